Source: an optimization exercise on an open RTL-to-GDS flow (aim: small area, a short achievable clock period and few clock cycles). Production flows keep margins and buffers that such runs may drop. Where RTL was checked, it was by simulation tests only, not by an equivalence proof against the original. Runs are listed by start time; runs that overlapped did not see each other's results, and the first one shown may already differ from the original design. The series may have gaps, and a smaller design here may also do less where the tests do not look. No functional check of the RTL was part of runs 2 to 5, 13 to 15, 20 to 22, 24, 25, 30 and 32 to 34. The flow treats the clock pin as an ideal source, which a real chip does not have. Power figures rest on the tool's default switching activity, not on a simulated workload.

==> flow/design.v <==
module LZ77_Encoder(clk,reset,chardata,valid,encode,finish,offset,match_len,char_nxt);
input 				clk;
input 				reset;
input 		[7:0] 	chardata;
output  	reg  valid;
output  			encode;
output  	reg	finish;
output  	reg [4:0] 	offset;
output  	reg [4:0] 	match_len;
output  		[7:0] 	char_nxt;
reg		[4*31-1:0]	hist;
reg		[29:0]		alive;
reg		[4:0]		j;
reg		[9:0]		cnt;	 
assign	encode = 1'b1;
assign	char_nxt = {2'b00, finish, 1'b0, hist[7:4]};
wire		run = ~cnt[9];
wire		eob = cnt[9] & ~|cnt[8:0];
wire		fresh = ~|j;
wire		full = j[4] & j[3];
reg		[29:0]		hv;
reg		[29:0]		m;
integer i;
always @(*)
begin
	for (i = 0; i < 30; i = i + 1)
	begin
		hv[i] = run & ((|cnt[8:5]) | (cnt[4:0] > i));
		m[i] = (hist[4*(i+1) +: 4] == hist[3:0]);
	end
end
wire	[29:0]	a = (fresh ? hv : alive) & m;
wire			emit = full | ~|a;
reg		[4:0]	best;
always @(*)
begin
	best = 5'd0;
	for (i = 0; i < 30; i = i + 1)
		if (alive[i]) best = i;
end
always @(posedge clk or posedge reset)
begin
	if (reset)
	begin
		cnt <= 10'h3ff;
		j <= 5'd0;
		valid <= 1'b0;
		finish <= 1'b0;
	end
	else
	begin
		cnt <= cnt + 10'd1;
		j <= emit ? 5'd0 : j + 5'd1;
		valid <= ~finish & (eob | (run & emit));
		finish <= finish | eob;
	end
end
always @(posedge clk)
begin
	hist <= {hist[4*30-1:0], (cnt == 10'd511) ? 4'h4 : chardata[3:0]};
	alive <= a;
	offset <= fresh ? 5'd0 : best;
	match_len <= j;
end
endmodule
==> flow/run.sh <==
#!/bin/bash
# synth_recipe.tcl (not shown) runs the flow's synth.tcl, then flattens the netlist and writes it again
# the make line also repeats each setting of config.mk as NAME=value (left out here)
make -C /OpenROAD-flow-scripts/flow DESIGN_CONFIG=/design/flow/config.mk WORK_HOME=/design/flow/orfs CLKGATE_MAP_FILE= SYNTH_SCRIPT=/design/flow/synth_recipe.tcl finish
==> flow/config.mk <==
export PLATFORM = sky130hd
export DESIGN_NAME = LZ77_Encoder
export DESIGN_NICKNAME = LZ77_Encoder
export VERILOG_FILES = /design/flow/design.v
export SDC_FILE = /design/flow/constraint.sdc
export NUM_CORES = 4
export LEC_CHECK = 0
export CAP_MARGIN = 20
export CORE_MARGIN = 2
export CORE_UTILIZATION = 30
export SLEW_MARGIN = 20
==> flow/constraint.sdc <==
create_clock -name core_clock -period 10.0 [get_ports {clk}]
set_input_delay 2.0000 -clock core_clock [delete_from_list [all_inputs] [get_ports {clk}]]
set_output_delay 2.0000 -clock core_clock [all_outputs]
set_load 0.01 [all_outputs]
==> summary.txt, run 1 <==
Async SR Flop Fraction 9.39%; Final Max Tran Viols 0; Filler cells 2221; Rel. slew slack between 30% and 40%; Seq/Total Area, Yosys ~56%; sw frac 29.1%; CTS HTree Levels 4; synthesized instance count 619; Final Hold Vio Count 0; non-filler cells, final 924; power share of the combinational group 19.0%; LEAKAGE 2.85 nW; Final Skew 10.3 ps; gr usage total roughly an eighth; Seq pwr share 43.8%; CTS sink count approximately 180; setup bufs post-CTS 0; final-report setup violation count 0; Power per Cell Area 245 nW/um^2; FMAX 0.294 GHz; multi-input combinational cell area 2710 um^2; grt ovf 0; Final Cell Area a little under 8000 um^2; Post-synth EDFFs 0; Hold Buf Count CTS 0; status timing/DRC/antenna clean; Rows 54; setup TNS 0 ps; post-synth top area share 49.1%; Yosys warnings 1; Die Footprint 23500 um^2; Buf/Inv on CP 1; Avg WL per Cell between 10 and 15 um; Hold Startpoint hist[102]; Setup crit start finish; CP Max Fanout 4; total CTS buffers 17; CORE AREA about 22000 um^2; internal power about 1.3 mW; RSZ-0062 raised after global routing no; Clk pin slew, worst setup/hold paths 70 ps; nets 648; clk root buf clkbuf_16; slowest stage delay, CP 560 ps; initial antenna violation count 1; Yosys cell types 62; Starting Density 30.6%; crit start category flip-flop; Worst Hold Class flip-flop to flip-flop; final setup margin 6600 ps; Net Sw Power 0.549 mW; n_diodes 0; ANT nets after route 0; area added between synthesis and finish 15.2%; via count 4285; Setup CP Type flip-flop to output port; clk buf depth 2; Pre-antenna DRT Iters 5; vias in the first global route 4100; total power roughly 1.9 mW; Yosys top cell by area dfxtp_1; Ports 31; Max rail drop VDD 0.129 mV; Crit path max-delay family buffers and inverters; clock network power share between 30 and 40%; slowest stage cell, crit path clkdlybuf4s50_1; GPL Wtd Cong 0.887; PortBufs 22; period utilization 34.0%; pre-CTS setup slack 6820 ps; max_cap viols 0; dpl hpwl 9460 um; Final Hold Slack roughly 360 ps; Yosys reg bits 181; Synth Flop Type dfxtp_1; Synth Cell Area 6690 um^2; worst-margin pin slew 981 ps; Setup crit end kind output port; Die H roughly 150 um; Worst-Skew Late Latency 420 ps; top post-synthesis cells by area dfxtp_1, xnor2_1, dfstp_2, dfrtp_1, nand4_1; post_cts resized 0; worst reg2reg startpoint j[0]; # DRC 0; Crit path arrival time 1400 ps; Starting DRT DRC Count between 300 and 400; Syn Area/Cell ~11 um^2; sequential cell area 3730 um^2; CTS tree yes; DP Area 7080 um^2; CP required ~8000 ps; largest net degree at the start of global routing 36; vias per cell about 4.6; total routed wirelength 13500 um; min cycle time layout about 3400 ps; Die X 153 um; CP Cell Sequence clkdlybuf4s50_1; final design utilization 35.2%; layout cell share with drive strength beyond 1 under 10%; Post-Place Cells 892; first-pass GRT wire length 22000 um
kinds of logic after synthesis:
family | count (synthesis) | share of synthesized area [%]
and+or+nand+nor | 156 | 12.5
DFF | 181 | 55.6
xor gates and xnor gates | 129 | 16.9
AOI/OAI and AO/OA | 93 | 9.27
adders and majority gates | 7 | 1.31
other | 2 | 0.112
buffers and inverters | 49 | 3.98
muxes | 2 | 0.299
registers in the layout, summed over array words and instances, names as in the netlist:
name,count
cnt,10
hist,124
valid,1
finish,1
match_len,5
j,5
offset,5
alive,30
power by group through the flow:
stage,Combinational [mW],Sequential (mW),Clock (mW)
6_report,0.358,0.825,0.702
3_5_place_dp,0.356,0.842,0
3_3_place_gp,0.354,0.840,0
2_1_floorplan,0.270,0.828,0
5_1_grt,0.394,0.834,0.747
4_1_cts,0.359,0.827,0.717
synthesized netlist by cell type (7+ instances only):
| master | instances |
|---|---|
| nand2_1 | 37 |
| xor2_1 | 14 |
| dfstp_2 | 10 |
| o21ai_0 | 17 |
| a21oi_1 | 29 |
| nor4_1 | 8 |
| ha_1 | 7 |
| dfrtp_1 | 7 |
| buf_2 | 15 |
| dfxtp_1 | 164 |
| buf_4 | 9 |
| xnor2_1 | 115 |
| nor3_1 | 8 |
| inv_1 | 16 |
| nor2_1 | 38 |
| o31ai_1 | 7 |
| nand4_1 | 28 |
cell type report:
cell class / count / share of cell area [%]
Timing Repair Buffer: 24 / 3.05
Clock buffer: 18 / 5.70
Multi-Input combinational cell: 391 / 35.2
Inverter: 16 / 0.779
Clock inverter: 14 / 2.40
Sequential cell: 181 / 48.3
Tap cell: 280 / 4.55
layer usage:
metal | part of all wire [%] | vias to the layer above | track usage, % | wire length (um)
met5 | 0 | - | 0 | 0
met4 | 1.1 | 0 | 3.80 | 143
met3 | 4.8 | 13 | 3.01 | 647
met2 | 46 | 102 | 18.7 | 6220
met1 | 48 | 2036 | 16.1 | 6460
li1 | - | 2134 | - | -
final timing paths:
kind	to	slack, ps	depth (start not counted)
min in group asynchronous	finish	1980	2
worst max-delay path	finish	6600	1
worst max register to register	valid	6820	11
worst min register to register	hist[106]	360	0
worst min-delay path	hist[106]	360	0
max in group asynchronous	j[3]	7590	2
cells in the final DEF (no fill, tap or decap), types with 8 or more instances in the layout:
cell type / netlist / final
o21ai_0: 17 / 17
a21oi_1: 29 / 29
clkdlybuf4s50_1: 0 / 22
nor4_1: 8 / 8
nand4_1: 28 / 28
nor2_1: 38 / 38
nand2_1: 37 / 37
dfstp_2: 10 / 10
dfxtp_1: 164 / 160
clkbuf_16: 0 / 17
nor3_1: 8 / 8
xnor2_1: 115 / 115
xor2_1: 14 / 14
inv_1: 16 / 16
Testbench counts, summed over its fixed seeds: cycles 16,448.
==> run 2, diff against run 1 <==
--- a/flow/design.v
+++ b/flow/design.v
@@ -14,2 +14,4 @@
 reg		[9:0]		cnt;	 
+reg					fresh;	 
+reg					full;	 
 assign	encode = 1'b1;
@@ -18,4 +20,2 @@
 wire		eob = cnt[9] & ~|cnt[8:0];
-wire		fresh = ~|j;
-wire		full = j[4] & j[3];
 reg		[29:0]		hv;
@@ -46,2 +46,4 @@
 		j <= 5'd0;
+		fresh <= 1'b1;
+		full <= 1'b0;
 		valid <= 1'b0;
@@ -53,2 +55,4 @@
 		j <= emit ? 5'd0 : j + 5'd1;
+		fresh <= emit;
+		full <= ~emit & (j == 5'd23);
 		valid <= ~finish & (eob | (run & emit));
==> flow/flow/run.sh (new file) <==
#!/bin/bash
# Standard ORFS layout, with port buffers of a real drive strength.
set -euo pipefail
export BUFFER_PORTS_ARGS="-buffer_cell sky130_fd_sc_hd__buf_4"
bash standard.sh finish > orfs_make.log 2>&1
==> flow/standard.sh (new file) <==
#!/bin/bash
# synth_recipe.tcl (not shown) runs the flow's synth.tcl, then flattens the netlist and writes it again
# the make line also repeats each setting of config.mk as NAME=value (left out here)
make -C /OpenROAD-flow-scripts/flow DESIGN_CONFIG=/design/flow/config.mk WORK_HOME=/design/flow/orfs CLKGATE_MAP_FILE= SYNTH_SCRIPT=/design/flow/synth_recipe.tcl "${@:-finish}"
removed: flow/run.sh
==> run 2 against run 1 <==
Effect of this change:
- synthesized cell count fell by 0.32%
- largest cell class unchanged
- critical path type is now flip-flop to flip-flop
- global-route usage is 0.087 points lower
- wire length is 0.34% lower
- sequential share of layout area rose by 0.71 points
- clock skew is 5.3 ps higher
- worst hold slack improved by 1.0 ps
- combinational power shrank 31%
- setup slack improved by 110 ps
- cell count down 0.65%
- via count shrank 0.84%
==> summary.txt, run 2 <==
initial antenna violation count 0; Yosys reg bits 183; GR Layer Usage met2 17.8%; met1 Use GR between 10% and 20%; final-report setup violation count 0; Top reg by flops hist; post_cts resized 0; Setup CP Type flip-flop to flip-flop; final setup margin about 6700 ps; clk root buf clkbuf_16; Yosys top cell by area dfxtp_1; GPL Wtd Cong 0.879; Avg WL per Cell 14.6 um; post-synth top area share 48.9%; PortBufs 22; Ports 31; Pre-antenna DRT Iters 4; Final Skew between 15 and 20 ps; Power per Cell Area 236 nW/um^2; Final Max Tran Viols 0; pre-CTS setup slack 6750 ps; grt ovf 0; first-pass GRT wire length roughly 22000 um; synth cell count leaders dfxtp_1, xnor2_1, nor2_1; FMAX 0.304 GHz; Starting DRT DRC Count ~220; Post-synth EDFFs 0; Async SR Flop Fraction between 10% and 20%; synthesized instance count ~600; dpl hpwl approximately 9300 um; vias per cell 4.63; RSZ-0062 raised after global routing no; status timing/DRC/antenna clean; period utilization 32.9%; nets around 640; Seq/Total Area, Yosys 56.2%; setup bufs post-CTS 0; vias in the first global route 4115; largest net degree at the start of global routing 32; CORE AREA around 22000 um^2; Yosys cell types 61; met3 usage 3.49%; Filler cells around 2200; Die H 154 um; CP Max Fanout 26; commonest non-fill, non-tap cells in the layout dfxtp_1, xnor2_1, nor2_1; Synth Flop Type dfxtp_1; # DRC 0; max reg flops 124; max_cap viols 0; Worst-Skew Late Latency 430 ps; Die Footprint 23600 um^2; global route hottest layer met2; Worst Hold Class flip-flop to flip-flop; Hold Buf Count CTS 0; CP required 10300 ps; Clk pin slew, worst setup/hold paths 70 ps; top-count cell post-synth dfxtp_1; CTS tree yes; final design utilization about a third; Crit path arrival time 3590 ps; Max rail drop VDD 0.115 mV; crit start category flip-flop; worst-margin pin slew roughly 1000 ps; Rel. slew slack 33.5%; layout cell share with drive strength beyond 1 approximately 12%; clk buf depth 2; slowest stage delay, CP about 880 ps; via count ~4200; Setup crit end kind flip-flop; Synth Cell Area 6720 um^2; CTS sink count 183; top post-synthesis cells by area dfxtp_1, xnor2_1, dfstp_2, dfrtp_1, nand4_1; commonest non-fill, non-tap cell in the layout dfxtp_1; total routed wirelength 13400 um; Yosys warnings 1; Rows 54; area added between synthesis and finish 14.6%; Syn Area/Cell 10.9 um^2; n_diodes 0; total CTS buffers 17; Starting Density about 30%; slowest stage cell, crit path dfstp_2; Final Hold Vio Count 0; CTS HTree Levels 4; Largest regs hist: 124 flops, alive: 30 flops, cnt: 10 flops; setup TNS 0 ps; ANT nets after route 0; min cycle time layout 3290 ps; LEAKAGE 2.88 nW; CP Cell Sequence inv_1 > a211oi_1 > nor3_1 > nor4_1 > o2111ai_1 > o31ai_4 > nor2_1; gr usage total 11.8%; Die X 154 um
==> run 2: cell count changes after synthesis, sizes merged, moves of 7 or more <==
cell	previous run	this run
nand2b	0	7
clkbuf	6	13
a31oi	1	13
a21oi	29	19
nand2	37	25
o211ai	0	9
==> run 2: kinds of logic (layout without fill, tap and decap cells) <==
| family | after synthesis | in the layout | synth area share, % |
|---|---|---|---|
| flip-flops | 183 | 183 | 56.2 |
| AO/OA/AOI/OAI | 93 | 93 | 9.96 |
| adder cells (fa/ha/maj) | 6 | 6 | 1.12 |
| AND/OR/NAND/NOR | 148 | 148 | 11.8 |
| other | 2 | 4 | 0.112 |
| XOR/XNOR | 130 | 130 | 16.9 |
| buffers and inverters | 55 | 74 | 3.91 |
==> run 2: path summary, 6_finish.rpt <==
path                           from        to  slack (ps)  cells past startpoint
min in group asynchronous     reset    finish        1690                      2
setup / recovery              fresh      j[3]        6710                      7
max in group asynchronous     reset      full        7850                      2
hold reg to reg            hist[47]  hist[51]         360                      0
hold / removal             hist[47]  hist[51]         360                      0
setup reg to reg              fresh      j[3]        6710                      7
==> run 2: where the power goes <==
group	leakage (nW)	internal [mW]	switching (mW)	total [mW]
Sequential	1.59	0.792	0.0632	0.855
Clock	0.308	0.426	0.288	0.714
Combinational	0.978	0.114	0.134	0.248
==> run 2: metrics by stage <==
| stage | std cells | hold slack (ps) | area (um^2) | total power, mW |
|---|---|---|---|---|
| 2_1_floorplan | 619 | 349 | 6730 | 1.03 |
| 3_5_place_dp | 886 | 354 | 7060 | 1.12 |
| 3_3_place_gp | 886 | 351 | 7060 | 1.11 |
| 5_1_grt | 918 | 365 | 7700 | 1.90 |
| 6_report | 918 | 358 | 7700 | 1.82 |
| 4_1_cts | 918 | 358 | 7700 | 1.83 |
==> run 2: routing by layer <==
metal  part of all wire [%]  wire, um  up-vias
li1                       -         -     2131
met1                     49      6550     2007
met2                     45      6000      100
met3                    5.5       735       11
met4                    1.1       147        0
met5                      0         0        -
==> run 2: critical path, delay by kind of cell, from the launching register on <==
family	cells	cell delay (ps)
AO/OA/AOI/OAI	3	1230
AND/OR/NAND/NOR	3	530
buffers and inverters	1	520
flip-flops	1	880
==> run 2: area by class of cell <==
cell class	instances	area, um^2	area share [%]
clock buffers	21	482	6.26
clock inverters	11	156	2.03
inverters	19	71.3	0.926
multi-input cells	381	2690	34.9
flip-flops and latches	183	3780	49.1
well taps	280	350	4.55
repair buffers	23	173	2.24
==> run 3, diff against run 2 <==
--- a/flow/flow/run.sh
+++ b/flow/flow/run.sh
@@ -4,2 +4,3 @@
 export BUFFER_PORTS_ARGS="-buffer_cell sky130_fd_sc_hd__buf_4"
+export SETUP_SLACK_MARGIN=7.0
 bash standard.sh finish > orfs_make.log 2>&1
==> run 3 against run 2 <==
Effect of this change:
- critical path depth fell by 6
- sequential power grew 0.6%
- cell count rose by 0.65%
- largest power group unchanged
- largest cell class unchanged
- setup slack improved by 310 ps
- die area unchanged
- global-route usage increased by 0.10 points
- highest routed layer unchanged
- synthesized cell count did not move
- maximum frequency is 11% higher
- critical path type is now flip-flop to output port
- via count is 1.2% higher
- design area increased by 1.1%
- wire length is 1.2% higher
- register-to-register slack better by 430 ps
- still clean on timing, DRC and antenna
==> summary.txt, run 3 <==
Top reg by flops hist; Final Skew 15.1 ps; slowest stage delay, CP slightly below 400 ps; Yosys reg bits ~180; first-pass GRT wire length 22100 um; Clk pin slew, worst setup/hold paths 70 ps; GPL Wtd Cong ~0.88; Final Cell Area roughly 8000 um^2; total routed wirelength between 10000 and 15000 um; status timing/DRC/antenna clean; worst reg2reg startpoint cnt[6]; RSZ-0062 raised after global routing yes; n_diodes 0; Synth Flop Type dfxtp_1; final-report setup violation count 0; hold path cells 0; Die Footprint 23600 um^2; total power 1.84 mW; Starting DRT DRC Count approximately 180; slowest stage cell, crit path dfrtp_1; Crit path max-delay family flip-flops; internal reg-to-reg setup slack slightly above 7000 ps; non-filler cells, final 924; Buf/Inv on CP 1; Filler cells 2187; Max rail drop VDD 0.121 mV; ANT nets after route 0; final setup margin between 7000 and 8000 ps; Crit path arrival time 970 ps; top post-synthesis cells by area dfxtp_1, xnor2_1, dfstp_2, dfrtp_1, nand4_1; max_cap viols 0; grt ovf 0; Yosys warnings 1; synthesized instance count 617; Ports 31; vias in the first global route between 4000 and 5000; CP Max Fanout 3; Die H 154 um; commonest non-fill, non-tap cell in the layout dfxtp_1; CP required 8000 ps; Avg WL per Cell 14.7 um; worst-margin pin slew 996 ps; dpl hpwl 9300 um; layout cell share with drive strength beyond 1 14.0%; area added between synthesis and finish 15.8%; LEAKAGE between 2 and 3 nW; Crit Reg-Reg Endpoint j[3]; vias per cell 4.65; Power per Cell Area 237 nW/um^2; Worst-Skew Late Latency 430 ps; Yosys cell types 61; Yosys top cell by area dfxtp_1; Rows 54; WHS Endpoint hist[51]; Final Max Tran Viols 0; Seq/Total Area, Yosys 56.2%; FMAX 0.336 GHz; min cycle time layout 2970 ps; Setup crit start finish; max reg flops 124; Post-synth EDFFs 0; total CTS buffers 17; Crit. path cell count 1; sequential cell area 3790 um^2; Syn Area/Cell 10.9 um^2; pre-CTS setup slack 6750 ps; clk root buf clkbuf_16; post-synth top area share 48.9%; CTS sink count around 180; R2R depth 7; setup TNS 0 ps; via count 4300; CTS tree yes; gr usage total 11.9%; CTS HTree Levels 4; Starting Density 30.7%; largest net degree at the start of global routing 32; Setup crit end kind output port; # DRC 0; Final Hold Vio Count 0; CP Cell Sequence buf_4; period utilization a little under 30%; Rel. slew slack 33.6%; Setup CP Type flip-flop to output port; commonest non-fill, non-tap cells in the layout dfxtp_1, xnor2_1, nor2_1; Die X 154 um; Async SR Flop Fraction about a tenth; Post-Place Cells 886; initial antenna violation count 0; multi-input combinational cell area 2700 um^2; clk buf depth 2; PortBufs 22; crit start category flip-flop; Largest regs hist: 124 flops, alive: 30 flops, cnt: 10 flops; Pre-antenna DRT Iters 6; CORE AREA 21900 um^2; DP Area 7060 um^2; Synth Cell Area 6720 um^2; Worst Hold Class flip-flop to flip-flop; Hold Startpoint hist[47]; synth cell count leaders dfxtp_1, xnor2_1, nor2_1; top-count cell post-synth dfxtp_1; nets 647
==> run 3: cell counts after synthesis <==
Identical to the previous run, type by type.
==> run 3: area by class of cell <==
class	instances	share of cell area [%]
clock buffer	21	6.19
timing repair inverter	1	0.0965
inverter	19	0.965
clock inverter	11	2.01
tap	280	4.50
timing repair buffer	28	2.86
sequential	183	48.7
multi-input combinational	381	34.7
==> run 3: cells by family after synthesis <==
kind of cell | after synthesis | share of synthesized area (%)
adder cells (fa/ha/maj) | 6 | 1.12
XOR/XNOR | 130 | 16.9
other | 2 | 0.112
AO/OA/AOI/OAI | 93 | 9.96
buffers and inverters | 55 | 3.91
flip-flops | 183 | 56.2
AND/OR/NAND/NOR | 148 | 11.8
==> run 3: stage by stage <==
step | util [%] | hold WS (ps)
CTS | 35.3 | 358
global route | 35.5 | 365
floorplan | - | 349
finish | 35.5 | 358
global placement | 32.3 | 351
detailed placement | 32.3 | 354
==> run 3: routing by layer <==
metal	part of all wire [%]	GRT usage [%]	wire length, um
met1	48	16.6	6560
met2	45	17.9	6090
met3	5.8	3.64	790
met4	1.1	3.28	144
met5	0	0	0
==> run 3: repair_timing <==
action	CTS	global route
gates cloned	1	0
pin swaps	0	0
endpoints found under the setup margin	11	13
gates resized for setup	3	6
setup buffers	1	4
hold buffers	0	0
==> run 3: worst max path at each step <==
stage / endpoint / slack (ps)
2_1_floorplan: char_nxt[5] / 7440
3_3_place_gp: full / 6780
3_5_place_dp: j[3] / 6750
4_1_cts: finish / 7000
5_1_grt: char_nxt[5] / 6980
6_report: finish / 7030
==> run 3: report_power, final <==
part / switching [mW] / total [mW] / internal (mW)
Combinational: 0.141 / 0.271 / 0.130
Clock: 0.286 / 0.712 / 0.426
Sequential: 0.0660 / 0.860 / 0.794
==> run 4, diff against run 3 <==
--- a/flow/design.v
+++ b/flow/design.v
@@ -8,3 +8,3 @@
 output  	reg [4:0] 	offset;
-output  	reg [4:0] 	match_len;
+output  		[4:0] 	match_len;
 output  		[7:0] 	char_nxt;
@@ -12,7 +12,8 @@
 reg		[29:0]		alive;
-reg		[4:0]		j;
-reg		[9:0]		cnt;	 
+reg		[4:0]		len;
 reg					fresh;	 
 reg					full;	 
+reg		[9:0]		cnt;	 
 assign	encode = 1'b1;
+assign	match_len = len;
 assign	char_nxt = {2'b00, finish, 1'b0, hist[7:4]};
@@ -32,3 +33,4 @@
 wire	[29:0]	a = (fresh ? hv : alive) & m;
-wire			emit = full | ~|a;
+wire			emit = full | cnt[9] | ~|a;
+wire	[4:0]	cur = fresh ? 5'd0 : len;
 reg		[4:0]	best;
@@ -45,5 +47,2 @@
 		cnt <= 10'h3ff;
-		j <= 5'd0;
-		fresh <= 1'b1;
-		full <= 1'b0;
 		valid <= 1'b0;
@@ -54,5 +53,2 @@
 		cnt <= cnt + 10'd1;
-		j <= emit ? 5'd0 : j + 5'd1;
-		fresh <= emit;
-		full <= ~emit & (j == 5'd23);
 		valid <= ~finish & (eob | (run & emit));
@@ -65,4 +61,6 @@
 	alive <= a;
+	len <= emit ? cur : cur + 5'd1;
+	fresh <= emit;
+	full <= ~emit & (cur == 5'd23);
 	offset <= fresh ? 5'd0 : best;
-	match_len <= j;
 end
==> flow/flow/run.sh (replaced) <==
#!/bin/bash
# Standard ORFS layout, with buf_4 port buffers and repair_timing aiming at
# a setup slack of 7.2 ns (the design's natural period is far below the 10 ns clock).
set -euo pipefail
export BUFFER_PORTS_ARGS="-buffer_cell sky130_fd_sc_hd__buf_4"
export SETUP_SLACK_MARGIN=7.2
bash standard.sh finish > orfs_make.log 2>&1
==> run 4 against run 3 <==
Effect of this change:
- still clean on timing, DRC and antenna
- worst hold slack worse by 0.76 ps
- combinational power increased by about 30%
- die area fell by 0.98%
- maximum frequency down 6.5%
- global-route usage grew 0.63 points
- largest power group unchanged
- highest routed layer unchanged
==> summary.txt, run 4 <==
status timing/DRC/antenna clean; Rel. slew slack 63.1%; Compound-Gate Fraction of Synth Area roughly a tenth; FMAX 0.314 GHz; Yosys warnings 1; PortBufs 22; final setup margin slightly below 7000 ps; RSZ-0062 raised after global routing yes; power share of the combinational group 19.2%; Die Footprint 23400 um^2; Die H 153 um; min cycle time layout about 3200 ps; Ports 31; gr usage total 12.5%; dpl hpwl 10000 um; Crit Reg-Reg Endpoint len[1]; Clk pin slew, worst setup/hold paths ~70 ps; CORE AREA 21800 um^2; area added between synthesis and finish 20.8%; period utilization about a third; Setup crit start cnt[0]; Starting Density 30.5%; top post-synthesis cells by area dfxtp_1, xnor2_1, xor2_1, dfstp_2, nand4_1; layout cell share with drive strength beyond 1 about a fifth; critical path capture point len[1]; largest net degree at the start of global routing 33; internal reg-to-reg setup slack 6820 ps; vias per cell 4.70; Setup CP Type flip-flop to flip-flop; n_diodes 0; LEAKAGE about 3.0 nW; commonest non-fill, non-tap cell in the layout dfxtp_1; post-synth top area share 50.0%; Crit path arrival time 3500 ps; GPL Wtd Cong 0.867; clock network power share 37.2%; Final Skew 6.13 ps; clk root buf clkbuf_16; via count 4462; Async SR Flop Fraction under 10%; Yosys reg bits ~180; xor-xnor portion of the synthesized cell area 17.0%; Syn Area/Cell between 10 and 15 um^2; pre-CTS setup slack roughly 6200 ps; sequential cell area 3660 um^2; Rows 54; worst-margin pin slew 548 ps; Power per Cell Area between 200 and 250 nW/um^2; Yosys top cell by area dfxtp_1; total CTS buffers 17; commonest non-fill, non-tap cells in the layout dfxtp_1, xnor2_1, xor2_1; non-filler cells, final 950; Net Sw Power ~0.51 mW; Synth Cell Area 6650 um^2; multi-input combinational cell area 2920 um^2; mux cell area share after synthesis 0.320%; ANT nets after route 0; setup TNS 0 ps; Synth Area in Adders 1.13%; # DRC 0; Die X around 150 um; top-count cell post-synth dfxtp_1; Pre-antenna DRT Iters 4; vias in the first global route 4423; nets 674; clk buf depth 2; Final Max Tran Viols 0; Seq/Total Area, Yosys between 50 and 60%; max reg flops 124; Filler cells 2135; Max rail drop VDD 0.111 mV; Worst Hold Class flip-flop to flip-flop; synth cell count leaders dfxtp_1, xnor2_1, xor2_1; CP Max Fanout 2; Top reg by flops hist; initial antenna violation count 0; worst reg2reg startpoint cnt[0]; Hold Buf Count CTS 0; synthesized instance count 626; sw frac between 20 and 30%; grt ovf 0; Final Cell Area roughly 8000 um^2; R2R depth 9; Post-Place Cells 901; final-report setup violation count 0; first-pass GRT wire length around 23000 um; Post-synth EDFFs 0; DP Area about 7000 um^2; CTS sink count approximately 180; Synth Flop Type dfxtp_1; CP required 10310 ps; max_cap viols 0; Avg WL per Cell ~15 um; internal power 1.33 mW; total routed wirelength 14300 um; crit start category flip-flop; Setup crit end kind flip-flop; Synth Area in Simple Gates 13.5%; Seq pwr share a little over two fifths; CTS tree yes; main combinational cell family by area after synthesis XOR/XNOR gates; CTS HTree Levels 4; Final Hold Vio Count 0; Worst-Skew Late Latency 420 ps; Yosys cell types 60; Starting DRT DRC Count 298; Largest regs hist: 124 flops, alive: 30 flops, cnt: 10 flops
[run 4: changes by cell type after synthesis, sizes merged, moves of 4 or more]
cell    before  now
a211oi       2    6
a21oi       19   26
a31oi       13    6
dfrtp        8    2
nand2b       7   11
nor2        39   25
nor2b        3   11
nor3         9    4
nor4        12   17
o211ai       9    4
o21ai       12   18
xnor2      113   88
xor2        17   41
[run 4: repair_timing]
action	4_1_cts	5_1_grt
pin swaps	10	6
gates resized for setup	41	25
setup endpoints to repair	25	25
buffers inserted	18	0
[run 4: cell families after synthesis]
| family | after synthesis |
|---|---|
| flops | 178 |
| simple gates | 158 |
| fa+ha+maj | 6 |
| xor+xnor | 129 |
| compound gates | 94 |
| mux | 2 |
| buf+inv | 57 |
| other cells | 2 |
[run 4: how the worst min path moves through the flow]
stage / from / end / depth (start not counted)
floorplan: hist[112] / hist[116] / 0
global placement: hist[86] / hist[90] / 0
detailed placement: hist[86] / hist[90] / 0
CTS: hist[95] / hist[99] / 0
global route: hist[114] / hist[118] / 0
finish: hist[95] / hist[99] / 0
[run 4: routing by layer]
| layer | vias up | GRT usage [%] | wire length [um] |
|---|---|---|---|
| met3 | 16 | 3.94 | 1050 |
| met4 | 0 | 3.79 | 190 |
| met1 | 2097 | 16.9 | 6640 |
| met2 | 151 | 19.3 | 6440 |
| li1 | 2198 | - | - |
| met5 | - | 0 | 0 |
[run 4: final cells by class]
| class | instances | share of cell area, % |
|---|---|---|
| well taps | 280 | 4.36 |
| flip-flops and latches | 178 | 45.5 |
| clock buffers | 18 | 5.34 |
| inverters | 21 | 1.01 |
| clock inverters | 13 | 2.18 |
| multi-input cells | 393 | 36.4 |
| repair buffers | 47 | 5.19 |
[run 4: power groups by stage]
stage | Sequential [mW] | Clock (mW) | Combinational [mW]
finish | 0.802 | 0.683 | 0.352
global route | 0.808 | 0.727 | 0.384
CTS | 0.801 | 0.697 | 0.334
detailed placement | 0.813 | 0 | 0.295
global placement | 0.812 | 0 | 0.296
floorplan | 0.817 | 0 | 0.197
[run 4: critical path, stage by stage, from the launching register on]
cell and delay [ps]:
dfstp_2 560, ha_4 140, and3b_2 220, or4_4 510
o211a_4 160, nor4_4 190, or4b_4 530, nor4_4 270
or2b_4 200, mux2_4 290
[run 4: metrics by stage]
step	util, %	total power [mW]	hold WS (ps)
3_5_place_dp	32.3	1.11	353
4_1_cts	36.3	1.83	359
2_1_floorplan	-	1.01	349
6_report	36.8	1.84	358
3_3_place_gp	32.3	1.11	350
5_1_grt	36.8	1.92	364
==> run 5, diff against run 4 <==
--- a/flow/config.mk
+++ b/flow/config.mk
@@ -9,3 +9,5 @@
 export CORE_MARGIN = 2
-export CORE_UTILIZATION = 30
+export CORE_UTILIZATION = 55
+export CTS_BUF_LIST = sky130_fd_sc_hd__clkbuf_8
+export CTS_CLUSTER_SIZE = 30
 export SLEW_MARGIN = 20
==> run 5 against run 4 <==
Effect of this change:
- sequential share of layout area grew 1.8 points
- maximum frequency fell by 2.2%
- clock power shrank 22%
- via count increased by 1.6%
- critical path depth did not move
- non-clock buffer count rose by 5
- first-iteration DRC count grew 4.0%
- global-route usage increased by 12 points
- highest routed layer unchanged
==> summary.txt, run 5 <==
Async SR Flop Fraction 6.74%; synthesized instance count 626; max reg flops 124; Top reg by flops hist; min cycle time layout around 3300 ps; Worst-Skew Late Latency 460 ps; synth cell count leaders dfxtp_1, xnor2_1, xor2_1; Synth Cell Area 6650 um^2; Pre-antenna DRT Iters 5; Final Skew 13.0 ps; DP Area between 6000 and 7000 um^2; PortBufs 22; Rows 40; CTS sink count 178; total routed wirelength 14800 um; CP required 10350 ps; CORE AREA about 12000 um^2; gr usage total 24.6%; dpl hpwl 10400 um; Rel. slew slack 61.8%; top post-synthesis cells by area dfxtp_1, xnor2_1, xor2_1, dfstp_2, nand4_1; Syn Area/Cell 10.6 um^2; Filler cells 966; Starting DRT DRC Count just over 300; Synth Flop Type dfxtp_1; CTS HTree Levels 4; ANT nets after route 0; Yosys cell types 60; top-count cell post-synth dfxtp_1; Setup crit end kind flip-flop; Power per Cell Area 217 nW/um^2; commonest non-fill, non-tap cell in the layout dfxtp_1; GPL Wtd Cong 0.957; first-pass GRT wire length around 24000 um; RSZ-0062 raised after global routing yes; Setup CP Type flip-flop to flip-flop; Post-synth EDFFs 0; post-synth top area share 50.0%; final setup margin 6740 ps; Clk pin slew, worst setup/hold paths 90 ps; total CTS buffers 17; layout cell share with drive strength beyond 1 19.9%; Yosys reg bits approximately 180; Ports 31; Max rail drop VDD 0.147 mV; Starting Density 55.8%; via count roughly 4500; Final Cell Area 7740 um^2; Largest regs hist: 124 flops, alive: 30 flops, cnt: 10 flops; crit start category flip-flop; status timing/DRC/antenna clean; nets 679; # DRC 0; largest net degree at the start of global routing 33; Die H 114 um; Seq/Total Area, Yosys 54.7%; Die Footprint 13000 um^2; Die X 114 um; vias in the first global route approximately 4600; n_diodes 0; final-report setup violation count 0; max_cap viols 0; clk root buf clkbuf_8; worst-margin pin slew 568 ps; Final Hold Vio Count 0; Avg WL per Cell 18.0 um; Final Max Tran Viols 0; Hold Buf Count CTS 0; vias per cell 5.52; Worst Hold Class flip-flop to flip-flop; FMAX a little over 0.3 GHz; Yosys warnings 1; CP Max Fanout 5; Crit path arrival time 3600 ps; initial antenna violation count 0; CTS tree yes; grt ovf 0; clk buf depth 2; Yosys top cell by area dfxtp_1; LEAKAGE 2.97 nW; setup TNS 0 ps; pre-CTS setup slack 6080 ps; area added between synthesis and finish 16.4%; period utilization 32.6%; commonest non-fill, non-tap cells in the layout dfxtp_1, xnor2_1, xor2_1
## run 5: metal layers
layer  share of wire (%)  vias up  track usage, %
met5                   0        -               0
li1                    -     2211               -
met4                 2.8        0            9.92
met3                 5.2       29            6.70
met1                  46     2158            33.0
met2                  46      137            37.9
## run 5: layout make-up
| cell class | count | area [um^2] | area share (%) |
|---|---|---|---|
| Timing Repair Buffer | 52 | 467 | 6.03 |
| Multi-Input combinational cell | 393 | 2900 | 37.4 |
| Clock inverter | 12 | 181 | 2.34 |
| Inverter | 21 | 83.8 | 1.08 |
| Tap cell | 147 | 184 | 2.38 |
| Sequential cell | 178 | 3670 | 47.4 |
| Clock buffer | 19 | 262 | 3.38 |
## run 5: through the flow
step	hold slack [ps]	total power [mW]	utilization [%]	instances
2_1_floorplan	349	1.01	-	628
4_1_cts	362	1.69	64.8	820
3_5_place_dp	353	1.11	57.7	766
5_1_grt	369	1.76	65.0	822
6_report	359	1.68	65.0	822
3_3_place_gp	352	1.11	57.7	766
## run 5: worst max-delay path, stage by stage, from the launching register on
cell and delay, ps:
dfstp_2 400, or4_4 550, buf_4 180, nor4_4 240, nor2b_1 230, o211ai_1 110
or4b_4 540, nor4_4 410, or2b_4 200, mux2_4 290
## run 5: final timing paths
kind / start / to / slack [ps] / cells past startpoint
hold reg to reg: hist[19] / hist[23] / 360 / 0
setup / recovery: cnt[5] / len[1] / 6740 / 9
setup reg to reg: cnt[5] / len[1] / 6740 / 9
hold / removal: hist[19] / hist[23] / 360 / 0
max in group asynchronous: reset / cnt[8] / 8090 / 2
min in group asynchronous: reset / valid / 1560 / 2
## run 5: cells by family (layout without fill, tap and decap cells)
kind of cell / after synthesis / after routing / synth area share, %
DFF: 178 / 178 / 54.7
and+or+nand+nor: 158 / 158 / 13.5
xor gates and xnor gates: 129 / 129 / 17.0
AOI/OAI and AO/OA: 94 / 94 / 9.33
buffers and inverters: 57 / 104 / 3.89
adders and majority gates: 6 / 6 / 1.13
other: 2 / 4 / 0.113
muxes: 2 / 2 / 0.320
## run 5: timing repair
action / CTS / global route
buffers inserted: 23 / 2
gates resized for setup: 59 / 4
gates cloned: 0 / 0
setup endpoints to repair: 25 / 25
pin swaps: 13 / 2
## run 5: power by group
group / switching (mW) / internal, mW
Combinational: 0.184 / 0.157
Clock: 0.247 / 0.286
Sequential: 0.0383 / 0.767
==> run 6, diff against run 5 <==
--- a/flow/design.v
+++ b/flow/design.v
@@ -11,3 +11,3 @@
 reg		[4*31-1:0]	hist;
-reg		[29:0]		alive;
+reg		[29:0]		base;
 reg		[4:0]		len;
@@ -21,2 +21,3 @@
 wire		eob = cnt[9] & ~|cnt[8:0];
+wire	[9:0]	cnt_nxt = cnt + 10'd1;
 reg		[29:0]		hv;
@@ -28,3 +29,3 @@
 	begin
-		hv[i] = run & ((|cnt[8:5]) | (cnt[4:0] > i));
+		hv[i] = ~cnt_nxt[9] & ((|cnt_nxt[8:5]) | (cnt_nxt[4:0] > i));
 		m[i] = (hist[4*(i+1) +: 4] == hist[3:0]);
@@ -32,3 +33,3 @@
 end
-wire	[29:0]	a = (fresh ? hv : alive) & m;
+wire	[29:0]	a = base & m;
 wire			emit = full | cnt[9] | ~|a;
@@ -40,3 +41,3 @@
 	for (i = 0; i < 30; i = i + 1)
-		if (alive[i]) best = i;
+		if (base[i]) best = i;
 end
@@ -52,3 +53,3 @@
 	begin
-		cnt <= cnt + 10'd1;
+		cnt <= cnt_nxt;
 		valid <= ~finish & (eob | (run & emit));
@@ -60,3 +61,3 @@
 	hist <= {hist[4*30-1:0], (cnt == 10'd511) ? 4'h4 : chardata[3:0]};
-	alive <= a;
+	base <= emit ? hv : a;
 	len <= emit ? cur : cur + 5'd1;
==> flow/flow/run.sh (replaced) <==
#!/bin/bash
# Standard ORFS layout, with buf_4 port buffers and repair_timing aiming at
# a setup slack of 7.0 ns (the design's natural period is far below the 10 ns clock).
set -euo pipefail
export BUFFER_PORTS_ARGS="-buffer_cell sky130_fd_sc_hd__buf_4"
export SETUP_SLACK_MARGIN=7.0
bash standard.sh finish > orfs_make.log 2>&1
--- a/flow/config.mk
+++ b/flow/config.mk
@@ -7,7 +7,6 @@
 export LEC_CHECK = 0
+export ABC_CLOCK_PERIOD_IN_PS = 2500
 export CAP_MARGIN = 20
 export CORE_MARGIN = 2
-export CORE_UTILIZATION = 55
-export CTS_BUF_LIST = sky130_fd_sc_hd__clkbuf_8
-export CTS_CLUSTER_SIZE = 30
+export CORE_UTILIZATION = 50
 export SLEW_MARGIN = 20
==> run 6 against run 5 <==
Effect of this change:
- count of clock-buffer cells in the layout rose by 2
- power rose by 20%
- maximum frequency is 9.7% higher
- core utilization shrank 8.5 points
- clock power up 18%
- design area is 0.57% higher
- worst hold slack worse by 0.77 ps
- combinational power up about 30%
- area after synthesis increased by 5.2%
- die area rose by 15%
- still clean
- via count is 4.7% lower
==> summary.txt, run 6 <==
Largest regs hist: 124 flops, base: 30 flops, cnt: 10 flops; gr usage total 19.5%; clk buf depth 2; Hold Startpoint hist[36]; Final Cell Area 7780 um^2; Filler cells 1192; synthesized instance count 624; period utilization 29.7%; # DRC 0; Final Hold Slack 358 ps; Async SR Flop Fraction 6.74%; internal reg-to-reg setup slack 7070 ps; worst-margin pin slew ~830 ps; vias in the first global route 4356; pre-CTS setup slack ~6500 ps; final setup margin 7030 ps; total CTS buffers 17; Die Footprint 15000 um^2; LEAKAGE 3.08 nW; Setup CP Type flip-flop to output port; Seq/Total Area, Yosys 51.9%; CTS HTree Levels 4; top post-synthesis cells by area dfxtp_1, xor2_1, xnor2_1, mux2_4, dfstp_2; clk root buf clkbuf_16; CORE AREA 13800 um^2; Ports 31; CP Max Fanout 3; grt ovf 0; synth cell count leaders dfxtp_1, xor2_1, xnor2_1; RSZ-0062 raised after global routing yes; Yosys warnings 1; Syn Area/Cell ~11 um^2; slowest stage cell, crit path dfrtp_1; Yosys cell types 45; commonest non-fill, non-tap cells in the layout dfxtp_1, xor2_1, xnor2_1; Synth Cell Area 7000 um^2; Final Hold Vio Count 0; min cycle time layout about 3000 ps; Max rail drop VDD 0.140 mV; Die H 122 um; n_diodes 0; GPL Wtd Cong 0.874; Hold Buf Count CTS 0; top-count cell post-synth dfxtp_1; Post-synth EDFFs 0; WHS Endpoint hist[40]; Clk pin slew, worst setup/hold paths 60 ps; Crit path arrival time 970 ps; CP Cell Sequence buf_4; Final Max Tran Viols 0; commonest non-fill, non-tap cell in the layout dfxtp_1; vias per cell roughly 5.2; slowest stage delay, CP 390 ps; ANT nets after route 0; Final Skew 14.2 ps; Crit Reg-Reg Endpoint base[0]; CP required 8000 ps; layout cell share with drive strength beyond 1 20.9%; hold path cells 0; largest net degree at the start of global routing 36; Setup crit end kind output port; Yosys top cell by area dfxtp_1; Buf/Inv on CP 1; via count 4320; max reg flops 124; Yosys reg bits 178; CTS tree yes; DP Area 7080 um^2; FMAX 0.337 GHz; Rel. slew slack 44.4%; worst reg2reg startpoint hist[0]; CTS sink count between 150 and 200; crit start category flip-flop; Die X 122 um; first-pass GRT wire length around 22000 um; initial antenna violation count 0; Starting DRT DRC Count 285; Synth Flop Type dfxtp_1; Pre-antenna DRT Iters 5; post-synth top area share 47.5%; PortBufs 22; area added between synthesis and finish 11.2%; nets 653; Rows 43; Worst Hold Class flip-flop to flip-flop; dpl hpwl 9470 um; Power per Cell Area between 200 and 300 nW/um^2; final-report setup violation count 0; Starting Density 50.8%; total routed wirelength 14500 um; Avg WL per Cell 17.5 um; Crit path max-delay family flip-flops; Worst-Skew Late Latency 430 ps; R2R depth 6; setup TNS 0 ps; status timing/DRC/antenna clean; max_cap viols 0; Top reg by flops hist
-- run 6: what timing repair did --
action	CTS	global route
hold endpoints to repair	0	0
resized for setup	7	6
setup endpoints to repair	37	32
setup buffers	1	3
-- run 6: cell type report --
| type | count | area (um^2) | area share (%) |
|---|---|---|---|
| timing repair buffer | 27 | 248 | 3.18 |
| clock inverter | 11 | 105 | 1.35 |
| multi-input combinational | 402 | 3050 | 39.2 |
| tap | 180 | 225 | 2.89 |
| sequential | 178 | 3650 | 46.9 |
| inverter | 11 | 41.3 | 0.530 |
| clock buffer | 21 | 460 | 5.92 |
-- run 6: how the worst max path moves through the flow --
stage               startpoint           end  cells after the start
floorplan               finish   char_nxt[5]                      1
global placement       hist[3]      base[24]                      7
detailed placement     hist[3]      base[12]                      6
CTS                     len[2]  match_len[2]                      1
global route           hist[0]       base[0]                      6
finish                  finish   char_nxt[5]                      1
-- run 6: routing by layer --
metal | wire, um | vias to the layer above | GRT usage [%] | part of all wire, %
met5 | 0 | - | 0 | 0
met4 | 334 | 0 | 8.98 | 2.3
met3 | 580 | 22 | 4.41 | 4.0
met2 | 6900 | 88 | 31.5 | 48
met1 | 6680 | 2091 | 24.9 | 46
li1 | - | 2119 | - | -
-- run 6: kinds of logic after synthesis --
group,synth area share (%)
buf+inv,5.29
fa+ha+maj,1.07
flops,51.9
mux,6.70
other cells,0.107
xor+xnor,16.3
simple gates,12.8
compound gates,5.79
-- run 6: metrics by stage --
stage          power (mW)  utilization (%)  instances
2_1_floorplan        1.31                -        626
3_3_place_gp         1.38             51.4        794
3_5_place_dp         1.39             51.4        794
4_1_cts              2.01             55.8        827
5_1_grt              2.10             56.5        830
6_report             2.01             56.5        830
-- run 6: report_power, final --
| part | total (mW) | switching (mW) | leakage [nW] | internal, mW |
|---|---|---|---|---|
| sequential | 0.931 | 0.107 | 1.53 | 0.824 |
| clock | 0.630 | 0.274 | 0.254 | 0.356 |
| combinational | 0.445 | 0.189 | 1.30 | 0.256 |
Testbench counts for the RTL of run 6, summed over its fixed seeds: cycles 16,448.
==> run 7, diff against run 6 <==
--- a/flow/config.mk
+++ b/flow/config.mk
@@ -7,3 +7,2 @@
 export LEC_CHECK = 0
-export ABC_CLOCK_PERIOD_IN_PS = 2500
 export CAP_MARGIN = 20
@@ -11,2 +10,3 @@
 export CORE_UTILIZATION = 50
+export CTS_BUF_LIST = sky130_fd_sc_hd__clkbuf_8
 export SLEW_MARGIN = 20
==> run 7 against run 6 <==
Effect of this change:
- first-iteration DRC count rose by 8.8%
- sequential power hardly changed
- combinational power about the same
- global-route usage decreased by 0.15 points
- via count down 0.74%
- cell count is 0.24% higher
- design area shrank 2.1%
- die area unchanged
- power is 8.5% lower
- largest power group unchanged
==> summary.txt, run 7 <==
FMAX 0.334 GHz; synthesized instance count 624; Setup crit end kind output port; top-count cell post-synth dfxtp_1; # DRC 0; layout cell share with drive strength beyond 1 21.9%; max_cap viols 0; vias per cell about 5; synth cell count leaders dfxtp_1, xor2_1, xnor2_1; Seq/Total Area, Yosys 51.9%; clock network power share around a quarter; Crit Reg-Reg Endpoint base[0]; Yosys warnings 1; Buf/Inv on CP 1; Yosys top cell by area dfxtp_1; setup TNS 0 ps; internal power 1.29 mW; largest net degree at the start of global routing 36; internal reg-to-reg setup slack 7140 ps; Die Footprint 15000 um^2; Async SR Flop Fraction 6.74%; Starting Density between 50% and 60%; Crit path arrival time 1000 ps; Yosys reg bits 178; Final Max Tran Viols 0; CORE AREA around 14000 um^2; total routed wirelength 14500 um; Worst-Skew Late Latency 460 ps; Post-synth EDFFs 0; status timing/DRC/antenna clean; non-filler cells, final 832; post-synth top area share around 47%; Starting DRT DRC Count slightly above 300; nets 655; Power per Cell Area approximately 240 nW/um^2; Final Skew 11.9 ps; DP Area 7080 um^2; Die X approximately 120 um; Hold Buf Count CTS 0; Top reg by flops hist; final setup margin 7000 ps; first-pass GRT wire length 21800 um; Syn Area/Cell ~11 um^2; CTS tree yes; Net Sw Power ~0.55 mW; slowest stage cell, crit path dfrtp_1; Final Hold Vio Count 0; gr usage total 19.4%; LEAKAGE 3.02 nW; sequential cell area between 3000 and 4000 um^2; commonest non-fill, non-tap cell in the layout dfxtp_1; CP Max Fanout 3; total CTS buffers 17; CTS HTree Levels 4; Ports 31; Largest regs hist: 124 flops, base: 30 flops, cnt: 10 flops; commonest non-fill, non-tap cells in the layout dfxtp_1, xor2_1, xnor2_1; vias in the first global route 4341; CTS sink count ~180; Crit. path cell count 1; Die H 122 um; Synth Flop Type dfxtp_1; Seq pwr share 50.6%; Post-Place Cells 794; clk root buf clkbuf_8; top post-synthesis cells by area dfxtp_1, xor2_1, xnor2_1, mux2_4, dfstp_2; min cycle time layout 3000 ps; grt ovf 0; Avg WL per Cell ~17 um; CP Cell Sequence buf_4; R2R depth 6; Final Hold Slack 352 ps; Final Cell Area 7620 um^2; final-report setup violation count 0; Rel. slew slack 43.7%; area added between synthesis and finish 8.92%; initial antenna violation count 0; Rows 43; Max rail drop VDD 0.115 mV; dpl hpwl 9470 um; GPL Wtd Cong about 0.9; Worst Hold Class flip-flop to flip-flop; period utilization 30.0%; RSZ-0062 raised after global routing yes; n_diodes 0; clk buf depth 2; multi-input combinational cell area 3050 um^2; CP required 8000 ps; Pre-antenna DRT Iters 4; WHS Endpoint hist[76]; Clk pin slew, worst setup/hold paths 90 ps; PortBufs 22; Crit path max-delay family flip-flops; slowest stage delay, CP 400 ps; max reg flops 124; worst-margin pin slew ~840 ps; sw frac between 20% and 30%; power share of the combinational group between 20% and 30%; hold path cells 0; crit start category flip-flop; Yosys cell types 45; ANT nets after route 0; Setup CP Type flip-flop to output port; via count 4288; Hold Startpoint hist[72]; worst reg2reg startpoint hist[2]; Filler cells 1219; Synth Cell Area 7000 um^2; pre-CTS setup slack 6520 ps
==> run 7: kinds of logic (layout without fill, tap and decap cells) <==
logic type / Yosys count / count (layout) / synth area share (%)
other cells: 2 / 4 / 0.107
buf+inv: 46 / 72 / 5.29
compound gates: 71 / 71 / 5.79
xor+xnor: 130 / 130 / 16.3
flops: 178 / 178 / 51.9
mux: 33 / 33 / 6.70
simple gates: 158 / 158 / 12.8
fa+ha+maj: 6 / 6 / 1.07
==> run 7: repair_timing <==
action | in CTS | in global routing
endpoints found under the setup margin | 40 | 38
gates resized for setup | 10 | 8
setup buffers | 1 | 5
==> run 7: routing by layer <==
metal,wire length (um),GRT usage (%)
met1,6510,25.0
met2,7060,31.0
met3,605,4.41
met4,287,8.55
met5,0,0
==> run 7: area by class of cell <==
class	instances	share of cell area, %
flip-flops and latches	178	48.0
multi-input cells	402	40.0
repair buffers	29	3.61
clock buffers	19	3.43
well taps	180	2.95
clock inverters	13	1.48
inverters	11	0.542
==> run 7: power groups by stage <==
stage	clock network, mW	logic (mW)	registers (mW)
floorplan	0	0.404	0.907
global placement	0	0.431	0.947
detailed placement	0	0.436	0.949
CTS	0.472	0.438	0.933
global route	0.502	0.488	0.945
finish	0.461	0.447	0.929
==> run 7: through the flow <==
step | total power, mW | util (%)
3_3_place_gp | 1.38 | 51.4
5_1_grt | 1.94 | 55.4
2_1_floorplan | 1.31 | -
3_5_place_dp | 1.39 | 51.4
4_1_cts | 1.84 | 54.4
6_report | 1.84 | 55.4
==> run 7: worst max-delay path by stage <==
stage                     slack, ps     from          end
after global routing           6960   finish       finish
after floorplan                7430   finish  char_nxt[5]
final                          7000   finish       finish
after CTS                      6970   finish  char_nxt[5]
after global placement         6550  hist[3]     base[24]
after detailed placement       6520  hist[3]     base[12]
==> run 8, diff against run 7 <==
--- a/flow/flow/run.sh
+++ b/flow/flow/run.sh
@@ -6,2 +6,3 @@
 export SETUP_SLACK_MARGIN=7.0
+export CTS_ARGS="-sink_clustering_enable -repair_clock_nets -dont_use_dummy_load -buf_list sky130_fd_sc_hd__clkbuf_8 -sink_clustering_size 30"
 bash standard.sh finish > orfs_make.log 2>&1
--- a/flow/config.mk
+++ b/flow/config.mk
@@ -10,3 +10,2 @@
 export CORE_UTILIZATION = 50
-export CTS_BUF_LIST = sky130_fd_sc_hd__clkbuf_8
 export SLEW_MARGIN = 20
==> run 8 against run 7 <==
Effect of this change:
- still clean
- combinational power is essentially flat
- global-route usage shrank 0.085 points
- synthesized cell count is the same
- wire length shrank 0.71%
- first-iteration DRC count grew 5.2%
- worst hold slack lost 13 ps
- maximum frequency grew 0.72%
- count of clock-buffer cells in the layout shrank 2
- sequential cell count is the same
- critical path depth is the same
- setup slack gained 22 ps
==> summary.txt, run 8 <==
commonest non-fill, non-tap cell in the layout dfxtp_1; grt ovf 0; FMAX 0.336 GHz; slowest stage delay, CP 390 ps; pre-CTS setup slack 6520 ps; Max rail drop VDD 0.102 mV; Power per Cell Area 233 nW/um^2; Die H 122 um; status timing/DRC/antenna clean; final-report setup violation count 0; Synth Area in Simple Gates 12.8%; crit start category flip-flop; vias per cell 5.22; power share of the combinational group 25.7%; via count 4263; Avg WL per Cell ~18 um; n_diodes 0; CP Max Fanout 3; slowest stage cell, crit path dfrtp_1; worst-margin pin slew 834 ps; Final Max Tran Viols 0; final setup margin 7020 ps; min cycle time layout roughly 3000 ps; Clk pin slew, worst setup/hold paths around 90 ps; top post-synthesis cells by area dfxtp_1, xor2_1, xnor2_1, mux2_4, dfstp_2; GPL Wtd Cong 0.874; CP required about 8000 ps; Synth Cell Area 7000 um^2; Largest regs hist: 124 flops, base: 30 flops, cnt: 10 flops; xor-xnor portion of the synthesized cell area 16.3%; met1 Use GR 24.8%; Final Hold Vio Count 0; Compound-Gate Fraction of Synth Area slightly below 6%; Final Hold Slack 338 ps; PortBufs 22; initial antenna violation count 0; max reg flops 124; Ports 31; final design utilization around 54%; Die Footprint 15000 um^2; Crit path arrival time ~980 ps; Setup CP Type flip-flop to output port; Top reg by flops hist; vias in the first global route 4307; period utilization 29.8%; total routed wirelength 14400 um; Seq pwr share 53.4%; global route hottest layer met2; clock network power share 20.8%; setup TNS 0 ps; largest net degree at the start of global routing 36; Yosys warnings 1; Rows 43; Worst-Skew Late Latency 450 ps; Setup crit end kind output port; first-pass GRT wire length 21700 um; Pre-antenna DRT Iters 4; Hold Buf Count CTS 0; post-synth top area share 47.5%; GR Layer Usage met2 30.9%; main combinational cell family by area after synthesis XOR/XNOR gates; # DRC 0; max_cap viols 0; Net Sw Power 0.508 mW; nets 655; Yosys reg bits 178; Yosys cell types 45; CORE AREA 13800 um^2; clk buf depth 2; Synth Flop Type dfxtp_1; sw frac ~29%; commonest non-fill, non-tap cells in the layout dfxtp_1, xor2_1, xnor2_1; mux cell area share after synthesis under 10%; total CTS buffers 17; CTS tree yes; CTS sink count 178; met3 usage 4.60%; Crit path max-delay family flip-flops; LEAKAGE 2.96 nW; Buf/Inv on CP 1; Starting DRT DRC Count 326; Final Skew 26.9 ps; ANT nets after route 0; Worst Hold Class flip-flop to flip-flop; Synth Area in Adders 1.07%; dpl hpwl 9470 um; area added between synthesis and finish 6.78%; Die X 122 um; synth cell count leaders dfxtp_1, xor2_1, xnor2_1; RSZ-0062 raised after global routing yes; Post-synth EDFFs 0; clk root buf clkbuf_8; internal power 1.23 mW; layout cell share with drive strength beyond 1 19.9%; Seq/Total Area, Yosys 51.9%; gr usage total 19.3%; Async SR Flop Fraction 6.74%; Rel. slew slack approximately 44%; top-count cell post-synth dfxtp_1; Yosys top cell by area dfxtp_1; CTS HTree Levels 4; Syn Area/Cell 11.2 um^2; synthesized instance count between 600 and 700; Starting Density between 50% and 60%; CP Cell Sequence buf_4
[run 8: metrics by stage]
step                      power [mW]  cell area, um^2  std cells
after floorplan                 1.31             7010        626
after global placement          1.38             7080        794
after detailed placement        1.39             7080        794
after CTS                       1.74             7360        812
after global routing            1.84             7470        817
final                           1.74             7470        817
[run 8: path summary, 6_finish.rpt]
check,startpoint,endpoint,slack [ps],cells past startpoint
max,finish,finish,7020,1
min in group asynchronous,reset,valid,1570,2
max reg2reg,hist[2],base[0],7170,6
min reg2reg,hist[41],hist[45],340,0
min,hist[41],hist[45],340,0
max in group asynchronous,reset,cnt[2],8080,2
[run 8: final cells by class]
cell class	instances	area [um^2]
multi-input cells	402	3040
flip-flops and latches	178	3660
clock buffers	17	234
inverters	11	41.3
well taps	180	225
repair buffers	29	275
fillers	1227	6300
[run 8: what timing repair did]
item                                    CTS  global route
endpoints found under the setup margin   39            36
endpoints found under the hold margin     0             0
pin swaps                                 0             0
buffers inserted                          1             5
gates resized for setup                   9             6
[run 8: routing by layer]
layer | part of all wire (%) | up-vias
met5 | 0 | -
met4 | 2.0 | 0
met3 | 3.8 | 21
met2 | 48 | 78
met1 | 46 | 2059
li1 | - | 2105
[run 8: cells by family (layout without fill, tap and decap cells)]
group | Yosys count | count (layout)
compound gates | 71 | 71
fa+ha+maj | 6 | 6
other cells | 2 | 4
buf+inv | 46 | 57
mux | 33 | 33
flops | 178 | 178
simple gates | 158 | 158
xor+xnor | 130 | 130
[run 8: power by group through the flow]
stage / combinational [mW] / clock (mW) / sequential (mW)
CTS: 0.438 / 0.374 / 0.933
detailed placement: 0.436 / 0 / 0.949
global route: 0.488 / 0.403 / 0.945
global placement: 0.431 / 0 / 0.947
finish: 0.448 / 0.362 / 0.929
floorplan: 0.404 / 0 / 0.907
==> run 9, diff against run 8 <==
--- a/flow/config.mk
+++ b/flow/config.mk
@@ -7,2 +7,3 @@
 export LEC_CHECK = 0
+export ABC_AREA = 1
 export CAP_MARGIN = 20
==> run 9 against run 8 <==
Effect of this change:
- global-route usage increased by 3.2 points
- first-iteration DRC count increased by 22%
- area after synthesis decreased by 2.8%
- maximum frequency decreased by 0.15%
- die area decreased by 2.7%
- critical path depth unchanged
- non-clock buffer count increased by 8
- clock skew decreased by 4.9 ps
- clock power about the same
- register-to-register slack got worse by 80 ps
- largest cell class unchanged
- highest routed layer unchanged
==> summary.txt, run 9 <==
DP Area 6960 um^2; setup TNS 0 ps; worst reg2reg startpoint hist[1]; commonest non-fill, non-tap cell in the layout dfxtp_1; largest net degree at the start of global routing 60; Setup CP Type flip-flop to output port; Crit path max-delay family flip-flops; area added between synthesis and finish 10.4%; grt ovf 0; slowest stage delay, CP 390 ps; top-count cell post-synth dfxtp_1; total CTS buffers 17; CP required 8000 ps; Syn Area/Cell 8.89 um^2; Buf/Inv on CP 1; CP Cell Sequence buf_4; min cycle time layout approximately 3000 ps; nets 798; Setup crit end kind output port; WHS Endpoint hist[89]; CTS HTree Levels 4; RSZ-0062 raised after global routing yes; Post-synth EDFFs 0; crit start category flip-flop; clk buf depth 2; max_cap viols 0; n_diodes 0; initial antenna violation count 0; synth cell count leaders dfxtp_1, nand2_1, inv_1; Yosys cell types 47; CTS tree yes; Rows between 40 and 50; Largest regs hist: 124 flops, base: 30 flops, cnt: 10 flops; Crit Reg-Reg Endpoint base[29]; dpl hpwl between 10000 and 15000 um; Starting DRT DRC Count 399; CP Max Fanout 3; clk root buf clkbuf_8; Hold Buf Count CTS 0; Yosys top cell by area dfxtp_1; Max rail drop VDD ~0.11 mV; Worst-Skew Late Latency between 400 and 500 ps; ANT nets after route 0; GPL Wtd Cong between 0.8 and 0.9; Final Cell Area 7510 um^2; Die X 121 um; Rel. slew slack about 45%; via count 5263; Synth Flop Type dfxtp_1; CTS sink count 178; Final Max Tran Viols 0; Seq/Total Area, Yosys roughly 53%; post-synth top area share 48.9%; R2R depth 13; Die H 121 um; total routed wirelength 15500 um; Hold Startpoint hist[85]; period utilization 29.8%; layout cell share with drive strength beyond 1 between 15 and 20%; top post-synthesis cells by area dfxtp_1, nand2_1, dfstp_2, inv_1, nand3_1; LEAKAGE 3.10 nW; final-report setup violation count 0; synthesized instance count roughly 770; Avg WL per Cell 16.3 um; Pre-antenna DRT Iters 5; hold path cells 0; Async SR Flop Fraction 6.74%; Yosys warnings 1; internal reg-to-reg setup slack slightly above 7000 ps; Die Footprint roughly 15000 um^2; Clk pin slew, worst setup/hold paths 80 ps; Yosys reg bits 178; Power per Cell Area 231 nW/um^2; FMAX 0.336 GHz; PortBufs 22; worst-margin pin slew 824 ps; GR Layer Usage met2 38.0%; Top reg by flops hist; Crit path arrival time 980 ps; CORE AREA 13200 um^2; Starting Density 51.4%; met1 Use GR 27.9%; global route hottest layer met2; Synth Cell Area 6800 um^2; # DRC 0; gr usage total 22.5%; vias in the first global route 5174; slowest stage cell, crit path dfrtp_1; Ports 31; Worst Hold Class flip-flop to flip-flop; max reg flops 124; met3 usage 4.91%; Final Skew 21.9 ps; first-pass GRT wire length roughly 26000 um; status timing/DRC/antenna clean; vias per cell between 5 and 6; commonest non-fill, non-tap cells in the layout dfxtp_1, nand2_1, inv_1; Final Hold Vio Count 0
==> run 9: cell type report <==
cell class                 instances  area [um^2]
fill                            1213         5730
sequential                       178         3640
multi-input combinational        477         2820
timing repair buffer              37          300
inverter                          71          288
clock buffer                      17          234
tap                              176          220
==> run 9: cells by family (layout without fill, tap and decap cells) <==
kind of cell | count (synthesis) | count (layout) | share of synthesized area [%]
AND/OR/NAND/NOR | 300 | 301 | 20.1
flip-flops | 178 | 178 | 53.4
AO/OA/AOI/OAI | 126 | 126 | 12.1
buffers and inverters | 113 | 125 | 7.93
XOR/XNOR | 38 | 38 | 4.89
adder cells (fa/ha/maj) | 6 | 6 | 1.10
other | 2 | 4 | 0.110
multiplexers | 2 | 2 | 0.331
==> run 9: worst max-delay path by stage <==
stage | from | slack, ps | cells after the start | endpoint
after global placement | hist[2] | 5570 | 11 | base[27]
after CTS | hist[1] | 6980 | 16 | base[27]
after floorplan | finish | 7450 | 1 | char_nxt[5]
after detailed placement | hist[2] | 5470 | 11 | base[27]
final | finish | 7020 | 1 | finish
after global routing | finish | 6980 | 1 | finish
==> run 9: routing by layer <==
metal  vias up  share of wire (%)
li1       2616                  -
met5         -                  0
met3        30                3.5
met2       104                 48
met4         0                2.4
met1      2513                 46
==> run 9: per-stage QoR <==
| step | setup slack, ps | total power [mW] | hold WS [ps] | instances | util [%] |
|---|---|---|---|---|---|
| CTS | 6980 | 1.73 | 347 | 952 | 55.5 |
| floorplan | 7450 | 1.20 | 332 | 767 | - |
| global route | 6980 | 1.85 | 350 | 956 | 56.7 |
| finish | 7020 | 1.73 | 349 | 956 | 56.7 |
| detailed placement | 5470 | 1.32 | 352 | 928 | 52.6 |
| global placement | 5570 | 1.31 | 350 | 928 | 52.6 |
==> run 9: power breakdown <==
| group | leakage, nW | total, mW | internal, mW | switching [mW] |
|---|---|---|---|---|
| clock | 0.122 | 0.360 | 0.150 | 0.210 |
| sequential | 1.53 | 0.897 | 0.823 | 0.0732 |
| combinational | 1.45 | 0.478 | 0.188 | 0.290 |
| total | 3.10 | 1.73 | 1.16 | 0.573 |
==> run 9: what timing repair did <==
| action | 4_1_cts | 5_1_grt |
|---|---|---|
| endpoints found under the setup margin | 40 | 35 |
| endpoints found under the hold margin | 0 | 0 |
| setup buffers | 6 | 4 |
| gates resized for setup | 25 | 35 |
| gates cloned | 1 | 0 |
| pin swaps | 2 | 1 |
==> run 10, diff against run 9 <==
==> flow/flow/run.sh (replaced) <==
#!/bin/bash
# Standard ORFS layout, with buf_4 port buffers and repair_timing aiming at
# a setup slack of 7.15 ns (the design's natural period is far below the 10 ns clock).
set -euo pipefail
export BUFFER_PORTS_ARGS="-buffer_cell sky130_fd_sc_hd__buf_4"
export SETUP_SLACK_MARGIN=7.15
export CTS_ARGS="-sink_clustering_enable -repair_clock_nets -dont_use_dummy_load -buf_list sky130_fd_sc_hd__clkbuf_16 -sink_clustering_size 50 -sink_clustering_max_diameter 100"
bash standard.sh finish > orfs_make.log 2>&1
--- a/flow/config.mk
+++ b/flow/config.mk
@@ -7,3 +7,2 @@
 export LEC_CHECK = 0
-export ABC_AREA = 1
 export CAP_MARGIN = 20
==> run 10 against run 9 <==
Effect of this change:
- wire length is 2.1% lower
- register-to-register slack better by 160 ps
- critical path type unchanged
- maximum frequency is 0.92% higher
- highest routed layer unchanged
- power is 15% higher
- combinational power is 11% higher
- largest power group unchanged
- cell count is 12% lower
==> summary.txt, run 10 <==
status timing/DRC/antenna clean; CP required 8000 ps; Hold Buf Count CTS 0; Pre-antenna DRT Iters 5; commonest non-fill, non-tap cell in the layout dfxtp_1; via count 4430; worst-margin pin slew 826 ps; Ports 31; Yosys warnings 1; Top reg by flops hist; FMAX 0.339 GHz; Final Hold Vio Count 0; dpl hpwl about 9500 um; Final Max Tran Viols 0; worst reg2reg startpoint hist[0]; final-report setup violation count 0; Seq/Total Area, Yosys between 50% and 60%; grt ovf 0; Post-synth EDFFs 0; Synth Cell Area 7000 um^2; Yosys reg bits 178; Buf/Inv on CP 1; largest net degree at the start of global routing 36; Final Hold Slack 349 ps; vias in the first global route 4449; Die Footprint 15000 um^2; Final Skew 14.9 ps; synthesized instance count 624; initial antenna violation count 0; GPL Wtd Cong a little under 0.9; total CTS buffers 17; internal reg-to-reg setup slack 7250 ps; Worst-Skew Late Latency between 400 and 500 ps; period utilization 29.5%; first-pass GRT wire length 23700 um; Rel. slew slack 44.7%; LEAKAGE roughly 3.2 nW; Crit path max-delay family flip-flops; top-count cell post-synth dfxtp_1; top post-synthesis cells by area dfxtp_1, xor2_1, xnor2_1, mux2_4, dfstp_2; Setup crit end kind output port; WHS Endpoint hist[76]; CP Cell Sequence buf_4; min cycle time layout 2950 ps; CORE AREA 13800 um^2; Avg WL per Cell 18.1 um; clk root buf clkbuf_16; non-filler cells, final 842; slowest stage delay, CP 390 ps; R2R depth 8; total routed wirelength 15200 um; Post-Place Cells just under 800; CP Max Fanout 3; # DRC 0; max_cap viols 0; Die H between 100 and 150 um; gr usage total 21.7%; post-synth top area share 47.5%; Power per Cell Area 248 nW/um^2; vias per cell ~5.3; n_diodes 0; DP Area ~7000 um^2; Yosys cell types 45; synth cell count leaders dfxtp_1, xor2_1, xnor2_1; hold path cells 0; Rows 43; layout cell share with drive strength beyond 1 24.5%; area added between synthesis and finish 14.8%; total power 1.99 mW; Crit path arrival time 950 ps; PortBufs 22; Crit Reg-Reg Endpoint base[0]; clk buf depth 2; max reg flops 124; RSZ-0062 raised after global routing yes; nets 680; crit start category flip-flop; Final Cell Area 8030 um^2; Max rail drop VDD 0.140 mV; Synth Flop Type dfxtp_1; Setup CP Type flip-flop to output port; commonest non-fill, non-tap cells in the layout dfxtp_1, xor2_1, xnor2_1; ANT nets after route 0; Worst Hold Class flip-flop to flip-flop; Starting DRT DRC Count 301; CTS sink count between 150 and 200; setup TNS 0 ps; Largest regs hist: 124 flops, base: 30 flops, cnt: 10 flops; CTS HTree Levels 4; Async SR Flop Fraction 6.74%; slowest stage cell, crit path dfrtp_1; Yosys top cell by area dfxtp_1; Clk pin slew, worst setup/hold paths 60 ps; Hold Startpoint hist[72]; CTS tree yes; Starting Density between 50% and 60%; Setup crit start finish; Syn Area/Cell 11.2 um^2; Die X about 120 um
run 10: cell types whose count changed after synthesis, moves of 16 or more:
cell / change
nand3_1: -32
nand2_1: -86
o22ai_1: -18
mux2_4: +26
inv_1: -56
xnor2_1: +35
xor2_1: +57
a21oi_1: +20
nor2_1: -20
nor4_2: +16
o21ai_0: -18
run 10: area by class of cell:
cell class / count / area [um^2]
Fill cell: 1176 / 5740
Sequential cell: 178 / 3670
Multi-Input combinational cell: 403 / 3060
Timing Repair Buffer: 53 / 612
Clock buffer: 17 / 425
Tap cell: 180 / 225
Inverter: 11 / 41.3
run 10: worst max path at each step:
stage,endpoint,slack (ps),cells past startpoint
final,finish,7050,1
after global placement,base[24],6550,7
after global routing,finish,7020,1
after detailed placement,base[12],6520,6
after CTS,char_nxt[5],7030,1
after floorplan,char_nxt[5],7430,1
run 10: repair_timing:
action / 4_1_cts / 5_1_grt
endpoints found under the setup margin: 54 / 51
cloned: 0 / 1
gates resized for setup: 37 / 4
pin swaps: 0 / 1
buffers inserted: 16 / 14
hold endpoints to repair: 0 / 0
run 10: where the power goes:
group | internal, mW | switching (mW) | total, mW
combinational | 0.315 | 0.217 | 0.532
clock | 0.295 | 0.236 | 0.531
sequential | 0.828 | 0.103 | 0.931
run 10: metal layers:
metal,part of all wire (%),GRT usage (%)
met2,47,34.2
met4,2.3,9.27
met1,46,28.5
met3,4.4,5.11
met5,0,0
run 10: cell families after synthesis:
| family | after synthesis | share of synthesized area (%) |
|---|---|---|
| DFF | 178 | 51.9 |
| and+or+nand+nor | 158 | 12.8 |
| xor gates and xnor gates | 130 | 16.3 |
| AOI/OAI and AO/OA | 71 | 5.79 |
| buffers and inverters | 46 | 5.29 |
| muxes | 33 | 6.70 |
| adders and majority gates | 6 | 1.07 |
| other | 2 | 0.107 |
run 10: stage by stage:
step,worst slack (ps),util [%]
floorplan,7430,-
global placement,6550,51.4
detailed placement,6520,51.4
CTS,7030,57.0
global route,7020,58.3
finish,7050,58.3
==> run 11, diff against run 10 <==
==> flow/flow/run.sh (replaced) <==
#!/bin/bash
# Standard ORFS layout, with buf_4 port buffers and repair_timing aiming at
# a setup slack of 7.0 ns (the design's natural period is far below the 10 ns clock).
set -euo pipefail
export BUFFER_PORTS_ARGS="-buffer_cell sky130_fd_sc_hd__buf_4"
export SETUP_SLACK_MARGIN=7.0
export CTS_ARGS="-sink_clustering_enable -repair_clock_nets -dont_use_dummy_load -buf_list sky130_fd_sc_hd__clkbuf_8 -sink_clustering_size 30"
export POST_FLOORPLAN_TCL=$PWD/flow/downsize.tcl
bash standard.sh finish > orfs_make.log 2>&1
==> flow/flow/downsize.tcl (new file) <==
# Size every combinational cell down to the smallest drive strength the
# platform allows; the flow's later repair steps size up what timing needs.
set db [ord::get_db]
set dont_use $::env(DONT_USE_CELLS)
set n 0
foreach inst [[ord::get_db_block] getInsts] {
  set m [[$inst getMaster] getName]
  if { ![regexp {^(sky130_fd_sc_hd__[a-z0-9]+)_(\d+)$} $m -> base drive] } { continue }
  if { [regexp {__(df|ed|sd|dl|tap|conb|fill|decap|clk)} $m] } { continue }
  foreach s {0 1 2 4} {
    set cand ${base}_$s
    if { $cand eq $m } { break }
    if { [lsearch -exact $dont_use $cand] >= 0 } { continue }
    set nm [$db findMaster $cand]
    if { $nm eq "NULL" } { continue }
    if { [$inst swapMaster $nm] } { incr n; break }
  }
}
puts "downsize: resized $n instances"
--- a/flow/config.mk
+++ b/flow/config.mk
@@ -7,2 +7,3 @@
 export LEC_CHECK = 0
+export ABC_AREA = 1
 export CAP_MARGIN = 20
==> run 11 against run 10 <==
Effect of this change:
- still clean
- register-to-register slack lost 150 ps
- power fell by 15%
- first-iteration DRC count increased by 65%
==> summary.txt, run 11 <==
Yosys warnings 1; vias per cell roughly 5.5; Die H between 100 and 150 um; dpl hpwl 10400 um; hold path cells 0; synth cell count leaders dfxtp_1, nand2_1, inv_1; Buf/Inv on CP 1; Ports 31; Yosys top cell by area dfxtp_1; clk root buf clkbuf_8; total CTS buffers 17; commonest non-fill, non-tap cells in the layout dfxtp_1, nand2_1, inv_1; n_diodes 0; max_cap viols 0; CP required ~8000 ps; CP Cell Sequence buf_6; Rel. slew slack between 40 and 50%; # DRC 0; LEAKAGE a little over 3 nW; CORE AREA 13200 um^2; Setup CP Type flip-flop to output port; commonest non-fill, non-tap cell in the layout dfxtp_1; Crit Reg-Reg Endpoint len[4]; Async SR Flop Fraction 6.74%; slowest stage delay, CP 410 ps; status timing/DRC/antenna clean; Setup crit end kind output port; min cycle time layout 3000 ps; Synth Cell Area 6800 um^2; GPL Wtd Cong between 0.9 and 1; Syn Area/Cell ~9 um^2; FMAX 0.333 GHz; synthesized instance count 765; Top reg by flops hist; slowest stage cell, crit path dfrtp_1; Post-Place Cells 930; grt ovf 0; Final Hold Slack 350 ps; Die Footprint between 10000 and 15000 um^2; total power 1.69 mW; Final Skew 27.4 ps; Rows 42; Pre-antenna DRT Iters 5; Largest regs hist: 124 flops, base: 30 flops, cnt: 10 flops; Final Cell Area approximately 7400 um^2; Yosys reg bits 178; CTS HTree Levels 4; Avg WL per Cell 16.0 um; Clk pin slew, worst setup/hold paths roughly 90 ps; WHS Endpoint hist[101]; via count 5206; nets 797; worst-margin pin slew 813 ps; Final Hold Vio Count 0; Synth Flop Type dfxtp_1; ANT nets after route 0; CTS tree yes; gr usage total 22.1%; period utilization 30.0%; CP Max Fanout 3; non-filler cells, final 955; Crit path arrival time 1000 ps; first-pass GRT wire length between 20000 and 25000 um; Seq/Total Area, Yosys a little over half; setup TNS 0 ps; Power per Cell Area 229 nW/um^2; area added between synthesis and finish 8.68%; multi-input combinational cell area 2700 um^2; Max rail drop VDD between 0.1 and 0.15 mV; R2R depth 12; Die X around 120 um; largest net degree at the start of global routing 60; PortBufs 22; post-synth top area share 48.9%; Yosys cell types 47; Worst Hold Class flip-flop to flip-flop; max reg flops 124; CTS sink count 178; layout cell share with drive strength beyond 1 11.0%; RSZ-0062 raised after global routing yes; top post-synthesis cells by area dfxtp_1, nand2_1, dfstp_2, inv_1, nand3_1; top-count cell post-synth dfxtp_1; Starting Density roughly half; total routed wirelength approximately 15000 um; Starting DRT DRC Count 497; Filler cells 1208; Final Max Tran Viols 0; Worst-Skew Late Latency between 400 and 500 ps; crit start category flip-flop; DP Area 6960 um^2; final-report setup violation count 0; vias in the first global route between 5000 and 6000; clk buf depth 2; Post-synth EDFFs 0; sequential cell area 3650 um^2; initial antenna violation count 0; Crit path max-delay family flip-flops; internal reg-to-reg setup slack between 7000 and 8000 ps; worst reg2reg startpoint hist[1]; Hold Startpoint hist[97]
==> run 11: repair_timing <==
item / 4_1_cts / 5_1_grt
buffers inserted: 4 / 4
gates cloned: 0 / 0
gates resized for setup: 20 / 26
pin swaps: 1 / 1
hold buffers: 0 / 0
setup endpoints to repair: 42 / 40
==> run 11: metrics by stage <==
| step | setup WS [ps] | utilization (%) |
|---|---|---|
| 3_3_place_gp | 5780 | 52.5 |
| 5_1_grt | 6920 | 55.8 |
| 4_1_cts | 6960 | 54.9 |
| 6_report | 7000 | 55.8 |
| 3_5_place_dp | 5740 | 52.5 |
| 2_1_floorplan | 7450 | - |
==> run 11: cells by family after synthesis <==
logic type / after synthesis / share of synthesized area [%]
buf+inv: 113 / 7.93
other cells: 2 / 0.110
compound gates: 126 / 12.1
fa+ha+maj: 6 / 1.10
flops: 178 / 53.4
mux: 2 / 0.331
simple gates: 300 / 20.1
xor+xnor: 38 / 4.89
==> run 11: cell type report <==
cell class / count / area share, %
clock buffer: 17 / 3.16
multi-input combinational: 476 / 36.5
inverter: 71 / 3.76
sequential: 178 / 49.3
tap: 176 / 2.98
timing repair buffer: 37 / 4.26
==> run 11: layer usage <==
layer	global-route usage (%)	up-vias	routed length [um]	share of wire, %
met2	35.8	119	7430	49
met3	5.57	22	645	4.2
met1	28.3	2466	6880	45
met5	0	-	0	0
li1	-	2599	-	-
met4	8.72	0	297	1.9
==> run 11: worst max path at each step <==
| stage | startpoint | endpoint | slack, ps | cells after the start |
|---|---|---|---|---|
| floorplan | finish | char_nxt[5] | 7450 | 1 |
| global route | hist[1] | len[4] | 6920 | 12 |
| finish | finish | char_nxt[5] | 7000 | 1 |
| detailed placement | hist[1] | base[27] | 5740 | 15 |
| global placement | hist[1] | base[27] | 5780 | 15 |
| CTS | finish | char_nxt[5] | 6960 | 1 |
==> run 11: power breakdown <==
group	total (mW)	leakage (nW)	switching, mW	internal, mW
combinational	0.434	1.41	0.266	0.168
sequential	0.897	1.53	0.0728	0.824
clock	0.361	0.122	0.211	0.150
==> run 12, diff against run 11 <==
--- a/flow/config.mk
+++ b/flow/config.mk
@@ -7,3 +7,2 @@
 export LEC_CHECK = 0
-export ABC_AREA = 1
 export CAP_MARGIN = 20
==> run 12 against run 11 <==
Effect of this change:
- still clean on timing, DRC and antenna
- die area increased by 2.8%
- cell count decreased by 13%
- sequential share of layout area is 0.31 points lower
- sequential cell count unchanged
- critical endpoint unchanged
- largest cell class unchanged
- largest power group unchanged
==> summary.txt, run 12 <==
status timing/DRC/antenna clean; area added between synthesis and finish 6.78%; Ports 31; via count 4288; CP required 8000 ps; CTS sink count 178; CORE AREA 13800 um^2; vias per cell 5.17; slowest stage cell, crit path dfrtp_1; Crit path arrival time 1000 ps; Final Hold Vio Count 0; total routed wirelength between 10000 and 15000 um; max_cap viols 0; GPL Wtd Cong around 0.92; Post-synth EDFFs 0; Setup crit end kind output port; Worst Hold Class flip-flop to flip-flop; Max rail drop VDD around 0.15 mV; Clk pin slew, worst setup/hold paths 90 ps; Avg WL per Cell 17.2 um; Crit path max-delay family flip-flops; Yosys cell types 45; CTS HTree Levels 4; vias in the first global route 4293; commonest non-fill, non-tap cells in the layout dfxtp_1, xor2_1, xnor2_1; gr usage total 20.4%; Final Max Tran Viols 0; max reg flops 124; CP Max Fanout 3; top post-synthesis cells by area dfxtp_1, xor2_1, xnor2_1, mux2_4, dfstp_2; Rel. slew slack 44.0%; Yosys reg bits 178; final design utilization 54.3%; Async SR Flop Fraction between 6 and 7%; Starting Density 50.8%; clk root buf clkbuf_8; initial antenna violation count 0; setup TNS 0 ps; Buf/Inv on CP 1; worst-margin pin slew 838 ps; commonest non-fill, non-tap cell in the layout dfxtp_1; Final Cell Area 7470 um^2; Worst-Skew Late Latency 460 ps; period utilization 30.0%; CTS tree yes; layout cell share with drive strength beyond 1 between 10% and 20%; clk buf depth 2; min cycle time layout around 3000 ps; Final Skew between 20 and 25 ps; DP Area slightly below 7000 um^2; synth cell count leaders dfxtp_1, xor2_1, xnor2_1; Starting DRT DRC Count 267; nets 668; # DRC 0; largest net degree at the start of global routing 34; synthesized instance count 624; top-count cell post-synth dfxtp_1; Die H 122 um; worst reg2reg startpoint hist[3]; Seq/Total Area, Yosys 51.9%; grt ovf 0; final-report setup violation count 0; Pre-antenna DRT Iters 4; dpl hpwl 9500 um; Rows 43; Hold Startpoint hist[12]; Die X approximately 120 um; first-pass GRT wire length 22800 um; Yosys top cell by area dfxtp_1; FMAX 0.333 GHz; slowest stage delay, CP 400 ps; crit start category flip-flop; post-synth top area share a little under half; Setup CP Type flip-flop to output port; Synth Cell Area 7000 um^2; LEAKAGE 2.96 nW; Yosys warnings 1; n_diodes 0; ANT nets after route 0; Syn Area/Cell 11.2 um^2; total CTS buffers 17; CP Cell Sequence buf_4; Largest regs hist: 124 flops, base: 30 flops, cnt: 10 flops; RSZ-0062 raised after global routing yes; Die Footprint about 15000 um^2; PortBufs 22; Top reg by flops hist; Synth Flop Type dfxtp_1; Power per Cell Area approximately 220 nW/um^2; Setup crit start finish
## run 12: cell types whose count changed in the layout (fill, tap and decap cells not counted), sizes merged, moves of 21 or more
cell	change
mux2	+31
xnor2	+35
nand2	-88
nor2	-21
nand3	-32
inv	-59
xor2	+57
o21ai	-27
## run 12: cell type report
type | count | area [um^2]
well taps | 180 | 225
multi-input cells | 402 | 2890
flip-flops and latches | 178 | 3660
fillers | 1251 | 6300
inverters | 11 | 41.3
clock buffers | 17 | 234
repair buffers | 42 | 424
## run 12: path summary, 6_finish.rpt
check,endpoint,slack [ps],depth (start not counted)
max in group asynchronous,cnt[9],8100,2
min reg2reg,hist[16],340,0
max,char_nxt[5],7000,1
min,hist[16],340,0
min in group asynchronous,finish,1550,2
max reg2reg,base[1],7160,9
## run 12: cells by family after synthesis
logic type,count (synthesis),share of synthesized area (%)
buffers and inverters,46,5.29
AND/OR/NAND/NOR,158,12.8
XOR/XNOR,130,16.3
multiplexers,33,6.70
flip-flops,178,51.9
other,2,0.107
adder cells (fa/ha/maj),6,1.07
AO/OA/AOI/OAI,71,5.79
## run 12: per-stage QoR
| stage | cells | hold WS, ps | power (mW) | setup slack [ps] |
|---|---|---|---|---|
| after floorplan | 626 | 329 | 1.31 | 7430 |
| after global placement | 796 | 351 | 1.28 | 6600 |
| after detailed placement | 796 | 353 | 1.29 | 6560 |
| after CTS | 817 | 340 | 1.66 | 6970 |
| after global routing | 830 | 345 | 1.76 | 6940 |
| final | 830 | 341 | 1.66 | 7000 |
## run 12: power breakdown
group / switching (mW) / internal (mW)
clock: 0.211 / 0.150
combinational: 0.189 / 0.188
sequential: 0.0970 / 0.825
total: 0.497 / 1.16
## run 12: routing by layer
metal	share of wire [%]	track usage, %	wire (um)
met3	3.9	5.58	552
met4	1.0	5.60	143
met2	48	33.1	6850
met5	0	0	0
met1	47	26.9	6740
## run 12: repair_timing
| action | CTS | global route |
|---|---|---|
| hold endpoints to repair | 0 | 0 |
| buffers inserted | 4 | 13 |
| hold buffers | 0 | 0 |
| gates resized for setup | 14 | 17 |
| setup endpoints to repair | 42 | 40 |
| gates cloned | 0 | 0 |
==> run 13, diff against run 12 <==
--- a/flow/design.v
+++ b/flow/design.v
@@ -33,4 +33,5 @@
 end
-wire	[29:0]	a = base & m;
-wire			emit = full | cnt[9] | ~|a;
+wire			go = run & ~full;
+wire	[29:0]	a = base & m & {30{go}};
+wire			emit = ~|a;
 wire	[4:0]	cur = fresh ? 5'd0 : len;
@@ -61,3 +62,3 @@
 	hist <= {hist[4*30-1:0], (cnt == 10'd511) ? 4'h4 : chardata[3:0]};
-	base <= emit ? hv : a;
+	base <= a | (hv & {30{emit}});	 
 	len <= emit ? cur : cur + 5'd1;
--- a/flow/config.mk
+++ b/flow/config.mk
@@ -7,2 +7,3 @@
 export LEC_CHECK = 0
+export ABC_AREA = 1
 export CAP_MARGIN = 20
==> run 13 against run 12 <==
Effect of this change:
- non-clock buffer count is 20 higher
- clock skew is 1.5 ps higher
- still clean
- worst hold slack worse by 3.6 ps
- setup slack better by 7.0 ps
- critical endpoint unchanged
- core utilization grew 3.2 points
- count of clock-buffer cells in the layout unchanged
- area after synthesis fell by 2.8%
- synthesized cell count rose by 19%
==> summary.txt, run 13 <==
Yosys cell types 52; Async SR Flop Fraction 6.74%; Syn Area/Cell 9.13 um^2; Die X 121 um; nets 810; largest net degree at the start of global routing 35; FMAX 0.334 GHz; total CTS buffers 17; Post-synth EDFFs 0; setup TNS 0 ps; ANT nets after route 0; top-count cell post-synth dfxtp_1; Worst-Skew Late Latency 460 ps; Synth Flop Type dfxtp_1; final-report setup violation count 0; clk root buf clkbuf_8; Pre-antenna DRT Iters 5; layout cell share with drive strength beyond 1 roughly 14%; internal reg-to-reg setup slack 7130 ps; Starting DRT DRC Count 401; Ports 31; Yosys reg bits 178; commonest non-fill, non-tap cells in the layout dfxtp_1, nand2_1, inv_1; post-synth top area share 48.8%; Rel. slew slack 53.5%; LEAKAGE 3.38 nW; Final Hold Vio Count 0; status timing/DRC/antenna clean; Worst Hold Class flip-flop to flip-flop; GPL Wtd Cong approximately 0.94; Die H approximately 120 um; Starting Density between 50 and 60%; Setup crit end kind output port; initial antenna violation count 0; Synth Cell Area a little under 7000 um^2; CTS sink count 178; Buf/Inv on CP 1; grt ovf 0; RSZ-0062 raised after global routing yes; Top reg by flops hist; Crit Reg-Reg Endpoint base[5]; max_cap viols 0; non-filler cells, final 968; CTS HTree Levels 4; period utilization 30.0%; Power per Cell Area 221 nW/um^2; synthesized instance count 745; slowest stage delay, CP 390 ps; Die Footprint 14600 um^2; R2R depth 14; total routed wirelength 15900 um; CTS tree yes; Clk pin slew, worst setup/hold paths 90 ps; final design utilization 57.5%; Yosys top cell by area dfxtp_1; Rows between 40 and 50; Avg WL per Cell 16.4 um; Setup crit start finish; Final Max Tran Viols 0; Crit path arrival time 1000 ps; n_diodes 0; synth cell count leaders dfxtp_1, nand2_1, inv_1; CP Max Fanout 3; Max rail drop VDD 0.122 mV; # DRC 0; via count 5096; commonest non-fill, non-tap cell in the layout dfxtp_1; min cycle time layout between 2000 and 3000 ps; Crit path max-delay family flip-flops; dpl hpwl roughly 11000 um; area added between synthesis and finish 11.9%; CORE AREA 13200 um^2; vias per cell 5.26; worst reg2reg startpoint hist[0]; first-pass GRT wire length 24900 um; Final Skew 26.4 ps; PortBufs 22; clk buf depth 2; CP Cell Sequence buf_4; critical path capture point char_nxt[5]; pre-CTS setup slack 6250 ps; crit start category flip-flop; top post-synthesis cells by area dfxtp_1, nand2_1, inv_1, nor2_1, dfstp_2; CP required 8000 ps; vias in the first global route ~4900; slowest stage cell, crit path dfrtp_1; Post-Place Cells slightly above 900; Seq/Total Area, Yosys 53.4%; Filler cells roughly 1200; Crit. path cell count 1; max reg flops 124; gr usage total 22.3%; Setup CP Type flip-flop to output port; worst-margin pin slew 695 ps; total power 1.68 mW; Yosys warnings 1; final setup margin 7000 ps; Largest regs hist: 124 flops, base: 30 flops, cnt: 10 flops
-- run 13: cell types whose count changed after synthesis, sizes merged, moves of 26 or more --
cell   before  now
inv        11   94
nand2      41  100
xor2       81   26
nor2       29   82
mux2       33    0
a21oi      42   16
-- run 13: what timing repair did --
action / CTS / global route
endpoints found under the setup margin: 37 / 34
cloned: 0 / 2
hold endpoints to repair: 0 / 0
setup buffers: 6 / 24
gates resized for setup: 21 / 39
hold buffers: 0 / 0
pin swaps: 2 / 7
-- run 13: layout make-up --
class	instances	area, um^2	share of cell area, %
tap	176	220	2.89
inverter	94	360	4.73
timing repair inverter	1	7.51	0.0986
multi-input combinational	440	2570	33.8
clock buffer	17	234	3.07
timing repair buffer	62	572	7.51
sequential	178	3650	47.9
-- run 13: kinds of logic (layout without fill, tap and decap cells) --
kind of cell / count (synthesis) / in the layout / synth area share (%)
AO/OA/AOI/OAI: 113 / 113 / 11.3
flip-flops: 178 / 178 / 53.4
XOR/XNOR: 56 / 56 / 7.21
buffers and inverters: 129 / 174 / 9.12
AND/OR/NAND/NOR: 261 / 261 / 17.7
other: 2 / 4 / 0.110
adder cells (fa/ha/maj): 6 / 6 / 1.10
-- run 13: layer usage --
layer  up-vias  GRT usage [%]  wire, um
met5         -              0         0
met4         0           8.21       308
met3        26           6.42       814
met2       106           36.8      7690
met1      2426           27.7      7040
li1       2538              -         -
-- run 13: power breakdown --
group,total (mW),switching (mW),leakage (nW),internal [mW]
Clock,0.358,0.208,0.122,0.150
Combinational,0.429,0.256,1.73,0.173
Sequential,0.892,0.0678,1.53,0.824
Total,1.68,0.532,3.38,1.15
-- run 13: worst min-delay path by stage --
| stage | startpoint | endpoint | slack, ps | depth (start not counted) |
|---|---|---|---|---|
| finish | hist[48] | hist[52] | 340 | 0 |
| global route | hist[48] | hist[52] | 340 | 0 |
| CTS | hist[48] | hist[52] | 340 | 0 |
| detailed placement | hist[83] | hist[87] | 350 | 0 |
| global placement | hist[36] | hist[40] | 350 | 0 |
| floorplan | hist[36] | hist[40] | 330 | 0 |
-- run 13: metrics by stage --
step / hold slack, ps / instance area, um^2
4_1_cts: 338 / 7260
5_1_grt: 344 / 7610
2_1_floorplan: 331 / 6810
3_5_place_dp: 354 / 6910
6_report: 337 / 7610
3_3_place_gp: 349 / 6910
==> run 14, diff against run 13 <==
==> flow/flow/run.sh (replaced) <==
#!/bin/bash
# Standard ORFS layout, with buf_4 port buffers and repair_timing aiming at
# a setup slack of 7.25 ns (the design's natural period is far below the 10 ns clock).
set -euo pipefail
export BUFFER_PORTS_ARGS="-buffer_cell sky130_fd_sc_hd__buf_4"
export SETUP_SLACK_MARGIN=7.25
export CTS_ARGS="-sink_clustering_enable -repair_clock_nets -dont_use_dummy_load -buf_list sky130_fd_sc_hd__clkbuf_8 -sink_clustering_size 30"
export POST_FLOORPLAN_TCL=$PWD/flow/downsize.tcl
export POST_CTS_TCL=$PWD/flow/clkinv.tcl CLKINV_ROOT=sky130_fd_sc_hd__clkinv_16 CLKINV_LEAF=sky130_fd_sc_hd__clkinv_4
bash standard.sh finish > orfs_make.log 2>&1
==> flow/flow/clkinv.tcl (new file) <==
# Rebuild the two-level clock tree that CTS made (one root buffer feeding
# leaf buffers that feed the flip-flops) from inverters: root clkinv_16,
# leaves clkinv_4. Two inversions keep the clock's polarity, every flip-flop
# still sees the same two stages, and inverters have far less delay than
# clkbuf cells. Then re-run the standard timing repair and legalisation.
set db [ord::get_db]
set block [ord::get_db_block]
set clk_net [[$block findBTerm clk] getNet]
proc swap_to_inv { inst mname } {
  global db block
  set a [[$inst findITerm A] getNet]
  set x [[$inst findITerm X] getNet]
  set name [$inst getName]
  set loc [$inst getLocation]
  set orient [$inst getOrient]
  odb::dbInst_destroy $inst
  set new [odb::dbInst_create $block [$db findMaster $mname] $name]
  $new setOrient $orient
  $new setLocation [lindex $loc 0] [lindex $loc 1]
  $new setPlacementStatus PLACED
  [$new findITerm A] connect $a
  [$new findITerm Y] connect $x
  $new setSourceType TIMING
}
# root: the clkbuf driven by the clock port
set roots {}
foreach it [$clk_net getITerms] {
  if { [string match sky130_fd_sc_hd__clkbuf_* [[[$it getInst] getMaster] getName]] } { lappend roots [$it getInst] }
}
if { [llength $roots] != 1 } { error "clkinv: expected one root buffer, found [llength $roots]" }
set root [lindex $roots 0]
set root_out [[$root findITerm X] getNet]
set leaves {}
set bad 0
foreach it [$root_out getITerms] {
  if { [$it isOutputSignal] } { continue }
  set inst [$it getInst]
  if { ![string match sky130_fd_sc_hd__clkbuf_* [[$inst getMaster] getName]] } { incr bad; continue }
  # every load of a leaf must be a flip-flop clock pin
  foreach lt [[[$inst findITerm X] getNet] getITerms] {
    if { [$lt isOutputSignal] } { continue }
    if { ![regexp {__(df|ed|sd)} [[[$lt getInst] getMaster] getName]] } { incr bad }
  }
  lappend leaves $inst
}
if { $bad } { error "clkinv: clock tree is not root -> leaf buffers -> flip-flops ($bad)" }
puts "clkinv: root [$root getName], [llength $leaves] leaves"
swap_to_inv $root $::env(CLKINV_ROOT)
foreach l $leaves { swap_to_inv $l $::env(CLKINV_LEAF) }
estimate_parasitics -placement
report_clock_latency
repair_timing_helper
detailed_placement
check_placement -verbose
estimate_parasitics -placement
report_clock_latency
report_worst_slack -max
==> run 14 against run 13 <==
Effect of this change:
- the flow now stops in clock tree synthesis (4_1_cts)
- synthesized cell count unchanged
- area after synthesis is the same
==> summary.txt, run 14 <==
status stopped before the end; Failed at clock tree synthesis (4_1_cts); First Err Error: cts.tcl, 90 can't read "block": no such variable; top-count cell post-synth dfxtp_1; post-synth top area share 48.8%; Die X roughly 120 um; Yosys cell types 52; DP Area approximately 6900 um^2; Starting Density 51.4%; Seq/Total Area, Yosys 53.4%; Yosys top cell by area dfxtp_1; Die H 121 um; Async SR Flop Fraction under 10%; PortBufs 22; Yosys reg bits 178; Synth Area in Adders 1.10%; top post-synthesis cells by area dfxtp_1, nand2_1, inv_1, nor2_1, dfstp_2; Rows 42; CTS sink count 178; synth cell count leaders dfxtp_1, nand2_1, inv_1; Compound-Gate Fraction of Synth Area 11.3%; synthesized instance count about 750; Post-synth EDFFs 0; mux cell area share after synthesis 0%; Syn Area/Cell slightly above 9 um^2; xor-xnor portion of the synthesized cell area under 10%; Synth Flop Type dfxtp_1; Yosys warnings 1; Synth Cell Area approximately 7000 um^2; Synth Area in Simple Gates between 15 and 20%; main combinational cell family by area after synthesis simple AND/OR/NAND/NOR gates; Ports 31; GPL Wtd Cong roughly 0.94; dpl hpwl 10700 um
## run 14: cell counts after synthesis
Identical to the previous run, type by type.
## run 14: cell families after synthesis
group | after synthesis
flip-flops | 178
AND/OR/NAND/NOR | 261
XOR/XNOR | 56
adder cells (fa/ha/maj) | 6
AO/OA/AOI/OAI | 113
buffers and inverters | 129
other | 2
## run 14: power by group through the flow
| stage | Combinational, mW | Sequential, mW | Clock, mW |
|---|---|---|---|
| floorplan | 0.304 | 0.895 | 0 |
| global placement | 0.378 | 0.904 | 0 |
| detailed placement | 0.383 | 0.906 | 0 |
## run 14: worst min-delay path by stage
stage / to / startpoint / cells past startpoint / slack, ps
global placement: hist[40] / hist[36] / 0 / 350
detailed placement: hist[87] / hist[83] / 0 / 350
floorplan: hist[40] / hist[36] / 0 / 330
## run 14: stage by stage
step                instances  worst slack (ps)
floorplan                 747              7430
global placement          919              6270
detailed placement        919              6250
==> run 15, diff against run 14 <==
--- a/flow/flow/clkinv.tcl
+++ b/flow/flow/clkinv.tcl
@@ -9,3 +9,4 @@
 proc swap_to_inv { inst mname } {
-  global db block
+  set db [ord::get_db]
+  set block [ord::get_db_block]
   set a [[$inst findITerm A] getNet]
==> run 15 against run 14 <==
Effect of this change:
- the run now finishes clean
- area after synthesis stayed put
- synthesized cell count did not move
==> summary.txt, run 15 <==
status timing/DRC/antenna clean; CTS sink count between 150 and 200; Final Max Tran Viols 0; n_diodes 0; Final Skew 39.7 ps; synth cell count leaders dfxtp_1, nand2_1, inv_1; # DRC 0; Yosys top cell by area dfxtp_1; Starting Density 51.4%; PortBufs 22; Rows 42; Seq/Total Area, Yosys 53.4%; Async SR Flop Fraction 6.74%; Synth Cell Area about 7000 um^2; Yosys warnings 1; area added between synthesis and finish 20.0%; gr usage total 26.1%; Pre-antenna DRT Iters 5; top-count cell post-synth dfxtp_1; Die X between 100 and 150 um; Setup crit end kind flip-flop; CORE AREA 13200 um^2; Setup CP Type flip-flop to flip-flop; Seq pwr share about half; final-report setup violation count 0; Worst-Skew Late Latency 260 ps; RSZ-0062 raised after global routing yes; Net Sw Power 0.631 mW; FMAX 0.346 GHz; Power per Cell Area 217 nW/um^2; slowest stage cell, crit path dfxtp_2; Largest regs hist: 124 flops, base: 30 flops, cnt: 10 flops; Worst Hold Class flip-flop to flip-flop; commonest non-fill, non-tap cell in the layout dfxtp_1; Synth Flop Type dfxtp_1; Syn Area/Cell between 9 and 10 um^2; CP Cell Sequence buf_12 > clkinvlp_4 > clkbuf_16 > o221a_1 > nand4_1 > o41ai_2 > or2_1 > nor4_4 > nand2_2 > buf_6 > nor2_4 > buf_12 > clkinvlp_4 > a211o_1 > nand2_1; Top reg by flops hist; Yosys reg bits 178; Rel. slew slack 54.2%; ANT nets after route 0; Final Hold Slack 334 ps; internal power between 1 and 1.5 mW; worst-margin pin slew 685 ps; Starting DRT DRC Count between 400 and 500; grt ovf 0; dpl hpwl 10700 um; Die Footprint 14600 um^2; min cycle time layout between 2000 and 3000 ps; largest net degree at the start of global routing 35; total power 1.77 mW; via count 5354; Crit path arrival time slightly above 3000 ps; Max rail drop VDD between 0.15 and 0.2 mV; synthesized instance count between 700 and 800; first-pass GRT wire length 28500 um; clock network power share 16.4%; CP required ~10000 ps; GPL Wtd Cong 0.938; slowest stage delay, CP about 360 ps; max_cap viols 0; Post-synth EDFFs 0; initial antenna violation count 0; nets 837; power share of the combinational group 32.9%; Yosys cell types 52; commonest non-fill, non-tap cells in the layout dfxtp_1, nand2_1, inv_1; sw frac between 30% and 40%; LEAKAGE 3.58 nW; Clk pin slew, worst setup/hold paths about 100 ps; total routed wirelength ~18000 um; period utilization 28.9%; Avg WL per Cell 18.2 um; top post-synthesis cells by area dfxtp_1, nand2_1, inv_1, nor2_1, dfstp_2; Ports 31; CTS tree yes; vias in the first global route 5365; max reg flops 124; layout cell share with drive strength beyond 1 23.2%; Final Hold Vio Count 0; non-filler cells, final 995; crit start category flip-flop; post-synth top area share 48.8%; setup TNS 0 ps; CP Max Fanout 5; Post-Place Cells 919; Die H 121 um; vias per cell about 5.4
-- run 15: cell counts after synthesis --
Identical to the previous run, type by type.
-- run 15: cell type report --
class / instances / area, um^2
clock inverters: 17 / 170
fillers: 1158 / 5080
inverters: 94 / 375
multi-input cells: 440 / 2780
flip-flops and latches: 178 / 3660
well taps: 176 / 220
repair buffers: 89 / 957
repair inverters: 1 / 7.51
-- run 15: worst paths after layout --
kind | from | endpoint | slack, ps | depth (start not counted)
max | hist[1] | base[5] | 7110 | 15
min | hist[48] | hist[52] | 330 | 0
max reg2reg | hist[1] | base[5] | 7110 | 15
min reg2reg | hist[48] | hist[52] | 330 | 0
max in group asynchronous | reset | cnt[4] | 7890 | 2
min in group asynchronous | reset | finish | 1760 | 2
-- run 15: logic make-up after synthesis --
group                    after synthesis  synth area share (%)
other                                  2                 0.110
XOR/XNOR                              56                  7.21
adder cells (fa/ha/maj)                6                  1.10
AO/OA/AOI/OAI                        113                  11.3
buffers and inverters                129                  9.12
flip-flops                           178                  53.4
AND/OR/NAND/NOR                      261                  17.7
-- run 15: stage by stage --
| stage | worst slack (ps) | util [%] | cell area (um^2) |
|---|---|---|---|
| floorplan | 7430 | - | 6810 |
| global placement | 6270 | 52.2 | 6910 |
| detailed placement | 6250 | 52.2 | 6910 |
| global route | 6990 | 61.6 | 8160 |
| finish | 7110 | 61.6 | 8160 |
-- run 15: metal layers --
layer	wire length, um	track usage (%)
met5	0	0
met4	521	8.72
met3	926	6.13
met2	8880	44.8
met1	7750	32.1
-- run 15: critical path: cells and delay by family, from the launching register on --
family,cells,cell delay (ps)
flops,1,360
simple gates,6,940
buf+inv,6,900
compound gates,3,600
-- run 15: power groups by stage --
| stage | logic [mW] | registers [mW] | clock network (mW) |
|---|---|---|---|
| floorplan | 0.304 | 0.895 | 0 |
| global placement | 0.378 | 0.904 | 0 |
| detailed placement | 0.383 | 0.906 | 0 |
| global route | 0.638 | 0.911 | 0.326 |
| finish | 0.582 | 0.898 | 0.290 |
==> run 16, diff against run 15 <==
--- a/flow/design.v
+++ b/flow/design.v
@@ -11,3 +11,3 @@
 reg		[4*31-1:0]	hist;
-reg		[29:0]		base;
+reg		[29:0]		alive;
 reg		[4:0]		len;
@@ -21,3 +21,2 @@
 wire		eob = cnt[9] & ~|cnt[8:0];
-wire	[9:0]	cnt_nxt = cnt + 10'd1;
 reg		[29:0]		hv;
@@ -29,3 +28,3 @@
 	begin
-		hv[i] = ~cnt_nxt[9] & ((|cnt_nxt[8:5]) | (cnt_nxt[4:0] > i));
+		hv[i] = (|cnt[8:5]) | (cnt[4:0] > i);
 		m[i] = (hist[4*(i+1) +: 4] == hist[3:0]);
@@ -34,3 +33,3 @@
 wire			go = run & ~full;
-wire	[29:0]	a = base & m & {30{go}};
+wire	[29:0]	a = (fresh ? hv : alive) & m & {30{go}};
 wire			emit = ~|a;
@@ -42,3 +41,3 @@
 	for (i = 0; i < 30; i = i + 1)
-		if (base[i]) best = i;
+		if (alive[i]) best = i;
 end
@@ -54,3 +53,3 @@
 	begin
-		cnt <= cnt_nxt;
+		cnt <= cnt + 10'd1;
 		valid <= ~finish & (eob | (run & emit));
@@ -62,3 +61,3 @@
 	hist <= {hist[4*30-1:0], (cnt == 10'd511) ? 4'h4 : chardata[3:0]};
-	base <= a | (hv & {30{emit}});	 
+	alive <= a;
 	len <= emit ? cur : cur + 5'd1;
==> flow/flow/run.sh (replaced) <==
#!/bin/bash
# Standard ORFS layout, with buf_4 port buffers and repair_timing aiming at
# a setup slack of 6.9 ns (the design's natural period is far below the 10 ns clock).
set -euo pipefail
export BUFFER_PORTS_ARGS="-buffer_cell sky130_fd_sc_hd__buf_4"
export SETUP_SLACK_MARGIN=6.9
export CTS_ARGS="-sink_clustering_enable -repair_clock_nets -dont_use_dummy_load -buf_list sky130_fd_sc_hd__clkbuf_8 -sink_clustering_size 30"
export POST_FLOORPLAN_TCL=$PWD/flow/downsize.tcl
export POST_CTS_TCL=$PWD/flow/clkinv.tcl CLKINV_ROOT=sky130_fd_sc_hd__clkinv_16 CLKINV_LEAF=sky130_fd_sc_hd__clkinv_4 CLKINV_MARGIN=7.1
bash standard.sh finish > orfs_make.log 2>&1
--- a/flow/flow/clkinv.tcl
+++ b/flow/flow/clkinv.tcl
@@ -52,2 +52,3 @@
 report_clock_latency
+set ::env(SETUP_SLACK_MARGIN) $::env(CLKINV_MARGIN)
 repair_timing_helper
==> run 16 against run 15 <==
Effect of this change:
- critical path type is now flip-flop to output port
- maximum frequency up 1.9%
- die area down 1.3%
- power down 23%
- critical endpoint is now char_nxt[5]
- register-to-register slack better by 140 ps
- clock power about the same
==> summary.txt, run 16 <==
Syn Area/Cell roughly 9.4 um^2; largest net degree at the start of global routing 44; period utilization about 28%; sequential cell area between 3000 and 4000 um^2; Yosys top cell by area dfxtp_1; CTS tree yes; Setup CP Type flip-flop to output port; n_diodes 0; Power per Cell Area 194 nW/um^2; vias per cell 5.47; first-pass GRT wire length ~26000 um; layout cell share with drive strength beyond 1 between 10% and 20%; Ports 31; post-synth top area share 49.5%; Max rail drop VDD 0.121 mV; GR Layer Usage met2 a little under two fifths; FMAX 0.353 GHz; crit start category flip-flop; Top reg by flops hist; Final Hold Slack 335 ps; dpl hpwl ~11000 um; synth cell count leaders dfxtp_1, nand2_1, inv_1; Crit path arrival time between 800 and 900 ps; LEAKAGE a little under 3 nW; max reg flops about 120; Post-synth EDFFs 0; Final Cell Area 7060 um^2; via count roughly 5000; grt ovf 0; met1 Use GR 32.1%; Rows 42; Synth Cell Area 6710 um^2; Die H 120 um; Clk pin slew, worst setup/hold paths 100 ps; gr usage total 23.8%; met3 usage 5.70%; synthesized instance count 712; Final Max Tran Viols 0; slowest stage delay, CP 420 ps; DP Area a little under 7000 um^2; final-report setup violation count 0; RSZ-0062 raised after global routing no; Async SR Flop Fraction 6.74%; area added between synthesis and finish 5.16%; Seq/Total Area, Yosys 54.2%; CP Max Fanout 4; Avg WL per Cell between 15 and 20 um; multi-input combinational cell area 2480 um^2; final setup margin 7170 ps; commonest non-fill, non-tap cells in the layout dfxtp_1, nand2_1, inv_1; global route hottest layer met2; ANT nets after route 0; commonest non-fill, non-tap cell in the layout dfxtp_1; nets 745; total power 1.37 mW; slowest stage cell, crit path dfrtp_1; CORE AREA 13200 um^2; total routed wirelength 16000 um; Synth Flop Type dfxtp_1; Filler cells 1259; CP Cell Sequence buf_4; top-count cell post-synth dfxtp_1; # DRC 0; Worst-Skew Late Latency 260 ps; Worst Hold Class flip-flop to flip-flop; vias in the first global route 4869; Yosys cell types 59; setup TNS 0 ps; internal reg-to-reg setup slack 7250 ps; CTS sink count 178; pre-CTS setup slack 5700 ps; GPL Wtd Cong 0.937; Starting Density between 50% and 60%; Yosys reg bits 178; Buf/Inv on CP 1; Final Hold Vio Count 0; PortBufs 22; max_cap viols 0; Pre-antenna DRT Iters 5; Final Skew 28.8 ps; initial antenna violation count 0; Largest regs hist: 124 flops, alive: 30 flops, cnt: 10 flops; worst-margin pin slew 614 ps; Rel. slew slack 58.5%; Yosys warnings 1; Die X between 100 and 150 um; Setup crit end kind output port; top post-synthesis cells by area dfxtp_1, nand2_1, dfstp_2, xor2_1, inv_1; Crit path max-delay family flip-flops; CP required 8000 ps; Die Footprint 14400 um^2; min cycle time layout 2830 ps; Starting DRT DRC Count 430; status timing/DRC/antenna clean
## run 16: cell types whose count changed in the layout (fill, tap and decap cells not counted), moves of 20 or more
cell / change
nor2_1: -35
o21ai_0: +30
buf_6: -28
nand4_1: -26
inv_1: -20
## run 16: layout make-up
type | instances | area share (%)
sequential | 178 | 51.6
multi-input combinational | 426 | 35.1
inverter | 70 | 3.90
timing repair buffer | 34 | 3.67
tap | 176 | 3.12
clock inverter | 17 | 2.41
timing repair inverter | 2 | 0.177
## run 16: final timing paths
check                         start     endpoint  cells past startpoint
hold / removal             hist[39]     hist[43]                      0
setup reg to reg            hist[2]       len[2]                     12
setup / recovery             finish  char_nxt[5]                      1
min in group asynchronous     reset        valid                      2
hold reg to reg            hist[39]     hist[43]                      0
max in group asynchronous     reset       cnt[1]                      2
## run 16: power by group
part | internal [mW] | total (mW) | switching [mW]
sequential | 0.765 | 0.806 | 0.0405
combinational | 0.108 | 0.269 | 0.161
clock | 0.0414 | 0.292 | 0.251
## run 16: metrics by stage
stage,util (%),instances
after floorplan,-,714
after global placement,51.6,880
after detailed placement,51.6,880
after global routing,53.5,903
final,53.5,903
## run 16: logic make-up (layout without fill, tap and decap cells)
kind of cell             after synthesis  count (layout)  share of synthesized area [%]
adder cells (fa/ha/maj)                6               6                           1.12
flip-flops                           178             178                           54.2
buffers and inverters                110             123                           7.87
XOR/XNOR                              51              51                           6.65
other                                  2               4                          0.112
AND/OR/NAND/NOR                      219             219                           14.9
AO/OA/AOI/OAI                        146             146                           15.2
## run 16: layer usage
metal	wire (um)	part of all wire, %
met2	7480	47
met4	311	1.9
met1	7500	47
met5	0	0
met3	702	4.4
Testbench counts for the RTL of run 16, summed over its fixed seeds: cycles 16,448.
==> run 17, diff against run 16 <==
--- a/flow/flow/run.sh
+++ b/flow/flow/run.sh
@@ -8,3 +8,3 @@
 export POST_FLOORPLAN_TCL=$PWD/flow/downsize.tcl
-export POST_CTS_TCL=$PWD/flow/clkinv.tcl CLKINV_ROOT=sky130_fd_sc_hd__clkinv_16 CLKINV_LEAF=sky130_fd_sc_hd__clkinv_4 CLKINV_MARGIN=7.1
+export POST_CTS_TCL=$PWD/flow/clkinv.tcl CLKINV_ROOT=sky130_fd_sc_hd__clkinv_16 CLKINV_LEAF=sky130_fd_sc_hd__clkinv_4 CLKINV_MARGIN=7.2
 bash standard.sh finish > orfs_make.log 2>&1
==> run 17 against run 16 <==
Effect of this change:
- critical endpoint unchanged
- core utilization grew 0.12 points
- power is essentially flat
- global-route usage about the same
- maximum frequency increased by 0.92%
- highest routed layer unchanged
- sequential cell count did not move
- first-iteration DRC count grew 5.3%
==> summary.txt, run 17 <==
RSZ-0062 raised after global routing no; CP Cell Sequence buf_4; Yosys reg bits 178; max reg flops 124; Die Footprint around 14000 um^2; LEAKAGE 2.96 nW; post-synth top area share 49.5%; Final Skew 28.6 ps; max_cap viols 0; Pre-antenna DRT Iters 5; Post-synth EDFFs 0; Top reg by flops hist; slowest stage cell, crit path dfrtp_1; metal3 WL 901 um; ANT nets after route 0; dpl hpwl 10600 um; Worst Hold Class flip-flop to flip-flop; top post-synthesis cells by area dfxtp_1, nand2_1, dfstp_2, xor2_1, inv_1; Die H ~120 um; FMAX 0.356 GHz; total routed wirelength 16000 um; initial antenna violation count 0; pre-CTS setup slack ~5700 ps; Avg WL per Cell between 15 and 20 um; first-pass GRT wire length 25800 um; Rel. slew slack 58.5%; CP required roughly 8000 ps; area added between synthesis and finish 5.41%; setup TNS 0 ps; Async SR Flop Fraction ~6.7%; nets 746; largest net degree at the start of global routing 44; Buf/Inv on CP 1; commonest non-fill, non-tap cell in the layout dfxtp_1; Die X approximately 120 um; n_diodes 0; worst reg2reg startpoint cnt[9]; grt ovf 0; Hold Startpoint hist[39]; R2R depth 12; min cycle time layout 2810 ps; Power per Cell Area 193 nW/um^2; CORE AREA 13200 um^2; vias in the first global route 4875; top-count cell post-synth dfxtp_1; Syn Area/Cell 9.43 um^2; # DRC 0; period utilization between 20 and 30%; Max rail drop VDD 0.122 mV; Ports 31; PortBufs 22; Clk pin slew, worst setup/hold paths 100 ps; Crit Reg-Reg Endpoint len[0]; Final Hold Vio Count 0; GPL Wtd Cong about 0.94; WHS Endpoint hist[43]; CTS sink count 178; wl on met1 7360 um; CP Max Fanout 3; Worst-Skew Late Latency 260 ps; slowest stage delay, CP roughly 400 ps; synth cell count leaders dfxtp_1, nand2_1, inv_1; WL met2 around 7400 um; Largest regs hist: 124 flops, alive: 30 flops, cnt: 10 flops; Seq/Total Area, Yosys 54.2%; synthesized instance count 712; Synth Flop Type dfxtp_1; Setup crit end kind output port; layout cell share with drive strength beyond 1 a little over a tenth; Yosys top cell by area dfxtp_1; Synth Cell Area 6710 um^2; Starting Density between 50% and 60%; hold path cells 0; internal reg-to-reg setup slack 7230 ps; via count 4934; vias per cell 5.46; gr usage total 23.8%; worst-margin pin slew approximately 600 ps; Yosys cell types 59; CTS tree yes; Rows 42; status timing/DRC/antenna clean; final setup margin around 7200 ps; Yosys warnings 1; Final Max Tran Viols 0; Crit path max-delay family flip-flops; Starting DRT DRC Count 453; Setup CP Type flip-flop to output port; Crit path arrival time around 810 ps; Max Used Layer met4; final-report setup violation count 0; commonest non-fill, non-tap cells in the layout dfxtp_1, nand2_1, inv_1; crit start category flip-flop
## run 17: cell types whose count changed in the layout (fill, tap and decap cells not counted), sizes merged
cell | before | now
buf | 34 | 35
## run 17: routing by layer
layer  track usage (%)  up-vias
met5                 0        -
met4              8.46        0
met3              5.70       21
met2              37.5      122
met1              32.1     2356
li1                  -     2435
## run 17: per-stage QoR
| stage | std cells | power (mW) | cell area, um^2 | util [%] | hold slack (ps) |
|---|---|---|---|---|---|
| after floorplan | 714 | 1.00 | 6720 | - | 332 |
| after global routing | 904 | 1.45 | 7080 | 53.6 | 343 |
| final | 904 | 1.37 | 7080 | 53.6 | 335 |
| after detailed placement | 880 | 1.08 | 6800 | 51.6 | 354 |
| after global placement | 880 | 1.07 | 6800 | 51.6 | 350 |
## run 17: cells by family after synthesis
| group | after synthesis | synth area share [%] |
|---|---|---|
| simple gates | 219 | 14.9 |
| other cells | 2 | 0.112 |
| fa+ha+maj | 6 | 1.12 |
| compound gates | 146 | 15.2 |
| buf+inv | 110 | 7.87 |
| flops | 178 | 54.2 |
| xor+xnor | 51 | 6.65 |
## run 17: worst max-delay path by stage
stage / start / to / slack (ps) / cells after the start
floorplan: finish / char_nxt[5] / 7420 / 1
global placement: fresh / len[0] / 5830 / 12
detailed placement: fresh / len[0] / 5700 / 12
global route: cnt[9] / valid / 6920 / 12
finish: finish / char_nxt[5] / 7190 / 1
## run 17: cell type report
class | instances | area, um^2
Fill cell | 1260 | 6110
Sequential cell | 178 | 3640
Multi-Input combinational cell | 426 | 2490
Inverter | 70 | 275
Timing Repair Buffer | 35 | 267
Tap cell | 176 | 220
Clock inverter | 17 | 170
Timing Repair inverter | 2 | 12.5
## run 17: power breakdown
group / internal [mW] / switching, mW
sequential: 0.765 / 0.0405
clock: 0.0414 / 0.251
combinational: 0.108 / 0.162
==> run 18, diff against run 17 <==
--- a/flow/config.mk
+++ b/flow/config.mk
@@ -7,3 +7,2 @@
 export LEC_CHECK = 0
-export ABC_AREA = 1
 export CAP_MARGIN = 20
==> run 18 against run 17 <==
Effect of this change:
- critical endpoint is now len[4]
- wire length down 14%
- core utilization increased by 1.4 points
- power hardly changed
- combinational power is essentially flat
- clock skew decreased by 6.3 ps
- worst hold slack gained 10 ps
- register-to-register slack got worse by 350 ps
- maximum frequency shrank 10%
==> summary.txt, run 18 <==
Die Footprint 14200 um^2; Yosys top cell by area dfxtp_1; Power per Cell Area between 150 and 200 nW/um^2; status timing/DRC/antenna clean; sw frac a little under a third; Rel. slew slack between 30% and 40%; crit start category flip-flop; Max rail drop VDD roughly 0.11 mV; Filler cells 1196; Compound-Gate Fraction of Synth Area a little over a tenth; slowest stage cell, crit path or4_4; Die H 119 um; Synth Cell Area roughly 6600 um^2; via count 4256; dpl hpwl 9710 um; # DRC 0; commonest non-fill, non-tap cells in the layout dfxtp_1, xor2_1, xnor2_1; WHS Endpoint hist[51]; Synth Flop Type dfxtp_1; R2R depth 11; Seq pwr share between 50% and 60%; Synth Area in Simple Gates 11.0%; Synth Area in Adders 1.13%; power share of the combinational group 19.8%; Final Hold Vio Count 0; Crit path arrival time between 3000 and 4000 ps; Yosys cell types 64; Top reg by flops hist; internal power 0.936 mW; Setup crit end kind flip-flop; CP Max Fanout 5; Crit Reg-Reg Endpoint len[4]; hold path cells 0; main combinational cell family by area after synthesis XOR/XNOR gates; Net Sw Power between 0.4 and 0.5 mW; Setup CP Type flip-flop to flip-flop; commonest non-fill, non-tap cell in the layout dfxtp_1; Final Skew 22.3 ps; worst-margin pin slew 990 ps; Seq/Total Area, Yosys 54.9%; RSZ-0062 raised after global routing yes; max reg flops around 120; area added between synthesis and finish 8.69%; Async SR Flop Fraction 6.74%; first-pass GRT wire length 22400 um; multi-input combinational cell area about 2800 um^2; Pre-antenna DRT Iters 4; CORE AREA 13100 um^2; PortBufs 22; period utilization 31.2%; Worst-Skew Late Latency 250 ps; Starting Density 50.6%; vias per cell 5.31; n_diodes 0; Final Max Tran Viols 0; GPL Wtd Cong 0.892; max_cap viols 0; Starting DRT DRC Count between 300 and 400; Syn Area/Cell 11.0 um^2; Rows 42; total routed wirelength between 10000 and 15000 um; CTS tree yes; clock network power share 20.9%; Clk pin slew, worst setup/hold paths 80 ps; layout cell share with drive strength beyond 1 between 10% and 20%; post-synth top area share 50.2%; sequential cell area approximately 3700 um^2; CTS sink count 178; initial antenna violation count 1; Avg WL per Cell roughly 17 um; CP Cell Sequence or4_4 > buf_6 > nor2_4 > buf_12 > a211oi_2 > or4_4 > nor4_4 > nand4_1 > buf_6 > nand4_1 > mux2_4; FMAX 0.320 GHz; Worst Hold Class flip-flop to flip-flop; grt ovf 0; LEAKAGE 2.87 nW; top post-synthesis cells by area dfxtp_1, xor2_1, xnor2_1, dfstp_2, nor3_1; worst reg2reg startpoint cnt[7]; mux cell area share after synthesis 0.510%; Ports 31; vias in the first global route 4212; Largest regs hist: 124 flops, alive: 30 flops, cnt: 10 flops; min cycle time layout 3120 ps; nets 643; CP required 10130 ps; Yosys reg bits approximately 180; total power 1.37 mW; internal reg-to-reg setup slack ~7000 ps; xor-xnor portion of the synthesized cell area 17.1%; synthesized instance count 600; Yosys warnings 1; ANT nets after route 0; largest net degree at the start of global routing 44; Post-synth EDFFs 0; setup TNS 0 ps; final-report setup violation count 0; Die X 119 um; synth cell count leaders dfxtp_1, xor2_1, xnor2_1; top-count cell post-synth dfxtp_1; Hold Startpoint hist[47]; slowest stage delay, CP 580 ps; gr usage total 20.8%
[run 18: cell count changes after synthesis, moves of 16 or more]
cell     change
inv_1       -46
o22ai_1     -16
nand2_1    -101
xor2_1      +41
xnor2_1     +37
o21ai_0     -16
[run 18: how the worst max path moves through the flow]
stage	start	to	slack, ps	cells past startpoint
floorplan	cnt[8]	len[3]	6960	8
global placement	cnt[8]	len[4]	5780	8
detailed placement	cnt[8]	len[3]	5750	8
global route	cnt[7]	len[4]	6750	11
finish	cnt[7]	len[4]	6880	11
[run 18: cells by family after synthesis]
group                    count (synthesis)
flip-flops                             178
AND/OR/NAND/NOR                        130
XOR/XNOR                               129
AO/OA/AOI/OAI                           99
buffers and inverters                   53
adder cells (fa/ha/maj)                  6
multiplexers                             3
other                                    2
[run 18: per-layer routing]
| layer | GRT usage, % | wire, um |
|---|---|---|
| met1 | 28.2 | 6530 |
| met5 | 0 | 0 |
| met2 | 32.5 | 6420 |
| met4 | 6.03 | 144 |
| met3 | 5.51 | 632 |
[run 18: worst max-delay path, delay by kind of cell (launching register included)]
kind	cells	cell delay, ps
simple gates	6	1830
compound gates	1	70
flops	1	380
mux	1	300
buf+inv	3	430
[run 18: area by class of cell]
| class | instances | share of cell area [%] |
|---|---|---|
| sequential | 178 | 50.7 |
| multi-input combinational | 371 | 38.2 |
| timing repair buffer | 42 | 4.76 |
| tap | 176 | 3.06 |
| clock inverter | 17 | 2.36 |
| inverter | 17 | 0.886 |
[run 18: power groups by stage]
stage | combinational (mW) | clock [mW] | sequential (mW)
3_5_place_dp | 0.229 | 0 | 0.828
6_report | 0.270 | 0.286 | 0.811
2_1_floorplan | 0.174 | 0 | 0.817
3_3_place_gp | 0.227 | 0 | 0.825
5_1_grt | 0.299 | 0.330 | 0.819
[run 18: stage by stage]
stage          area, um^2  instances  utilization (%)  setup slack [ps]  hold slack [ps]
2_1_floorplan        6630        602                -              6960              349
3_3_place_gp         6770        768             51.7              5780              351
3_5_place_dp         6770        768             51.7              5750              354
5_1_grt              7200        801             55.0              6750              344
6_report             7200        801             55.0              6880              346
==> run 19, diff against run 18 <==
--- a/flow/flow/run.sh
+++ b/flow/flow/run.sh
@@ -8,3 +8,3 @@
 export POST_FLOORPLAN_TCL=$PWD/flow/downsize.tcl
-export POST_CTS_TCL=$PWD/flow/clkinv.tcl CLKINV_ROOT=sky130_fd_sc_hd__clkinv_16 CLKINV_LEAF=sky130_fd_sc_hd__clkinv_4 CLKINV_MARGIN=7.2
+export POST_CTS_TCL=$PWD/flow/clkinv.tcl CLKINV_ROOT=sky130_fd_sc_hd__clkinv_16 CLKINV_LEAF=sky130_fd_sc_hd__clkinv_8 CLKINV_MARGIN=7.2
 bash standard.sh finish > orfs_make.log 2>&1
--- a/flow/config.mk
+++ b/flow/config.mk
@@ -7,2 +7,3 @@
 export LEC_CHECK = 0
+export ABC_AREA = 1
 export CAP_MARGIN = 20
==> run 19 against run 18 <==
Effect of this change:
- core utilization hardly changed
- setup slack better by 250 ps
- via count is 17% higher
- maximum frequency is 8.7% higher
- critical path type is now flip-flop to output port
- critical endpoint is now char_nxt[5]
- largest cell class unchanged
==> summary.txt, run 19 <==
top-count cell post-synth dfxtp_1; total routed wirelength 16200 um; min cycle time layout 2870 ps; Yosys cell types 59; sw frac 35.0%; Die H 120 um; synthesized instance count 712; PortBufs 22; # DRC 0; hold path cells 0; Top reg by flops hist; Post-synth EDFFs 0; Rel. slew slack 58.4%; clock network power share 25.5%; Yosys reg bits 178; total power 1.45 mW; first-pass GRT wire length 26100 um; Crit path max-delay family flip-flops; Final Skew between 20 and 25 ps; FMAX about 0.35 GHz; Hold Startpoint hist[39]; Setup crit end kind output port; layout cell share with drive strength beyond 1 12.0%; Seq pwr share 55.5%; Power per Cell Area 200 nW/um^2; Starting Density 50.9%; pre-CTS setup slack 5700 ps; Setup CP Type flip-flop to output port; final-report setup violation count 0; via count roughly 5000; largest net degree at the start of global routing between 40 and 50; Async SR Flop Fraction under 10%; Syn Area/Cell 9.43 um^2; internal power 0.944 mW; n_diodes 0; ANT nets after route 0; Seq/Total Area, Yosys 54.2%; Setup crit start finish; worst-margin pin slew 615 ps; Yosys top cell by area dfxtp_1; Filler cells 1240; RSZ-0062 raised after global routing no; power share of the combinational group 18.9%; CORE AREA 13200 um^2; Ports 31; grt ovf 0; CTS tree yes; max reg flops 124; CP Cell Sequence buf_4; CTS sink count around 180; synth cell count leaders dfxtp_1, nand2_1, inv_1; CP required 8000 ps; Clk pin slew, worst setup/hold paths 90 ps; Buf/Inv on CP 1; Net Sw Power 0.509 mW; Rows between 40 and 50; LEAKAGE around 3.0 nW; Starting DRT DRC Count between 400 and 500; final design utilization 55.0%; slowest stage cell, crit path dfrtp_1; status timing/DRC/antenna clean; Largest regs hist: 124 flops, alive: 30 flops, cnt: 10 flops; Pre-antenna DRT Iters 5; initial antenna violation count 0; Synth Flop Type dfxtp_1; Die Footprint 14400 um^2; Max rail drop VDD 0.194 mV; commonest non-fill, non-tap cells in the layout dfxtp_1, nand2_1, inv_1; Final Max Tran Viols 0; slowest stage delay, CP roughly 400 ps; commonest non-fill, non-tap cell in the layout dfxtp_1; top post-synthesis cells by area dfxtp_1, nand2_1, dfstp_2, xor2_1, inv_1; Worst Hold Class flip-flop to flip-flop; R2R depth 14; Yosys warnings 1; GPL Wtd Cong 0.937; Final Hold Vio Count 0; vias per cell 5.50; worst reg2reg startpoint hist[3]; Synth Cell Area 6710 um^2; crit start category flip-flop; Crit. path cell count 1; gr usage total 24.2%; setup TNS 0 ps; max_cap viols 0; Worst-Skew Late Latency approximately 330 ps; period utilization 28.7%; area added between synthesis and finish 8.16%; Die X 120 um; post-synth top area share 49.5%; dpl hpwl about 11000 um; vias in the first global route between 4000 and 5000; Crit path arrival time around 870 ps; Final Hold Slack 346 ps; Avg WL per Cell 17.8 um; final setup margin 7130 ps; CP Max Fanout 3; nets between 700 and 800
## run 19: changes by cell type after synthesis, sizes merged, moves of 7 or more
| cell | delta |
|---|---|
| a211oi | +8 |
| a221oi | +15 |
| buf | +11 |
| clkbuf | -7 |
| inv | +52 |
| nand2 | +101 |
| nor2 | +14 |
| nor2b | -8 |
| nor3 | -12 |
| nor4 | +11 |
| o21ai | +21 |
| o22ai | +16 |
| xnor2 | -37 |
| xor2 | -41 |
## run 19: cell type report
class | instances | area (um^2) | area share [%]
clock inverter | 17 | 290 | 4.00
sequential | 178 | 3650 | 50.3
timing repair inverter | 2 | 12.5 | 0.172
tap | 176 | 220 | 3.03
inverter | 70 | 275 | 3.79
multi-input combinational | 426 | 2490 | 34.3
timing repair buffer | 39 | 319 | 4.39
## run 19: routing by layer
layer  up-vias  GRT usage [%]  wire length [um]
li1       2443              -                 -
met1      2396           32.4              7320
met2       122           38.0              7540
met3        32           5.09               890
met4         0           10.4               435
met5         -              0                 0
## run 19: path summary, 6_finish.rpt
| kind | endpoint | slack (ps) |
|---|---|---|
| worst min-delay path | hist[43] | 350 |
| worst max-delay path | char_nxt[5] | 7130 |
| worst min register to register | hist[43] | 350 |
| max in group asynchronous | cnt[6] | 7940 |
| min in group asynchronous | valid | 1680 |
| worst max register to register | len[2] | 7240 |
## run 19: power groups by stage
stage	sequential [mW]	clock (mW)	combinational [mW]
2_1_floorplan	0.811	0	0.192
3_3_place_gp	0.824	0	0.246
3_5_place_dp	0.826	0	0.250
5_1_grt	0.814	0.415	0.310
6_report	0.807	0.371	0.275
## run 19: cells by family (layout without fill, tap and decap cells)
logic type	count (synthesis)	after routing	synth area share, %
DFF	178	178	54.2
adders and majority gates	6	6	1.12
buffers and inverters	110	128	7.87
other	2	4	0.112
and+or+nand+nor	219	219	14.9
xor gates and xnor gates	51	51	6.65
AOI/OAI and AO/OA	146	146	15.2
## run 19: through the flow
step           instance area (um^2)  std cells
6_report                       7260        908
5_1_grt                        7260        908
3_5_place_dp                   6800        880
3_3_place_gp                   6800        880
2_1_floorplan                  6720        714
==> run 20, diff against run 19 <==
--- a/flow/design.v
+++ b/flow/design.v
@@ -11,2 +11,3 @@
 reg		[4*31-1:0]	hist;
+reg		[3:0]		xinv;	 
 reg		[29:0]		alive;
@@ -19,2 +20,3 @@
 assign	char_nxt = {2'b00, finish, 1'b0, hist[7:4]};
+wire	[3:0]	nxt = (cnt == 10'd511) ? 4'h4 : chardata[3:0];
 wire		run = ~cnt[9];
@@ -29,3 +31,3 @@
 		hv[i] = (|cnt[8:5]) | (cnt[4:0] > i);
-		m[i] = (hist[4*(i+1) +: 4] == hist[3:0]);
+		m[i] = (i < 15) ? (hist[4*(i+1) +: 4] == hist[3:0]) : (hist[4*(i+1) +: 4] == ~xinv);
 	end
@@ -33,3 +35,3 @@
 wire			go = run & ~full;
-wire	[29:0]	a = (fresh ? hv : alive) & m & {30{go}};
+wire	[29:0]	a = (alive | (hv & {30{fresh}})) & m & {30{go}};
 wire			emit = ~|a;
@@ -60,3 +62,4 @@
 begin
-	hist <= {hist[4*30-1:0], (cnt == 10'd511) ? 4'h4 : chardata[3:0]};
+	hist <= {hist[4*30-1:0], nxt};
+	xinv <= ~nxt;
 	alive <= a;
--- a/flow/flow/run.sh
+++ b/flow/flow/run.sh
@@ -8,3 +8,3 @@
 export POST_FLOORPLAN_TCL=$PWD/flow/downsize.tcl
-export POST_CTS_TCL=$PWD/flow/clkinv.tcl CLKINV_ROOT=sky130_fd_sc_hd__clkinv_16 CLKINV_LEAF=sky130_fd_sc_hd__clkinv_8 CLKINV_MARGIN=7.2
+export POST_CTS_TCL=$PWD/flow/clkinv.tcl CLKINV_ROOT=sky130_fd_sc_hd__clkinv_16 CLKINV_LEAF=sky130_fd_sc_hd__clkinv_4 CLKINV_MARGIN=7.2
 bash standard.sh finish > orfs_make.log 2>&1
==> run 20 against run 19 <==
Effect of this change:
- clock skew hardly changed
- design area is 0.48% higher
- area after synthesis is 3.6% higher
- highest routed layer unchanged
- global-route usage is 2.6 points lower
- critical endpoint is now len[4]
- largest power group unchanged
- still clean on timing, DRC and antenna
- worst hold slack worse by 3.1 ps
- setup slack better by 37 ps
==> summary.txt, run 20 <==
period utilization 28.4%; Rows 43; LEAKAGE around 3.2 nW; Worst Hold Class flip-flop to flip-flop; Crit path arrival time 2980 ps; Power per Cell Area just under 200 nW/um^2; R2R depth 17; CP required between 10000 and 15000 ps; first-pass GRT wire length 24600 um; Yosys cell types between 60 and 70; CP Max Fanout 8; # DRC 0; min cycle time layout about 2800 ps; initial antenna violation count 0; grt ovf 0; Yosys reg bits 182; Syn Area/Cell 9.00 um^2; RSZ-0062 raised after global routing no; vias per cell roughly 5.3; Final Hold Vio Count 0; Pre-antenna DRT Iters 5; Yosys top cell by area dfxtp_1; non-filler cells, final 968; Final Max Tran Viols 0; FMAX 0.352 GHz; Worst-Skew Late Latency 250 ps; Avg WL per Cell 15.0 um; synth cell count leaders dfxtp_1, nand2_1, inv_1; GR Layer Usage met2 33.7%; post-synth top area share 48.9%; gr usage total 21.6%; slowest stage delay, CP 400 ps; crit start category flip-flop; Final Skew 23.6 ps; Crit path max-delay family simple AND/OR/NAND/NOR gates; CTS sink count 182; pre-CTS setup slack 6620 ps; Yosys warnings 1; Ports 31; setup TNS 0 ps; Synth Flop Type dfxtp_1; Die H 122 um; Die X 122 um; largest net degree at the start of global routing 29; Max rail drop VDD about 0.13 mV; top post-synthesis cells by area dfxtp_1, nand2_1, inv_1, dfstp_2, xor2_1; area added between synthesis and finish 4.91%; total power 1.41 mW; synthesized instance count slightly below 800; ANT nets after route 0; commonest non-fill, non-tap cell in the layout dfxtp_1; CP Cell Sequence nor2_1 > nand3_4 > inv_2 > nor2_2 > inv_1 > nand2_1 > o31ai_1 > nand2_1 > nand2_1 > inv_1 > nor4_1 > nand2_1 > nor3_2 > nand2_2 > nand2_1 > nor3_2 > xor2_1; GPL Wtd Cong 0.871; Seq/Total Area, Yosys 53.4%; Rel. slew slack 33.5%; met1 Use GR 27.7%; layout cell share with drive strength beyond 1 9.90%; Post-synth EDFFs 0; Starting Density about half; met3 usage ~7.2%; Synth Cell Area between 6000 and 7000 um^2; Post-Place Cells 940; Buf/Inv on CP 3; commonest non-fill, non-tap cells in the layout dfxtp_1, nand2_1, inv_1; most frequent CP cell nand2_1; Crit. path cell count 17; Clk pin slew, worst setup/hold paths 90 ps; top-count cell post-synth dfxtp_1; Die Footprint 14900 um^2; final setup margin 7160 ps; final-report setup violation count 0; Setup CP Type flip-flop to flip-flop; n_diodes 0; vias in the first global route 4995; total routed wirelength 14600 um; global route hottest layer met2; CORE AREA between 10000 and 15000 um^2; Filler cells 1300; nets 806; status timing/DRC/antenna clean; CTS tree yes; max_cap viols 0; Largest regs hist: 124 flops, alive: 30 flops, cnt: 10 flops; Top reg by flops hist; Async SR Flop Fraction about 6.6%; hold path cells 0; via count 5083; worst-margin pin slew approximately 1000 ps; Final Hold Slack 343 ps; slowest stage cell, crit path dfstp_2; max reg flops 124; Setup crit end kind flip-flop; Starting DRT DRC Count 271; PortBufs 22; dpl hpwl 10500 um
run 20: cell types whose count changed after synthesis, sizes merged, moves of 5 or more:
| cell | change |
|---|---|
| inv | +27 |
| nand2 | +21 |
| nor2 | +14 |
| a221oi | -12 |
| nand4 | +12 |
| o2111ai | -12 |
| o21ai | -12 |
| a21oi | +9 |
| nand3 | +9 |
| o211ai | +7 |
| xor2 | -6 |
| or2 | +5 |
run 20: path summary, 6_finish.rpt:
path                          start  slack [ps]  endpoint
setup reg to reg             cnt[5]        7160    len[4]
hold / removal             hist[81]         340  hist[85]
hold reg to reg            hist[81]         340  hist[85]
min in group asynchronous     reset        1750    finish
setup / recovery             cnt[5]        7160    len[4]
max in group asynchronous     reset        7890    cnt[1]
run 20: cells by family after synthesis:
logic type	synth area share [%]
other cells	0.108
flops	53.4
fa+ha+maj	1.08
xor+xnor	5.29
buf+inv	8.74
compound gates	12.6
simple gates	18.8
run 20: metal layers:
| metal | routed length, um | vias to the layer above |
|---|---|---|
| li1 | - | 2570 |
| met3 | 917 | 29 |
| met5 | 0 | - |
| met4 | 351 | 0 |
| met2 | 6580 | 119 |
| met1 | 6720 | 2365 |
run 20: power by group:
group | internal [mW] | total [mW] | switching [mW]
clock | 0.0413 | 0.292 | 0.250
sequential | 0.782 | 0.831 | 0.0497
combinational | 0.114 | 0.284 | 0.170
run 20: stage by stage:
stage	area (um^2)	utilization (%)
5_1_grt	7300	53.2
2_1_floorplan	6960	-
6_report	7300	53.2
3_3_place_gp	6970	50.8
3_5_place_dp	6970	50.8
run 20: cell type report:
| type | count | area (um^2) | share of cell area [%] |
|---|---|---|---|
| inverter | 96 | 375 | 5.14 |
| timing repair buffer | 33 | 260 | 3.57 |
| timing repair inverter | 1 | 5.00 | 0.0686 |
| multi-input combinational | 459 | 2540 | 34.8 |
| clock inverter | 17 | 170 | 2.33 |
| tap | 180 | 225 | 3.09 |
| sequential | 182 | 3720 | 51.0 |
==> run 21, diff against run 20 <==
--- a/flow/design.v
+++ b/flow/design.v
@@ -11,3 +11,2 @@
 reg		[4*31-1:0]	hist;
-reg		[3:0]		xinv;	 
 reg		[29:0]		alive;
@@ -17,2 +16,3 @@
 reg		[9:0]		cnt;	 
+reg					late;	 
 assign	encode = 1'b1;
@@ -30,4 +30,4 @@
 	begin
-		hv[i] = (|cnt[8:5]) | (cnt[4:0] > i);
-		m[i] = (i < 15) ? (hist[4*(i+1) +: 4] == hist[3:0]) : (hist[4*(i+1) +: 4] == ~xinv);
+		hv[i] = late | (cnt[4:0] > i);
+		m[i] = (hist[4*(i+1) +: 4] == hist[3:0]);
 	end
@@ -50,2 +50,3 @@
 		cnt <= 10'h3ff;
+		late <= 1'b0;
 		valid <= 1'b0;
@@ -56,2 +57,3 @@
 		cnt <= cnt + 10'd1;
+		late <= run & (late | (&cnt[4:0]));
 		valid <= ~finish & (eob | (run & emit));
@@ -63,3 +65,2 @@
 	hist <= {hist[4*30-1:0], nxt};
-	xinv <= ~nxt;
 	alive <= a;
==> run 21 against run 20 <==
Effect of this change:
- still clean on timing, DRC and antenna
- synthesized cell count grew 3.1%
- clock skew grew 11 ps
- global-route usage is 2.5 points higher
- design area up 2.1%
- combinational power up 6%
- wire length increased by 14%
- sequential share of layout area is 1.7 points lower
- first-iteration DRC count up 14%
- die area increased by 0.24%
- register-to-register slack improved by 20 ps
- critical path depth down 4
- core utilization is 0.89 points higher
- largest cell class unchanged
==> summary.txt, run 21 <==
xor-xnor portion of the synthesized cell area under 10%; mux cell area share after synthesis 0%; top post-synthesis cells by area dfxtp_1, nand2_1, inv_1, dfstp_2, nor2_1; Async SR Flop Fraction 7.26%; nets 840; Synth Area in Simple Gates 21.7%; Power per Cell Area 189 nW/um^2; Yosys top cell by area dfxtp_1; setup TNS 0 ps; Synth Flop Type dfxtp_1; Clk pin slew, worst setup/hold paths 110 ps; Ports 31; period utilization 28.1%; vias per cell 5.34; CORE AREA 13800 um^2; Post-synth EDFFs 0; Largest regs hist: 124 flops, alive: 30 flops, cnt: 10 flops; worst-margin pin slew 608 ps; Max rail drop VDD 0.128 mV; dpl hpwl around 11000 um; CP Max Fanout 19; Setup crit end kind flip-flop; main combinational cell family by area after synthesis simple AND/OR/NAND/NOR gates; Synth Area in Adders 1.26%; area added between synthesis and finish 6.82%; status timing/DRC/antenna clean; Rows 43; Syn Area/Cell around 8.7 um^2; PortBufs 22; n_diodes 0; via count 5349; Die H 122 um; crit start category flip-flop; Compound-Gate Fraction of Synth Area 11.5%; Worst-Skew Late Latency ~260 ps; Yosys reg bits between 150 and 200; max reg flops 124; max_cap viols 0; LEAKAGE 3.25 nW; gr usage total 24.1%; GPL Wtd Cong 0.915; ANT nets after route 0; Final Hold Vio Count 0; Setup crit start fresh; Die Footprint 14900 um^2; Hold Startpoint hist[51]; largest net degree at the start of global routing 47; Crit path arrival time 2960 ps; Rel. slew slack 59.1%; commonest non-fill, non-tap cells in the layout dfxtp_1, nand2_1, inv_1; DP Area 7070 um^2; Synth Cell Area between 6000 and 7000 um^2; CP required 10150 ps; Top reg by flops hist; non-filler cells, final between 1000 and 1500; Final Skew 34.2 ps; Final Cell Area 7450 um^2; Setup CP Type flip-flop to flip-flop; layout cell share with drive strength beyond 1 11.0%; worst reg2reg startpoint fresh; synthesized instance count 797; total routed wirelength 16600 um; top-count cell post-synth dfxtp_1; CTS tree yes; CTS sink count 179; final setup margin 7190 ps; RSZ-0062 raised after global routing no; FMAX 0.356 GHz; Seq/Total Area, Yosys 52.5%; Avg WL per Cell about 17 um; final-report setup violation count 0; commonest non-fill, non-tap cell in the layout dfxtp_1; post-synth top area share 47.7%; pre-CTS setup slack 6400 ps; Worst Hold Class flip-flop to flip-flop; synth cell count leaders dfxtp_1, nand2_1, inv_1; # DRC 0; Final Max Tran Viols 0; first-pass GRT wire length ~27000 um; vias in the first global route 5352; grt ovf 0; Die X 122 um; Yosys warnings 1; min cycle time layout 2810 ps; Starting Density 50.6%; Yosys cell types 53; Pre-antenna DRT Iters 7; Post-Place Cells about 970; initial antenna violation count 0; Starting DRT DRC Count 309; internal reg-to-reg setup slack slightly above 7000 ps
run 21: layer usage:
layer	routed length, um	up-vias	share of wire [%]	track usage (%)
li1	-	2704	-	-
met1	7470	2518	45	29.6
met2	8300	105	50	41.8
met3	543	22	3.3	5.06
met4	338	0	2.0	8.69
met5	0	-	0	0
run 21: worst max-delay path: stages (launching register included):
cell and delay (ps):
dfxtp_4 510, clkinvlp_4 190, nor2_2 250, inv_1 190, nor2_1 230, nand2_1 160
o21ai_0 210, nor4b_2 240, nand3b_1 150, nor2_1 60, nand2_2 120, and3_1 200
nand2_1 70, xor2_1 140
run 21: final timing paths:
check | cells after the start | to
min | 0 | hist[55]
max | 13 | len[4]
min reg2reg | 0 | hist[55]
min in group asynchronous | 2 | valid
max reg2reg | 13 | len[4]
max in group asynchronous | 2 | cnt[6]
run 21: power breakdown:
part           switching [mW]  internal (mW)  leakage (nW)
registers              0.0446          0.769          1.53
clock network           0.251         0.0414        0.0773
logic                   0.182          0.118          1.64
run 21: logic make-up after synthesis:
| logic type | after synthesis |
|---|---|
| fa+ha+maj | 7 |
| xor+xnor | 33 |
| compound gates | 124 |
| flops | 179 |
| simple gates | 319 |
| buf+inv | 133 |
| other cells | 2 |
run 21: cell type report:
class                   count  area [um^2]
clock inverters            17          170
fillers                  1314         6330
inverters                  95          375
multi-input cells         487         2660
flip-flops and latches    179         3670
well taps                 180          225
repair buffers             42          334
repair inverters            1         7.51
run 21: per-stage QoR:
step                power (mW)  utilization [%]  hold slack [ps]
detailed placement        1.11             51.3              337
finish                    1.41             54.1              346
global placement          1.10             51.3              338
floorplan                 1.03                -              331
global route              1.49             54.1              350
==> run 22, diff against run 21 <==
--- a/flow/design.v
+++ b/flow/design.v
@@ -11,2 +11,3 @@
 reg		[4*31-1:0]	hist;
+reg		[3:0]		xinv;	 
 reg		[29:0]		alive;
@@ -31,3 +32,3 @@
 		hv[i] = late | (cnt[4:0] > i);
-		m[i] = (hist[4*(i+1) +: 4] == hist[3:0]);
+		m[i] = (i < 15) ? (hist[4*(i+1) +: 4] == hist[3:0]) : (hist[4*(i+1) +: 4] == ~xinv);
 	end
@@ -65,2 +66,3 @@
 	hist <= {hist[4*30-1:0], nxt};
+	xinv <= ~nxt;
 	alive <= a;
==> run 22 against run 21 <==
Effect of this change:
- still clean on timing, DRC and antenna
- design area is 2.7% lower
- power about the same
- sequential cell count is 4 higher
- wire length shrank 9.5%
- via count shrank 6.9%
- clock skew is 2.5 ps lower
- area after synthesis is 1.5% lower
- worst hold slack got worse by 5.2 ps
- sequential power grew 2.7%
- setup slack got worse by 77 ps
- sequential share of layout area rose by 2.6 points
- highest routed layer unchanged
==> summary.txt, run 22 <==
status timing/DRC/antenna clean; Top reg by flops hist; Final Hold Slack 341 ps; via count 4979; Yosys cell types just under 60; vias in the first global route 4880; Final Hold Vio Count 0; layout cell share with drive strength beyond 1 roughly 9.6%; initial antenna violation count 0; Synth Flop Type dfxtp_1; LEAKAGE 3.06 nW; crit start category flip-flop; Hold Startpoint hist[54]; grt ovf 0; CP required 10180 ps; PortBufs 22; Pre-antenna DRT Iters 4; hold path cells 0; main combinational cell family by area after synthesis simple AND/OR/NAND/NOR gates; RSZ-0062 raised after global routing no; CORE AREA approximately 13000 um^2; pre-CTS setup slack 6330 ps; Filler cells around 1300; Crit path arrival time 3070 ps; Worst Hold Class flip-flop to flip-flop; CTS tree yes; final setup margin roughly 7100 ps; setup TNS 0 ps; Ports 31; max reg flops 124; dpl hpwl about 11000 um; mux cell area share after synthesis 0%; Yosys warnings 1; synthesized instance count 758; gr usage total 22.0%; Syn Area/Cell 9.06 um^2; period utilization 28.9%; Yosys reg bits ~180; Final Max Tran Viols 0; Synth Cell Area a little under 7000 um^2; ANT nets after route 0; Seq/Total Area, Yosys 54.5%; # DRC 0; min cycle time layout 2890 ps; Starting DRT DRC Count 430; internal reg-to-reg setup slack about 7100 ps; total power 1.40 mW; R2R depth 12; Largest regs hist: 124 flops, alive: 30 flops, cnt: 10 flops; top-count cell post-synth dfxtp_1; top post-synthesis cells by area dfxtp_1, nand2_1, inv_1, dfstp_2, xnor2_1; Power per Cell Area just under 200 nW/um^2; post-synth top area share 49.6%; worst-margin pin slew 930 ps; Crit Reg-Reg Endpoint len[3]; Synth Area in Adders 1.28%; CP Max Fanout 26; commonest non-fill, non-tap cell in the layout dfxtp_1; Die X 121 um; Final Skew roughly 32 ps; vias per cell 5.28; Rows 42; Avg WL per Cell 16.0 um; Setup crit end kind flip-flop; n_diodes 0; synth cell count leaders dfxtp_1, nand2_1, inv_1; area added between synthesis and finish 5.52%; Compound-Gate Fraction of Synth Area between 10% and 20%; Synth Area in Simple Gates 16.4%; FMAX 0.346 GHz; GPL Wtd Cong 0.947; Async SR Flop Fraction 7.10%; max_cap viols 0; Die Footprint 14700 um^2; largest net degree at the start of global routing 29; CTS sink count 183; Clk pin slew, worst setup/hold paths 100 ps; total routed wirelength 15100 um; Worst-Skew Late Latency between 200 and 300 ps; Starting Density approximately half; worst reg2reg startpoint hist[0]; Post-synth EDFFs 0; Rel. slew slack 37.9%; final-report setup violation count 0; commonest non-fill, non-tap cells in the layout dfxtp_1, nand2_1, inv_1; WHS Endpoint hist[58]; xor-xnor portion of the synthesized cell area under 10%; Max rail drop VDD 0.115 mV; nets 786; Die H 121 um; first-pass GRT wire length 24600 um; Yosys top cell by area dfxtp_1; Setup CP Type flip-flop to flip-flop
[run 22: cell types whose count changed after synthesis, sizes merged, moves of 9 or more]
| cell | change |
|---|---|
| nand2 | -28 |
| xnor2 | +12 |
| o211ai | -11 |
| a211oi | +10 |
| a21oi | +9 |
| nor4 | -9 |
[run 22: power by group]
part | switching [mW] | total [mW] | internal (mW)
Clock | 0.252 | 0.293 | 0.0414
Sequential | 0.0505 | 0.836 | 0.786
Combinational | 0.166 | 0.275 | 0.109
Total | 0.468 | 1.40 | 0.936
[run 22: kinds of logic (layout without fill, tap and decap cells)]
kind of cell               count (synthesis)  count (layout)
and+or+nand+nor                          249             249
DFF                                      183             183
buffers and inverters                    126             133
xor gates and xnor gates                  46              46
AOI/OAI and AO/OA                        145             145
other                                      2               4
adders and majority gates                  7               7
[run 22: critical path, cell delays in order, from the launching register on]
cell and delay, ps:
dfxtp_1 530, inv_1 430, o22ai_1 300, a21oi_1 60
o2111ai_1 170, a21oi_1 110, nor4_2 380, nand2_1 120
nor3_1 180, nand3_2 100, buf_4 190, nand4_1 90
xor2_1 160
[run 22: layout make-up]
cell class,instances,area [um^2],area share (%)
Sequential cell,183,3760,51.9
Multi-Input combinational cell,451,2540,35.0
Inverter,88,338,4.66
Timing Repair Buffer,28,223,3.07
Tap cell,176,220,3.04
Clock inverter,17,170,2.35
[run 22: worst max-delay path by stage]
stage | from | to | slack (ps)
global route | hist[0] | len[3] | 6930
detailed placement | fresh | len[3] | 6330
floorplan | finish | char_nxt[5] | 7430
finish | hist[0] | len[3] | 7110
global placement | fresh | len[3] | 6410
[run 22: metrics by stage]
step | util (%) | cells | cell area (um^2)
3_3_place_gp | 52.1 | 922 | 6960
5_1_grt | 54.3 | 943 | 7250
3_5_place_dp | 52.1 | 922 | 6960
6_report | 54.3 | 943 | 7250
2_1_floorplan | - | 760 | 6870
[run 22: metal layers]
metal / wire [um] / track usage [%]
met1: 7510 / 31.0
met2: 6630 / 32.3
met3: 571 / 5.69
met4: 348 / 8.33
met5: 0 / 0
==> run 23, diff against run 22 <==
--- a/flow/design.v
+++ b/flow/design.v
@@ -11,3 +11,2 @@
 reg		[4*31-1:0]	hist;
-reg		[3:0]		xinv;	 
 reg		[29:0]		alive;
@@ -17,3 +16,2 @@
 reg		[9:0]		cnt;	 
-reg					late;	 
 assign	encode = 1'b1;
@@ -21,3 +19,2 @@
 assign	char_nxt = {2'b00, finish, 1'b0, hist[7:4]};
-wire	[3:0]	nxt = (cnt == 10'd511) ? 4'h4 : chardata[3:0];
 wire		run = ~cnt[9];
@@ -31,4 +28,4 @@
 	begin
-		hv[i] = late | (cnt[4:0] > i);
-		m[i] = (i < 15) ? (hist[4*(i+1) +: 4] == hist[3:0]) : (hist[4*(i+1) +: 4] == ~xinv);
+		hv[i] = (|cnt[8:5]) | (cnt[4:0] > i);
+		m[i] = (hist[4*(i+1) +: 4] == hist[3:0]);
 	end
@@ -36,3 +33,3 @@
 wire			go = run & ~full;
-wire	[29:0]	a = (alive | (hv & {30{fresh}})) & m & {30{go}};
+wire	[29:0]	a = (fresh ? hv : alive) & m & {30{go}};
 wire			emit = ~|a;
@@ -51,3 +48,2 @@
 		cnt <= 10'h3ff;
-		late <= 1'b0;
 		valid <= 1'b0;
@@ -58,3 +54,2 @@
 		cnt <= cnt + 10'd1;
-		late <= run & (late | (&cnt[4:0]));
 		valid <= ~finish & (eob | (run & emit));
@@ -65,4 +60,3 @@
 begin
-	hist <= {hist[4*30-1:0], nxt};
-	xinv <= ~nxt;
+	hist <= {hist[4*30-1:0], (cnt == 10'd511) ? 4'h4 : chardata[3:0]};
 	alive <= a;
--- a/flow/flow/run.sh
+++ b/flow/flow/run.sh
@@ -4,6 +4,6 @@
 set -euo pipefail
-export BUFFER_PORTS_ARGS="-buffer_cell sky130_fd_sc_hd__buf_4"
+export BUFFER_PORTS_ARGS="-buffer_cell sky130_fd_sc_hd__buf_2"
 export SETUP_SLACK_MARGIN=6.9
 export CTS_ARGS="-sink_clustering_enable -repair_clock_nets -dont_use_dummy_load -buf_list sky130_fd_sc_hd__clkbuf_8 -sink_clustering_size 30"
-export POST_FLOORPLAN_TCL=$PWD/flow/downsize.tcl
+export POST_FLOORPLAN_TCL=$PWD/flow/restructure.tcl RMP_LIB=$FLOW_HOME/platforms/sky130hd/lib/sky130_fd_sc_hd__tt_025C_1v80.lib
 export POST_CTS_TCL=$PWD/flow/clkinv.tcl CLKINV_ROOT=sky130_fd_sc_hd__clkinv_16 CLKINV_LEAF=sky130_fd_sc_hd__clkinv_4 CLKINV_MARGIN=7.2
==> flow/flow/restructure.tcl (new file) <==
# Re-map the synthesized combinational logic for area (registers untouched),
# then size every combinational cell down to the smallest drive strength; the
# flow's later repair steps size up what timing needs.
# restructure reads a liberty file and ignores set_dont_use, so hand it a copy
# of the platform's library without the don't-use cells.
set rmp_dir $::env(RESULTS_DIR)/rmp
file mkdir $rmp_dir
set f [open $::env(RMP_LIB) r]
set lib [read $f]
close $f
set starts [regexp -all -indices -inline {\n\s*cell\s*\(\s*"?([A-Za-z0-9_]+)"?\s*\)} $lib]
set out ""
set prev 0
set dropped 0
for {set k 0} {$k < [llength $starts]} {incr k 2} {
  set s [lindex [lindex $starts $k] 0]
  set name [string range $lib {*}[lindex $starts [expr {$k + 1}]]]
  if { $k + 2 < [llength $starts] } {
    set e [expr {[lindex [lindex $starts [expr {$k + 2}]] 0] - 1}]
  } else {
    set e [expr {[string last "\}" $lib] - 1}]
  }
  set drop 0
  foreach pat $::env(DONT_USE_CELLS) { if { [string match $pat $name] } { set drop 1 } }
  append out [string range $lib $prev [expr {$s - 1}]]
  if { !$drop } { append out [string range $lib $s $e] } else { incr dropped }
  set prev [expr {$e + 1}]
}
append out [string range $lib $prev end]
set f [open $rmp_dir/rmp.lib w]
puts -nonewline $f $out
close $f
puts "restructure: library without $dropped don't-use cells"
restructure -target area -liberty_file $rmp_dir/rmp.lib \
  -tielo_port sky130_fd_sc_hd__conb_1/LO -tiehi_port sky130_fd_sc_hd__conb_1/HI \
  -work_dir $rmp_dir -abc_logfile $rmp_dir/abc.log
report_design_area
foreach inst [[ord::get_db_block] getInsts] {
  set m [[$inst getMaster] getName]
  foreach pat $::env(DONT_USE_CELLS) { if { [string match $pat $m] } { error "restructure: don't-use cell $m" } }
}
source [file join [file dirname [info script]] downsize.tcl]
==> run 23 against run 22 <==
Effect of this change:
- clock power fell by 2%
- maximum frequency is 10% lower
- critical endpoint is now len[4]
- die area fell by 2.2%
- sequential power decreased by 3.6%
- cell count decreased by 13%
- wire length up 16%
- first-iteration DRC count rose by 18%
- clock skew about the same
- global-route usage up 1.3 points
- design area increased by 1.2%
- highest routed layer unchanged
- via count is 2.7% higher
- sequential cell count fell by 5
==> summary.txt, run 23 <==
Die H 120 um; most frequent CP cell nor2_4; Worst Hold Class flip-flop to flip-flop; Compound-Gate Fraction of Synth Area between 15 and 20%; Largest regs hist: 124 flops, alive: 30 flops, cnt: 10 flops; xor-xnor portion of the synthesized cell area 6.65%; Yosys top cell by area dfxtp_1; Synth Area in Simple Gates between 10 and 15%; largest net degree at the start of global routing 57; Starting Density 50.9%; layout cell share with drive strength beyond 1 25.5%; Synth Flop Type dfxtp_1; Final Max Tran Viols 0; Top reg by flops hist; CTS tree yes; slowest stage delay, CP 560 ps; commonest non-fill, non-tap cells in the layout dfxtp_1, o22ai_1, nor2_1; CP required 10150 ps; CORE AREA between 10000 and 15000 um^2; FMAX 0.311 GHz; Ports 31; min cycle time layout 3220 ps; Avg WL per Cell 21.2 um; synth cell count leaders dfxtp_1, nand2_1, inv_1; Die Footprint around 14000 um^2; main combinational cell family by area after synthesis compound AO/OA/AOI/OAI gates; Filler cells ~1100; grt ovf 0; Rel. slew slack approximately 61%; Pre-antenna DRT Iters 6; Async SR Flop Fraction 6.74%; Setup crit start cnt[5]; via count 5115; Yosys reg bits 178; Rows between 40 and 50; total routed wirelength 17500 um; setup TNS 0 ps; Power per Cell Area 192 nW/um^2; commonest non-fill, non-tap cell in the layout dfxtp_1; Setup crit end kind flip-flop; Worst-Skew Late Latency 250 ps; Final Skew 31.9 ps; period utilization 32.2%; LEAKAGE 2.70 nW; worst-margin pin slew about 590 ps; Crit path arrival time about 3400 ps; Clk pin slew, worst setup/hold paths 80 ps; GPL Wtd Cong 0.930; RSZ-0062 raised after global routing yes; n_diodes 0; gr usage total 23.2%; Starting DRT DRC Count 508; slowest stage cell, crit path or4_4; top-count cell post-synth dfxtp_1; dpl hpwl 10300 um; critical path capture point len[4]; top post-synthesis cells by area dfxtp_1, nand2_1, dfstp_2, xor2_1, inv_1; Final Hold Vio Count 0; Die X 120 um; nets 660; Post-synth EDFFs 0; Seq/Total Area, Yosys 54.2%; Max rail drop VDD about 0.15 mV; vias per cell 6.21; Yosys warnings 1; final-report setup violation count 0; internal reg-to-reg setup slack 6780 ps; max reg flops 124; max_cap viols 0; crit start category flip-flop; vias in the first global route 4710; # DRC 0; ANT nets after route 0; CTS sink count 178; initial antenna violation count 0; Synth Area in Adders under 10%; first-pass GRT wire length 25600 um; non-filler cells, final 824; synthesized instance count 712; worst reg2reg startpoint cnt[5]; Setup CP Type flip-flop to flip-flop; Synth Cell Area 6710 um^2; CP Max Fanout 6; Post-Place Cells 765; Syn Area/Cell 9.43 um^2; post-synth top area share 49.5%; PortBufs 22; CP Cell Sequence or4_4 > nor2_4 > clkinv_4 > nor2_4 > clkinv_4 > nor2_4 > buf_6 > nor4_2 > nor4_1 > nand4_1 > nor2_2 > or2_4 > or3_4 > nor2_4 > o31ai_2; Yosys cell types 59; status timing/DRC/antenna clean; R2R depth 15; Crit Reg-Reg Endpoint len[4]; area added between synthesis and finish 9.19%; mux cell area share after synthesis 0%
==> run 23: metrics by stage <==
step	hold WS [ps]	power, mW	setup WS (ps)	instance area, um^2	util [%]
after floorplan	332	1.00	7420	6720	-
after global placement	347	1.06	5360	6290	47.7
after detailed placement	354	1.07	5360	6290	47.7
after global routing	353	1.48	6630	7330	55.6
final	354	1.41	6780	7330	55.6
==> run 23: routing by layer <==
metal,vias to the layer above,track usage (%),part of all wire [%]
li1,2334,-,-
met1,2492,31.3,43
met2,240,35.6,47
met3,49,5.09,7.0
met4,0,10.9,2.9
met5,-,0,0
==> run 23: final cells by class <==
type	count	area [um^2]	area share (%)
clock inverter	17	170	2.32
inverter	43	219	2.99
multi-input combinational	340	2450	33.5
sequential	178	3650	49.8
tap	176	220	3.00
timing repair buffer	67	592	8.07
timing repair inverter	3	20.0	0.273
==> run 23: how the worst min path moves through the flow <==
stage	depth (start not counted)	to	startpoint	slack, ps
global placement	0	hist[55]	hist[51]	350
global route	0	hist[65]	hist[61]	350
finish	0	hist[65]	hist[61]	350
detailed placement	0	hist[55]	hist[51]	350
floorplan	0	hist[4]	hist[0]	330
==> run 23: where the power goes <==
part | internal (mW) | switching (mW) | total, mW
clock | 0.0413 | 0.247 | 0.288
combinational | 0.133 | 0.179 | 0.312
sequential | 0.766 | 0.0398 | 0.806
==> run 23: worst max-delay path: cells and delay by family, from the launching register on <==
| kind | cells | cell delay (ps) |
|---|---|---|
| AO/OA/AOI/OAI | 1 | 210 |
| flip-flops | 1 | 380 |
| AND/OR/NAND/NOR | 11 | 2240 |
| buffers and inverters | 3 | 320 |
==> run 23: cells by family (layout without fill, tap and decap cells) <==
kind of cell / after synthesis / count (layout)
simple gates: 219 / 130
flops: 178 / 178
compound gates: 146 / 200
buf+inv: 110 / 130
xor+xnor: 51 / 2
fa+ha+maj: 6 / 0
other cells: 2 / 8
Testbench counts for the RTL of run 23, summed over its fixed seeds: cycles 16,448.
==> run 24, diff against run 23 <==
--- a/flow/design.v
+++ b/flow/design.v
@@ -16,2 +16,3 @@
 reg		[9:0]		cnt;	 
+reg					late;	 
 assign	encode = 1'b1;
@@ -28,3 +29,3 @@
 	begin
-		hv[i] = (|cnt[8:5]) | (cnt[4:0] > i);
+		hv[i] = late | (cnt[4:0] > i);
 		m[i] = (hist[4*(i+1) +: 4] == hist[3:0]);
@@ -48,2 +49,3 @@
 		cnt <= 10'h3ff;
+		late <= 1'b0;
 		valid <= 1'b0;
@@ -54,2 +56,3 @@
 		cnt <= cnt + 10'd1;
+		late <= run & (late | (&cnt[4:0]));
 		valid <= ~finish & (eob | (run & emit));
@@ -65,3 +68,3 @@
 	full <= ~emit & (cur == 5'd23);
-	offset <= fresh ? 5'd0 : best;
+	offset <= best;	 
 end
--- a/flow/flow/run.sh
+++ b/flow/flow/run.sh
@@ -7,3 +7,3 @@
 export CTS_ARGS="-sink_clustering_enable -repair_clock_nets -dont_use_dummy_load -buf_list sky130_fd_sc_hd__clkbuf_8 -sink_clustering_size 30"
-export POST_FLOORPLAN_TCL=$PWD/flow/restructure.tcl RMP_LIB=$FLOW_HOME/platforms/sky130hd/lib/sky130_fd_sc_hd__tt_025C_1v80.lib
+export POST_FLOORPLAN_TCL=$PWD/flow/downsize.tcl
 export POST_CTS_TCL=$PWD/flow/clkinv.tcl CLKINV_ROOT=sky130_fd_sc_hd__clkinv_16 CLKINV_LEAF=sky130_fd_sc_hd__clkinv_4 CLKINV_MARGIN=7.2
removed: flow/flow/restructure.tcl
==> run 24 against run 23 <==
Effect of this change:
- core utilization is 0.67 points lower
- cell count increased by 14%
- sequential cell count grew 1
- register-to-register slack better by 360 ps
- combinational power fell by 9.9%
- synthesized cell count grew 1.3%
- worst hold slack got worse by 22 ps
- sequential power about the same
- critical path depth unchanged
- design area is 0.38% higher
- area after synthesis rose by 3.1%
- critical path type unchanged
- largest cell class unchanged
- highest routed layer unchanged
==> summary.txt, run 24 <==
status timing/DRC/antenna clean; Worst-Skew Late Latency 260 ps; period utilization 28.5%; total routed wirelength 17400 um; GPL Wtd Cong 0.928; CTS sink count roughly 180; ANT nets after route 0; gr usage total approximately a quarter; final-report setup violation count 0; Filler cells between 1000 and 1500; Post-synth EDFFs 0; synthesized instance count 721; RSZ-0062 raised after global routing no; grt ovf 0; Yosys top cell by area dfxtp_1; Yosys warnings 1; CP required between 10000 and 15000 ps; top post-synthesis cells by area dfxtp_1, nand2_1, xor2_1, dfstp_2, xnor2_1; CTS tree yes; Max rail drop VDD 0.161 mV; Worst Hold Class flip-flop to flip-flop; first-pass GRT wire length about 28000 um; max_cap viols 0; CP Cell Sequence ha_1 > inv_1 > nor2_2 > nor4_1 > nand2_1 > nor2_1 > or2_0 > nor3_1 > nand3_1 > nor2_1 > nand2_2 > nand2_1 > nor2_1 > nand2_1 > xor2_1; Final Skew 30.4 ps; via count 5213; layout cell share with drive strength beyond 1 15.2%; Pre-antenna DRT Iters 6; synth cell count leaders dfxtp_1, nand2_1, inv_1; n_diodes 0; Crit. path cell count 15; Crit path max-delay family simple AND/OR/NAND/NOR gates; Setup crit end kind flip-flop; Die Footprint 14800 um^2; FMAX 0.351 GHz; CORE AREA 13400 um^2; commonest non-fill, non-tap cells in the layout dfxtp_1, nand2_1, inv_1; Clk pin slew, worst setup/hold paths 100 ps; Starting DRT DRC Count 454; area added between synthesis and finish 6.35%; slowest stage delay, CP 630 ps; max reg flops 124; Rows between 40 and 50; total power 1.38 mW; crit start category flip-flop; Die H 122 um; Final Hold Slack 332 ps; Ports 31; commonest non-fill, non-tap cell in the layout dfxtp_1; Die X 122 um; top-count cell post-synth dfxtp_1; CP Max Fanout 8; non-filler cells, final 939; Buf/Inv on CP 1; Power per Cell Area 187 nW/um^2; Synth Cell Area 6920 um^2; vias per cell around 5.6; post-synth top area share ~48%; Yosys cell types 58; PortBufs 22; Post-Place Cells 891; Seq/Total Area, Yosys a little over half; Top reg by flops hist; slowest stage cell, crit path dfstp_2; # DRC 0; dpl hpwl 11600 um; Synth Flop Type dfxtp_1; Rel. slew slack 49.1%; vias in the first global route 5223; setup TNS 0 ps; LEAKAGE 3.06 nW; Largest regs hist: 124 flops, alive: 30 flops, cnt: 10 flops; Final Max Tran Viols 0; Setup CP Type flip-flop to flip-flop; min cycle time layout 2850 ps; Yosys reg bits 179; Final Hold Vio Count 0; Crit path arrival time around 3000 ps; Async SR Flop Fraction under 10%; Starting Density 51.6%; worst-margin pin slew 756 ps; Syn Area/Cell around 9.6 um^2; largest net degree at the start of global routing 26; Avg WL per Cell 18.6 um; R2R depth 15; nets 782; initial antenna violation count 0; hold path cells 0
## run 24: cell count changes after synthesis, moves of 5 or more
cell,previous run,this run
o21ai_0,36,17
inv_2,3,12
nor2_1,41,50
o221ai_1,1,9
a221oi_1,16,9
nor4_2,1,8
a211oi_1,12,6
nor3_2,1,7
xnor2_1,22,28
a21oi_1,20,25
nand4_1,3,8
o2111ai_1,15,10
## run 24: kinds of logic after synthesis
kind of cell	count (synthesis)	share of synthesized area, %
flip-flops	179	52.9
AND/OR/NAND/NOR	242	17.6
AO/OA/AOI/OAI	119	12.2
adder cells (fa/ha/maj)	7	1.27
buffers and inverters	110	7.83
other	2	0.109
XOR/XNOR	62	8.07
## run 24: layout make-up
type | instances | area, um^2 | area share (%)
multi-input combinational | 434 | 2590 | 35.3
timing repair buffer | 58 | 388 | 5.27
inverter | 73 | 304 | 4.13
clock inverter | 17 | 170 | 2.31
timing repair inverter | 2 | 10.0 | 0.136
sequential | 179 | 3670 | 49.9
tap | 176 | 220 | 2.99
## run 24: layer usage
| metal | global-route usage (%) | share of wire (%) | vias to the layer above |
|---|---|---|---|
| li1 | - | - | 2491 |
| met1 | 31.2 | 43 | 2522 |
| met2 | 43.1 | 49 | 169 |
| met3 | 5.20 | 5.2 | 31 |
| met4 | 10.3 | 2.7 | 0 |
| met5 | 0 | 0 | - |
## run 24: stage by stage
stage	utilization, %	setup slack [ps]	instance area [um^2]
after floorplan	-	7430	6930
after global placement	50.9	6280	6820
after detailed placement	50.9	6240	6820
after global routing	54.9	6910	7360
final	54.9	7150	7360
## run 24: final timing paths
check	startpoint	to	slack, ps
hold / removal	hist[38]	hist[42]	330
setup / recovery	cnt[0]	len[4]	7150
min in group asynchronous	reset	valid	1790
max in group asynchronous	reset	cnt[0]	7830
hold reg to reg	hist[38]	hist[42]	330
setup reg to reg	cnt[0]	len[4]	7150
## run 24: report_power, final
group	internal [mW]	total [mW]	switching, mW
logic	0.108	0.281	0.172
registers	0.770	0.807	0.0370
clock network	0.0413	0.288	0.247
==> run 25, diff against run 24 <==
--- a/flow/flow/run.sh
+++ b/flow/flow/run.sh
@@ -7,3 +7,3 @@
 export CTS_ARGS="-sink_clustering_enable -repair_clock_nets -dont_use_dummy_load -buf_list sky130_fd_sc_hd__clkbuf_8 -sink_clustering_size 30"
-export POST_FLOORPLAN_TCL=$PWD/flow/downsize.tcl
+export POST_FLOORPLAN_TCL=$PWD/flow/restructure.tcl RMP_LIB=$FLOW_HOME/platforms/sky130hd/lib/sky130_fd_sc_hd__tt_025C_1v80.lib
 export POST_CTS_TCL=$PWD/flow/clkinv.tcl CLKINV_ROOT=sky130_fd_sc_hd__clkinv_16 CLKINV_LEAF=sky130_fd_sc_hd__clkinv_4 CLKINV_MARGIN=7.2
==> flow/flow/restructure.tcl (new file) <==
# Re-map the synthesized combinational logic for area (registers untouched),
# then size every combinational cell down to the smallest drive strength; the
# flow's later repair steps size up what timing needs.
# restructure reads a liberty file and ignores set_dont_use, so hand it a copy
# of the platform's library without the don't-use cells.
set rmp_dir $::env(RESULTS_DIR)/rmp
file mkdir $rmp_dir
set f [open $::env(RMP_LIB) r]
set lib [read $f]
close $f
set starts [regexp -all -indices -inline {\n\s*cell\s*\(\s*"?([A-Za-z0-9_]+)"?\s*\)} $lib]
set out ""
set prev 0
set dropped 0
for {set k 0} {$k < [llength $starts]} {incr k 2} {
  set s [lindex [lindex $starts $k] 0]
  set name [string range $lib {*}[lindex $starts [expr {$k + 1}]]]
  if { $k + 2 < [llength $starts] } {
    set e [expr {[lindex [lindex $starts [expr {$k + 2}]] 0] - 1}]
  } else {
    set e [expr {[string last "\}" $lib] - 1}]
  }
  set drop 0
  foreach pat $::env(DONT_USE_CELLS) { if { [string match $pat $name] } { set drop 1 } }
  append out [string range $lib $prev [expr {$s - 1}]]
  if { !$drop } { append out [string range $lib $s $e] } else { incr dropped }
  set prev [expr {$e + 1}]
}
append out [string range $lib $prev end]
set f [open $rmp_dir/rmp.lib w]
puts -nonewline $f $out
close $f
puts "restructure: library without $dropped don't-use cells"
restructure -target area -liberty_file $rmp_dir/rmp.lib \
  -tielo_port sky130_fd_sc_hd__conb_1/LO -tiehi_port sky130_fd_sc_hd__conb_1/HI \
  -work_dir $rmp_dir -abc_logfile $rmp_dir/abc.log
report_design_area
foreach inst [[ord::get_db_block] getInsts] {
  set m [[$inst getMaster] getName]
  foreach pat $::env(DONT_USE_CELLS) { if { [string match $pat $m] } { error "restructure: don't-use cell $m" } }
}
source [file join [file dirname [info script]] downsize.tcl]
==> run 25 against run 24 <==
Effect of this change:
- first-iteration DRC count rose by 9.5%
- setup slack got worse by 120 ps
- critical path depth did not move
- power rose by 4.9%
- wire length fell by 0.20%
- via count fell by 2.0%
- critical endpoint is now len[3]
- synthesized cell count did not move
- largest power group unchanged
- cell count fell by 13%
==> summary.txt, run 25 <==
# DRC 0; Top reg by flops hist; Async SR Flop Fraction 7.26%; gr usage total 24.8%; dpl hpwl 10600 um; Worst Hold Class flip-flop to flip-flop; slowest stage cell, crit path dfxtp_4; Yosys warnings 1; CORE AREA 13400 um^2; crit start category flip-flop; final-report setup violation count 0; Setup crit end kind flip-flop; PortBufs 22; max reg flops between 100 and 150; commonest non-fill, non-tap cells in the layout dfxtp_1, nor2_1, o22ai_1; commonest non-fill, non-tap cell in the layout dfxtp_1; Buf/Inv on CP 4; layout cell share with drive strength beyond 1 26.0%; CP required approximately 10000 ps; Rows 42; synth cell count leaders dfxtp_1, nand2_1, inv_1; Final Max Tran Viols 0; pre-CTS setup slack 5060 ps; total routed wirelength around 17000 um; Avg WL per Cell 21.2 um; Worst-Skew Late Latency 250 ps; Ports 31; Yosys cell types 58; slowest stage delay, CP 370 ps; Final Hold Vio Count 0; period utilization between 20 and 30%; synthesized instance count 721; top-count cell post-synth dfxtp_1; CTS sink count 179; initial antenna violation count 1; top post-synthesis cells by area dfxtp_1, nand2_1, xor2_1, dfstp_2, xnor2_1; nets 655; grt ovf 0; setup TNS 0 ps; most frequent CP cell nor4_4; Yosys reg bits ~180; post-synth top area share 48.0%; Die Footprint 14800 um^2; Crit path arrival time 3110 ps; Synth Cell Area 6920 um^2; Largest regs hist: 124 flops, alive: 30 flops, cnt: 10 flops; Seq/Total Area, Yosys between 50% and 60%; vias in the first global route 5075; Die X between 100 and 150 um; vias per cell 6.23; largest net degree at the start of global routing 44; worst-margin pin slew 584 ps; ANT nets after route 0; Starting DRT DRC Count between 400 and 500; FMAX between 0.3 and 0.4 GHz; Pre-antenna DRT Iters 6; LEAKAGE 2.79 nW; GPL Wtd Cong 0.904; max_cap viols 0; CTS tree yes; CP Max Fanout 9; final setup margin 7030 ps; status timing/DRC/antenna clean; Post-synth EDFFs 0; RSZ-0062 raised after global routing no; Synth Flop Type dfxtp_1; Final Skew between 20 and 25 ps; Syn Area/Cell 9.59 um^2; Setup CP Type flip-flop to flip-flop; Rel. slew slack 60.5%; area added between synthesis and finish 7.85%; Die H 122 um; Crit path max-delay family simple AND/OR/NAND/NOR gates; min cycle time layout 2970 ps; first-pass GRT wire length 27500 um; Yosys top cell by area dfxtp_1; Starting Density 51.6%; CP Cell Sequence buf_12 > clkinv_8 > nor2_4 > nand3_4 > nor4_4 > nor4_2 > buf_4 > nor4_4 > nand3_2 > nor3_4 > clkinv_2 > nand4_1 > or2_1 > o21ai_1 > and2_1; Power per Cell Area 193 nW/um^2; Max rail drop VDD 0.162 mV; via count 5107; Clk pin slew, worst setup/hold paths 90 ps
## run 25: report_power, final
group          internal, mW  total (mW)  switching [mW]  leakage [nW]
Clock                0.0413       0.290           0.249        0.0773
Combinational         0.152       0.339           0.187          1.18
Sequential            0.773       0.815          0.0417          1.53
Total                 0.966        1.44           0.477          2.79
## run 25: path summary, 6_finish.rpt
kind                       slack (ps)  endpoint  cells past startpoint      from
setup / recovery                 7030    len[3]                     15     fresh
hold / removal                    360  hist[80]                      0  hist[76]
setup reg to reg                 7030    len[3]                     15     fresh
hold reg to reg                   360  hist[80]                      0  hist[76]
max in group asynchronous        7990    cnt[6]                      2     reset
min in group asynchronous        1700    finish                      2     reset
## run 25: logic make-up (layout without fill, tap and decap cells)
group                    Yosys count  after routing  share of synthesized area, %
XOR/XNOR                          62              2                          8.07
buffers and inverters            110            121                          7.83
AND/OR/NAND/NOR                  242            140                          17.6
flip-flops                       179            179                          52.9
AO/OA/AOI/OAI                    119            193                          12.2
other                              2              9                         0.109
adder cells (fa/ha/maj)            7              0                          1.27
## run 25: per-layer routing
layer  up-vias  part of all wire (%)  wire length (um)  track usage [%]
li1       2326                     -                 -                -
met1      2493                    42              7250             31.2
met2       239                    48              8280             39.8
met3        49                   7.8              1360             6.13
met4         0                   2.9               505             12.1
met5         -                     0                 0                0
## run 25: worst reg2reg max path: cells and delay by family, from the launching register on
| family | cells | cell delay (ps) |
|---|---|---|
| buf+inv | 4 | 440 |
| flops | 1 | 370 |
| simple gates | 10 | 1970 |
| compound gates | 1 | 80 |
## run 25: final cells by class
class / count / area [um^2]
Fill cell: 1151 / 5940
Sequential cell: 179 / 3680
Multi-Input combinational cell: 343 / 2530
Timing Repair Buffer: 68 / 618
Inverter: 36 / 239
Tap cell: 176 / 220
Clock inverter: 17 / 170
Antenna cell: 1 / 2.50
## run 25: metrics by stage
step / area (um^2) / hold WS (ps) / utilization [%] / power [mW] / std cells
global placement: 6330 / 355 / 47.2 / 1.07 / 763
finish: 7460 / 357 / 55.7 / 1.44 / 820
detailed placement: 6330 / 356 / 47.2 / 1.07 / 763
global route: 7460 / 363 / 55.7 / 1.51 / 819
floorplan: 6930 / 331 / - / 1.03 / 723
==> run 26, diff against run 25 <==
--- a/flow/design.v
+++ b/flow/design.v
@@ -8,3 +8,3 @@
 output  	reg [4:0] 	offset;
-output  		[4:0] 	match_len;
+output  	reg [4:0] 	match_len;
 output  		[7:0] 	char_nxt;
@@ -18,3 +18,2 @@
 assign	encode = 1'b1;
-assign	match_len = len;
 assign	char_nxt = {2'b00, finish, 1'b0, hist[7:4]};
@@ -33,3 +32,3 @@
 end
-wire			go = run & ~full;
+wire			go = run & (fresh | ~full);
 wire	[29:0]	a = (fresh ? hv : alive) & m & {30{go}};
@@ -65,5 +64,6 @@
 	alive <= a;
-	len <= emit ? cur : cur + 5'd1;
+	len <= cur + 5'd1;	 
+	match_len <= cur;
 	fresh <= emit;
-	full <= ~emit & (cur == 5'd23);
+	full <= (cur == 5'd23);
 	offset <= best;	 
--- a/flow/flow/run.sh
+++ b/flow/flow/run.sh
@@ -7,3 +7,3 @@
 export CTS_ARGS="-sink_clustering_enable -repair_clock_nets -dont_use_dummy_load -buf_list sky130_fd_sc_hd__clkbuf_8 -sink_clustering_size 30"
-export POST_FLOORPLAN_TCL=$PWD/flow/restructure.tcl RMP_LIB=$FLOW_HOME/platforms/sky130hd/lib/sky130_fd_sc_hd__tt_025C_1v80.lib
+export POST_FLOORPLAN_TCL=$PWD/flow/downsize.tcl
 export POST_CTS_TCL=$PWD/flow/clkinv.tcl CLKINV_ROOT=sky130_fd_sc_hd__clkinv_16 CLKINV_LEAF=sky130_fd_sc_hd__clkinv_4 CLKINV_MARGIN=7.2
removed: flow/flow/restructure.tcl
==> run 26 against run 25 <==
Effect of this change:
- clock skew fell by 3.9 ps
- clock power barely moved
- first-iteration DRC count fell by 24%
- global-route usage fell by 1.0 points
- maximum frequency rose by 5.8%
- die area rose by 0.12%
- sequential power rose by 2%
- largest cell class unchanged
- register-to-register slack improved by 170 ps
- sequential cell count rose by 5
- power fell by 3.9%
==> summary.txt, run 26 <==
FMAX 0.356 GHz; area added between synthesis and finish 5.29%; final design utilization 53.2%; period utilization 28.1%; vias per cell 5.38; ANT nets after route 0; first-pass GRT wire length 26000 um; crit start category flip-flop; RSZ-0062 raised after global routing no; Seq/Total Area, Yosys a little over half; commonest non-fill, non-tap cells in the layout dfxtp_1, nand2_1, inv_1; Avg WL per Cell 17.5 um; largest net degree at the start of global routing 39; layout cell share with drive strength beyond 1 10.1%; CP Cell Sequence buf_2; clock network power share between 20% and 30%; Crit path arrival time 810 ps; Max rail drop VDD 0.127 mV; GPL Wtd Cong 0.922; gr usage total a little under a quarter; Synth Flop Type dfxtp_1; Synth Area in Adders 1.26%; top post-synthesis cells by area dfxtp_1, xor2_1, nand2_1, dfstp_2, inv_1; CORE AREA 13700 um^2; power share of the combinational group roughly a fifth; via count 5021; CP required 8000 ps; LEAKAGE 3.14 nW; Yosys top cell by area dfxtp_1; vias in the first global route 4844; synthesized instance count 735; Final Skew 20.8 ps; slowest stage delay, CP 410 ps; max reg flops ~120; Yosys warnings 1; Buf/Inv on CP 1; top-count cell post-synth dfxtp_1; CTS tree yes; Yosys cell types 47; Seq pwr share 59.7%; PortBufs 22; total routed wirelength 16300 um; Power per Cell Area between 150 and 200 nW/um^2; Starting DRT DRC Count 380; # DRC 0; Async SR Flop Fraction under 10%; Final Hold Vio Count 0; Starting Density 50.5%; post-synth top area share 49.4%; status timing/DRC/antenna clean; Largest regs hist: 124 flops, alive: 30 flops, cnt: 10 flops; Die Footprint 14800 um^2; nets 772; Clk pin slew, worst setup/hold paths 90 ps; initial antenna violation count 0; Post-synth EDFFs 0; Synth Area in Simple Gates 16.6%; Setup crit end kind output port; internal power 0.940 mW; Rows 43; Die X 122 um; Compound-Gate Fraction of Synth Area 10.0%; Net Sw Power 0.447 mW; main combinational cell family by area after synthesis simple AND/OR/NAND/NOR gates; setup TNS 0 ps; min cycle time layout 2810 ps; CTS sink count 184; Rel. slew slack 48.4%; dpl hpwl 11200 um; Crit path max-delay family flip-flops; synth cell count leaders dfxtp_1, nand2_1, inv_1; max_cap viols 0; Syn Area/Cell roughly 9.4 um^2; Yosys reg bits 184; slowest stage cell, crit path dfrtp_1; Synth Cell Area 6930 um^2; Pre-antenna DRT Iters 6; worst-margin pin slew between 700 and 800 ps; final-report setup violation count 0; Worst-Skew Late Latency between 200 and 300 ps; Die H about 120 um; DP Area 6980 um^2; Top reg by flops hist; Filler cells around 1300; n_diodes 0; Final Cell Area ~7300 um^2; mux cell area share after synthesis 0%; grt ovf 0; Ports 31; xor-xnor portion of the synthesized cell area roughly a tenth; Final Max Tran Viols 0; commonest non-fill, non-tap cell in the layout dfxtp_1; sw frac 32.3%; Setup CP Type flip-flop to output port; CP Max Fanout 3; Worst Hold Class flip-flop to flip-flop
## run 26: power groups by stage
stage / clock (mW) / combinational, mW / sequential, mW
floorplan: 0 / 0.185 / 0.846
finish: 0.293 / 0.265 / 0.828
global placement: 0 / 0.251 / 0.843
detailed placement: 0 / 0.254 / 0.845
global route: 0.334 / 0.299 / 0.836
## run 26: cells by family (layout without fill, tap and decap cells)
family,Yosys count,count (layout)
XOR/XNOR,76,76
other,2,4
AO/OA/AOI/OAI,101,101
flip-flops,184,184
AND/OR/NAND/NOR,248,248
buffers and inverters,117,133
adder cells (fa/ha/maj),7,7
## run 26: cell type report
| type | count | area, um^2 | share of cell area (%) |
|---|---|---|---|
| Timing Repair inverter | 1 | 7.51 | 0.103 |
| Multi-Input combinational cell | 436 | 2560 | 35.2 |
| Inverter | 77 | 302 | 4.13 |
| Sequential cell | 184 | 3760 | 51.6 |
| Tap cell | 180 | 225 | 3.09 |
| Clock inverter | 17 | 170 | 2.33 |
| Timing Repair Buffer | 38 | 259 | 3.55 |
## run 26: metal layers
layer	global-route usage (%)	vias up	routed length, um
met5	0	-	0
met4	7.61	0	259
met3	4.78	23	864
met2	37.7	151	7430
met1	32.6	2393	7790
li1	-	2454	-
## run 26: through the flow
step	hold WS [ps]	total power, mW	instances	worst slack [ps]
finish	344	1.39	933	7190
global route	352	1.47	933	6950
detailed placement	336	1.10	906	6310
global placement	338	1.09	906	6280
floorplan	326	1.03	737	7430
## run 26: worst paths after layout
kind                                from           to  slack [ps]  cells past startpoint
max in group asynchronous          reset       cnt[3]        7900                      2
worst min-delay path            hist[95]     hist[99]         340                      0
worst max-delay path              finish  char_nxt[5]        7190                      1
worst min register to register  hist[95]     hist[99]         340                      0
worst max register to register     fresh        valid        7200                     14
min in group asynchronous          reset       finish        1740                      2
Testbench counts for the RTL of run 26, summed over its fixed seeds: cycles 16,448.
==> run 27, diff against run 26 <==
--- a/flow/flow/run.sh
+++ b/flow/flow/run.sh
@@ -7,3 +7,3 @@
 export CTS_ARGS="-sink_clustering_enable -repair_clock_nets -dont_use_dummy_load -buf_list sky130_fd_sc_hd__clkbuf_8 -sink_clustering_size 30"
-export POST_FLOORPLAN_TCL=$PWD/flow/downsize.tcl
+export POST_FLOORPLAN_TCL=$PWD/flow/restructure.tcl RMP_LIB=$FLOW_HOME/platforms/sky130hd/lib/sky130_fd_sc_hd__tt_025C_1v80.lib
 export POST_CTS_TCL=$PWD/flow/clkinv.tcl CLKINV_ROOT=sky130_fd_sc_hd__clkinv_16 CLKINV_LEAF=sky130_fd_sc_hd__clkinv_4 CLKINV_MARGIN=7.2
==> flow/flow/restructure.tcl (new file) <==
# Re-map the synthesized combinational logic for area (registers untouched),
# then size every combinational cell down to the smallest drive strength; the
# flow's later repair steps size up what timing needs.
# restructure reads a liberty file and ignores set_dont_use, so hand it a copy
# of the platform's library without the don't-use cells.
set rmp_dir $::env(RESULTS_DIR)/rmp
file mkdir $rmp_dir
set f [open $::env(RMP_LIB) r]
set lib [read $f]
close $f
set starts [regexp -all -indices -inline {\n\s*cell\s*\(\s*"?([A-Za-z0-9_]+)"?\s*\)} $lib]
set out ""
set prev 0
set dropped 0
for {set k 0} {$k < [llength $starts]} {incr k 2} {
  set s [lindex [lindex $starts $k] 0]
  set name [string range $lib {*}[lindex $starts [expr {$k + 1}]]]
  if { $k + 2 < [llength $starts] } {
    set e [expr {[lindex [lindex $starts [expr {$k + 2}]] 0] - 1}]
  } else {
    set e [expr {[string last "\}" $lib] - 1}]
  }
  set drop 0
  foreach pat $::env(DONT_USE_CELLS) { if { [string match $pat $name] } { set drop 1 } }
  append out [string range $lib $prev [expr {$s - 1}]]
  if { !$drop } { append out [string range $lib $s $e] } else { incr dropped }
  set prev [expr {$e + 1}]
}
append out [string range $lib $prev end]
set f [open $rmp_dir/rmp.lib w]
puts -nonewline $f $out
close $f
puts "restructure: library without $dropped don't-use cells"
restructure -target area -liberty_file $rmp_dir/rmp.lib \
  -tielo_port sky130_fd_sc_hd__conb_1/LO -tiehi_port sky130_fd_sc_hd__conb_1/HI \
  -work_dir $rmp_dir -abc_logfile $rmp_dir/abc.log
report_design_area
foreach inst [[ord::get_db_block] getInsts] {
  set m [[$inst getMaster] getName]
  foreach pat $::env(DONT_USE_CELLS) { if { [string match $pat $m] } { error "restructure: don't-use cell $m" } }
}
source [file join [file dirname [info script]] downsize.tcl]
==> run 27 against run 26 <==
Effect of this change:
- still clean on timing, DRC and antenna
- die area did not move
- design area fell by 8.4%
- area after synthesis did not move
- power fell by 0.13%
- wire length fell by 7.7%
- sequential cell count did not move
- maximum frequency fell by 1.1%
==> summary.txt, run 27 <==
Die X 122 um; max_cap viols 0; vias in the first global route 4566; Die Footprint approximately 15000 um^2; max reg flops 124; Max rail drop VDD approximately 0.12 mV; top-count cell post-synth dfxtp_1; Post-synth EDFFs 0; Pre-antenna DRT Iters 5; Final Hold Slack about 350 ps; # DRC 0; Top reg by flops hist; WHS Endpoint hist[88]; setup TNS 0 ps; area added between synthesis and finish -3.52%; internal power between 0.9 and 1 mW; Avg WL per Cell 18.7 um; min cycle time layout between 2000 and 3000 ps; hold path cells 0; Yosys cell types 47; Seq/Total Area, Yosys 54.3%; final-report setup violation count 0; nets 640; LEAKAGE ~2.5 nW; Syn Area/Cell 9.42 um^2; dpl hpwl 10100 um; synth cell count leaders dfxtp_1, nand2_1, inv_1; sw frac roughly a third; Rows 43; period utilization 28.4%; via count 4799; Setup crit end kind flip-flop; R2R depth 13; pre-CTS setup slack 5930 ps; worst reg2reg startpoint cnt[0]; Post-Place Cells 789; RSZ-0062 raised after global routing no; crit start category flip-flop; Crit path arrival time 2970 ps; Final Max Tran Viols 0; CTS tree yes; Yosys top cell by area dfxtp_1; ANT nets after route 0; total routed wirelength ~15000 um; PortBufs 22; initial antenna violation count 0; Starting DRT DRC Count 497; CP required 10130 ps; largest net degree at the start of global routing 59; Yosys reg bits 184; non-filler cells, final 808; Clk pin slew, worst setup/hold paths 90 ps; Rel. slew slack 50.7%; internal reg-to-reg setup slack about 7000 ps; Starting Density about half; Async SR Flop Fraction 7.07%; Final Hold Vio Count 0; commonest non-fill, non-tap cell in the layout dfxtp_1; power share of the combinational group 18.4%; Final Skew 31.3 ps; Setup CP Type flip-flop to flip-flop; synthesized instance count 735; CTS sink count 184; first-pass GRT wire length 24200 um; Crit Reg-Reg Endpoint valid; worst-margin pin slew 722 ps; Seq pwr share a little over 60%; Net Sw Power 0.443 mW; Worst Hold Class flip-flop to flip-flop; commonest non-fill, non-tap cells in the layout dfxtp_1, nor2_1, o22ai_1; total power 1.39 mW; layout cell share with drive strength beyond 1 11.1%; n_diodes 0; grt ovf 0; Hold Startpoint hist[84]; clock network power share 21.2%; final setup margin approximately 7200 ps; Ports 31; FMAX 0.353 GHz; top post-synthesis cells by area dfxtp_1, xor2_1, nand2_1, dfstp_2, inv_1; gr usage total around 21%; status timing/DRC/antenna clean; Die H 122 um; Power per Cell Area 207 nW/um^2; Worst-Skew Late Latency 260 ps; Yosys warnings 1; post-synth top area share 49.4%; CORE AREA around 14000 um^2; Synth Flop Type dfxtp_1; Largest regs hist: 124 flops, alive: 30 flops, cnt: 10 flops; vias per cell 5.94; CP Max Fanout 5; GPL Wtd Cong 0.896; Synth Cell Area between 6000 and 7000 um^2
-- run 27: cell counts after synthesis --
No cell type changed its count.
-- run 27: per-layer routing --
layer	GRT usage [%]	wire, um	up-vias
li1	-	-	2299
met1	28.9	6890	2258
met3	5.52	1020	31
met5	0	0	-
met2	33.0	6810	211
met4	8.55	374	0
-- run 27: worst max-delay path by stage --
stage               cells past startpoint  startpoint  slack (ps)           to
floorplan                               1      finish        7430  char_nxt[5]
global placement                       12       fresh        5930        valid
detailed placement                     12       fresh        5930        valid
global route                           13      cnt[0]        6940        valid
finish                                 13      cnt[0]        7160        valid
-- run 27: stage by stage --
stage	area (um^2)	utilization [%]
2_1_floorplan	6930	-
3_3_place_gp	6430	46.9
3_5_place_dp	6430	46.9
5_1_grt	6680	48.7
6_report	6680	48.7
-- run 27: logic make-up after synthesis --
group	after synthesis	share of synthesized area [%]
simple gates	248	16.6
flops	184	54.3
buf+inv	117	8.09
compound gates	101	10.0
xor+xnor	76	9.61
fa+ha+maj	7	1.26
other cells	2	0.108
-- run 27: area by class of cell --
type | instances | area, um^2
Fill cell | 1268 | 7040
Inverter | 40 | 163
Timing Repair Buffer | 31 | 190
Clock inverter | 17 | 170
Sequential cell | 184 | 3760
Multi-Input combinational cell | 356 | 2170
Tap cell | 180 | 225
-- run 27: power groups by stage --
stage	clock network, mW	logic (mW)	registers [mW]
after global routing	0.332	0.284	0.844
after detailed placement	0	0.241	0.851
after floorplan	0	0.185	0.846
final	0.294	0.255	0.837
after global placement	0	0.238	0.850
-- run 27: critical path: stages (launching register included) --
cell and delay (ps):
dfstp_2 550, clkinv_1 120, nor2_1 170, clkinv_1 180, nor2_1 220, clkinv_1 200
nor2_1 240, nor2_1 100, nor4_1 470, nor4_1 120, nand4_1 160, nor2_2 80
nand2_1 70, a21oi_1 60
==> run 28, diff against run 27 <==
==> flow/flow/run.sh (replaced) <==
#!/bin/bash
# Standard ORFS layout, with buf_4 port buffers and repair_timing aiming at
# a setup slack of 6.9 ns (the design's natural period is far below the 10 ns clock).
set -euo pipefail
export BUFFER_PORTS_ARGS="-buffer_cell sky130_fd_sc_hd__buf_2"
export SETUP_SLACK_MARGIN=6.9
export CTS_ARGS="-sink_clustering_enable -repair_clock_nets -dont_use_dummy_load -buf_list sky130_fd_sc_hd__clkbuf_8 -sink_clustering_size 30"
export POST_FLOORPLAN_TCL=$PWD/flow/downsize.tcl
export POST_CTS_TCL=$PWD/flow/clkinv.tcl CLKINV_ROOT=sky130_fd_sc_hd__clkinv_16 CLKINV_LEAF=sky130_fd_sc_hd__clkinv_4 CLKINV_MARGIN=7.15
bash standard.sh cts > orfs_make.log 2>&1
# after the clock tree is rebuilt, repair against the faster clock
export SETUP_SLACK_MARGIN=7.15
bash standard.sh finish > orfs_make2.log 2>&1
removed: flow/flow/restructure.tcl
==> run 28 against run 27 <==
Effect of this change:
- still clean on timing, DRC and antenna
- design area rose by 9.7%
- cell count is 16% higher
- synthesized cell count stayed put
- register-to-register slack better by 210 ps
- combinational power grew 7%
- sequential power down 1%
- worst hold slack got worse by 8.2 ps
- sequential share of layout area decreased by 5.0 points
- global-route usage is 1.9 points higher
- critical path type is now flip-flop to output port
- largest cell class unchanged
- largest power group unchanged
==> summary.txt, run 28 <==
status timing/DRC/antenna clean; metal3 WL 898 um; WHS Endpoint hist[99]; worst reg2reg startpoint fresh; Top reg by flops hist; CTS sink count 184; min cycle time layout 2810 ps; Crit Reg-Reg Endpoint valid; slowest stage delay, CP 410 ps; Die H 122 um; crit start category flip-flop; final-report setup violation count 0; Buf/Inv on CP 1; initial antenna violation count 0; Max rail drop VDD 0.128 mV; Yosys warnings 1; vias in the first global route between 4000 and 5000; synthesized instance count 735; R2R depth 14; gr usage total 23.3%; total routed wirelength 16200 um; max_cap viols 0; Seq pwr share 59.4%; Rel. slew slack between 50 and 60%; Setup CP Type flip-flop to output port; commonest non-fill, non-tap cell in the layout dfxtp_1; Crit path max-delay family flip-flops; Final Max Tran Viols 0; layout cell share with drive strength beyond 1 10.4%; Seq/Total Area, Yosys 54.3%; RSZ-0062 raised after global routing yes; multi-input combinational cell area about 2600 um^2; Pre-antenna DRT Iters 6; synth cell count leaders dfxtp_1, nand2_1, inv_1; Setup crit end kind output port; Yosys reg bits about 180; GPL Wtd Cong 0.922; Worst-Skew Late Latency 260 ps; Die Footprint roughly 15000 um^2; CTS tree yes; top post-synthesis cells by area dfxtp_1, xor2_1, nand2_1, dfstp_2, inv_1; Rows 43; Synth Flop Type dfxtp_1; clock network power share 21.1%; sw frac 32.3%; Net Sw Power around 0.45 mW; FMAX approximately 0.36 GHz; hold path cells 0; internal reg-to-reg setup slack 7370 ps; period utilization 28.1%; Final Hold Slack 343 ps; Die X 122 um; Async SR Flop Fraction 7.07%; Starting Density 50.5%; Starting DRT DRC Count 343; n_diodes 0; total power about 1.4 mW; Synth Cell Area approximately 6900 um^2; commonest non-fill, non-tap cells in the layout dfxtp_1, nand2_1, inv_1; via count just under 5000; Filler cells 1279; Avg WL per Cell 17.3 um; Ports 31; Max Used Layer met4; slowest stage cell, crit path dfrtp_1; power share of the combinational group 19.5%; CORE AREA between 10000 and 15000 um^2; CP Cell Sequence buf_2; Crit path arrival time 810 ps; wl on met1 between 7000 and 8000 um; largest net degree at the start of global routing 39; grt ovf 0; Post-synth EDFFs 0; max reg flops about 120; CP required 8000 ps; ANT nets after route 0; # DRC 0; PortBufs 22; dpl hpwl 11200 um; vias per cell 5.30; worst-margin pin slew 748 ps; Final Hold Vio Count 0; top-count cell post-synth dfxtp_1; post-synth top area share 49.4%; setup TNS 0 ps; sequential cell area 3760 um^2; Final Skew 21.3 ps; Largest regs hist: 124 flops, alive: 30 flops, cnt: 10 flops; Clk pin slew, worst setup/hold paths approximately 90 ps; Hold Startpoint hist[95]; LEAKAGE 3.15 nW; area added between synthesis and finish 5.87%; Syn Area/Cell roughly 9.4 um^2; Yosys top cell by area dfxtp_1; Power per Cell Area 190 nW/um^2; internal power 0.945 mW; WL met2 7370 um; Yosys cell types 47; first-pass GRT wire length 25500 um; CP Max Fanout 4; Worst Hold Class flip-flop to flip-flop; nets 775
run 28: changes by cell type in the layout (fill, tap and decap cells not counted), sizes merged, moves of 21 or more:
cell | before | now
nand2 | 13 | 105
xnor2 | 1 | 23
clkinv | 57 | 18
nand3 | 3 | 24
o22ai | 48 | 11
xor2 | 0 | 53
nor2 | 85 | 54
inv | 0 | 72
run 28: worst max-delay path by stage:
stage               slack [ps]           to    from  cells past startpoint
floorplan                 7430  char_nxt[5]  finish                      1
global placement          6280        valid   fresh                     15
detailed placement        6310        valid   fresh                     15
global route              7150  char_nxt[5]  finish                      1
finish                    7190  char_nxt[5]  finish                      1
run 28: power by group through the flow:
stage          Clock, mW  Combinational [mW]  Sequential (mW)
5_1_grt            0.334               0.306            0.837
3_5_place_dp           0               0.254            0.845
6_report           0.294               0.272            0.829
2_1_floorplan          0               0.185            0.846
3_3_place_gp           0               0.251            0.843
run 28: worst register-to-register path: cells and delay by family, from the launching register on:
kind	cells	cell delay (ps)
buffers and inverters	6	1000
AOI/OAI and AO/OA	3	490
DFF	1	360
and+or+nand+nor	5	670
run 28: cell families after synthesis:
group | synth area share [%]
AO/OA/AOI/OAI | 10.0
XOR/XNOR | 9.61
adder cells (fa/ha/maj) | 1.26
buffers and inverters | 8.09
flip-flops | 54.3
other | 0.108
AND/OR/NAND/NOR | 16.6
run 28: cell type report:
| type | count | area share (%) |
|---|---|---|
| Timing Repair inverter | 1 | 0.102 |
| Tap cell | 180 | 3.07 |
| Multi-Input combinational cell | 436 | 35.0 |
| Sequential cell | 184 | 51.3 |
| Inverter | 77 | 4.15 |
| Clock inverter | 17 | 2.32 |
| Timing Repair Buffer | 41 | 4.01 |
run 28: per-layer routing:
layer / vias to the layer above / track usage, %
met5: - / 0
met4: 0 / 7.47
met3: 16 / 4.45
met2: 135 / 37.0
met1: 2349 / 32.3
li1: 2464 / -
run 28: through the flow:
step / worst slack, ps / utilization [%] / area [um^2] / cells
global placement: 6280 / 50.9 / 6980 / 906
floorplan: 7430 / - / 6930 / 737
finish: 7190 / 53.5 / 7330 / 936
detailed placement: 6310 / 50.9 / 6980 / 906
global route: 7150 / 53.5 / 7330 / 936
==> run 29, diff against run 28 <==
--- a/flow/flow/run.sh
+++ b/flow/flow/run.sh
@@ -7,3 +7,3 @@
 export CTS_ARGS="-sink_clustering_enable -repair_clock_nets -dont_use_dummy_load -buf_list sky130_fd_sc_hd__clkbuf_8 -sink_clustering_size 30"
-export POST_FLOORPLAN_TCL=$PWD/flow/downsize.tcl
+export POST_FLOORPLAN_TCL=$PWD/flow/restructure.tcl RMP_LIB=$FLOW_HOME/platforms/sky130hd/lib/sky130_fd_sc_hd__tt_025C_1v80.lib
 export POST_CTS_TCL=$PWD/flow/clkinv.tcl CLKINV_ROOT=sky130_fd_sc_hd__clkinv_16 CLKINV_LEAF=sky130_fd_sc_hd__clkinv_4 CLKINV_MARGIN=7.15
==> flow/flow/restructure.tcl (new file) <==
# Re-map the synthesized combinational logic for area (registers untouched),
# then size every combinational cell down to the smallest drive strength; the
# flow's later repair steps size up what timing needs.
# restructure reads a liberty file and ignores set_dont_use, so hand it a copy
# of the platform's library without the don't-use cells.
set rmp_dir $::env(RESULTS_DIR)/rmp
file mkdir $rmp_dir
set f [open $::env(RMP_LIB) r]
set lib [read $f]
close $f
set starts [regexp -all -indices -inline {\n\s*cell\s*\(\s*"?([A-Za-z0-9_]+)"?\s*\)} $lib]
set out ""
set prev 0
set dropped 0
for {set k 0} {$k < [llength $starts]} {incr k 2} {
  set s [lindex [lindex $starts $k] 0]
  set name [string range $lib {*}[lindex $starts [expr {$k + 1}]]]
  if { $k + 2 < [llength $starts] } {
    set e [expr {[lindex [lindex $starts [expr {$k + 2}]] 0] - 1}]
  } else {
    set e [expr {[string last "\}" $lib] - 1}]
  }
  set drop 0
  foreach pat $::env(DONT_USE_CELLS) { if { [string match $pat $name] } { set drop 1 } }
  append out [string range $lib $prev [expr {$s - 1}]]
  if { !$drop } { append out [string range $lib $s $e] } else { incr dropped }
  set prev [expr {$e + 1}]
}
append out [string range $lib $prev end]
set f [open $rmp_dir/rmp.lib w]
puts -nonewline $f $out
close $f
puts "restructure: library without $dropped don't-use cells"
restructure -target area -liberty_file $rmp_dir/rmp.lib \
  -tielo_port sky130_fd_sc_hd__conb_1/LO -tiehi_port sky130_fd_sc_hd__conb_1/HI \
  -work_dir $rmp_dir -abc_logfile $rmp_dir/abc.log
report_design_area
foreach inst [[ord::get_db_block] getInsts] {
  set m [[$inst getMaster] getName]
  foreach pat $::env(DONT_USE_CELLS) { if { [string match $pat $m] } { error "restructure: don't-use cell $m" } }
}
source [file join [file dirname [info script]] downsize.tcl]
==> run 29 against run 28 <==
Effect of this change:
- synthesized cell count unchanged
- die area unchanged
- still clean
- global-route usage down 1.9 points
- sequential cell count unchanged
- sequential share of layout area up 4.3 points
- critical path depth unchanged
- setup slack better by 23 ps
- power up 0.65%
- clock skew up 13 ps
==> summary.txt, run 29 <==
status timing/DRC/antenna clean; Crit path arrival time 790 ps; max reg flops 124; Die H between 100 and 150 um; Crit path max-delay family flip-flops; initial antenna violation count 0; Yosys warnings 1; via count between 4000 and 5000; sequential cell area between 3000 and 4000 um^2; Pre-antenna DRT Iters 5; main combinational cell family by area after synthesis simple AND/OR/NAND/NOR gates; gr usage total a little over a fifth; nets between 600 and 700; Async SR Flop Fraction under 10%; CP required around 8000 ps; slowest stage cell, crit path dfxtp_1; top post-synthesis cells by area dfxtp_1, xor2_1, nand2_1, dfstp_2, inv_1; top-count cell post-synth dfxtp_1; vias in the first global route 4557; Rows 43; Starting DRT DRC Count 459; CP Max Fanout 4; Die X 122 um; Yosys cell types 47; xor-xnor portion of the synthesized cell area 9.61%; Clk pin slew, worst setup/hold paths approximately 90 ps; worst-margin pin slew 636 ps; CP Cell Sequence buf_2; synth cell count leaders dfxtp_1, nand2_1, inv_1; Yosys top cell by area dfxtp_1; sw frac 32.1%; Filler cells 1253; Max rail drop VDD around 0.13 mV; CTS sink count around 180; Setup crit end kind output port; largest net degree at the start of global routing 59; synthesized instance count 735; RSZ-0062 raised after global routing yes; Avg WL per Cell 19.0 um; Final Skew 34.0 ps; Starting Density 50.5%; FMAX 0.358 GHz; crit start category flip-flop; area added between synthesis and finish -2.19%; CTS tree yes; ANT nets after route 0; Setup CP Type flip-flop to output port; setup TNS 0 ps; Syn Area/Cell 9.42 um^2; power share of the combinational group 19.5%; PortBufs 22; pre-CTS setup slack about 5900 ps; Top reg by flops hist; mux cell area share after synthesis 0%; period utilization 27.9%; Worst-Skew Late Latency 260 ps; Seq pwr share 59.8%; Final Hold Vio Count 0; Post-synth EDFFs 0; Ports 31; layout cell share with drive strength beyond 1 12.6%; commonest non-fill, non-tap cells in the layout dfxtp_1, nor2_1, o22ai_1; Seq/Total Area, Yosys 54.3%; slowest stage delay, CP 390 ps; Compound-Gate Fraction of Synth Area 10.0%; clock network power share 20.7%; Yosys reg bits 184; Net Sw Power 0.450 mW; Synth Cell Area a little under 7000 um^2; CORE AREA about 14000 um^2; final-report setup violation count 0; Final Max Tran Viols 0; Synth Area in Adders 1.26%; post-synth top area share 49.4%; multi-input combinational cell area 2230 um^2; final setup margin 7210 ps; vias per cell 5.97; Synth Area in Simple Gates 16.6%; total routed wirelength 15300 um; min cycle time layout about 2800 ps; first-pass GRT wire length 24100 um; Worst Hold Class flip-flop to flip-flop; internal power roughly 0.95 mW; commonest non-fill, non-tap cell in the layout dfxtp_1; Power per Cell Area ~210 nW/um^2; GPL Wtd Cong 0.896; dpl hpwl 10100 um; grt ovf 0; Buf/Inv on CP 1; n_diodes 0; LEAKAGE approximately 2.6 nW; Synth Flop Type dfxtp_1; # DRC 0; max_cap viols 0; Rel. slew slack 57.6%; Largest regs hist: 124 flops, alive: 30 flops, cnt: 10 flops; Die Footprint 14800 um^2
[run 29: worst paths after layout]
kind	from	endpoint	slack (ps)	depth (start not counted)
worst max-delay path	hist[5]	char_nxt[1]	7210	1
worst min-delay path	hist[84]	hist[88]	350	0
worst max register to register	hist[1]	valid	7320	10
worst min register to register	hist[84]	hist[88]	350	0
max in group asynchronous	reset	cnt[1]	7970	2
min in group asynchronous	reset	late	1690	2
[run 29: cells by family after synthesis]
| family | count (synthesis) |
|---|---|
| fa+ha+maj | 7 |
| flops | 184 |
| compound gates | 101 |
| xor+xnor | 76 |
| buf+inv | 117 |
| simple gates | 248 |
| other cells | 2 |
[run 29: routing by layer]
layer / vias up / global-route usage [%] / part of all wire, %
met4: 0 / 8.55 / 1.9
met1: 2320 / 28.9 / 46
met2: 183 / 32.9 / 46
met5: - / 0 / 0
li1: 2300 / - / -
met3: 19 / 5.52 / 6.7
[run 29: cell type report]
type,instances,area share (%)
Multi-Input combinational cell,356,32.9
Tap cell,180,3.32
Sequential cell,184,55.6
Inverter,40,2.42
Timing Repair Buffer,31,3.23
Clock inverter,17,2.51
[run 29: power groups by stage]
stage / logic [mW] / clock network [mW] / registers (mW)
floorplan: 0.185 / 0 / 0.846
global placement: 0.238 / 0 / 0.850
detailed placement: 0.241 / 0 / 0.851
global route: 0.302 / 0.332 / 0.847
finish: 0.274 / 0.291 / 0.840
[run 29: per-stage QoR]
step           cells  power (mW)  hold slack [ps]  cell area [um^2]  util [%]
6_report         808        1.40              347              6780      49.4
5_1_grt          808        1.48              360              6780      49.4
3_5_place_dp     789        1.09              342              6430      46.9
3_3_place_gp     789        1.09              344              6430      46.9
2_1_floorplan    737        1.03              326              6930         -
==> run 30, diff against run 29 <==
--- a/flow/design.v
+++ b/flow/design.v
@@ -15,3 +15,5 @@
 reg					full;	 
-reg		[9:0]		cnt;	 
+reg		[9:5]		cnt;
+reg		[2:0]		tl;
+reg		[6:0]		th;
 reg					late;	 
@@ -19,4 +21,9 @@
 assign	char_nxt = {2'b00, finish, 1'b0, hist[7:4]};
+wire		lo_max = tl[2];				 
+wire		low_max = tl[2] & th[6];	 
+wire		low_zero = ~tl[0] & ~th[0];	 
 wire		run = ~cnt[9];
-wire		eob = cnt[9] & ~|cnt[8:0];
+wire		eob = cnt[9] & ~|cnt[8:5] & low_zero;
+wire		last = ~cnt[9] & (&cnt[8:5]) & low_max;	 
+wire	[3:0]	nxt = last ? 4'h4 : chardata[3:0];
 reg		[29:0]		hv;
@@ -28,3 +35,4 @@
 	begin
-		hv[i] = late | (cnt[4:0] > i);
+		hv[i] = late | ((i / 4 < 7) ? th[i / 4] : 1'b0)
+			| (((i / 4 == 0) ? 1'b1 : th[(i / 4) - 1]) & ((i % 4 < 3) ? tl[i % 4] : 1'b0));
 		m[i] = (hist[4*(i+1) +: 4] == hist[3:0]);
@@ -47,3 +55,5 @@
 	begin
-		cnt <= 10'h3ff;
+		cnt <= 5'h1f;
+		tl <= 3'b111;
+		th <= 7'h7f;
 		late <= 1'b0;
@@ -54,4 +64,8 @@
 	begin
-		cnt <= cnt + 10'd1;
-		late <= run & (late | (&cnt[4:0]));
+		tl <= lo_max ? 3'b000 : {tl[1:0], 1'b1};
+		if (lo_max)
+			th <= th[6] ? 7'h00 : {th[5:0], 1'b1};
+		if (low_max)
+			cnt <= cnt + 5'd1;
+		late <= run & (late | low_max);
 		valid <= ~finish & (eob | (run & emit));
@@ -62,3 +76,3 @@
 begin
-	hist <= {hist[4*30-1:0], (cnt == 10'd511) ? 4'h4 : chardata[3:0]};
+	hist <= {hist[4*30-1:0], nxt};
 	alive <= a;
==> run 30 against run 29 <==
Effect of this change:
- area after synthesis shrank 0.72%
- critical endpoint is now char_nxt[2]
- sequential share of layout area is 1.2 points higher
- design area increased by 1.2%
- setup slack worse by 13 ps
- via count is 2.3% lower
==> summary.txt, run 30 <==
Setup CP Type flip-flop to output port; Setup crit end kind output port; dpl hpwl 10300 um; Final Max Tran Viols 0; Worst-Skew Late Latency about 250 ps; clock network power share about a fifth; Die H 121 um; Syn Area/Cell 9.92 um^2; LEAKAGE 2.52 nW; area added between synthesis and finish -0.291%; CP Cell Sequence buf_2; max reg flops 124; Yosys reg bits 189; internal reg-to-reg setup slack 7240 ps; worst-margin pin slew 721 ps; post-synth top area share around half; Filler cells 1268; slowest stage delay, CP 400 ps; Largest regs hist: 124 flops, alive: 30 flops, th: 7 flops; final-report setup violation count 0; Yosys top cell by area dfxtp_1; Final Hold Vio Count 0; GPL Wtd Cong around 0.81; slowest stage cell, crit path dfxtp_1; Buf/Inv on CP 1; setup TNS 0 ps; commonest non-fill, non-tap cell in the layout dfxtp_1; FMAX 0.357 GHz; Crit path max-delay family flip-flops; gr usage total 21.9%; # DRC 0; Die X 121 um; Seq/Total Area, Yosys 56.6%; Rows 42; GR Layer Usage met2 between 30% and 40%; Worst Hold Class flip-flop to flip-flop; synthesized instance count 693; Power per Cell Area 205 nW/um^2; commonest non-fill, non-tap cells in the layout dfxtp_1, nor2_1, o22ai_1; via count 4713; ANT nets after route 0; max_cap viols 0; min cycle time layout 2800 ps; power share of the combinational group 17.9%; Max rail drop VDD 0.148 mV; met1 Use GR 30.4%; initial antenna violation count 0; Final Skew 21.2 ps; nets between 600 and 700; top-count cell post-synth dfxtp_1; CP Max Fanout 4; Crit path arrival time roughly 800 ps; Starting DRT DRC Count 348; final design utilization 51.4%; Yosys warnings 1; RSZ-0062 raised after global routing yes; vias in the first global route 4538; status timing/DRC/antenna clean; layout cell share with drive strength beyond 1 13.5%; n_diodes 0; global route hottest layer met2; crit start category flip-flop; PortBufs 22; CORE AREA 13300 um^2; Avg WL per Cell 19.5 um; Die Footprint approximately 15000 um^2; first-pass GRT wire length about 25000 um; vias per cell 5.97; Yosys cell types slightly below 50; grt ovf 0; Clk pin slew, worst setup/hold paths 90 ps; top post-synthesis cells by area dfxtp_1, dfstp_2, nand2_1, xnor2_1, xor2_1; Synth Cell Area 6880 um^2; CTS tree yes; Synth Flop Type dfxtp_1; synth cell count leaders dfxtp_1, nand2_1, inv_1; total routed wirelength roughly 15000 um; Post-synth EDFFs 0; Async SR Flop Fraction 9.52%; Net Sw Power 0.441 mW; Starting Density between 50% and 60%; period utilization around 28%; internal power 0.962 mW; Rel. slew slack 51.5%; CTS sink count 189; Ports 31; Seq pwr share 61.1%; Top reg by flops hist; met3 usage 4.79%; sw frac between 30% and 40%; CP required 8000 ps; Pre-antenna DRT Iters 5; largest net degree at the start of global routing a little under 60
run 30: kinds of logic after synthesis:
kind of cell,Yosys count,share of synthesized area [%]
AOI/OAI and AO/OA,101,10.3
xor gates and xnor gates,68,8.66
adders and majority gates,4,0.728
buffers and inverters,105,7.99
DFF,189,56.6
other,2,0.109
and+or+nand+nor,224,15.6
run 30: cell type report:
type                       instances  area [um^2]  share of cell area (%)
clock inverter                    17          170                    2.48
inverter                          37          163                    2.37
multi-input combinational        342         2250                    32.8
sequential                       189         3900                    56.9
tap                              176          220                    3.21
timing repair buffer              28          155                    2.26
run 30: power by group through the flow:
stage / clock network (mW) / logic, mW / registers [mW]
final: 0.294 / 0.252 / 0.857
after global routing: 0.333 / 0.279 / 0.866
after detailed placement: 0 / 0.243 / 0.872
after global placement: 0 / 0.240 / 0.871
after floorplan: 0 / 0.185 / 0.867
run 30: worst register-to-register path, delay by kind of cell, from the launching register on:
kind,cells,cell delay (ps)
buffers and inverters,2,590
and+or+nand+nor,5,1030
AOI/OAI and AO/OA,3,500
DFF,1,530
run 30: path summary, 6_finish.rpt:
check | from | end | cells after the start
setup / recovery | hist[6] | char_nxt[2] | 1
setup reg to reg | hist[2] | valid | 10
max in group asynchronous | reset | th[4] | 2
min in group asynchronous | reset | valid | 2
hold / removal | hist[54] | hist[58] | 0
hold reg to reg | hist[54] | hist[58] | 0
run 30: per-layer routing:
metal	vias to the layer above	routed length, um
met2	142	7060
li1	2289	-
met4	0	298
met1	2261	7310
met5	-	0
met3	21	712
run 30: through the flow:
step	cell area [um^2]	power (mW)	hold WS, ps	cells	worst slack (ps)
global route	6860	1.48	363	789	7050
floorplan	6880	1.05	332	695	7430
detailed placement	6580	1.12	348	772	6040
finish	6860	1.40	348	789	7200
global placement	6580	1.11	349	772	6130
==> run 31, diff against run 30 <==
--- a/flow/design.v
+++ b/flow/design.v
@@ -15,5 +15,3 @@
 reg					full;	 
-reg		[9:5]		cnt;
-reg		[2:0]		tl;
-reg		[6:0]		th;
+reg		[9:0]		cnt;	 
 reg					late;	 
@@ -21,9 +19,4 @@
 assign	char_nxt = {2'b00, finish, 1'b0, hist[7:4]};
-wire		lo_max = tl[2];				 
-wire		low_max = tl[2] & th[6];	 
-wire		low_zero = ~tl[0] & ~th[0];	 
 wire		run = ~cnt[9];
-wire		eob = cnt[9] & ~|cnt[8:5] & low_zero;
-wire		last = ~cnt[9] & (&cnt[8:5]) & low_max;	 
-wire	[3:0]	nxt = last ? 4'h4 : chardata[3:0];
+wire		eob = cnt[9] & ~|cnt[8:0];
 reg		[29:0]		hv;
@@ -35,4 +28,3 @@
 	begin
-		hv[i] = late | ((i / 4 < 7) ? th[i / 4] : 1'b0)
-			| (((i / 4 == 0) ? 1'b1 : th[(i / 4) - 1]) & ((i % 4 < 3) ? tl[i % 4] : 1'b0));
+		hv[i] = late | (cnt[4:0] > i);
 		m[i] = (hist[4*(i+1) +: 4] == hist[3:0]);
@@ -55,5 +47,3 @@
 	begin
-		cnt <= 5'h1f;
-		tl <= 3'b111;
-		th <= 7'h7f;
+		cnt <= 10'h3ff;
 		late <= 1'b0;
@@ -64,8 +54,4 @@
 	begin
-		tl <= lo_max ? 3'b000 : {tl[1:0], 1'b1};
-		if (lo_max)
-			th <= th[6] ? 7'h00 : {th[5:0], 1'b1};
-		if (low_max)
-			cnt <= cnt + 5'd1;
-		late <= run & (late | low_max);
+		cnt <= cnt + 10'd1;
+		late <= run & (late | (&cnt[4:0]));
 		valid <= ~finish & (eob | (run & emit));
@@ -76,3 +62,3 @@
 begin
-	hist <= {hist[4*30-1:0], nxt};
+	hist <= {hist[4*30-1:0], (cnt == 10'd511) ? 4'h4 : chardata[3:0]};
 	alive <= a;
--- a/flow/config.mk
+++ b/flow/config.mk
@@ -10,3 +10,3 @@
 export CORE_MARGIN = 2
-export CORE_UTILIZATION = 50
+export CORE_UTILIZATION = 65
 export SLEW_MARGIN = 20
==> run 31 against run 30 <==
Effect of this change:
- maximum frequency up 0.10%
- core utilization rose by 14 points
- critical path depth is the same
- synthesized cell count grew 6.1%
- combinational power up 2%
- via count grew 1.2%
- sequential share of layout area decreased by 0.78 points
==> summary.txt, run 31 <==
R2R depth 10; Crit Reg-Reg Endpoint valid; GPL Wtd Cong between 0.8 and 0.9; xor-xnor portion of the synthesized cell area about a tenth; Async SR Flop Fraction 7.07%; CTS tree yes; PortBufs 22; Final Skew ~15 ps; WHS Endpoint hist[47]; Crit path max-delay family flip-flops; Die X 107 um; Final Hold Vio Count 0; via count 4769; period utilization 28.0%; Synth Cell Area 6930 um^2; CTS sink count 184; top-count cell post-synth dfxtp_1; max_cap viols 0; main combinational cell family by area after synthesis simple AND/OR/NAND/NOR gates; Yosys reg bits 184; synthesized instance count 735; worst-margin pin slew 639 ps; area added between synthesis and finish -3.11%; hold path cells 0; Ports 31; Syn Area/Cell 9.42 um^2; Yosys cell types 47; # DRC 0; commonest non-fill, non-tap cells in the layout dfxtp_1, nor2_1, o22ai_1; first-pass GRT wire length 23200 um; Synth Area in Adders 1.26%; vias in the first global route 4571; CORE AREA 10300 um^2; FMAX 0.357 GHz; crit start category flip-flop; Synth Area in Simple Gates between 10% and 20%; Hold Startpoint hist[43]; Post-Place Cells ~740; CP Cell Sequence buf_2; slowest stage cell, crit path dfxtp_1; commonest non-fill, non-tap cell in the layout dfxtp_1; min cycle time layout 2800 ps; Max rail drop VDD about 0.14 mV; max reg flops 124; CP required 8000 ps; Pre-antenna DRT Iters 7; Die H 107 um; setup TNS 0 ps; largest net degree at the start of global routing 59; Yosys warnings 1; top post-synthesis cells by area dfxtp_1, xor2_1, nand2_1, dfstp_2, inv_1; Setup CP Type flip-flop to output port; Post-synth EDFFs 0; Worst-Skew Late Latency roughly 250 ps; Filler cells 840; Worst Hold Class flip-flop to flip-flop; Synth Flop Type dfxtp_1; Crit path arrival time 800 ps; status timing/DRC/antenna clean; non-filler cells, final 763; Clk pin slew, worst setup/hold paths 90 ps; grt ovf 0; Compound-Gate Fraction of Synth Area 10.0%; Buf/Inv on CP 1; mux cell area share after synthesis 0%; Starting Density approximately 67%; Top reg by flops hist; final-report setup violation count 0; nets about 640; layout cell share with drive strength beyond 1 roughly an eighth; vias per cell 6.25; synth cell count leaders dfxtp_1, nand2_1, inv_1; Rel. slew slack roughly 57%; total routed wirelength 14800 um; Avg WL per Cell 19.3 um; ANT nets after route 0; worst reg2reg startpoint hist[1]; Final Hold Slack 357 ps; Starting DRT DRC Count 352; slowest stage delay, CP 400 ps; n_diodes 0; Power per Cell Area 207 nW/um^2; Die Footprint 11500 um^2; CP Max Fanout 4; Seq/Total Area, Yosys 54.3%; Setup crit end kind output port; LEAKAGE 2.55 nW; internal reg-to-reg setup slack 7340 ps; final design utilization 65.0%; Yosys top cell by area dfxtp_1; Rows 37; Largest regs hist: 124 flops, alive: 30 flops, cnt: 10 flops; Final Max Tran Viols 0; gr usage total 26.8%; dpl hpwl 9990 um; RSZ-0062 raised after global routing no; initial antenna violation count 0; post-synth top area share 49.4%
run 31: power breakdown:
| part | internal, mW | leakage [nW] | switching [mW] |
|---|---|---|---|
| combinational | 0.104 | 0.901 | 0.153 |
| sequential | 0.798 | 1.57 | 0.0383 |
| clock | 0.0414 | 0.0773 | 0.251 |
| total | 0.944 | 2.55 | 0.442 |
run 31: cells by family (layout without fill, tap and decap cells):
logic type / Yosys count / count (layout)
xor+xnor: 76 / 1
buf+inv: 117 / 87
compound gates: 101 / 177
other cells: 2 / 8
flops: 184 / 184
fa+ha+maj: 7 / 0
simple gates: 248 / 170
run 31: per-layer routing:
metal / global-route usage, % / vias up / share of wire (%)
met5: 0 / - / 0
met4: 9.18 / 0 / 1.9
met3: 7.23 / 20 / 6.1
met2: 42.9 / 175 / 47
met1: 35.1 / 2285 / 45
li1: - / 2289 / -
run 31: per-stage QoR:
stage / power (mW) / worst slack [ps] / area (um^2)
after floorplan: 1.03 / 7430 / 6930
after global placement: 1.08 / 6280 / 6370
after detailed placement: 1.09 / 6180 / 6370
after global routing: 1.45 / 7150 / 6710
final: 1.39 / 7200 / 6710
run 31: final cells by class:
cell class / count / area [um^2] / share of cell area, %
inverters: 40 / 165 / 2.46
flip-flops and latches: 184 / 3760 / 56.1
well taps: 136 / 170 / 2.54
clock inverters: 17 / 170 / 2.54
repair buffers: 30 / 194 / 2.89
multi-input cells: 356 / 2250 / 33.5
run 31: how the worst max path moves through the flow:
stage                     startpoint           to  cells past startpoint
final                        hist[6]  char_nxt[2]                      1
after global routing          finish       finish                      1
after detailed placement       fresh        valid                     12
after global placement         fresh        valid                     12
after floorplan               finish  char_nxt[5]                      1
Testbench counts for the RTL of run 31, summed over its fixed seeds: cycles 16,448.
==> run 32, diff against run 31 <==
--- a/flow/design.v
+++ b/flow/design.v
@@ -14,3 +14,2 @@
 reg					fresh;	 
-reg					full;	 
 reg		[9:0]		cnt;	 
@@ -32,2 +31,3 @@
 end
+wire			full = len[4] & len[3];
 wire			go = run & (fresh | ~full);
@@ -67,3 +67,2 @@
 	fresh <= emit;
-	full <= (cur == 5'd23);
 	offset <= best;	 
--- a/flow/config.mk
+++ b/flow/config.mk
@@ -10,3 +10,3 @@
 export CORE_MARGIN = 2
-export CORE_UTILIZATION = 65
+export CORE_UTILIZATION = 50
 export SLEW_MARGIN = 20
==> run 32 against run 31 <==
Effect of this change:
- still clean on timing, DRC and antenna
- power shrank 0.33%
- critical path depth is the same
- area after synthesis shrank 1.1%
- critical endpoint is now finish
- largest cell class unchanged
- largest power group unchanged
==> summary.txt, run 32 <==
CORE AREA 13300 um^2; Crit path max-delay family flip-flops; CP Max Fanout 4; Async SR Flop Fraction 7.10%; RSZ-0062 raised after global routing yes; Pre-antenna DRT Iters 5; Setup crit end kind output port; Max rail drop VDD ~0.14 mV; max reg flops 124; # DRC 0; top post-synthesis cells by area dfxtp_1, nand2_1, xor2_1, xnor2_1, inv_1; Yosys warnings 1; commonest non-fill, non-tap cells in the layout dfxtp_1, nor2_1, o22ai_1; pre-CTS setup slack 5750 ps; worst reg2reg startpoint cnt[4]; Crit path arrival time 800 ps; CP Cell Sequence buf_2; CTS tree yes; Crit. path cell count 1; Die X 121 um; Die H 121 um; initial antenna violation count 0; Final Max Tran Viols 0; LEAKAGE 2.49 nW; layout cell share with drive strength beyond 1 14.4%; min cycle time layout 2800 ps; Crit Reg-Reg Endpoint valid; PortBufs 22; top-count cell post-synth dfxtp_1; setup TNS 0 ps; Final Hold Slack 346 ps; Yosys reg bits 183; via count 4652; FMAX between 0.3 and 0.4 GHz; R2R depth 11; Setup CP Type flip-flop to output port; Post-synth EDFFs 0; max_cap viols 0; total power 1.38 mW; area added between synthesis and finish -1.55%; largest net degree at the start of global routing 61; Final Hold Vio Count 0; DP Area 6410 um^2; CP required 8000 ps; ANT nets after route 0; Top reg by flops hist; total routed wirelength 14900 um; Clk pin slew, worst setup/hold paths roughly 100 ps; Worst Hold Class flip-flop to flip-flop; Yosys top cell by area dfxtp_1; Largest regs hist: 124 flops, alive: 30 flops, cnt: 10 flops; Power per Cell Area 205 nW/um^2; critical path capture point finish; CTS sink count 183; period utilization 28.0%; Rows 42; final-report setup violation count 0; vias in the first global route about 4400; commonest non-fill, non-tap cell in the layout dfxtp_1; crit start category flip-flop; post-synth top area share 49.7%; final setup margin 7200 ps; Ports 31; Final Cell Area about 6700 um^2; slowest stage delay, CP 410 ps; Yosys cell types 44; final design utilization 50.7%; vias per cell roughly 6; Syn Area/Cell between 9 and 10 um^2; Starting Density between 50% and 60%; internal reg-to-reg setup slack roughly 7200 ps; Final Skew 36.8 ps; first-pass GRT wire length between 20000 and 25000 um; status timing/DRC/antenna clean; synth cell count leaders dfxtp_1, nand2_1, inv_1; nets 630; grt ovf 0; Worst-Skew Late Latency 250 ps; Synth Flop Type dfxtp_1; Post-Place Cells around 770; Setup crit start finish; GPL Wtd Cong 0.933; gr usage total 21.6%; Starting DRT DRC Count 538; Die Footprint 14700 um^2; Buf/Inv on CP 1; Synth Cell Area 6850 um^2; Avg WL per Cell 18.7 um; slowest stage cell, crit path dfrtp_1; synthesized instance count between 700 and 800; Seq/Total Area, Yosys 54.6%; worst-margin pin slew 606 ps; n_diodes 0; dpl hpwl 10300 um; non-filler cells, final 794; Rel. slew slack 58.6%
-- run 32: final cells by class --
| class | instances | area, um^2 |
|---|---|---|
| Tap cell | 176 | 220 |
| Sequential cell | 183 | 3750 |
| Fill cell | 1180 | 6550 |
| Clock inverter | 17 | 170 |
| Multi-Input combinational cell | 346 | 2220 |
| Timing Repair Buffer | 33 | 213 |
| Inverter | 39 | 174 |
-- run 32: worst min path at each step --
stage               depth (start not counted)        to     start
finish                                      0  hist[84]  hist[80]
global route                                0  hist[81]  hist[77]
detailed placement                          0  hist[19]  hist[15]
global placement                            0   hist[4]   hist[0]
floorplan                                   0   hist[5]   hist[1]
-- run 32: cell families after synthesis --
kind of cell	after synthesis	synth area share, %
and+or+nand+nor	275	18.6
DFF	183	54.6
buffers and inverters	122	7.78
AOI/OAI and AO/OA	92	8.40
xor gates and xnor gates	72	9.20
adders and majority gates	7	1.28
other	2	0.110
-- run 32: power breakdown --
group	switching (mW)	leakage, nW	internal, mW
clock network	0.248	0.0773	0.0414
registers	0.0376	1.56	0.794
logic	0.152	0.849	0.108
total	0.438	2.49	0.944
-- run 32: worst reg2reg max path, delay by kind of cell (launching register included) --
family / cells / cell delay [ps]
DFF: 1 / 610
and+or+nand+nor: 5 / 620
AOI/OAI and AO/OA: 4 / 980
buffers and inverters: 2 / 450
-- run 32: layer usage --
| layer | share of wire (%) | routed length [um] | vias to the layer above | GRT usage, % |
|---|---|---|---|---|
| met3 | 5.8 | 870 | 20 | 5.36 |
| met4 | 1.8 | 272 | 0 | 7.70 |
| li1 | - | - | 2277 | - |
| met2 | 45 | 6700 | 142 | 32.2 |
| met5 | 0 | 0 | - | 0 |
| met1 | 47 | 7030 | 2213 | 30.6 |
==> run 33, diff against run 32 <==
--- a/flow/design.v
+++ b/flow/design.v
@@ -14,3 +14,5 @@
 reg					fresh;	 
-reg		[9:0]		cnt;	 
+reg					full;	 
+reg		[9:0]		ncnt;	 
+wire	[9:0]		cnt = ~ncnt;	 
 reg					late;	 
@@ -31,3 +33,2 @@
 end
-wire			full = len[4] & len[3];
 wire			go = run & (fresh | ~full);
@@ -47,3 +48,3 @@
 	begin
-		cnt <= 10'h3ff;
+		ncnt <= 10'h000;
 		late <= 1'b0;
@@ -54,3 +55,3 @@
 	begin
-		cnt <= cnt + 10'd1;
+		ncnt <= ncnt - 10'd1;
 		late <= run & (late | (&cnt[4:0]));
@@ -67,2 +68,3 @@
 	fresh <= emit;
+	full <= (cur == 5'd23);
 	offset <= best;	 
==> run 33 against run 32 <==
Effect of this change:
- still clean
- maximum frequency hardly changed
- first-iteration DRC count is 9.1% lower
- sequential power is 1% higher
- combinational power is 2% lower
- sequential cell count is 1 higher
- core utilization is 0.38 points higher
- power is 0.26% higher
- largest cell class unchanged
==> summary.txt, run 33 <==
status timing/DRC/antenna clean; Pre-antenna DRT Iters 5; Starting DRT DRC Count around 500; crit start category flip-flop; min cycle time layout ~2800 ps; Largest regs hist: 124 flops, alive: 30 flops, ncnt: 10 flops; Starting Density 51.0%; via count 4722; Compound-Gate Fraction of Synth Area 9.96%; Synth Area in Adders 1.12%; Final Max Tran Viols 0; Seq/Total Area, Yosys 55.8%; vias in the first global route 4498; mux cell area share after synthesis 0%; RSZ-0062 raised after global routing yes; Filler cells 1233; nets 628; Yosys top cell by area dfxtp_1; main combinational cell family by area after synthesis simple AND/OR/NAND/NOR gates; CTS tree yes; Ports 31; worst-margin pin slew 651 ps; Die X 120 um; n_diodes 0; Die H 120 um; Worst Hold Class flip-flop to flip-flop; # DRC 0; PortBufs 22; Setup CP Type flip-flop to output port; Worst-Skew Late Latency approximately 240 ps; final-report setup violation count 0; Yosys cell types 46; Rel. slew slack 56.5%; Top reg by flops hist; Final Hold Slack 342 ps; Final Hold Vio Count 0; Power per Cell Area 205 nW/um^2; area added between synthesis and finish 0.317%; LEAKAGE 2.53 nW; Die Footprint 14400 um^2; Avg WL per Cell 19.0 um; ANT nets after route 0; Final Skew 31.0 ps; total power between 1 and 1.5 mW; commonest non-fill, non-tap cell in the layout dfxtp_1; layout cell share with drive strength beyond 1 11.7%; Setup crit end kind output port; top-count cell post-synth dfxtp_1; Max rail drop VDD 0.138 mV; post-synth top area share 50.9%; Crit path arrival time around 800 ps; vias per cell 5.96; Syn Area/Cell 9.48 um^2; period utilization 28.0%; first-pass GRT wire length 24200 um; dpl hpwl between 10000 and 15000 um; top post-synthesis cells by area dfxtp_1, nand2_1, xnor2_1, dfrtp_1, xor2_1; setup TNS 0 ps; Yosys warnings 1; Yosys reg bits 184; FMAX between 0.3 and 0.4 GHz; Post-synth EDFFs 0; largest net degree at the start of global routing 59; total routed wirelength 15000 um; Async SR Flop Fraction 7.07%; CP required 8000 ps; CORE AREA 13200 um^2; Clk pin slew, worst setup/hold paths 100 ps; Synth Cell Area 6720 um^2; synth cell count leaders dfxtp_1, nand2_1, inv_1; Rows 42; synthesized instance count 709; slowest stage cell, crit path dfxtp_1; CP Max Fanout 4; final design utilization between 50% and 60%; Synth Area in Simple Gates 16.2%; CP Cell Sequence buf_2; max reg flops ~120; Buf/Inv on CP 1; max_cap viols 0; xor-xnor portion of the synthesized cell area slightly below 10%; gr usage total 22.0%; slowest stage delay, CP 390 ps; commonest non-fill, non-tap cells in the layout dfxtp_1, nor2_1, o22ai_1; Synth Flop Type dfxtp_1; CTS sink count 184; grt ovf 0; GPL Wtd Cong about 0.91; initial antenna violation count 0; Crit path max-delay family flip-flops
-- run 33: final cells by class --
class                           instances  area, um^2  share of cell area (%)
Tap cell                              176         220                    3.27
Sequential cell                       184        3750                    55.7
Multi-Input combinational cell        344        2230                    33.0
Inverter                               40         184                    2.73
Clock inverter                         17         170                    2.52
Timing Repair Buffer                   31         189                    2.80
-- run 33: per-stage QoR --
| step | setup WS, ps | cell area (um^2) | instances |
|---|---|---|---|
| 6_report | 7200 | 6740 | 792 |
| 5_1_grt | 7060 | 6740 | 792 |
| 3_5_place_dp | 5760 | 6400 | 772 |
| 3_3_place_gp | 5840 | 6400 | 772 |
| 2_1_floorplan | 7420 | 6730 | 711 |
-- run 33: power breakdown --
group | switching [mW] | leakage, nW | internal (mW)
logic | 0.151 | 0.888 | 0.105
clock network | 0.248 | 0.0773 | 0.0414
registers | 0.0411 | 1.56 | 0.798
total | 0.440 | 2.53 | 0.945
-- run 33: cells by family after synthesis --
group | count (synthesis)
XOR/XNOR | 75
AO/OA/AOI/OAI | 100
AND/OR/NAND/NOR | 235
adder cells (fa/ha/maj) | 6
other | 2
buffers and inverters | 107
flip-flops | 184
-- run 33: routing by layer --
layer  global-route usage, %  share of wire, %  vias up  wire [um]
met5                       0                 0        -          0
met4                    8.24               1.9        0        291
met3                    5.89               6.0       22        894
met2                    32.7                45      162       6700
met1                    30.6                47     2273       7130
li1                        -                 -     2265          -
-- run 33: final timing paths --
path / start / endpoint / slack (ps) / cells after the start
setup / recovery: hist[4] / char_nxt[0] / 7200 / 1
hold / removal: hist[38] / hist[42] / 340 / 0
setup reg to reg: fresh / valid / 7250 / 13
hold reg to reg: hist[38] / hist[42] / 340 / 0
max in group asynchronous: reset / ncnt[5] / 8040 / 2
min in group asynchronous: reset / finish / 1690 / 2
==> run 34, diff against run 33 <==
--- a/flow/design.v
+++ b/flow/design.v
@@ -34,4 +34,4 @@
 wire			go = run & (fresh | ~full);
-wire	[29:0]	a = (fresh ? hv : alive) & m & {30{go}};
-wire			emit = ~|a;
+wire	[29:0]	a = (fresh ? hv : alive) & m;
+wire			emit = ~go | ~|a;
 wire	[4:0]	cur = fresh ? 5'd0 : len;
@@ -69,3 +69,3 @@
 	full <= (cur == 5'd23);
-	offset <= best;	 
+	offset <= fresh ? 5'd0 : best;
 end
==> run 34 against run 33 <==
Effect of this change:
- worst hold slack is essentially flat
- sequential share of layout area decreased by 0.23 points
- clock power hardly changed
- setup slack worse by 25 ps
- via count is 3.5% lower
- sequential power decreased by 0.7%
- clock skew is 8.1 ps lower
- core utilization decreased by 0.41 points
- wire length is 1.9% lower
- register-to-register slack gained 30 ps
- maximum frequency fell by 0.90%
- critical path type unchanged
==> summary.txt, run 34 <==
final design utilization around 51%; Die X between 100 and 150 um; layout cell share with drive strength beyond 1 10.8%; first-pass GRT wire length around 23000 um; initial antenna violation count 0; Final Hold Vio Count 0; CP required 8000 ps; main combinational cell family by area after synthesis simple AND/OR/NAND/NOR gates; Top reg by flops hist; area added between synthesis and finish -1.85%; top-count cell post-synth dfxtp_1; R2R depth 11; CP Cell Sequence buf_2; vias per cell 5.74; slowest stage delay, CP 420 ps; post-synth top area share 49.6%; PortBufs 22; min cycle time layout 2820 ps; Power per Cell Area around 210 nW/um^2; Seq/Total Area, Yosys between 50% and 60%; Ports 31; Synth Cell Area 6900 um^2; Post-Place Cells 776; Rows 42; GPL Wtd Cong 0.846; Yosys warnings 1; status timing/DRC/antenna clean; nets 630; Synth Flop Type dfxtp_1; CP Max Fanout 4; Compound-Gate Fraction of Synth Area between 6 and 7%; total routed wirelength roughly 15000 um; Yosys cell types 53; CTS tree yes; CORE AREA 13300 um^2; Avg WL per Cell 18.6 um; Largest regs hist: 124 flops, alive: 30 flops, ncnt: 10 flops; FMAX between 0.3 and 0.4 GHz; Filler cells 1234; top post-synthesis cells by area dfxtp_1, xor2_1, xnor2_1, dfrtp_1, nand2_1; Starting Density 51.7%; xor-xnor portion of the synthesized cell area 13.0%; Die Footprint 14700 um^2; crit start category flip-flop; n_diodes 0; gr usage total a little over a fifth; final-report setup violation count 0; Syn Area/Cell 9.67 um^2; Crit. path cell count 1; largest net degree at the start of global routing 53; Yosys reg bits 184; worst-margin pin slew 784 ps; grt ovf 0; synth cell count leaders dfxtp_1, nand2_1, inv_1; Clk pin slew, worst setup/hold paths 90 ps; Buf/Inv on CP 1; CTS sink count about 180; total power 1.40 mW; Final Skew 22.8 ps; Starting DRT DRC Count 315; commonest non-fill, non-tap cell in the layout dfxtp_1; vias in the first global route roughly 4400; Setup CP Type flip-flop to output port; commonest non-fill, non-tap cells in the layout dfxtp_1, nor2_1, clkinv_1; LEAKAGE 2.54 nW; mux cell area share after synthesis 0%; Crit path arrival time 820 ps; period utilization 28.2%; Worst Hold Class flip-flop to flip-flop; ANT nets after route 0; slowest stage cell, crit path dfrtp_1; setup TNS 0 ps; Worst-Skew Late Latency 250 ps; Max rail drop VDD 0.140 mV; Post-synth EDFFs 0; Yosys top cell by area dfxtp_1; # DRC 0; dpl hpwl 10100 um; Crit path max-delay family flip-flops; non-filler cells, final a little under 800; Final Max Tran Viols 0; Synth Area in Simple Gates between 10% and 20%; via count between 4000 and 5000; Die H 121 um; Synth Area in Adders 1.09%; hold path cells 0; RSZ-0062 raised after global routing yes; max_cap viols 0; Setup crit end kind output port; Async SR Flop Fraction 7.07%; synthesized instance count just over 700; Pre-antenna DRT Iters 5; Final Cell Area 6770 um^2; max reg flops 124; DP Area 6470 um^2; Rel. slew slack between 40 and 50%
run 34: cell count changes after synthesis, moves of 5 or more:
cell,change
clkbuf_1,-7
nand2_1,-13
o2111ai_1,-7
or2_2,+11
a221oi_1,-5
nor2_1,+6
buf_4,+5
nand3_1,-5
o22ai_1,-13
xor2_1,+27
o21ai_0,-6
run 34: final cells by class:
| cell class | instances | area [um^2] | area share [%] |
|---|---|---|---|
| clock inverter | 17 | 170 | 2.51 |
| inverter | 48 | 191 | 2.83 |
| multi-input combinational | 338 | 2250 | 33.2 |
| sequential | 184 | 3750 | 55.4 |
| tap | 176 | 220 | 3.25 |
| timing repair buffer | 31 | 189 | 2.79 |
run 34: cell families (layout without fill, tap and decap cells):
logic type | count (synthesis) | in the layout
AND/OR/NAND/NOR | 240 | 135
flip-flops | 184 | 184
buffers and inverters | 108 | 96
XOR/XNOR | 102 | 7
AO/OA/AOI/OAI | 71 | 188
adder cells (fa/ha/maj) | 6 | 0
other | 2 | 8
run 34: routing by layer:
metal | part of all wire [%] | vias to the layer above | wire length, um | global-route usage [%]
met3 | 5.7 | 21 | 835 | 5.73
li1 | - | 2237 | - | -
met1 | 47 | 2157 | 6910 | 28.8
met2 | 46 | 140 | 6780 | 32.4
met5 | 0 | - | 0 | 0
met4 | 1.4 | 0 | 212 | 7.40
run 34: path summary, 6_finish.rpt:
check | startpoint | endpoint | slack [ps]
setup / recovery | finish | finish | 7180
hold / removal | hist[53] | hist[57] | 340
setup reg to reg | hist[3] | valid | 7280
hold reg to reg | hist[53] | hist[57] | 340
max in group asynchronous | reset | ncnt[6] | 8000
min in group asynchronous | reset | ncnt[9] | 1700
run 34: where the power goes:
group | total (mW) | internal (mW) | switching, mW
logic | 0.271 | 0.106 | 0.164
clock network | 0.292 | 0.0413 | 0.251
registers | 0.834 | 0.797 | 0.0375
total | 1.40 | 0.945 | 0.453
run 34: through the flow:
stage | worst slack (ps) | hold WS, ps
after floorplan | 7450 | 326
after global placement | 6440 | 344
after detailed placement | 6380 | 347
after global routing | 7120 | 345
final | 7180 | 342
==> run 35, diff against run 34 <==
--- a/flow/design.v
+++ b/flow/design.v
@@ -15,4 +15,3 @@
 reg					full;	 
-reg		[9:0]		ncnt;	 
-wire	[9:0]		cnt = ~ncnt;	 
+reg		[9:0]		cnt;	 
 reg					late;	 
@@ -34,4 +33,4 @@
 wire			go = run & (fresh | ~full);
-wire	[29:0]	a = (fresh ? hv : alive) & m;
-wire			emit = ~go | ~|a;
+wire	[29:0]	a = (fresh ? hv : alive) & m & {30{go}};
+wire			emit = ~|a;
 wire	[4:0]	cur = fresh ? 5'd0 : len;
@@ -48,3 +47,3 @@
 	begin
-		ncnt <= 10'h000;
+		cnt <= 10'h3ff;
 		late <= 1'b0;
@@ -55,3 +54,3 @@
 	begin
-		ncnt <= ncnt - 10'd1;
+		cnt <= cnt + 10'd1;
 		late <= run & (late | (&cnt[4:0]));
@@ -69,3 +68,3 @@
 	full <= (cur == 5'd23);
-	offset <= fresh ? 5'd0 : best;
+	offset <= best;	 
 end
--- a/flow/flow/run.sh
+++ b/flow/flow/run.sh
@@ -8,3 +8,3 @@
 export POST_FLOORPLAN_TCL=$PWD/flow/restructure.tcl RMP_LIB=$FLOW_HOME/platforms/sky130hd/lib/sky130_fd_sc_hd__tt_025C_1v80.lib
-export POST_CTS_TCL=$PWD/flow/clkinv.tcl CLKINV_ROOT=sky130_fd_sc_hd__clkinv_16 CLKINV_LEAF=sky130_fd_sc_hd__clkinv_4 CLKINV_MARGIN=7.15
+export POST_CTS_TCL=$PWD/flow/clkinv.tcl CLKINV_ROOT=sky130_fd_sc_hd__clkinv_16 CLKINV_LEAF=sky130_fd_sc_hd__clkinv_8 CLKINV_MARGIN=7.15
 bash standard.sh cts > orfs_make.log 2>&1
==> run 35 against run 34 <==
Effect of this change:
- still clean on timing, DRC and antenna
- sequential cell count unchanged
- sequential power up 0.6%
- via count up 5.5%
- critical path depth unchanged
- power up 5.9%
- wire length up 3.3%
- maximum frequency down 1.1%
- die area up 0.42%
- critical endpoint is now char_nxt[5]
- largest cell class unchanged
- largest power group unchanged
==> summary.txt, run 35 <==
GPL Wtd Cong 0.896; Rows 43; setup TNS 0 ps; # DRC 0; CP Max Fanout 3; Worst-Skew Late Latency 330 ps; ANT nets after route 0; internal power 0.978 mW; Max rail drop VDD 0.165 mV; Async SR Flop Fraction 7.07%; largest net degree at the start of global routing 59; synthesized instance count approximately 740; Crit path arrival time about 850 ps; commonest non-fill, non-tap cells in the layout dfxtp_1, nor2_1, o22ai_1; gr usage total 21.4%; RSZ-0062 raised after global routing yes; Pre-antenna DRT Iters 5; Rel. slew slack between 50% and 60%; Worst Hold Class flip-flop to flip-flop; max reg flops roughly 120; sw frac 34.0%; crit start category flip-flop; slowest stage delay, CP 400 ps; Die Footprint around 15000 um^2; internal reg-to-reg setup slack 7280 ps; area added between synthesis and finish -0.614%; vias in the first global route 4563; Ports 31; final-report setup violation count 0; non-filler cells, final 809; Yosys warnings 1; top post-synthesis cells by area dfxtp_1, xor2_1, nand2_1, dfstp_2, inv_1; Seq/Total Area, Yosys 54.3%; Yosys top cell by area dfxtp_1; Synth Flop Type dfxtp_1; Avg WL per Cell 18.8 um; dpl hpwl between 10000 and 15000 um; Final Hold Vio Count 0; Yosys reg bits 184; CP required 8000 ps; Synth Cell Area about 6900 um^2; Final Max Tran Viols 0; first-pass GRT wire length roughly 24000 um; Final Skew 33.2 ps; grt ovf 0; Buf/Inv on CP 1; Crit path max-delay family flip-flops; synth cell count leaders dfxtp_1, nand2_1, inv_1; vias per cell about 6; FMAX ~0.35 GHz; period utilization 28.5%; worst-margin pin slew 619 ps; CTS tree yes; CTS sink count 184; post-synth top area share slightly below 50%; Die X 122 um; CORE AREA roughly 14000 um^2; power share of the combinational group 18.4%; LEAKAGE about 2.6 nW; multi-input combinational cell area roughly 2200 um^2; Starting DRT DRC Count roughly 460; min cycle time layout around 2900 ps; Power per Cell Area about 220 nW/um^2; clock network power share 24.9%; Top reg by flops hist; Setup CP Type flip-flop to output port; Final Hold Slack roughly 350 ps; max_cap viols 0; top-count cell post-synth dfxtp_1; Syn Area/Cell 9.42 um^2; Filler cells 1252; Setup crit end kind output port; Largest regs hist: 124 flops, alive: 30 flops, cnt: 10 flops; Seq pwr share 56.7%; Clk pin slew, worst setup/hold paths 80 ps; total routed wirelength 15200 um; layout cell share with drive strength beyond 1 between 10% and 20%; PortBufs 22; status timing/DRC/antenna clean; n_diodes 0; Net Sw Power 0.503 mW; via count 4804; commonest non-fill, non-tap cell in the layout dfxtp_1; CP Cell Sequence buf_2; Post-synth EDFFs 0; Post-Place Cells 789; Starting Density 50.5%; nets approximately 640; sequential cell area 3770 um^2; slowest stage cell, crit path dfrtp_1; initial antenna violation count 0; Die H 122 um; Yosys cell types 47
-- run 35: changes by cell type after synthesis, sizes merged, moves of 7 or more --
cell     previous run  this run
nand2              88       105
xnor2              39        23
dfrtp              13         3
dfstp               0        10
xor2               63        53
nor4               23        30
o2111ai             2         9
o22ai               4        11
-- run 35: power groups by stage --
| stage | logic (mW) | clock network [mW] | registers, mW |
|---|---|---|---|
| after floorplan | 0.185 | 0 | 0.846 |
| after global placement | 0.238 | 0 | 0.850 |
| after detailed placement | 0.241 | 0 | 0.851 |
| after global routing | 0.300 | 0.415 | 0.847 |
| final | 0.272 | 0.369 | 0.839 |
-- run 35: final cells by class --
class,count,share of cell area (%)
inverter,40,2.38
tap,180,3.27
multi-input combinational,356,32.0
timing repair buffer,32,3.29
sequential,184,54.8
clock inverter,17,4.22
-- run 35: through the flow --
| step | util [%] | instance area [um^2] | total power, mW | setup WS, ps |
|---|---|---|---|---|
| 3_5_place_dp | 46.9 | 6430 | 1.09 | 5930 |
| 2_1_floorplan | - | 6930 | 1.03 | 7430 |
| 3_3_place_gp | 46.9 | 6430 | 1.09 | 5930 |
| 5_1_grt | 50.2 | 6880 | 1.56 | 7090 |
| 6_report | 50.2 | 6880 | 1.48 | 7150 |
-- run 35: cell families after synthesis --
logic type	count (synthesis)	share of synthesized area, %
other cells	2	0.108
xor+xnor	76	9.61
flops	184	54.3
fa+ha+maj	7	1.26
buf+inv	117	8.09
simple gates	248	16.6
compound gates	101	10.0
-- run 35: final timing paths --
kind / startpoint / end / cells after the start
max reg2reg: fresh / valid / 12
min reg2reg: hist[98] / hist[102] / 0
min: hist[98] / hist[102] / 0
max in group asynchronous: reset / cnt[1] / 2
min in group asynchronous: reset / late / 2
max: finish / char_nxt[5] / 1
-- run 35: per-layer routing --
metal	global-route usage [%]	wire, um	up-vias
met4	8.55	350	0
met2	33.0	6990	192
li1	-	-	2297
met1	28.8	6930	2288
met5	0	0	-
met3	5.52	951	27
Testbench counts for the RTL of run 35, summed over its fixed seeds: cycles 16,448.

==> what the ideal ports hide <==
No port has a modelled driver above. Below, the same layouts with a new extraction and two added sets of constraints.
Step 1 assumes that a clkbuf_16 drives the clock port and a buf_2 every other input.
Step 2 adds t to the input delays and takes it off the output delays; t is the mean of the earliest and latest rising clock arrival at the registers after step 1. Input paths then give back, and output paths get back, about the clock's delay inside the block.
Three values: no drivers, after step 1, after step 2; two values: the first two.
run	shift t [ns]	setup slack, ns	worst setup path after step 2	pins driven straight from the clock port
run 1	0.464	6.601 / 6.557 / 6.823	register to register	1
run 2	0.464	6.712 / 6.712 / 6.712	register to register	1
run 3	0.465	7.025 / 6.984 / 7.140	register to register	1
run 4	0.464	6.817 / 6.817 / 6.817	register to register	1
run 5	0.486	6.745 / 6.745 / 6.745	register to register	1
run 6	0.469	7.033 / 6.989 / 7.071	register to register	1
run 7	0.492	7.003 / 6.964 / 7.137	register to register	1
run 8	0.479	7.025 / 6.986 / 7.167	register to register	1
run 9	0.481	7.020 / 6.984 / 7.086	register to register	1
run 10	0.463	7.047 / 7.003 / 7.254	register to register	1
run 11	0.488	6.997 / 6.955 / 7.100	register to register	1
run 12	0.482	6.996 / 6.959 / 7.163	register to register	1
run 13	0.489	7.003 / 6.964 / 7.134	register to register	1
run 15	0.316	7.114 / 7.114 / 7.114	register to register	1
run 16	0.318	7.168 / 7.093 / 7.250	register to register	1
run 17	0.320	7.193 / 7.118 / 7.235	register to register	1
run 18	0.310	6.876 / 6.876 / 6.876	register to register	1
run 19	0.391	7.126 / 7.051 / 7.236	register to register	1
run 20	0.313	7.163 / 7.117 / 7.163	register to register	1
run 21	0.313	7.188 / 7.126 / 7.188	register to register	1
run 22	0.310	7.111 / 7.105 / 7.111	register to register	1
run 23	0.312	6.784 / 6.783 / 6.783	register to register	1
run 24	0.318	7.148 / 7.131 / 7.148	register to register	1
run 25	0.314	7.031 / 7.031 / 7.031	register to register	1
run 26	0.318	7.195 / 7.121 / 7.195	register to register	1
run 27	0.314	7.164 / 7.141 / 7.164	register to register	1
run 28	0.319	7.186 / 7.111 / 7.369	register to register	1
run 29	0.314	7.209 / 7.136 / 7.318	register to register	1
run 30	0.309	7.196 / 7.122 / 7.241	register to register	1
run 31	0.309	7.199 / 7.128 / 7.337	register to register	1
run 32	0.309	7.202 / 7.129 / 7.236	register to register	1
run 33	0.306	7.204 / 7.130 / 7.253	register to register	1
run 34	0.317	7.178 / 7.104 / 7.276	register to register	1
run 35	0.389	7.148 / 7.074 / 7.277	register to register	1
After both steps every run listed still meets setup and hold. The setup slack of run 23, which loses most, moves by -0.001 ns with the drivers and by -0.001 ns with both steps.
